Context: an optimization exercise on an open-source flow, tuned for small area and a short achievable clock period. The choices shown serve that exercise and are no tape-out recipe. At most, simulation tests tie the RTL to the original design; equivalence was not proved. Runs are listed by start time; runs that overlapped did not see each other's results, and the first one shown may already differ from the original design. Not every run is shown, and edits may drop behaviour that the tests do not exercise. The RTL of runs 2, 3, 14 and 15 was laid out without a check of its function. Power figures rest on the tool's default switching activity, not on a simulated workload.

File: design.v
`timescale 1ns / 1ps
module TwoToOneMux(input logic [15:0] a, b,
	input logic sel_mux,
	output logic [15:0] out);
    always_comb
	    out <= sel_mux ? b : a;
endmodule
`timescale 1ns / 1ps
module alu(input logic [15:0] a, b,
	input logic [3:0] s,
	output logic [15:0] f,
	output logic ovf, take_branch);
	always_comb
	case(s)
		0: begin
			f <= a + b;
			ovf <= (~a[15] & ~b[15] & f[15]) | (a[15] & b[15] & ~f[15]);
			take_branch <= 0;
		end
		1: begin
			f <= ~b;
			ovf <= 0;
			take_branch <= 0;
		end
		2: begin
			f <= a & b;
			ovf <= 0;
			take_branch <= 0;
		end
		3: begin
			f <= a | b;
			ovf <= 0;
			take_branch <= 0;
		end
		4: begin
			f <= a >>> b;
			if (a[15]) f[15] <= 1;
			ovf <= 0;
			take_branch <= 0;
		end
		5: begin
			f <= a << b;
			ovf <= 0;
			take_branch <= 0;
		end
		6: begin
			f <= 0;
			ovf <= 0;
			if (a == 0) take_branch <= 1;
			else take_branch <= 0;
		end 
		7: begin
			f <= 0;
			ovf <= 0;
			if (a != 0) take_branch <= 1;
			else take_branch <= 0;
		end 
		8: begin
			f <= a ^ b;
			ovf <= 0;
			take_branch <= 0;
		end
		default: begin
			f <= 0;
			ovf <= 0;
			take_branch <= 0;
		end
	endcase
endmodule
`timescale 1ns / 1ps
module instruction_decoder(input logic [6:0] immediate,
    input logic [5:0] nzimm,
    input logic [8:0] offset,
    input logic [3:0] opcode,
    output logic RegWrite, RegDst, ALUSrc1, ALUSrc2, MemWrite, MemToReg, Regsrc,
    output logic [3:0] ALUOp,
    output logic [15:0] instr_i);
    always_comb
        case (opcode)
            0:  begin
                RegWrite <= 1;
                RegDst <= 1;
                instr_i <= 16'(signed'(immediate));
                ALUSrc1 <= 0;
                ALUSrc2 <= 1;
                ALUOp <= 0;
                MemWrite <= 0;
                MemToReg <= 1;
                Regsrc <= 0;
            end
            1:  begin
                RegWrite <= 0;
                RegDst <= 0;
                instr_i <= 16'(signed'(immediate));
                ALUSrc1 <= 0;
                ALUSrc2 <= 1;
                ALUOp <= 0;
                MemWrite <= 1;
                MemToReg <= 0;
                Regsrc <= 0;
            end
            2:  begin
                RegWrite <= 1;
                RegDst <= 1;
                instr_i <= 0;
                ALUSrc1 <= 0;
                ALUSrc2 <= 0;
                ALUOp <= 0;
                MemWrite <= 0;
                MemToReg <= 0;
                Regsrc <= 1;
            end
            3:  begin
                RegWrite <= 1;
                RegDst <= 1;
                instr_i <= 16'(signed'(nzimm));
                ALUSrc1 <= 0;
                ALUSrc2 <= 1;
                ALUOp <= 0;
                MemWrite <= 0;
                MemToReg <= 0;
                Regsrc <= 1;
            end
            4:  begin
                RegWrite <= 1;
                RegDst <= 1;
                instr_i <= 0;
                ALUSrc1 <= 0;
                ALUSrc2 <= 0;
                ALUOp <= 2;
                MemWrite <= 0;
                MemToReg <= 0;
                Regsrc <= 1;
            end
            5:  begin
                RegWrite <= 1;
                RegDst <= 1;
                instr_i <= 16'(signed'(immediate));
                ALUSrc1 <= 0;
                ALUSrc2 <= 1;
                ALUOp <= 2;
                MemWrite <= 0;
                MemToReg <= 0;
                Regsrc <= 1;
            end
            6:  begin
                RegWrite <= 1;
                RegDst <= 1;
                instr_i <= 0;
                ALUSrc1 <= 0;
                ALUSrc2 <= 0;
                ALUOp <= 3;
                MemWrite <= 0;
                MemToReg <= 0;
                Regsrc <= 1;
            end
            7:  begin
                RegWrite <= 1;
                RegDst <= 1;
                instr_i <= 0;
                ALUSrc1 <= 0;
                ALUSrc2 <= 0;
                ALUOp <= 8;
                MemWrite <= 0;
                MemToReg <= 0;
                Regsrc <= 1;
            end
            8:  begin
                RegWrite <= 1;
                RegDst <= 1;
                instr_i <= 16'(signed'(nzimm));
                ALUSrc1 <= 0;
                ALUSrc2 <= 1;
                ALUOp <= 4;
                MemWrite <= 0;
                MemToReg <= 0;
                Regsrc <= 1;
            end
            9:  begin
                RegWrite <= 1;
                RegDst <= 1;
                instr_i <= 16'(signed'(nzimm));
                ALUSrc1 <= 0;
                ALUSrc2 <= 1;
                ALUOp <= 5;
                MemWrite <= 0;
                MemToReg <= 0;
                Regsrc <= 1;
            end
            10:  begin
                RegWrite <= 0;
                RegDst <= 0;
                instr_i <= 16'(signed'(offset));
                ALUSrc1 <= 0;
                ALUSrc2 <= 1;
                ALUOp <= 6;
                MemWrite <= 0;
                MemToReg <= 0;
                Regsrc <= 0;
            end
            11:  begin
                RegWrite <= 0;
                RegDst <= 0;
                instr_i <= 16'(signed'(offset));
                ALUSrc1 <= 0;
                ALUSrc2 <= 1;
                ALUOp <= 7;
                MemWrite <= 0;
                MemToReg <= 0;
                Regsrc <= 0;
            end
            default: begin
                RegWrite <= 0;
                RegDst <= 0;
                instr_i <= 0;
                ALUSrc1 <= 1;
                ALUSrc2 <= 1;
                ALUOp <= 0;
                MemWrite <= 0;
                MemToReg <= 0;
                Regsrc <= 1;
            end
        endcase
endmodule
`timescale 1ns / 1ps
module mapper(input [15:0] instruction,
              output logic [2:0] rs1,rs2,rd,
              output logic [6:0] immediate,
              output logic [5:0] nzimm,
              output logic [8:0] offset,
              output logic [3:0] opcode);
  always_comb
  begin
  opcode = 4'b1111;  
  nzimm = 0;
  offset = 0;
  immediate = 0;
  rs1=0;
  rs2=0;
  rd=0;
  case(instruction[15:13])
  3'b110:begin 
         case(instruction[1:0])
            2'b00 : begin immediate = {instruction[5],instruction[12],instruction[11:10],instruction[6],2'b00};rs1=instruction[9:7];rs2=instruction[4:2];opcode=4'b0001;end  
            2'b01 : begin offset = {instruction[12],instruction[12],instruction[6:5],instruction[2],instruction[11:10],instruction[4:3]}; rs1=instruction[9:7];opcode=4'b1010; end  
         endcase
           end
  3'b010: begin immediate = {instruction[5],instruction[12],instruction[11:10],instruction[6],2'b00};rs1=instruction[9:7]; rd = instruction[4:2];opcode=4'b0000; end  
  3'b100 : begin
           case(instruction[11:10])
                2'b01 : begin
                        case(instruction[1:0])
                        2'b10: begin rd = instruction[9:7]; rs2 = instruction[4:2];opcode=4'b0010; end  
                        2'b01: begin nzimm = {instruction[12],instruction[6:5],instruction[4:2]};rd = instruction[9:7];rs1=instruction[9:7];opcode= 4'b1000; end  
                        endcase 
                        end                                    
                2'b11 : begin
                        case(instruction[6:5])
                            2'b11: begin rs1 = instruction[9:7]; rd = instruction[9:7];rs2 = instruction[4:2];opcode=4'b0100;end  
                            2'b10: begin rs1 = instruction[9:7]; rd = instruction[9:7]; rs2 = instruction[4:2];opcode=4'b0110;end  
                            2'b01 : begin rs1 = instruction[9:7]; rd = instruction[9:7]; rs2 = instruction[4:2];opcode=4'b0111; end  
                         endcase 
                        end 
                2'b10 : begin immediate = {1'b0,instruction[12],instruction[6:5],instruction[4:2]}; rs1 = instruction[9:7]; rd = instruction[9:7];opcode=4'b0101; end  
            endcase
           end
  3'b000 : begin
           case(instruction[1:0])
                2'b01: begin nzimm = {instruction[12],instruction[6:5],instruction[4:2]};rs1 = instruction[9:7]; rd = instruction[9:7];opcode=4'b0011; end  
                2'b10 : begin nzimm = {instruction[12],instruction[6:5],instruction[4:2]};rd = instruction[9:7];opcode=4'b1001; end  
           endcase 
           end
  3'b111 : begin offset = {instruction[12],instruction[12],instruction[6:5],instruction[2],instruction[11:10],instruction[4:3]}; rs1 = instruction[9:7];opcode=4'b1011; end  
  endcase
  end
endmodule
`timescale 1ns / 1ps
module program_counter(input logic clk, rst, take_branch,
    input logic [8:0] offset,
	output logic [8:0] pc);
	always_ff @(posedge clk, posedge rst)
		if (rst) pc <= 0;
		else if (take_branch) pc <= pc + offset;
		else pc <= pc + 1;
endmodule
`timescale 1ns / 1ps
module regfile(input logic rst, clk, wr_en,
	input logic [2:0] rd0_addr, rd1_addr, wr_addr,
	input logic [15:0] wr_data,
	output logic [15:0] rd0_data, rd1_data);
	reg [15:0] reg_vals [0:7];
	int i;
	always_ff @(posedge clk, posedge rst)
	begin
		if (rst)
		begin
			for (i = 0; i < 8; i = i + 1)
			reg_vals[i] <= 0;
		end
		else if (wr_en)     
			reg_vals[wr_addr] <= wr_data;
	end
	always_comb
	begin
	    rd0_data <= reg_vals[rd0_addr];
		rd1_data <= reg_vals[rd1_addr];
	end
endmodule
`timescale 1ns / 1ps
module cpu16_top(input logic clk,
        input logic reset,
        output logic [7:0] imem_addr,       
        input logic [15:0] imem_rdata,      
        output logic [9:0] dmem_addr,       
        output logic [15:0] dmem_wdata,     
        output logic dmem_we,               
        input logic [15:0] dmem_rdata,      
        output logic ovf_ctrl,
        output logic take_branch
    );
    logic [8:0] pc;
    logic [15:0] alu_input1, alu_input2,alu_input2_instr_src;
    logic [15:0] alu_output;
    logic [3:0] ALUOp;
    logic RegWrite;
    logic alu_ovf_flag, alu_take_branch;
    logic [2:0] regfile_ReadAddress1;	 
    logic [2:0] regfile_ReadAddress2;	 
    logic [2:0] regfile_WriteAddress;	 
    logic [15:0] regfile_WriteData;		 
    logic [15:0] regfile_ReadData1;		 
    logic [15:0] regfile_ReadData2;		 
    logic ALUSrc1, ALUSrc2;
    logic [15:0] DataMemOut;
    logic [15:0] zero_register;
    logic MemWrite, MemToReg;
    logic Regdst,Regsrc;
    logic [2:0] rs1,rs2,rd;
    logic [6:0] immediate;
    logic [8:0] offset;
    logic [3:0] opcode;
    logic [5:0] nzimm;
    logic [15:0] instruction;
    logic [15:0] rd_addr1_wide, wr_addr_wide;
    assign zero_register = 16'd0;
    assign ovf_ctrl = alu_ovf_flag;
    assign take_branch = alu_take_branch;
    assign imem_addr = pc[7:0];
    assign instruction = imem_rdata;
    program_counter prog_count(.clk(clk),.rst(reset),.pc(pc),.take_branch(alu_take_branch),.offset(offset));
    mapper map(.instruction(instruction), .rs1(rs1),.rs2(rs2),.rd(rd),.immediate(immediate),.nzimm(nzimm),.offset(offset),.opcode(opcode));
    instruction_decoder inst (.nzimm(nzimm),
    .opcode(opcode),.immediate(immediate),.offset(offset),.RegWrite(RegWrite),.RegDst(Regdst),
    .ALUSrc1(ALUSrc1),.ALUSrc2(ALUSrc2),.MemWrite(MemWrite),.MemToReg(MemToReg),.Regsrc(Regsrc),
    .instr_i(alu_input2_instr_src),.ALUOp(ALUOp));
    regfile reg1(.rst(reset),.clk(clk),.wr_en(RegWrite),.rd0_addr(regfile_ReadAddress1),
    .rd1_addr(regfile_ReadAddress2),.wr_addr(regfile_WriteAddress),
    .wr_data(regfile_WriteData),.rd0_data(regfile_ReadData1),.rd1_data(regfile_ReadData2)
    );
    TwoToOneMux mux1(.a(regfile_ReadData1),.b(zero_register),.sel_mux(ALUSrc1),.out(alu_input1));
    TwoToOneMux mux2(.a(regfile_ReadData2),.b(alu_input2_instr_src),.sel_mux(ALUSrc2),.out(alu_input2));
    alu sixteenbit_alu(
        .s(ALUOp),
        .a(alu_input1),
        .b(alu_input2),
        .f(alu_output),
        .ovf(alu_ovf_flag),
        .take_branch(alu_take_branch)
        );
    assign dmem_addr = alu_output[9:0];
    assign dmem_wdata = regfile_ReadData2;
    assign dmem_we = MemWrite;
    assign DataMemOut = dmem_rdata;
    TwoToOneMux mux3(.a(alu_output),.b(DataMemOut),.sel_mux(MemToReg),.out(regfile_WriteData));
    TwoToOneMux mux4(.a({13'd0, rs1}),.b({13'd0, rd}),.sel_mux(Regsrc),.out(rd_addr1_wide));
    TwoToOneMux mux5(.a({13'd0, rs2}),.b({13'd0, rd}),.sel_mux(Regdst),.out(wr_addr_wide));
    assign regfile_ReadAddress1 = rd_addr1_wide[2:0];
    assign regfile_WriteAddress = wr_addr_wide[2:0];
    assign regfile_ReadAddress2 = rs2;
endmodule
File: run.sh
#!/bin/bash
# synth_recipe.tcl (not shown) runs the flow's synth.tcl, then flattens the netlist and writes it again
# the make line also repeats each setting of config.mk as NAME=value (left out here)
make -C /OpenROAD-flow-scripts/flow DESIGN_CONFIG=/design/flow/config.mk WORK_HOME=/design/flow/orfs CLKGATE_MAP_FILE= SYNTH_SCRIPT=/design/flow/synth_recipe.tcl finish
File: config.mk
export PLATFORM = sky130hd
export DESIGN_NAME = cpu16_top
export DESIGN_NICKNAME = cpu16_top
export VERILOG_FILES = /design/flow/design.v
export SDC_FILE = /design/flow/constraint.sdc
export NUM_CORES = 4
export LEC_CHECK = 0
export CAP_MARGIN = 20
export CORE_MARGIN = 2
export CORE_UTILIZATION = 40
export SLEW_MARGIN = 20
File: constraint.sdc
create_clock -name core_clock -period 15.0 [get_ports {clk}]
set_input_delay 3.0000 -clock core_clock [delete_from_list [all_inputs] [get_ports {clk}]]
set_output_delay 3.0000 -clock core_clock [all_outputs]
set_load 0.01 [all_outputs]
==> results of run 1 <==
through the flow:
step                instances  hold slack, ns
finish                   2032          0.5189
CTS                      2032          0.5193
global route             2032          0.5458
global placement         2000          0.4904
detailed placement       2000          0.5083
floorplan                1575          0.4600
routing by layer:
| layer | part of all wire, % | global-route usage (%) |
|---|---|---|
| met1 | 41 | 49.51 |
| met2 | 45 | 59.15 |
| met3 | 8.9 | 7.943 |
| met4 | 5.8 | 20.94 |
| met5 | 0 | 0 |
sequential cells by signal, summed over array words and instances, names as in the netlist:
signal / flops
reg1.reg_vals: 128
prog_count.pc: 8
tightest hold or removal path: stages, from the launching register on:
cell and delay, ns:
dfrtp_1 0.36, nand2_1 0.06, o31ai_1 0.06
cells by family (layout without fill, tap and decap cells):
family / Yosys count / in the layout
AOI/OAI and AO/OA: 574 / 574
xor gates and xnor gates: 19 / 19
adders and majority gates: 46 / 46
buffers and inverters: 166 / 221
DFF: 136 / 136
muxes: 105 / 105
and+or+nand+nor: 529 / 529
layout make-up:
class	count	area [um^2]	area share (%)
clock buffers	18	439.2	3.022
repair buffers	116	1046	7.198
well taps	402	503.0	3.461
flip-flops and latches	136	3403	23.42
inverters	73	279.0	1.920
clock inverters	14	185.2	1.274
multi-input cells	1273	8676	59.70
Yosys cell counts, drive strengths merged, types with 7 or more instances:
cell,n,area (um^2)
ha,43,538.0
a222oi,9,90.09
o22ai,26,175.2
xor2,7,61.31
nor2b,8,50.05
nand2b,11,68.82
clkbuf,37,140.1
dfrtp,136,3403
o2bb2ai,8,70.07
a221oi,25,266.5
o211ai,22,165.2
o221ai,27,242.7
a21oi,91,481.7
nand2,210,788.3
inv,71,266.5
nor3,37,200.2
mux2i,38,400.4
o311ai,7,61.31
a31oi,23,150.1
mux2,67,769.5
buf,56,325.3
and3,14,87.58
a21o,10,82.57
o31ai,46,359.1
nor2,125,484.2
o21ai,111,563.0
o32ai,8,126.4
o2111ai,7,61.31
or3,11,73.82
a22oi,21,157.7
nand4,19,118.9
nand3,48,245.2
xnor2,12,105.1
a211oi,40,325.3
a32oi,9,86.34
and2,16,100.1
a211o,7,61.31
worst paths after layout:
kind | end | cells past startpoint
min reg2reg | reg1.reg_vals[7][14] | 2
max in group asynchronous | reg1.reg_vals[0][12] | 3
min in group asynchronous | reg1.reg_vals[1][10] | 2
max | ovf_ctrl | 23
max reg2reg | reg1.reg_vals[2][10] | 24
min | reg1.reg_vals[7][14] | 2
power breakdown:
group	internal (mW)	total [mW]	switching, mW
sequential	0.481	0.635	0.155
clock	0.270	0.454	0.184
combinational	0.412	1.12	0.710
==> impl_metrics.ini, run 1 <==
[run_status]
status = no timing/DRC/antenna violations

[final_layout]
nFillCells = 3152
antenna_cells = 0
fin_util_pct = 46.17
syn_to_final_growth_pct = 13.72
final_nets = 1696
drive_above_1_share_pct = 13.25
final_area_mm2 = 0.01453
layout_commonest_cell = nand2_1
layout_common_cells = 210 x nand2_1, 136 x dfrtp_1, 116 x nor2_1, 98 x o21ai_0, 85 x a21oi_1

[global_routing]
grt_pass1_vias = 13340
grt_pass1_wl_um = 92640
grt_overflow_total = 0
antenna_found_initial = 0
grt.total_usage_pct = 38.05
grt_start_max_net_pins = 78

[place]
hpwlAfterDp_um = 48010
place_area_mm2 = 0.01390
place_ws_ns = 1.584
numPortBuffers = 70
place_congestion = 1.035

[setup_path]
slowest_delay_ns = 1.06
crit_type = input port to primary output
worst_setup_path_start_kind = input port
reg2reg_slack_ns = 8.12
worstSetupStartpoint = imem_rdata[14]
slowest_stage = clkdlybuf4s50_1
cpMostUsedCell = o21ai_0
cp_data_required_time_ns = 12.00
cp_top_family = compound AO/OA/AOI/OAI gates
crit_chain = clkdlybuf4s50_1 > or3b_1 > nor3_1 > o21ai_0 > nand2_1 > o31ai_1 > a221oi_2 > a211oi_1 > o21ai_2 > ha_1 > a21o_1 > a21oi_1 > o21ai_0 > nand2_1 > o21ai_0 > o31ai_1 > o21ai_0 > a21o_1 > a21oi_1 > xnor2_1 > or3b_1 > a21oi_1 > clkdlybuf4s50_1
cp_num_buf_inv = 2
critPathCaptureType = primary output
critical_path_arrival_ns = 10.63
reg2reg_from = reg1.reg_vals[5][0]
path_max_fanout = 26

[yosys]
yosys.area_share.simple_pct = 19.28
synth_edf_count = 0
yosys.area_share.xor_xnor_pct = 1.302
synthMuxAreaShare_pct = 9.155
synth_fa_ha_area_share_pct = 4.602
postSynthAreaPerCell_um2 = 8.113
ys_async_sr_fraction_pct = 100.0
synth-seq-cells = 136
netlist_area_mm2 = 0.01278
syn_inst = 1575
yosysSeqAreaShare_pct = 26.63
synth_compound_area_share_pct = 33.24
ys_warn_count = 7
synth_ff_type = dfrtp_1
ys_types = 113
synth_top_family_by_area = compound AO/OA/AOI/OAI gates
synth_fp_nets = 1654

[detailed_routing]
wire_per_inst_um = 31.40
antenna_left = 0
wl_um = 63810
first_iter_violations = 1836
vias = 14200
viasPerCell = 6.987
drc = 0
first_pass_iters = 8

[clock_tree]
cts_made_buffers = 17
clk_pin_slew_ns = 0.06
hold_buffers = 0
htreeDepth = 4
cts_buffer_depth = 2
post_cts_buffers = 0
cts-root-buf = clkbuf_16
insertion_delay_ns = 0.45
cts_tree = done
ctsResizeCount = 0
cts.sinks = 136

[timing]
finalCriticalPeriod_ns = 13.63
finClkSkew_ns = 0.01149
fin_crit_sh_pct = 90.88
rsz0062_at_grt = no
setup_tns_ns = 0
fin_ws_ns = 1.368
setup_viol = 0
worstMarginPinSlew_ns = 1.165
slew_viol_final = 0
hold_viol_final = 0
fmax_mhz = 73.36
maxSlewHeadroom_pct = 22.35

[floorplanning]
die_width_um = 182.7
fp.dieH_um = 182.7
initial_core_util_pct = 40.60
fp.coreArea_mm2 = 0.03147
fp-row-count = 65
num_io_pins = 71
die_area_mm2 = 0.03339

[min_path]
worstHoldStart = reg1.reg_vals[7][14]
worstHoldPathType = flop to flop

[power_and_ir_drop]
leakagePower_nw = 5.901
ir_drop_v = 0.0001131
power_mw = 2.212
power_density_mw_per_mm2 = 152.2

[flow_run]
max-cap-violations = 0
==> run 2: changes to the inputs <==
==> design.v (replaced) <==
`timescale 1ns / 1ps
module TwoToOneMux(input logic [15:0] a, b,
	input logic sel_mux,
	output logic [15:0] out);
    always_comb
	    out <= sel_mux ? b : a;
endmodule
`timescale 1ns / 1ps
module alu(input logic [15:0] I, a, b, mem_rdata,
	input logic is_lw, is_sw, is_add, is_addi, is_and, is_or, is_xor,
	            is_andi, is_slli, is_srai,
	output logic [15:0] wd, sum,
	output logic ovf);
	logic [15:0] y, sh_in, sh_out, rev_out;
	logic [5:0] nz;
	logic [3:0] sh;
	logic sh_ok;
	assign nz = {I[12], I[6:5], I[4:2]};
	always_comb
		if (is_lw | is_sw) y = {{10{I[5]}}, I[12], I[11:10], I[6], 2'b00};
		else if (is_add) y = b;
		else y = {{10{nz[5]}}, nz};
	assign sum = a + y;
	assign ovf = (is_lw | is_sw | is_add | is_addi) &
		((~a[15] & ~y[15] & sum[15]) | (a[15] & y[15] & ~sum[15]));
	assign sh = nz[3:0];
	assign sh_ok = nz[5:4] == 2'b00;
	always_comb
		for (int i = 0; i < 16; i++)
			sh_in[i] = is_srai ? a[15 - i] : a[i];
	assign sh_out = sh_ok ? (sh_in << sh) : 16'd0;
	always_comb
		for (int i = 0; i < 16; i++)
			rev_out[i] = sh_out[15 - i];
	always_comb begin
		wd = 16'd0;
		if (is_lw) wd = mem_rdata;
		if (is_add | is_addi) wd = wd | sum;
		if (is_and) wd = wd | (a & b);
		if (is_or) wd = wd | (a | b);
		if (is_xor) wd = wd | (a ^ b);
		if (is_andi) wd = wd | (a & {10'd0, nz});
		if (is_slli) wd = wd | sh_out;
		if (is_srai) wd = wd | rev_out | {a[15], 15'd0};
	end
endmodule
`timescale 1ns / 1ps
module instruction_decoder(input logic [15:0] I,
    output logic is_lw, is_sw, is_beqz, is_bnez, is_add, is_addi, is_and,
                 is_or, is_xor, is_andi, is_slli, is_srai,
    output logic wen,
    output logic [2:0] waddr);
    logic q0, q2;
    assign q0 = I[15:13] == 3'b000;
    assign q2 = I[15:13] == 3'b100;
    assign is_lw   = I[15:13] == 3'b010;
    assign is_sw   = I[15:13] == 3'b110 && I[1:0] == 2'b00;
    assign is_beqz = I[15:13] == 3'b110 && I[1:0] == 2'b01;
    assign is_bnez = I[15:13] == 3'b111;
    assign is_add  = q2 && I[11:10] == 2'b01 && I[1:0] == 2'b10;
    assign is_srai = q2 && I[11:10] == 2'b01 && I[1:0] == 2'b01;
    assign is_and  = q2 && I[11:10] == 2'b11 && I[6:5] == 2'b11;
    assign is_or   = q2 && I[11:10] == 2'b11 && I[6:5] == 2'b10;
    assign is_xor  = q2 && I[11:10] == 2'b11 && I[6:5] == 2'b01;
    assign is_andi = q2 && I[11:10] == 2'b10;
    assign is_addi = q0 && I[1:0] == 2'b01;
    assign is_slli = q0 && I[1:0] == 2'b10;
    assign wen = is_lw | is_add | is_srai | is_and | is_or | is_xor |
                 is_andi | is_addi | is_slli;
    assign waddr = is_lw ? I[4:2] : I[9:7];
endmodule
`timescale 1ns / 1ps
module mapper(input [15:0] instruction,
              output logic [2:0] rs1,rs2,rd,
              output logic [6:0] immediate,
              output logic [5:0] nzimm,
              output logic [8:0] offset,
              output logic [3:0] opcode);
  always_comb
  begin
  opcode = 4'b1111;  
  nzimm = 0;
  offset = 0;
  immediate = 0;
  rs1=0;
  rs2=0;
  rd=0;
  case(instruction[15:13])
  3'b110:begin 
         case(instruction[1:0])
            2'b00 : begin immediate = {instruction[5],instruction[12],instruction[11:10],instruction[6],2'b00};rs1=instruction[9:7];rs2=instruction[4:2];opcode=4'b0001;end  
            2'b01 : begin offset = {instruction[12],instruction[12],instruction[6:5],instruction[2],instruction[11:10],instruction[4:3]}; rs1=instruction[9:7];opcode=4'b1010; end  
         endcase
           end
  3'b010: begin immediate = {instruction[5],instruction[12],instruction[11:10],instruction[6],2'b00};rs1=instruction[9:7]; rd = instruction[4:2];opcode=4'b0000; end  
  3'b100 : begin
           case(instruction[11:10])
                2'b01 : begin
                        case(instruction[1:0])
                        2'b10: begin rd = instruction[9:7]; rs2 = instruction[4:2];opcode=4'b0010; end  
                        2'b01: begin nzimm = {instruction[12],instruction[6:5],instruction[4:2]};rd = instruction[9:7];rs1=instruction[9:7];opcode= 4'b1000; end  
                        endcase 
                        end                                    
                2'b11 : begin
                        case(instruction[6:5])
                            2'b11: begin rs1 = instruction[9:7]; rd = instruction[9:7];rs2 = instruction[4:2];opcode=4'b0100;end  
                            2'b10: begin rs1 = instruction[9:7]; rd = instruction[9:7]; rs2 = instruction[4:2];opcode=4'b0110;end  
                            2'b01 : begin rs1 = instruction[9:7]; rd = instruction[9:7]; rs2 = instruction[4:2];opcode=4'b0111; end  
                         endcase 
                        end 
                2'b10 : begin immediate = {1'b0,instruction[12],instruction[6:5],instruction[4:2]}; rs1 = instruction[9:7]; rd = instruction[9:7];opcode=4'b0101; end  
            endcase
           end
  3'b000 : begin
           case(instruction[1:0])
                2'b01: begin nzimm = {instruction[12],instruction[6:5],instruction[4:2]};rs1 = instruction[9:7]; rd = instruction[9:7];opcode=4'b0011; end  
                2'b10 : begin nzimm = {instruction[12],instruction[6:5],instruction[4:2]};rd = instruction[9:7];opcode=4'b1001; end  
           endcase 
           end
  3'b111 : begin offset = {instruction[12],instruction[12],instruction[6:5],instruction[2],instruction[11:10],instruction[4:3]}; rs1 = instruction[9:7];opcode=4'b1011; end  
  endcase
  end
endmodule
`timescale 1ns / 1ps
module program_counter(input logic clk, rst, take_branch,
    input logic [7:0] offset,
	output logic [7:0] pc);
	always_ff @(posedge clk, posedge rst)
		if (rst) pc <= 0;
		else pc <= pc + (take_branch ? offset : 8'd1);
endmodule
`timescale 1ns / 1ps
module regfile(input logic rst, clk, wr_en,
	input logic [2:0] rd0_addr, rd1_addr, wr_addr,
	input logic [15:0] wr_data,
	output logic [15:0] rd0_data, rd1_data);
	logic [15:0] data [0:7];
	logic [7:0] valid;
	logic [7:0] we, s0, s1;
	always_comb
		for (int i = 0; i < 8; i++) begin
			we[i] = wr_en && wr_addr == i;
			s0[i] = valid[i] && rd0_addr == i;
			s1[i] = valid[i] && rd1_addr == i;
		end
	always_ff @(posedge clk, posedge rst)
		if (rst) valid <= 8'd0;
		else valid <= valid | we;
	always_ff @(posedge clk)
		for (int i = 0; i < 8; i++)
			if (we[i]) data[i] <= wr_data;
	always_comb begin
		rd0_data = 16'd0;
		rd1_data = 16'd0;
		for (int i = 0; i < 8; i++) begin
			rd0_data = rd0_data | ({16{s0[i]}} & data[i]);
			rd1_data = rd1_data | ({16{s1[i]}} & data[i]);
		end
	end
endmodule
`timescale 1ns / 1ps
module cpu16_top(input logic clk,
        input logic reset,
        output logic [7:0] imem_addr,       
        input logic [15:0] imem_rdata,      
        output logic [9:0] dmem_addr,       
        output logic [15:0] dmem_wdata,     
        output logic dmem_we,               
        input logic [15:0] dmem_rdata,      
        output logic ovf_ctrl,
        output logic take_branch
    );
    logic [15:0] I;
    logic [15:0] ra, rb, wd, sum;
    logic [2:0] waddr;
    logic wen;
    logic is_lw, is_sw, is_beqz, is_bnez, is_add, is_addi, is_and, is_or,
          is_xor, is_andi, is_slli, is_srai;
    assign I = imem_rdata;
    instruction_decoder dec(.I(I), .is_lw(is_lw), .is_sw(is_sw),
        .is_beqz(is_beqz), .is_bnez(is_bnez), .is_add(is_add),
        .is_addi(is_addi), .is_and(is_and), .is_or(is_or), .is_xor(is_xor),
        .is_andi(is_andi), .is_slli(is_slli), .is_srai(is_srai),
        .wen(wen), .waddr(waddr));
    regfile rf(.clk(clk), .rst(reset), .wr_en(wen), .wr_addr(waddr),
        .wr_data(wd), .rd0_addr(I[9:7]), .rd1_addr(I[4:2]),
        .rd0_data(ra), .rd1_data(rb));
    alu u_alu(.I(I), .a(ra), .b(rb), .mem_rdata(dmem_rdata),
        .is_lw(is_lw), .is_sw(is_sw), .is_add(is_add), .is_addi(is_addi),
        .is_and(is_and), .is_or(is_or), .is_xor(is_xor), .is_andi(is_andi),
        .is_slli(is_slli), .is_srai(is_srai),
        .wd(wd), .sum(sum), .ovf(ovf_ctrl));
    assign take_branch = (is_beqz & ~|ra) | (is_bnez & |ra);
    program_counter pcu(.clk(clk), .rst(reset), .take_branch(take_branch),
        .offset({I[12], I[6:5], I[2], I[11:10], I[4:3]}), .pc(imem_addr));
    assign dmem_addr = sum[9:0];
    assign dmem_wdata = rb;
    assign dmem_we = is_sw;
endmodule
==> impl_metrics.ini, run 2 <==
[clock_tree]
cts-root-buf = clkbuf_16
cts_tree = done
cts.sinks = 144
clk_pin_slew_ns = 0.06
ctsResizeCount = 0
cts_made_buffers = 17
cts_buffer_depth = 2
hold_buffers = 0
insertion_delay_ns = 0.43
htreeDepth = 4
post_cts_buffers = 0

[final_layout]
largest_reg_flops = 128
largest-register = rf.data
drive_above_1_share_pct = 13.38
antenna_cells = 0
regArea_mm2 = 0.004244
final_area_mm2 = 0.01116
multi_input_area_mm2 = 0.004847
fin_util_pct = 47.56
layout_common_cells = 128 x edfxtp_1, 94 x a22oi_1, 80 x nand2_1, 70 x clkdlybuf4s50_1, 56 x ha_1
layout_commonest_cell = edfxtp_1
nFillCells = 2149
syn_to_final_growth_pct = 17.06
largestRegisters = rf.data: 128 flops, pcu.pc: 8 flops, rf.valid: 8 flops
final_nets = 1028

[floorplanning]
die_width_um = 158.4
fp.dieH_um = 158.4
die_area_mm2 = 0.02509
num_io_pins = 71
fp.coreArea_mm2 = 0.02347
initial_core_util_pct = 40.63
fp-row-count = 56

[timing]
maxSlewHeadroom_pct = 25.16
slew_viol_final = 0
fmax_mhz = 85.20
worstMarginPinSlew_ns = 1.112
setup_viol = 0
rsz0062_at_grt = no
fin_crit_sh_pct = 78.25
finalCriticalPeriod_ns = 11.74
finClkSkew_ns = 0.01086
setup_tns_ns = 0
hold_viol_final = 0
timing.hold.ws_ns = 0.5022

[detailed_routing]
wire_per_inst_um = 25.45
vias = 7966
antenna_left = 0
first_iter_violations = 1058
viasPerCell = 6.282
wl_um = 32270
first_pass_iters = 7
drc = 0

[setup_path]
slowest_stage = and3_1
slowest_delay_ns = 0.82
cp_data_required_time_ns = 12.00
critPathCaptureType = primary output
cpMostUsedCell = nor2_1
critical_path_arrival_ns = 8.74
worst_setup_path_start_kind = input port
path_max_fanout = 17
cp_top_family = compound AO/OA/AOI/OAI gates
crit_type = input port to primary output
cp_num_buf_inv = 2
crit_chain = clkdlybuf4s50_1 > nor2_1 > and3_1 > a221oi_1 > and3_1 > o22ai_1 > ha_1 > a211oi_1 > o21ai_0 > a41oi_1 > a21oi_1 > a41oi_1 > mux2_2 > nor2_1 > mux2i_1 > nor2_1 > clkdlybuf4s50_1

[global_routing]
grt_pass1_wl_um = 47620
antenna_found_initial = 0
grt.total_usage_pct = 26.09
grt_pass1_vias = 7869
grt_start_max_net_pins = 27
grt_overflow_total = 0

[place]
place_area_mm2 = 0.01055
place_congestion = 0.9940
hpwlAfterDp_um = 22330
numPortBuffers = 70

[power_and_ir_drop]
power_density_mw_per_mm2 = 121.9
leakagePower_nw = 4.287
ir_drop_v = 0.00007732

[yosys]
ys_warn_count = 4
netlist_area_mm2 = 0.009537
yosys.area.top_type = edfxtp_1
ys_types = 77
ys_top_cells_by_area = edfxtp_1 40%, a22oi_1 7.4%, ha_1 7.3%
postSynthAreaPerCell_um2 = 10.92
synth_top_area_share_pct = 40.30
synth-seq-cells = 144
synth_common_cells = 128 x edfxtp_1, 94 x a22oi_1, 80 x nand2_1, 56 x ha_1, 48 x nor2_1
synth_ff_type = edfxtp_1
syn_inst = 873
synth_fp_nets = 965
synth_edf_count = 128
ys_async_sr_fraction_pct = 11.11
yosysMostFrequentCell = edfxtp_1
yosysSeqAreaShare_pct = 44.50

[run_status]
status = no timing/DRC/antenna violations

[flow_run]
max-cap-violations = 0

[min_path]
worstHoldPathType = flop to flop
## run 2: cell count changes after synthesis, sizes merged, moves of 26 or more
cell | before | now
a211oi | 40 | 7
o21ai | 111 | 25
a22oi | 21 | 96
mux2 | 67 | 7
dfrtp | 136 | 16
buf | 56 | 20
edfxtp | 0 | 128
o31ai | 46 | 3
nand3 | 48 | 5
nand2 | 210 | 81
a21oi | 91 | 42
nor2 | 125 | 57
o221ai | 27 | 1
## run 2: final timing paths
| kind | startpoint | endpoint | slack [ns] | depth (start not counted) |
|---|---|---|---|---|
| worst max-delay path | imem_rdata[4] | ovf_ctrl | 3.26 | 17 |
| worst min register to register | rf.valid[2] | rf.valid[2] | 0.50 | 1 |
| max in group asynchronous | reset | rf.valid[0] | 11.61 | 2 |
| worst max register to register | rf.valid[1] | rf.data[2][14] | 9.63 | 16 |
| min in group asynchronous | reset | rf.valid[3] | 2.96 | 2 |
| worst min-delay path | rf.valid[2] | rf.valid[2] | 0.50 | 1 |
## run 2: layer usage
| layer | up-vias | global-route usage (%) | routed length, um |
|---|---|---|---|
| met2 | 517 | 41.97 | 14730 |
| met3 | 106 | 4.818 | 3283 |
| li1 | 3543 | - | - |
| met4 | 0 | 13.77 | 1500 |
| met1 | 3800 | 33.58 | 12760 |
| met5 | - | 0 | 0 |
## run 2: cells by family after synthesis
kind of cell | after synthesis | share of synthesized area [%]
fa+ha+maj | 58 | 7.767
mux | 47 | 7.465
compound gates | 274 | 20.85
xor+xnor | 19 | 1.745
simple gates | 233 | 12.50
buf+inv | 98 | 5.169
flops | 144 | 44.50
## run 2: per-stage QoR
stage / power, mW / std cells / worst slack, ns
5_1_grt: 1.424 / 1268 / 3.024
4_1_cts: 1.361 / 1268 / 3.385
3_3_place_gp: 0.9192 / 1236 / 3.519
2_1_floorplan: 0.7524 / 873 / 5.231
6_report: 1.361 / 1268 / 3.263
3_5_place_dp: 0.9212 / 1236 / 3.426
## run 2: cell type report
class,instances,share of cell area (%)
Sequential cell,144,38.02
Clock inverter,15,1.692
Inverter,49,1.659
Timing Repair Buffer,93,7.823
Clock buffer,17,3.811
Multi-Input combinational cell,631,43.42
Tap cell,319,3.575
## run 2: worst register-to-register path, delay by kind of cell, from the launching register on
| family | cells | cell delay (ns) |
|---|---|---|
| buffers and inverters | 1 | 0.16 |
| XOR/XNOR | 1 | 0.33 |
| adder cells (fa/ha/maj) | 2 | 0.74 |
| AO/OA/AOI/OAI | 7 | 2.17 |
| flip-flops | 1 | 0.40 |
| AND/OR/NAND/NOR | 5 | 1.36 |
## run 2: power by group
group	total, mW	internal [mW]	switching [mW]
clock network	0.439	0.254	0.185
registers	0.479	0.463	0.0160
logic	0.442	0.191	0.252
==> run 3: changes to the inputs <==
--- a/config.mk
+++ b/config.mk
@@ -10,2 +10,3 @@
 export CORE_UTILIZATION = 40
+export SETUP_SLACK_MARGIN = 5
 export SLEW_MARGIN = 20
==> impl_metrics.ini, run 3 <==
[clock_tree]
clk_pin_slew_ns = 0.06
insertion_delay_ns = 0.43
cts_buffer_depth = 2
cts.sinks = 144
cts-root-buf = clkbuf_16
cts_made_buffers = 17
htreeDepth = 4
cts_tree = done
hold_buffers = 0

[yosys]
synth_top_area_share_pct = 40.30
yosysMostFrequentCell = edfxtp_1
synth_ff_type = edfxtp_1
synth_common_cells = 128 x edfxtp_1, 94 x a22oi_1, 80 x nand2_1, 56 x ha_1, 48 x nor2_1
ys_warn_count = 4
yosysSeqAreaShare_pct = 44.50
synth_edf_count = 128
ys_async_sr_fraction_pct = 11.11
ys_top_cells_by_area = edfxtp_1 40%, a22oi_1 7.4%, ha_1 7.3%
syn_inst = 873
synth-seq-cells = 144
yosys.area.top_type = edfxtp_1
netlist_area_mm2 = 0.009537
ys_types = 77
postSynthAreaPerCell_um2 = 10.92
synth_fp_nets = 965

[power_and_ir_drop]
power_density_mw_per_mm2 = 119.4
leakagePower_nw = 4.481
ir_drop_v = 0.00007718

[run_status]
status = no timing/DRC/antenna violations

[place]
hpwlAfterDp_um = 22330
placedCellCount = 1236
place_congestion = 0.9940
place_ws_ns = 3.426
numPortBuffers = 70

[timing]
hold_viol_final = 0
fin_ws_ns = 5.127
slew_viol_final = 0
maxSlewHeadroom_pct = 27.38
worstMarginPinSlew_ns = 1.079
setup_tns_ns = 0
fmax_mhz = 101.3
fin_crit_sh_pct = 65.82
finClkSkew_ns = 0.01080
rsz0062_at_grt = no
finalCriticalPeriod_ns = 9.873
setup_viol = 0

[final_layout]
largest_reg_flops = 128
largest-register = rf.data
antenna_cells = 0
largestRegisters = rf.data: 128 flops, pcu.pc: 8 flops, rf.valid: 8 flops
layout_commonest_cell = edfxtp_1
layout_common_cells = 128 x edfxtp_1, 94 x a22oi_1, 77 x nand2_1, 59 x clkdlybuf4s50_1, 53 x ha_1
drive_above_1_share_pct = 20.12
fin_cells = 1288
syn_to_final_growth_pct = 21.83
final_nets = 1048

[detailed_routing]
wire_per_inst_um = 25.46
antenna_left = 0
first_iter_violations = 1038
first_pass_iters = 6
viasPerCell = 6.331
drc = 0
wl_um = 32800
vias = 8154

[setup_path]
cp_data_required_time_ns = 12.00
critical_path_arrival_ns = 6.87
cp_top_family = buffers and inverters
critPathCaptureType = primary output
slowest_stage = ha_1
worst_setup_path_start_kind = input port
path_max_fanout = 10
crit_chain = clkdlybuf4s15_2 > buf_12 > inv_8 > nor3_2 > buf_6 > buf_4 > a22o_1 > a221oi_1 > and3_4 > a21oi_1 > ha_1 > nand2_1 > nand2_1 > a41oi_2 > a21oi_2 > a41oi_2 > mux2_2 > nor2_1 > mux2i_1 > nor2_1 > dlygate4sd2_1
crit_type = input port to primary output
slowest_delay_ns = 0.38
cp_num_buf_inv = 6

[global_routing]
grt_overflow_total = 0
antenna_found_initial = 0
grt_pass1_wl_um = 48080
grt_pass1_vias = 7982
grt_start_max_net_pins = 27
grt.total_usage_pct = 26.36

[flow_run]
max-cap-violations = 0

[floorplanning]
fp.coreArea_mm2 = 0.02347
die_area_mm2 = 0.02509
num_io_pins = 71
die_width_um = 158.4
fp-row-count = 56
initial_core_util_pct = 40.63
fp.dieH_um = 158.4

[min_path]
worstHoldPathType = flop to flop
-- run 3: cell counts after synthesis --
Identical to the previous run, type by type.
-- run 3: kinds of logic (layout without fill, tap and decap cells) --
| group | Yosys count | after routing | synth area share [%] |
|---|---|---|---|
| AO/OA/AOI/OAI | 274 | 274 | 20.85 |
| adder cells (fa/ha/maj) | 58 | 58 | 7.767 |
| buffers and inverters | 98 | 194 | 5.169 |
| AND/OR/NAND/NOR | 233 | 233 | 12.50 |
| flip-flops | 144 | 144 | 44.50 |
| multiplexers | 47 | 47 | 7.465 |
| XOR/XNOR | 19 | 19 | 1.745 |
-- run 3: path summary, 6_finish.rpt --
path | endpoint | startpoint | slack [ns] | depth (start not counted)
max | ovf_ctrl | imem_rdata[2] | 5.13 | 21
min | pcu.pc[0] | pcu.pc[0] | 0.51 | 1
max reg2reg | rf.data[2][14] | rf.valid[6] | 10.20 | 17
min reg2reg | pcu.pc[0] | pcu.pc[0] | 0.51 | 1
max in group asynchronous | rf.valid[4] | reset | 11.62 | 2
min in group asynchronous | rf.valid[3] | reset | 2.96 | 2
-- run 3: area by class of cell --
cell class,count,area [um^2]
well taps,319,399.1
repair buffers,113,1116
clock buffers,17,425.4
multi-input cells,631,5047
clock inverters,15,188.9
fillers,2118,11850
flip-flops and latches,144,4244
inverters,49,197.7
-- run 3: per-stage QoR --
step	hold WS (ns)	util, %	total power, mW	cell area (um^2)
finish	0.5133	49.50	1.387	11620
global route	0.5353	49.50	1.450	11620
CTS	0.5142	48.53	1.373	11390
detailed placement	0.4801	44.94	0.9212	10550
global placement	0.4857	44.91	0.9192	10540
floorplan	0.4457	-	0.7524	9537
-- run 3: power by group --
| group | switching [mW] | internal [mW] |
|---|---|---|
| logic | 0.260 | 0.208 |
| clock network | 0.185 | 0.254 |
| registers | 0.0169 | 0.463 |
-- run 3: metal layers --
metal,wire (um),track usage [%],up-vias
met5,0,0,-
met4,1691,13.81,0
met3,3276,5.117,117
met2,14980,43.06,544
met1,12850,33.23,3905
li1,-,-,3588
-- run 3: what timing repair did --
item                                    in CTS  in global routing
gates cloned                                 1                  0
pin swaps                                    6                 15
buffers inserted                             8                 11
resized for setup                           70                 36
endpoints found under the setup margin      11                  3
==> run 4: changes to the inputs <==
--- a/design.v
+++ b/design.v
@@ -13,15 +13,35 @@
 	output logic ovf);
-	logic [15:0] y, sh_in, sh_out, rev_out;
+	logic [15:0] y, p, g, sh_in, sh_out;
+	logic [15:0] G [0:4];
+	logic [15:0] P [0:4];
+	logic [16:0] c;
 	logic [5:0] nz;
-	logic [3:0] sh;
-	logic sh_ok;
+	logic [15:0] mimm, snz, znz;
+	logic mem_op, reg_op, sh_ok;
 	assign nz = {I[12], I[6:5], I[4:2]};
-	always_comb
-		if (is_lw | is_sw) y = {{10{I[5]}}, I[12], I[11:10], I[6], 2'b00};
-		else if (is_add) y = b;
-		else y = {{10{nz[5]}}, nz};
-	assign sum = a + y;
-	assign ovf = (is_lw | is_sw | is_add | is_addi) &
-		((~a[15] & ~y[15] & sum[15]) | (a[15] & y[15] & ~sum[15]));
-	assign sh = nz[3:0];
+	assign mimm = {{10{I[5]}}, I[12], I[11:10], I[6], 2'b00};
+	assign snz = {{10{nz[5]}}, nz};
+	assign znz = {10'd0, nz};
+	assign mem_op = is_lw | is_sw;
+	assign reg_op = is_add | is_and | is_or | is_xor;
+	assign y = ({16{mem_op}} & mimm) | ({16{reg_op}} & b) |
+	           ({16{is_addi}} & snz) | ({16{is_andi}} & znz);
+	assign p = a ^ y;
+	assign g = a & y;
+	always_comb begin
+		G[0] = g;
+		P[0] = p;
+		for (int l = 0; l < 4; l++)
+			for (int i = 0; i < 16; i++)
+				if ((i >> l) & 1) begin
+					G[l+1][i] = G[l][i] | (P[l][i] & G[l][((i >> l) << l) - 1]);
+					P[l+1][i] = P[l][i] & P[l][((i >> l) << l) - 1];
+				end else begin
+					G[l+1][i] = G[l][i];
+					P[l+1][i] = P[l][i];
+				end
+	end
+	assign c = {G[4], 1'b0};
+	assign sum = p ^ c[15:0];
+	assign ovf = (mem_op | is_add | is_addi) & ~(a[15] ^ y[15]) & (c[15] ^ a[15]);
 	assign sh_ok = nz[5:4] == 2'b00;
@@ -30,16 +50,9 @@
 			sh_in[i] = is_srai ? a[15 - i] : a[i];
-	assign sh_out = sh_ok ? (sh_in << sh) : 16'd0;
-	always_comb
+	assign sh_out = sh_in << nz[3:0];
+	always_comb begin
+		wd = ({16{is_lw}} & mem_rdata) | ({16{is_add | is_addi}} & sum) |
+		     ({16{is_and | is_andi | is_or}} & g) | ({16{is_xor | is_or}} & p) |
+		     ({16{is_slli & sh_ok}} & sh_out) | {is_srai & a[15], 15'd0};
 		for (int i = 0; i < 16; i++)
-			rev_out[i] = sh_out[15 - i];
-	always_comb begin
-		wd = 16'd0;
-		if (is_lw) wd = mem_rdata;
-		if (is_add | is_addi) wd = wd | sum;
-		if (is_and) wd = wd | (a & b);
-		if (is_or) wd = wd | (a | b);
-		if (is_xor) wd = wd | (a ^ b);
-		if (is_andi) wd = wd | (a & {10'd0, nz});
-		if (is_slli) wd = wd | sh_out;
-		if (is_srai) wd = wd | rev_out | {a[15], 15'd0};
+			wd[i] = wd[i] | (is_srai & sh_ok & sh_out[15 - i]);
 	end
@@ -127,5 +140,15 @@
 	output logic [7:0] pc);
+	logic [7:0] inc, nxt;
+	logic [8:0] c;
+	assign inc = take_branch ? offset : 8'd1;
+	always_comb begin
+		c[0] = 1'b0;
+		for (int i = 0; i < 8; i++) begin
+			nxt[i] = pc[i] ^ inc[i] ^ c[i];
+			c[i+1] = (pc[i] & inc[i]) | (pc[i] & c[i]) | (inc[i] & c[i]);
+		end
+	end
 	always_ff @(posedge clk, posedge rst)
 		if (rst) pc <= 0;
-		else pc <= pc + (take_branch ? offset : 8'd1);
+		else pc <= nxt;
 endmodule
--- a/config.mk
+++ b/config.mk
@@ -7,2 +7,3 @@
 export LEC_CHECK = 0
+export ABC_CLOCK_PERIOD_IN_PS = 4000
 export CAP_MARGIN = 20
==> impl_metrics.ini, run 4 <==
[yosys]
synth_edf_count = 128
netlist_area_mm2 = 0.008901
ys_async_sr_fraction_pct = 11.11
yosysSeqAreaShare_pct = 47.68
ys_top_cells_by_area = edfxtp_1 43%, a22oi_1 5.7%, a222oi_1 5.2%
ys_warn_count = 6
synth_common_cells = 128 x edfxtp_1, 68 x a22oi_1, 64 x nand2_1, 50 x nor2_1, 46 x a222oi_1
synth_ff_type = edfxtp_1
syn_inst = 792
synth_top_area_share_pct = 43.18
ys_types = 75
postSynthAreaPerCell_um2 = 11.24
synth_fp_nets = 853
yosysMostFrequentCell = edfxtp_1
synth-seq-cells = 144
yosys.area.top_type = edfxtp_1

[clock_tree]
cts-root-buf = clkbuf_16
insertion_delay_ns = 0.43
cts_tree = done
clk_pin_slew_ns = 0.07
cts.sinks = 144
hold_buffers = 0
cts_buffer_depth = 2
htreeDepth = 4
cts_made_buffers = 17

[setup_path]
path_max_fanout = 10
critical_path_arrival_ns = 6.92
reg2reg_slack_ns = 8.76
r2r_end = pcu.pc[7]
worst_setup_path_start_kind = input port
critPathCaptureType = primary output
reg2reg_from = rf.valid[7]
endpoint = ovf_ctrl
worstSetupStartpoint = imem_rdata[2]
cp_data_required_time_ns = 12.00
reg2regPathDepth = 20
crit_type = input port to primary output

[floorplanning]
initial_core_util_pct = 40.79
die_area_mm2 = 0.02346
fp.dieH_um = 153.2
die_width_um = 153.2
fp-row-count = 54
num_io_pins = 71
fp.coreArea_mm2 = 0.02182

[place]
hpwlAfterDp_um = 21820
numPortBuffers = 70
place_congestion = 0.9821

[final_layout]
nFillCells = 1971
antenna_cells = 0
largestRegisters = rf.data: 128 flops, pcu.pc: 8 flops, rf.valid: 8 flops
final_nets = 947
multi_input_area_mm2 = 0.004378
largest-register = rf.data
regArea_mm2 = 0.004244
syn_to_final_growth_pct = 23.78
layout_commonest_cell = edfxtp_1
drive_above_1_share_pct = 22.36
layout_common_cells = 128 x edfxtp_1, 68 x a22oi_1, 64 x nand2_1, 58 x clkdlybuf4s50_1, 56 x buf_4
largest_reg_flops = 128

[power_and_ir_drop]
power_mw = 1.257
ir_drop_v = 0.00007093
power.net_switching_mw = 0.4183
power_density_mw_per_mm2 = 114.1
combinationalPowerShare_pct = 27.9
leakagePower_nw = 4.189
sw_frac_of_total_pct = 33.29
p_clk_share_pct = 34.0
seqPwrFrac_pct = 38.1
intPower_mw = 0.8384

[timing]
finClkSkew_ns = 0.01682
hold_viol_final = 0
setup_viol = 0
setup_tns_ns = 0
fin_crit_sh_pct = 66.13
maxSlewHeadroom_pct = 25.18
slew_viol_final = 0
finalCriticalPeriod_ns = 9.919
fmax_mhz = 100.8
rsz0062_at_grt = no
worstMarginPinSlew_ns = 1.111

[detailed_routing]
antenna_left = 0
vias = 8091
first_iter_violations = 1639
wire_per_inst_um = 28.22
viasPerCell = 6.863
first_pass_iters = 14
drc = 0
wl_um = 33270

[global_routing]
grt_pass1_wl_um = 49700
grt_overflow_total = 0
grt_start_max_net_pins = 24
grt.total_usage_pct = 28.19
antenna_found_initial = 0
grt_pass1_vias = 7728

[min_path]
min_path_cells = 1
worstHoldPathType = flop to flop

[flow_run]
max-cap-violations = 0

[run_status]
status = no timing/DRC/antenna violations
-- run 4: power by group through the flow --
stage | clock, mW | combinational (mW) | sequential [mW]
6_report | 0.427 | 0.351 | 0.479
5_1_grt | 0.449 | 0.372 | 0.481
4_1_cts | 0.430 | 0.337 | 0.478
3_5_place_dp | 0 | 0.319 | 0.486
3_3_place_gp | 0 | 0.318 | 0.486
2_1_floorplan | 0 | 0.179 | 0.487
-- run 4: critical path: stages --
cell,delay [ns]
clkbuf_2,0.15
buf_12,0.18
clkinvlp_4,0.14
nor3_4,0.06
and2_4,0.15
buf_4,0.16
a222oi_1,0.40
nand3_1,0.26
a21o_1,0.24
ha_1,0.31
nor2b_2,0.17
o31a_1,0.33
o221a_4,0.26
o221ai_4,0.21
o21ai_2,0.11
a21o_1,0.20
a21oi_4,0.20
xnor2_1,0.08
nor3_1,0.13
buf_2,0.16
-- run 4: layout make-up --
cell class	count	share of cell area [%]
inverters	35	1.295
multi-input cells	553	39.73
repair buffers	135	11.71
well taps	280	3.180
clock buffers	17	3.861
clock inverters	15	1.703
flip-flops and latches	144	38.52
-- run 4: worst min path at each step --
stage,start,end,slack [ns]
after global routing,rf.valid[5],rf.valid[5],0.52
after CTS,rf.valid[5],rf.valid[5],0.50
after detailed placement,rf.valid[7],rf.valid[7],0.48
final,rf.valid[5],rf.valid[5],0.49
after global placement,rf.valid[1],rf.valid[1],0.48
after floorplan,rf.valid[1],rf.valid[1],0.45
-- run 4: cell families (layout without fill, tap and decap cells) --
logic type	Yosys count	in the layout	share of synthesized area [%]
and+or+nand+nor	235	235	13.62
buffers and inverters	95	202	5.201
DFF	144	144	47.68
muxes	27	27	4.681
xor gates and xnor gates	16	16	1.574
adders and majority gates	27	27	4.639
AOI/OAI and AO/OA	248	248	22.60
-- run 4: timing repair --
item                                    4_1_cts  5_1_grt
endpoints found under the setup margin       11        8
resized for setup                            59       21
setup buffers                                34        7
gates cloned                                  1        1
pin swaps                                    18       10
-- run 4: through the flow --
step	setup slack (ns)	std cells	instance area, um^2	hold WS [ns]	utilization [%]
global placement	2.875	1102	9807	0.4800	44.94
global route	4.979	1179	11020	0.5190	50.49
finish	5.081	1179	11020	0.4874	50.49
detailed placement	2.718	1102	9807	0.4753	44.94
floorplan	5.008	792	8902	0.4456	-
CTS	4.805	1169	10900	0.4980	49.95
-- run 4: layer usage --
metal	up-vias	global-route usage, %	wire length (um)	share of wire, %
met5	-	0	0	0
li1	3365	-	-	-
met1	3947	38.45	13260	40
met4	0	11.29	1281	3.8
met2	678	41.20	14410	43
met3	101	9.753	4321	13
==> run 5: changes to the inputs <==
--- a/config.mk
+++ b/config.mk
@@ -7,3 +7,2 @@
 export LEC_CHECK = 0
-export ABC_CLOCK_PERIOD_IN_PS = 4000
 export CAP_MARGIN = 20
==> impl_metrics.ini, run 5 <==
[run_status]
status = no timing/DRC/antenna violations

[yosys]
synth_ff_type = edfxtp_1
synth_top_area_share_pct = 43.18
yosys.area.top_type = edfxtp_1
ys_warn_count = 6
synth_edf_count = 128
ys_async_sr_fraction_pct = 11.11
synth-seq-cells = 144
ys_types = 75
syn_inst = 792
yosysSeqAreaShare_pct = 47.68
netlist_area_mm2 = 0.008901
ys_top_cells_by_area = edfxtp_1 43%, a22oi_1 5.7%, a222oi_1 5.2%
synth_fp_nets = 853
postSynthAreaPerCell_um2 = 11.24
yosysMostFrequentCell = edfxtp_1
synth_common_cells = 128 x edfxtp_1, 68 x a22oi_1, 64 x nand2_1, 50 x nor2_1, 46 x a222oi_1

[clock_tree]
insertion_delay_ns = 0.43
cts_buffer_depth = 2
cts.sinks = 144
clk_pin_slew_ns = 0.07
cts_tree = done
cts_made_buffers = 17
cts-root-buf = clkbuf_16
htreeDepth = 4

[final_layout]
antenna_cells = 0
largest-register = rf.data
layout_commonest_cell = edfxtp_1
fin_cells = 1179
largest_reg_flops = 128
drive_above_1_share_pct = 22.36
final_nets = 947
fin_util_pct = 50.49
largestRegisters = rf.data: 128 flops, pcu.pc: 8 flops, rf.valid: 8 flops
syn_to_final_growth_pct = 23.78
layout_common_cells = 128 x edfxtp_1, 68 x a22oi_1, 64 x nand2_1, 58 x clkdlybuf4s50_1, 56 x buf_4

[timing]
hold_viol_final = 0
finClkSkew_ns = 0.01682
rsz0062_at_grt = no
worstMarginPinSlew_ns = 1.111
fin_crit_sh_pct = 66.13
slew_viol_final = 0
maxSlewHeadroom_pct = 25.18
setup_viol = 0
setup_tns_ns = 0
finalCriticalPeriod_ns = 9.919
fmax_mhz = 100.8

[min_path]
worstHoldStart = rf.valid[5]
worstHoldPathType = flop to flop
min_path_cells = 1
hold_end = rf.valid[5]

[detailed_routing]
first_pass_iters = 14
drc = 0
first_iter_violations = 1639
antenna_left = 0
wl_um = 33270
wire_per_inst_um = 28.22
viasPerCell = 6.863
vias = 8091

[setup_path]
slowest_stage = a222oi_1
cpMostUsedCell = a21o_1
reg2regPathDepth = 20
cp_num_buf_inv = 5
crit_type = input port to primary output
slowest_delay_ns = 0.40
r2r_end = pcu.pc[7]
worst_setup_path_start_kind = input port
critical_path_arrival_ns = 6.92
cp_data_required_time_ns = 12.00
cp_top_family = compound AO/OA/AOI/OAI gates
reg2reg_slack_ns = 8.76
reg2reg_from = rf.valid[7]
critPathCaptureType = primary output
crit_chain = clkbuf_2 > buf_12 > clkinvlp_4 > nor3_4 > and2_4 > buf_4 > a222oi_1 > nand3_1 > a21o_1 > ha_1 > nor2b_2 > o31a_1 > o221a_4 > o221ai_4 > o21ai_2 > a21o_1 > a21oi_4 > xnor2_1 > nor3_1 > buf_2
path_max_fanout = 10

[floorplanning]
num_io_pins = 71
die_width_um = 153.2
fp-row-count = 54
fp.coreArea_mm2 = 0.02182
fp.dieH_um = 153.2
initial_core_util_pct = 40.79
die_area_mm2 = 0.02346

[global_routing]
grt_overflow_total = 0
grt.total_usage_pct = 28.19
grt_pass1_wl_um = 49700
grt_pass1_vias = 7728
antenna_found_initial = 0
grt_start_max_net_pins = 24

[place]
hpwlAfterDp_um = 21820
place_congestion = 0.9821
placedCellCount = 1102
numPortBuffers = 70

[flow_run]
max-cap-violations = 0

[power_and_ir_drop]
leakagePower_nw = 4.189
ir_drop_v = 0.00007093
power_density_mw_per_mm2 = 114.1
## run 5: cell counts in the layout (fill, tap and decap cells not counted)
No cell type changed its count.
## run 5: worst max path at each step
stage | from | endpoint | slack, ns | cells after the start
2_1_floorplan | imem_rdata[2] | ovf_ctrl | 5.01 | 21
3_3_place_gp | imem_rdata[3] | ovf_ctrl | 2.87 | 20
3_5_place_dp | imem_rdata[3] | ovf_ctrl | 2.72 | 20
4_1_cts | imem_rdata[2] | ovf_ctrl | 4.81 | 20
5_1_grt | imem_rdata[2] | ovf_ctrl | 4.98 | 20
6_report | imem_rdata[2] | ovf_ctrl | 5.08 | 20
## run 5: layout make-up
| type | count | area (um^2) |
|---|---|---|
| clock buffers | 17 | 425.4 |
| clock inverters | 15 | 187.7 |
| fillers | 1971 | 10810 |
| inverters | 35 | 142.6 |
| multi-input cells | 553 | 4378 |
| flip-flops and latches | 144 | 4244 |
| well taps | 280 | 350.3 |
| repair buffers | 135 | 1290 |
## run 5: worst register-to-register path, delay by kind of cell, from the launching register on
kind            cells  cell delay, ns
simple gates        5            1.72
fa+ha+maj           7            2.46
buf+inv             3            0.35
flops               1            0.39
compound gates      3            0.89
xor+xnor            2            0.30
## run 5: through the flow
step / setup WS [ns] / hold slack (ns) / power, mW / area (um^2)
2_1_floorplan: 5.008 / 0.4456 / 0.6664 / 8902
3_3_place_gp: 2.875 / 0.4800 / 0.8042 / 9807
3_5_place_dp: 2.718 / 0.4753 / 0.8045 / 9807
4_1_cts: 4.805 / 0.4980 / 1.245 / 10900
5_1_grt: 4.979 / 0.5190 / 1.302 / 11020
6_report: 5.081 / 0.4874 / 1.257 / 11020
## run 5: repair_timing
item	4_1_cts	5_1_grt
hold buffers	0	0
setup endpoints to repair	11	8
cloned	1	1
buffers inserted	34	7
gates resized for setup	59	21
endpoints found under the hold margin	0	0
pin swaps	18	10
## run 5: power breakdown
part | switching, mW | internal, mW | total (mW)
clock network | 0.201 | 0.227 | 0.427
registers | 0.0167 | 0.462 | 0.479
logic | 0.201 | 0.150 | 0.351
total | 0.418 | 0.838 | 1.26
## run 5: logic make-up after synthesis
| group | count (synthesis) | share of synthesized area, % |
|---|---|---|
| buf+inv | 95 | 5.201 |
| compound gates | 248 | 22.60 |
| simple gates | 235 | 13.62 |
| xor+xnor | 16 | 1.574 |
| fa+ha+maj | 27 | 4.639 |
| flops | 144 | 47.68 |
| mux | 27 | 4.681 |
## run 5: routing by layer
layer / GRT usage [%] / routed length, um / vias up
li1: - / - / 3365
met1: 38.45 / 13260 / 3947
met2: 41.20 / 14410 / 678
met3: 9.753 / 4321 / 101
met4: 11.29 / 1281 / 0
met5: 0 / 0 / -
==> run 6: changes to the inputs <==
==> flow/run.sh (new file) <==
#!/bin/bash
set -euo pipefail
cd "$(dirname "$0")/.."
export BUFFER_PORTS_ARGS="-buffer_cell sky130_fd_sc_hd__buf_1"
export SETUP_SLACK_MARGIN=7
bash standard.sh > make.log 2>&1
==> standard.sh (new file) <==
#!/bin/bash
# synth_recipe.tcl (not shown) runs the flow's synth.tcl, then flattens the netlist and writes it again
# the make line also repeats each setting of config.mk as NAME=value (left out here)
make -C /OpenROAD-flow-scripts/flow DESIGN_CONFIG=/design/flow/config.mk WORK_HOME=/design/flow/orfs CLKGATE_MAP_FILE= SYNTH_SCRIPT=/design/flow/synth_recipe.tcl "${@:-finish}"
--- a/config.mk
+++ b/config.mk
@@ -10,3 +10,2 @@
 export CORE_UTILIZATION = 40
-export SETUP_SLACK_MARGIN = 5
 export SLEW_MARGIN = 20
removed: run.sh
==> impl_metrics.ini, run 6 <==
[run_status]
status = no timing/DRC/antenna violations

[timing]
slew_viol_final = 0
finClkSkew_ns = 0.01145
hold_viol_final = 0
timing.hold.ws_ns = 0.5008
finalCriticalPeriod_ns = 9.413
fin_crit_sh_pct = 62.75
setup_tns_ns = 0
maxSlewHeadroom_pct = 23.75
fmax_mhz = 106.2
setup_viol = 0
fin_ws_ns = 5.587
worstMarginPinSlew_ns = 1.132
rsz0062_at_grt = yes

[floorplanning]
initial_core_util_pct = 40.79
fp.coreArea_mm2 = 0.02182
fp.dieH_um = 153.2
fp-row-count = 54
die_area_mm2 = 0.02346
die_width_um = 153.2
num_io_pins = 71

[final_layout]
layout_common_cells = 128 x edfxtp_1, 72 x buf_4, 64 x a22oi_1, 59 x nand2_1, 52 x buf_1
antenna_cells = 0
layout_commonest_cell = edfxtp_1
drive_above_1_share_pct = 31.91
final_nets = 982
largest-register = rf.data
largestRegisters = rf.data: 128 flops, pcu.pc: 8 flops, rf.valid: 8 flops
nFillCells = 1915
largest_reg_flops = 128
syn_to_final_growth_pct = 26.98

[detailed_routing]
first_pass_iters = 9
wire_per_inst_um = 28.92
vias = 8276
first_iter_violations = 1641
wl_um = 35110
antenna_left = 0
viasPerCell = 6.817
drc = 0

[global_routing]
grt.total_usage_pct = 29.26
antenna_found_initial = 1
grt_start_max_net_pins = 24
grt_pass1_vias = 8043
grt_overflow_total = 0
grt_pass1_wl_um = 51210

[setup_path]
critical_path_arrival_ns = 6.41
path_max_fanout = 7
worstSetupStartpoint = imem_rdata[2]
reg2reg_from = rf.valid[2]
critPathCaptureType = primary output
worst_setup_path_start_kind = input port
crit_type = input port to primary output
cp_data_required_time_ns = 12.00

[clock_tree]
htreeDepth = 4
cts_buffer_depth = 2
cts-root-buf = clkbuf_16
cts_made_buffers = 17
hold_buffers = 0
clk_pin_slew_ns = 0.06
insertion_delay_ns = 0.43
cts_tree = done
cts.sinks = 144

[yosys]
synth_compound_area_share_pct = 22.60
yosysMostFrequentCell = edfxtp_1
netlist_area_mm2 = 0.008901
syn_inst = 792
synth-seq-cells = 144
ys_top_cells_by_area = edfxtp_1 43%, a22oi_1 5.7%, a222oi_1 5.2%
ys_warn_count = 6
synth_fp_nets = 853
ys_types = 75
synth_top_area_share_pct = 43.18
yosysSeqAreaShare_pct = 47.68
synthMuxAreaShare_pct = 4.681
yosys.area.top_type = edfxtp_1
postSynthAreaPerCell_um2 = 11.24
synth_top_family_by_area = compound AO/OA/AOI/OAI gates
yosys.area_share.simple_pct = 13.62
yosys.area_share.xor_xnor_pct = 1.574
synth_fa_ha_area_share_pct = 4.639
ys_async_sr_fraction_pct = 11.11
synth_ff_type = edfxtp_1
synth_edf_count = 128
synth_common_cells = 128 x edfxtp_1, 68 x a22oi_1, 64 x nand2_1, 50 x nor2_1, 46 x a222oi_1

[min_path]
worstHoldPathType = flop to flop
worstHoldStart = rf.valid[5]

[flow_run]
max-cap-violations = 0

[place]
hpwlAfterDp_um = 22240
numPortBuffers = 70
place_congestion = 0.9763
place_ws_ns = 4.687

[power_and_ir_drop]
power_density_mw_per_mm2 = 109.8
ir_drop_v = 0.00009546
leakagePower_nw = 4.254
power_mw = 1.241
## run 6: metrics by stage
| stage | instance area, um^2 | util, % | instances |
|---|---|---|---|
| after CTS | 10980 | 50.33 | 1197 |
| final | 11300 | 51.79 | 1214 |
| after global placement | 9532 | 43.68 | 1108 |
| after global routing | 11300 | 51.79 | 1214 |
| after detailed placement | 9532 | 43.68 | 1108 |
| after floorplan | 9123 | - | 792 |
## run 6: worst paths after layout
| kind | cells after the start | to | slack [ns] |
|---|---|---|---|
| setup / recovery | 20 | ovf_ctrl | 5.59 |
| hold / removal | 1 | rf.valid[5] | 0.50 |
| setup reg to reg | 24 | pcu.pc[7] | 9.39 |
| hold reg to reg | 1 | rf.valid[5] | 0.50 |
| max in group asynchronous | 2 | pcu.pc[4] | 11.94 |
| min in group asynchronous | 2 | rf.valid[7] | 2.64 |
## run 6: logic make-up (layout without fill, tap and decap cells)
kind of cell / after synthesis / after routing
buffers and inverters: 95 / 233
DFF: 144 / 144
AOI/OAI and AO/OA: 248 / 248
muxes: 27 / 27
adders and majority gates: 27 / 27
and+or+nand+nor: 235 / 239
xor gates and xnor gates: 16 / 16
## run 6: metal layers
layer  vias up  GRT usage (%)  routed length [um]
met3       103          8.733                4656
met2       670          42.52               15280
met5         -              0                  11
li1       3437              -                   -
met4         2          10.85                1272
met1      4064          41.40               13900
## run 6: cell type report
type                    instances  area (um^2)  share of cell area [%]
flip-flops and latches        144         4244                   37.55
inverters                      35        160.2                   1.417
well taps                     280        350.3                   3.100
multi-input cells             557         4652                   41.16
clock inverters                15        125.1                   1.107
clock buffers                  17        425.4                   3.764
repair buffers                166         1345                   11.90
## run 6: what timing repair did
action / 4_1_cts / 5_1_grt
cloned: 7 / 1
endpoints found under the setup margin: 31 / 13
setup buffers: 50 / 16
gates resized for setup: 111 / 52
pin swaps: 31 / 36
## run 6: power breakdown
part / internal (mW) / total (mW) / switching (mW) / leakage, nW
Combinational: 0.143 / 0.358 / 0.215 / 2.62
Clock: 0.217 / 0.401 / 0.185 / 0.266
Sequential: 0.462 / 0.482 / 0.0192 / 1.37
Total: 0.822 / 1.24 / 0.419 / 4.25
## run 6: critical path: stages
cell and delay, ns:
buf_8 0.10, buf_12 0.14, inv_12 0.06, nor3_4 0.06, and2_4 0.18, buf_4 0.16, a222oi_1 0.39, nand3_1 0.21
a21o_1 0.22, ha_2 0.32, o21a_1 0.18, o31a_1 0.12, o221a_4 0.25, o221ai_4 0.16, o21ai_2 0.09, a21o_1 0.20
a21oi_4 0.22, xnor2_2 0.09, nor3_2 0.10, buf_2 0.15
==> run 7: changes to the inputs <==
--- a/design.v
+++ b/design.v
@@ -9,4 +9,3 @@
 module alu(input logic [15:0] I, a, b, mem_rdata,
-	input logic is_lw, is_sw, is_add, is_addi, is_and, is_or, is_xor,
-	            is_andi, is_slli, is_srai,
+	input logic add_op,
 	output logic [15:0] wd, sum,
@@ -17,13 +16,11 @@
 	logic [16:0] c;
-	logic [5:0] nz;
-	logic [15:0] mimm, snz, znz;
-	logic mem_op, reg_op, sh_ok;
+	logic [5:0] nz, lo;
+	logic use_b, hi, sh_ok;
+	logic sel_sum, sel_sll, sel_sra, sel_g, sel_p;
 	assign nz = {I[12], I[6:5], I[4:2]};
-	assign mimm = {{10{I[5]}}, I[12], I[11:10], I[6], 2'b00};
-	assign snz = {{10{nz[5]}}, nz};
-	assign znz = {10'd0, nz};
-	assign mem_op = is_lw | is_sw;
-	assign reg_op = is_add | is_and | is_or | is_xor;
-	assign y = ({16{mem_op}} & mimm) | ({16{reg_op}} & b) |
-	           ({16{is_addi}} & snz) | ({16{is_andi}} & znz);
+	assign use_b = I[15] & ~(I[11] & ~I[10]);
+	assign lo = use_b ? b[5:0] : nz;
+	assign hi = I[14] ? I[5] : ~I[15] & I[12];
+	assign y[5:0] = I[14] ? {I[12], I[11:10], I[6], 2'b00} : lo;
+	assign y[15:6] = (use_b & ~I[14]) ? b[15:6] : {10{hi}};
 	assign p = a ^ y;
@@ -45,3 +42,3 @@
 	assign sum = p ^ c[15:0];
-	assign ovf = (mem_op | is_add | is_addi) & ~(a[15] ^ y[15]) & (c[15] ^ a[15]);
+	assign ovf = add_op & ~(a[15] ^ y[15]) & (c[15] ^ a[15]);
 	assign sh_ok = nz[5:4] == 2'b00;
@@ -49,10 +46,15 @@
 		for (int i = 0; i < 16; i++)
-			sh_in[i] = is_srai ? a[15 - i] : a[i];
+			sh_in[i] = I[15] ? a[15 - i] : a[i];
 	assign sh_out = sh_in << nz[3:0];
-	always_comb begin
-		wd = ({16{is_lw}} & mem_rdata) | ({16{is_add | is_addi}} & sum) |
-		     ({16{is_and | is_andi | is_or}} & g) | ({16{is_xor | is_or}} & p) |
-		     ({16{is_slli & sh_ok}} & sh_out) | {is_srai & a[15], 15'd0};
+	assign sel_sum = ~I[14] & (I[15] ? ~I[11] & I[1] : I[0]);
+	assign sel_sll = ~I[14] & ~I[15] & ~I[0] & sh_ok;
+	assign sel_sra = ~I[14] & I[15] & ~I[11] & ~I[1];
+	assign sel_g = ~I[14] & I[15] & I[11] & (~I[10] | I[6]);
+	assign sel_p = ~I[14] & I[15] & I[11] & I[10] & (I[6] ^ I[5]);
+	always_comb begin
+		wd = ({16{I[14]}} & mem_rdata) | ({16{sel_sum}} & sum) |
+		     ({16{sel_g}} & g) | ({16{sel_p}} & p) |
+		     ({16{sel_sll}} & sh_out) | {sel_sra & a[15], 15'd0};
 		for (int i = 0; i < 16; i++)
-			wd[i] = wd[i] | (is_srai & sh_ok & sh_out[15 - i]);
+			wd[i] = wd[i] | (sel_sra & sh_ok & sh_out[15 - i]);
 	end
@@ -61,6 +63,6 @@
 module instruction_decoder(input logic [15:0] I,
-    output logic is_lw, is_sw, is_beqz, is_bnez, is_add, is_addi, is_and,
-                 is_or, is_xor, is_andi, is_slli, is_srai,
-    output logic wen,
+    output logic is_sw, is_beqz, is_bnez, add_op, wen,
     output logic [2:0] waddr);
+    logic is_lw, is_add, is_srai, is_and, is_or, is_xor, is_andi, is_addi,
+          is_slli;
     logic q0, q2;
@@ -80,5 +82,6 @@
     assign is_slli = q0 && I[1:0] == 2'b10;
+    assign add_op = is_lw | is_sw | is_add | is_addi;
     assign wen = is_lw | is_add | is_srai | is_and | is_or | is_xor |
                  is_andi | is_addi | is_slli;
-    assign waddr = is_lw ? I[4:2] : I[9:7];
+    assign waddr = I[14] ? I[4:2] : I[9:7];
 endmodule
@@ -199,10 +202,6 @@
     logic wen;
-    logic is_lw, is_sw, is_beqz, is_bnez, is_add, is_addi, is_and, is_or,
-          is_xor, is_andi, is_slli, is_srai;
+    logic is_sw, is_beqz, is_bnez, add_op;
     assign I = imem_rdata;
-    instruction_decoder dec(.I(I), .is_lw(is_lw), .is_sw(is_sw),
-        .is_beqz(is_beqz), .is_bnez(is_bnez), .is_add(is_add),
-        .is_addi(is_addi), .is_and(is_and), .is_or(is_or), .is_xor(is_xor),
-        .is_andi(is_andi), .is_slli(is_slli), .is_srai(is_srai),
-        .wen(wen), .waddr(waddr));
+    instruction_decoder dec(.I(I), .is_sw(is_sw), .is_beqz(is_beqz),
+        .is_bnez(is_bnez), .add_op(add_op), .wen(wen), .waddr(waddr));
     regfile rf(.clk(clk), .rst(reset), .wr_en(wen), .wr_addr(waddr),
@@ -210,6 +209,3 @@
         .rd0_data(ra), .rd1_data(rb));
-    alu u_alu(.I(I), .a(ra), .b(rb), .mem_rdata(dmem_rdata),
-        .is_lw(is_lw), .is_sw(is_sw), .is_add(is_add), .is_addi(is_addi),
-        .is_and(is_and), .is_or(is_or), .is_xor(is_xor), .is_andi(is_andi),
-        .is_slli(is_slli), .is_srai(is_srai),
+    alu u_alu(.I(I), .a(ra), .b(rb), .mem_rdata(dmem_rdata), .add_op(add_op),
         .wd(wd), .sum(sum), .ovf(ovf_ctrl));
==> flow/run.sh (replaced) <==
#!/bin/bash
set -euo pipefail
cd "$(dirname "$0")/.."
export BUFFER_PORTS_ARGS="-buffer_cell sky130_fd_sc_hd__buf_1"
export SETUP_SLACK_MARGIN=8
bash standard.sh > make.log 2>&1
--- a/config.mk
+++ b/config.mk
@@ -10,2 +10,3 @@
 export CORE_UTILIZATION = 40
+export CTS_BUF_LIST = sky130_fd_sc_hd__clkbuf_4 sky130_fd_sc_hd__clkbuf_8
 export SLEW_MARGIN = 20
==> impl_metrics.ini, run 7 <==
[run_status]
status = no timing/DRC/antenna violations

[detailed_routing]
first_iter_violations = 1271
m1WireLength_um = 13750
dr_wl_met3_um = 3534
antenna_left = 0
highest_layer = met4
wl_um = 35340
wire_per_inst_um = 27.70
vias = 8425
drc = 0
viasPerCell = 6.603
first_pass_iters = 7
wl_met2_um = 16470

[power_and_ir_drop]
ir_drop_v = 0.00007927
leakagePower_nw = 4.377
power_density_mw_per_mm2 = 108.3

[setup_path]
cpMostUsedCell = nor3_2
cp_num_buf_inv = 5
critical_path_arrival_ns = 6.51
cp_data_required_time_ns = 12.00
cp_top_family = simple AND/OR/NAND/NOR gates
crit_chain = buf_12 > buf_12 > buf_4 > nor2_4 > and3b_4 > a22oi_2 > nand4_1 > nor2_2 > nor3_2 > ha_2 > inv_2 > fa_2 > nor2b_4 > o31ai_4 > a211oi_2 > nor3_2 > o21bai_1 > a21o_1 > a31o_4 > xnor2_2 > nor3_2 > buf_2
slowest_stage = fa_2
reg2regPathDepth = 22
r2r_end = pcu.pc[7]
path_max_fanout = 7
crit_type = input port to primary output
reg2reg_slack_ns = 9.54
worst_setup_path_start_kind = input port
slowest_delay_ns = 0.37
reg2reg_from = rf.valid[2]
critPathCaptureType = primary output

[final_layout]
largest-register = rf.data
syn_to_final_growth_pct = 29.57
antenna_cells = 0
layout_common_cells = 128 x a22oi_1, 128 x edfxtp_1, 79 x buf_4, 60 x nand2_1, 53 x nor2_1
largest_reg_flops = 128
fin_util_pct = 52.81
final_area_mm2 = 0.01152
drive_above_1_share_pct = 32.33
final_nets = 1047
largestRegisters = rf.data: 128 flops, pcu.pc: 8 flops, rf.valid: 8 flops

[timing]
maxSlewHeadroom_pct = 20.89
fmax_mhz = 105.1
finalCriticalPeriod_ns = 9.511
finClkSkew_ns = 0.01893
rsz0062_at_grt = yes
fin_ws_ns = 5.489
worstMarginPinSlew_ns = 1.185
slew_viol_final = 0
setup_viol = 0
hold_viol_final = 0
fin_crit_sh_pct = 63.41
setup_tns_ns = 0

[yosys]
yosysMostFrequentCell = a22oi_1
ys_types = 77
syn_inst = 836
ys_top_cells_by_area = edfxtp_1 43%, a22oi_1 12%, dfrtp_1 4.5%
synth_ff_type = edfxtp_1
yosysSeqAreaShare_pct = 47.71
synth-seq-cells = 144
postSynthAreaPerCell_um2 = 10.64
yosys.area.top_type = edfxtp_1
ys_warn_count = 6
synth_common_cells = 138 x a22oi_1, 128 x edfxtp_1, 68 x nor2_1, 65 x nand2_1, 41 x clkbuf_1
synth_top_area_share_pct = 43.21
synth_edf_count = 128
netlist_area_mm2 = 0.008895
ys_async_sr_fraction_pct = 11.11
synth_fp_nets = 900

[floorplanning]
initial_core_util_pct = 40.76
die_area_mm2 = 0.02345
fp.coreArea_mm2 = 0.02182
fp.dieH_um = 153.1
die_width_um = 153.1
fp-row-count = 54
num_io_pins = 71

[place]
place_congestion = 1.002
hpwlAfterDp_um = 23060
numPortBuffers = 70
place_ws_ns = 3.263
place_area_mm2 = 0.009564

[clock_tree]
cts_buffer_depth = 2
cts_made_buffers = 17
htreeDepth = 4
clk_pin_slew_ns = 0.10
cts.sinks = 144
cts_tree = done
cts-root-buf = clkbuf_8
insertion_delay_ns = 0.47

[global_routing]
antenna_found_initial = 0
grt_start_max_net_pins = 47
grt_pass1_wl_um = 51270
grt_overflow_total = 0
grt_pass1_vias = 8113
grt.total_usage_pct = 29.17

[min_path]
worstHoldStart = rf.valid[5]
hold_end = rf.valid[5]
min_path_cells = 1
worstHoldPathType = flop to flop

[flow_run]
max-cap-violations = 0
## run 7: worst max path at each step
stage,from,endpoint,slack (ns),cells after the start
after global placement,imem_rdata[3],ovf_ctrl,3.41,19
final,imem_rdata[4],ovf_ctrl,5.49,22
after detailed placement,imem_rdata[3],ovf_ctrl,3.26,19
after floorplan,imem_rdata[2],ovf_ctrl,5.51,22
after CTS,imem_rdata[4],ovf_ctrl,5.58,23
after global routing,imem_rdata[4],ovf_ctrl,5.33,23
## run 7: final cells by class
cell class                 count  area [um^2]
tap                          280        350.3
multi-input combinational    589         4691
fill                        1895        10300
timing repair buffer         193         1704
inverter                      37        155.1
clock buffer                  17        234.0
sequential                   144         4244
clock inverter                15        141.4
timing repair inverter         1        5.005
## run 7: metrics by stage
stage / hold slack [ns] / total power, mW / instances
final: 0.5144 / 1.248 / 1276
after global routing: 0.5481 / 1.299 / 1276
after CTS: 0.5081 / 1.211 / 1255
after detailed placement: 0.4755 / 0.8514 / 1141
after global placement: 0.4758 / 0.8512 / 1140
after floorplan: 0.4462 / 0.7303 / 836
## run 7: logic make-up (layout without fill, tap and decap cells)
family | count (synthesis) | count (layout) | synth area share [%]
XOR/XNOR | 14 | 14 | 1.379
adder cells (fa/ha/maj) | 30 | 30 | 5.064
AND/OR/NAND/NOR | 254 | 254 | 14.70
flip-flops | 144 | 144 | 47.71
AO/OA/AOI/OAI | 263 | 263 | 21.76
multiplexers | 28 | 28 | 4.473
buffers and inverters | 103 | 263 | 4.909
## run 7: metal layers
layer	up-vias	track usage, %
met4	0	13.76
li1	3568	-
met3	108	4.735
met5	-	0
met1	4119	38.68
met2	630	46.90
## run 7: repair_timing
item	CTS	global route
endpoints found under the setup margin	162	32
pin swaps	57	23
hold endpoints to repair	0	0
buffers inserted	76	19
gates resized for setup	144	58
gates cloned	6	1
hold buffers	0	0
## run 7: worst register-to-register path, cell delays in order (launching register included)
cell and delay [ns]:
dfrtp_1 0.44, and4bb_2 0.31, buf_12 0.15, a22o_1 0.24, a221oi_2 0.20, and3_4 0.26, buf_6 0.10, nand4_1 0.21
or4_4 0.62, a21oi_4 0.16, buf_6 0.13, nand2_4 0.05, ha_4 0.15, fa_2 0.38, inv_2 0.06, fa_2 0.18
inv_2 0.04, fa_2 0.34, fa_2 0.37, fa_2 0.35, fa_2 0.34, xor2_1 0.16, xnor2_1 0.12
## run 7: power breakdown
part / leakage [nW] / internal [mW] / total (mW) / switching (mW)
logic: 2.84 / 0.197 / 0.464 / 0.268
registers: 1.34 / 0.472 / 0.491 / 0.0182
clock network: 0.191 / 0.123 / 0.293 / 0.171
total: 4.38 / 0.791 / 1.25 / 0.457
==> run 8: changes to the inputs <==
==> flow/run.sh (replaced) <==
#!/bin/bash
set -euo pipefail
cd "$(dirname "$0")/.."
export BUFFER_PORTS_ARGS="-buffer_cell sky130_fd_sc_hd__buf_1"
export SETUP_SLACK_MARGIN=7
bash standard.sh > make.log 2>&1
==> impl_metrics.ini, run 8 <==
[place]
numPortBuffers = 70
hpwlAfterDp_um = 22410
place_area_mm2 = 0.009544
place_congestion = 0.9686
place_ws_ns = 3.323
placedCellCount = 1144

[clock_tree]
cts.sinks = 144
hold_buffers = 0
insertion_delay_ns = 0.48
htreeDepth = 4
clk_pin_slew_ns = 0.10
cts-root-buf = clkbuf_8
cts_made_buffers = 17
cts_buffer_depth = 2
cts_tree = done

[yosys]
ys_async_sr_fraction_pct = 11.11
netlist_area_mm2 = 0.008895
synth_ff_type = edfxtp_1
yosysSeqAreaShare_pct = 47.71
syn_inst = 836
synth_fp_nets = 900
ys_types = 77
ys_top_cells_by_area = edfxtp_1 43%, a22oi_1 12%, dfrtp_1 4.5%
yosysMostFrequentCell = a22oi_1
yosys.area.top_type = edfxtp_1
synth-seq-cells = 144
postSynthAreaPerCell_um2 = 10.64
synth_edf_count = 128
ys_warn_count = 6
synth_common_cells = 138 x a22oi_1, 128 x edfxtp_1, 68 x nor2_1, 65 x nand2_1, 41 x clkbuf_1
synth_top_area_share_pct = 43.21

[global_routing]
antenna_found_initial = 0
grt_start_max_net_pins = 47
grt_pass1_vias = 7978
grt_pass1_wl_um = 50250
grt_overflow_total = 0
grt.total_usage_pct = 28.49

[timing]
slew_viol_final = 0
finalCriticalPeriod_ns = 9.571
hold_viol_final = 0
maxSlewHeadroom_pct = 28.26
fin_ws_ns = 5.429
setup_tns_ns = 0
fin_crit_sh_pct = 63.80
fmax_mhz = 104.5
setup_viol = 0
rsz0062_at_grt = yes
worstMarginPinSlew_ns = 1.072
finClkSkew_ns = 0.02302

[final_layout]
layout_commonest_cell = a22oi_1
drive_above_1_share_pct = 28.44
final_area_mm2 = 0.01110
nFillCells = 1987
syn_to_final_growth_pct = 24.81
layout_common_cells = 129 x a22oi_1, 128 x edfxtp_1, 87 x buf_4, 59 x nand2_1, 54 x nor2_1
largest-register = rf.data
largestRegisters = rf.data: 128 flops, pcu.pc: 8 flops, rf.valid: 8 flops
fin_cells = 1254
largest_reg_flops = 128
antenna_cells = 0
final_nets = 1025

[floorplanning]
fp.coreArea_mm2 = 0.02182
die_area_mm2 = 0.02345
fp.dieH_um = 153.1
num_io_pins = 71
die_width_um = 153.1
fp-row-count = 54
initial_core_util_pct = 40.76

[detailed_routing]
first_iter_violations = 1085
first_pass_iters = 6
wl_um = 33610
viasPerCell = 6.436
drc = 0
wire_per_inst_um = 26.80
antenna_left = 0
vias = 8071

[setup_path]
worst_setup_path_start_kind = input port
critical_path_arrival_ns = 6.57
crit_type = input port to primary output
cp_data_required_time_ns = 12.00
path_max_fanout = 19
critPathCaptureType = primary output

[run_status]
status = no timing/DRC/antenna violations

[power_and_ir_drop]
ir_drop_v = 0.00008283
leakagePower_nw = 4.131
power_density_mw_per_mm2 = 111.8
power_mw = 1.242

[min_path]
worstHoldPathType = flop to flop

[flow_run]
max-cap-violations = 0
## run 8: cell counts after synthesis
Identical to the previous run, type by type.
## run 8: final cells by class
class / count / area (um^2) / share of cell area (%)
timing repair buffer: 171 / 1249 / 11.25
clock buffer: 17 / 234.0 / 2.108
inverter: 37 / 157.7 / 1.420
sequential: 144 / 4244 / 38.23
tap: 280 / 350.3 / 3.156
clock inverter: 15 / 166.4 / 1.499
timing repair inverter: 1 / 5.005 / 0.04508
multi-input combinational: 589 / 4696 / 42.30
## run 8: critical path, cell delays in order
cell,delay [ns]
buf_12,0.13
clkinvlp_4,0.17
buf_6,0.16
and3_4,0.21
a22oi_1,0.20
nand4_1,0.20
buf_4,0.20
buf_4,0.12
buf_4,0.12
buf_4,0.12
buf_4,0.12
buf_4,0.12
buf_4,0.12
buf_4,0.12
buf_4,0.12
buf_4,0.12
buf_4,0.13
buf_4,0.12
buf_4,0.12
buf_4,0.12
buf_4,0.12
buf_4,0.12
buf_4,0.12
buf_4,0.12
buf_4,0.12
buf_1,0.13
## run 8: repair_timing
| action | CTS | global route |
|---|---|---|
| gates resized for setup | 103 | 49 |
| endpoints found under the setup margin | 119 | 14 |
| pin swaps | 34 | 27 |
| buffers inserted | 62 | 14 |
| cloned | 2 | 0 |
## run 8: where the power goes
part | total [mW] | internal (mW) | switching, mW
clock network | 0.314 | 0.139 | 0.175
registers | 0.489 | 0.472 | 0.0167
logic | 0.438 | 0.178 | 0.260
total | 1.24 | 0.790 | 0.452
## run 8: per-stage QoR
stage / hold slack (ns) / util (%)
2_1_floorplan: 0.4462 / -
3_3_place_gp: 0.4788 / 43.73
3_5_place_dp: 0.4678 / 43.73
4_1_cts: 0.5137 / 49.43
5_1_grt: 0.5412 / 50.87
6_report: 0.5098 / 50.87
## run 8: final timing paths
check	start	endpoint	slack, ns	cells after the start
min reg2reg	rf.valid[3]	rf.valid[3]	0.51	1
max reg2reg	rf.valid[2]	pcu.pc[7]	9.42	23
max in group asynchronous	reset	rf.valid[3]	11.99	2
max	imem_rdata[3]	dmem_wdata[2]	5.43	26
min	rf.valid[3]	rf.valid[3]	0.51	1
min in group asynchronous	reset	pcu.pc[5]	2.57	2
## run 8: kinds of logic after synthesis
kind of cell / synth area share [%]
adders and majority gates: 5.064
and+or+nand+nor: 14.70
xor gates and xnor gates: 1.379
AOI/OAI and AO/OA: 21.76
muxes: 4.473
DFF: 47.71
buffers and inverters: 4.909
## run 8: metal layers
layer / global-route usage, % / routed length (um)
met1: 37.66 / 13640
met3: 4.877 / 2796
met5: 0 / 0
met2: 47.00 / 16170
met4: 10.89 / 998
==> run 9: changes to the inputs <==
==> design.v: back to that of run 4 <==
==> run.sh (new file) <==
#!/bin/bash
# synth_recipe.tcl (not shown) runs the flow's synth.tcl, then flattens the netlist and writes it again
# the make line also repeats each setting of config.mk as NAME=value (left out here)
make -C /OpenROAD-flow-scripts/flow DESIGN_CONFIG=/design/flow/config.mk WORK_HOME=/design/flow/orfs CLKGATE_MAP_FILE= SYNTH_SCRIPT=/design/flow/synth_recipe.tcl finish
--- a/config.mk
+++ b/config.mk
@@ -11,2 +11,3 @@
 export CTS_BUF_LIST = sky130_fd_sc_hd__clkbuf_4 sky130_fd_sc_hd__clkbuf_8
+export SETUP_SLACK_MARGIN = 5
 export SLEW_MARGIN = 20
removed: flow/run.sh
removed: standard.sh
==> impl_metrics.ini, run 9 <==
[run_status]
status = no timing/DRC/antenna violations

[detailed_routing]
viasPerCell = 6.766
wl_um = 33110
wire_per_inst_um = 28.13
antenna_left = 0
first_pass_iters = 9
drc = 0
vias = 7964
first_iter_violations = 1659

[place]
place_congestion = 0.9821
hpwlAfterDp_um = 21820
numPortBuffers = 70

[clock_tree]
cts_made_buffers = 17
cts.sinks = 144
cts_tree = done
insertion_delay_ns = 0.47
htreeDepth = 4
cts-root-buf = clkbuf_8
cts_buffer_depth = 2
hold_buffers = 0
clk_pin_slew_ns = 0.09

[yosys]
yosys.area.top_type = edfxtp_1
yosysSeqAreaShare_pct = 47.68
synth_top_area_share_pct = 43.18
ys_async_sr_fraction_pct = 11.11
synth_fp_nets = 853
ys_warn_count = 6
synth_edf_count = 128
synth-seq-cells = 144
yosysMostFrequentCell = edfxtp_1
netlist_area_mm2 = 0.008901
synth_common_cells = 128 x edfxtp_1, 68 x a22oi_1, 64 x nand2_1, 50 x nor2_1, 46 x a222oi_1
postSynthAreaPerCell_um2 = 11.24
ys_top_cells_by_area = edfxtp_1 43%, a22oi_1 5.7%, a222oi_1 5.2%
ys_types = 75
synth_ff_type = edfxtp_1
syn_inst = 792

[timing]
slew_viol_final = 0
rsz0062_at_grt = no
setup_viol = 0
maxSlewHeadroom_pct = 19.30
setup_tns_ns = 0
worstMarginPinSlew_ns = 1.198
finalCriticalPeriod_ns = 9.872
fin_crit_sh_pct = 65.82
hold_viol_final = 0
fmax_mhz = 101.3
finClkSkew_ns = 0.02388

[global_routing]
grt_pass1_wl_um = 49130
grt_overflow_total = 0
grt_pass1_vias = 7697
grt_start_max_net_pins = 24
grt.total_usage_pct = 28.04
antenna_found_initial = 0

[floorplanning]
fp.coreArea_mm2 = 0.02182
die_area_mm2 = 0.02346
num_io_pins = 71
fp-row-count = 54
fp.dieH_um = 153.2
die_width_um = 153.2
initial_core_util_pct = 40.79

[setup_path]
worst_setup_path_start_kind = input port
reg2reg_slack_ns = 8.75
cp_data_required_time_ns = 12.00
crit_type = input port to primary output
critical_path_arrival_ns = 6.87
critPathCaptureType = primary output
path_max_fanout = 10

[final_layout]
nFillCells = 2003
largest-register = rf.data
largestRegisters = rf.data: 128 flops, pcu.pc: 8 flops, rf.valid: 8 flops
syn_to_final_growth_pct = 21.46
final_nets = 945
drive_above_1_share_pct = 22.19
largest_reg_flops = 128
fin_util_pct = 49.54
antenna_cells = 0
layout_commonest_cell = edfxtp_1
layout_common_cells = 128 x edfxtp_1, 68 x a22oi_1, 64 x nand2_1, 58 x clkdlybuf4s50_1, 54 x buf_4

[power_and_ir_drop]
power_density_mw_per_mm2 = 105.9
ir_drop_v = 0.00006674
leakagePower_nw = 4.092

[flow_run]
max-cap-violations = 0

[min_path]
worstHoldPathType = flop to flop
==> run 9: where the power goes <==
group / switching, mW / total, mW / internal, mW
logic: 0.201 / 0.350 / 0.149
registers: 0.0168 / 0.479 / 0.462
clock network: 0.188 / 0.316 / 0.129
==> run 9: cells by family after synthesis <==
| kind of cell | synth area share, % |
|---|---|
| mux | 4.681 |
| buf+inv | 5.201 |
| flops | 47.68 |
| compound gates | 22.60 |
| simple gates | 13.62 |
| fa+ha+maj | 4.639 |
| xor+xnor | 1.574 |
==> run 9: worst max-delay path, cell delays in order <==
cell and delay, ns:
clkbuf_2 0.15, buf_12 0.18, clkinvlp_4 0.14, nor3_4 0.06, and2_4 0.15, buf_4 0.16, a222oi_1 0.36, nand3_1 0.25
a21o_1 0.24, ha_1 0.31, nor2b_2 0.17, o31a_1 0.33, o221a_4 0.26, o221ai_4 0.21, o21ai_2 0.11, a21o_1 0.20
a21oi_4 0.20, xnor2_1 0.08, nor3_1 0.13, buf_2 0.16
==> run 9: cell type report <==
type                            instances  area (um^2)  share of cell area, %
Tap cell                              280        350.3                  3.240
Multi-Input combinational cell        553         4378                  40.49
Clock buffer                           17        234.0                  2.164
Timing Repair Buffer                  133         1275                  11.79
Sequential cell                       144         4244                  39.25
Inverter                               35        142.6                  1.319
Clock inverter                         15        187.7                  1.736
==> run 9: per-layer routing <==
metal,global-route usage [%],wire length [um]
met1,37.63,13070
met2,40.18,13930
met3,10.77,4621
met4,12.17,1488
met5,2.277,0
==> run 9: worst paths after layout <==
check | startpoint | endpoint | depth (start not counted)
setup reg to reg | rf.valid[7] | pcu.pc[7] | 20
max in group asynchronous | reset | rf.valid[4] | 2
hold / removal | rf.valid[7] | rf.valid[7] | 1
hold reg to reg | rf.valid[7] | rf.valid[7] | 1
setup / recovery | imem_rdata[2] | ovf_ctrl | 20
min in group asynchronous | reset | rf.valid[3] | 2
==> run 9: through the flow <==
stage               total power [mW]  area, um^2  setup WS [ns]  cells  hold slack (ns)
global route                   1.190       10810          4.981   1177           0.5261
floorplan                     0.6664        8902          5.008    792           0.4456
global placement              0.8042        9807          2.875   1102           0.4800
CTS                            1.134       10690          4.809   1167           0.5048
finish                         1.145       10810          5.128   1177           0.5026
detailed placement            0.8045        9807          2.718   1102           0.4753
==> run 9: timing repair <==
| item | 4_1_cts | 5_1_grt |
|---|---|---|
| cloned | 1 | 1 |
| pin swaps | 17 | 11 |
| gates resized for setup | 59 | 21 |
| buffers inserted | 32 | 7 |
| endpoints found under the setup margin | 11 | 8 |
==> run 10: changes to the inputs <==
==> design.v: back to that of run 7 <==
==> flow/run.sh (new file) <==
#!/bin/bash
set -euo pipefail
cd "$(dirname "$0")/.."
export BUFFER_PORTS_ARGS="-buffer_cell sky130_fd_sc_hd__buf_1"
export SETUP_SLACK_MARGIN=6
bash standard.sh > make.log 2>&1
==> standard.sh (new file) <==
#!/bin/bash
# synth_recipe.tcl (not shown) runs the flow's synth.tcl, then flattens the netlist and writes it again
# the make line also repeats each setting of config.mk as NAME=value (left out here)
make -C /OpenROAD-flow-scripts/flow DESIGN_CONFIG=/design/flow/config.mk WORK_HOME=/design/flow/orfs CLKGATE_MAP_FILE= SYNTH_SCRIPT=/design/flow/synth_recipe.tcl "${@:-finish}"
--- a/config.mk
+++ b/config.mk
@@ -11,3 +11,2 @@
 export CTS_BUF_LIST = sky130_fd_sc_hd__clkbuf_4 sky130_fd_sc_hd__clkbuf_8
-export SETUP_SLACK_MARGIN = 5
 export SLEW_MARGIN = 20
removed: run.sh
==> impl_metrics.ini, run 10 <==
[timing]
worstMarginPinSlew_ns = 0.8873
finalCriticalPeriod_ns = 9.421
setup_tns_ns = 0
slew_viol_final = 0
maxSlewHeadroom_pct = 40.59
finClkSkew_ns = 0.01969
rsz0062_at_grt = yes
fin_crit_sh_pct = 62.81
hold_viol_final = 0
fmax_mhz = 106.1
setup_viol = 0

[detailed_routing]
viasPerCell = 6.659
first_pass_iters = 9
wl_um = 33620
drc = 0
wire_per_inst_um = 27.27
first_iter_violations = 1362
vias = 8210
antenna_left = 0

[final_layout]
antenna_cells = 0
drive_above_1_share_pct = 24.66
fin_cells = 1233
largestRegisters = rf.data: 128 flops, pcu.pc: 8 flops, rf.valid: 8 flops
layout_common_cells = 131 x a22oi_1, 128 x edfxtp_1, 68 x buf_4, 64 x nand2_1, 57 x buf_1
layout_commonest_cell = a22oi_1
final_area_mm2 = 0.01071
largest-register = rf.data
fin_util_pct = 49.09
largest_reg_flops = 128
syn_to_final_growth_pct = 20.44
final_nets = 1006

[clock_tree]
clk_pin_slew_ns = 0.09
insertion_delay_ns = 0.47
cts_tree = done
htreeDepth = 4
cts-root-buf = clkbuf_8
cts_buffer_depth = 2
hold_buffers = 0
cts.sinks = 144
cts_made_buffers = 17

[yosys]
yosysMostFrequentCell = a22oi_1
yosysSeqAreaShare_pct = 47.71
ys_types = 77
yosys.area.top_type = edfxtp_1
netlist_area_mm2 = 0.008895
synth-seq-cells = 144
synth_edf_count = 128
ys_async_sr_fraction_pct = 11.11
synth_common_cells = 138 x a22oi_1, 128 x edfxtp_1, 68 x nor2_1, 65 x nand2_1, 41 x clkbuf_1
synth_fp_nets = 900
ys_top_cells_by_area = edfxtp_1 43%, a22oi_1 12%, dfrtp_1 4.5%
synth_top_area_share_pct = 43.21
postSynthAreaPerCell_um2 = 10.64
ys_warn_count = 6
synth_ff_type = edfxtp_1
syn_inst = 836

[setup_path]
path_max_fanout = 4
critPathCaptureType = primary output
reg2reg_slack_ns = 9.06
r2r_end = pcu.pc[7]
critical_path_arrival_ns = 6.42
reg2reg_from = rf.valid[1]
reg2regPathDepth = 20
crit_chain = buf_1 > buf_6 > clkinvlp_4 > nor2_4 > and3b_4 > buf_6 > a22oi_2 > nand4_1 > mux2i_1 > o21ai_1 > ha_1 > o21a_1 > o31ai_4 > a211oi_2 > nor3_2 > o21bai_1 > a21o_1 > a31o_4 > xnor2_2 > nor3_2 > buf_2
worst_setup_path_start_kind = input port
cp_top_family = compound AO/OA/AOI/OAI gates
cp_data_required_time_ns = 12.00
cp_num_buf_inv = 5
crit_type = input port to primary output
slowest_delay_ns = 0.32
slowest_stage = ha_1

[place]
hpwlAfterDp_um = 22110
place_congestion = 0.9700
numPortBuffers = 70
place_area_mm2 = 0.009497
placedCellCount = 1141

[min_path]
min_path_cells = 1
hold_end = rf.valid[7]
worstHoldPathType = flop to flop
worstHoldStart = rf.valid[7]

[floorplanning]
fp.dieH_um = 153.1
fp-row-count = 54
fp.coreArea_mm2 = 0.02182
die_width_um = 153.1
num_io_pins = 71
initial_core_util_pct = 40.76
die_area_mm2 = 0.02345

[power_and_ir_drop]
power_density_mw_per_mm2 = 111.6
ir_drop_v = 0.00008641
leakagePower_nw = 3.962
power_mw = 1.195

[global_routing]
grt_pass1_wl_um = 49320
grt_start_max_net_pins = 47
grt_overflow_total = 0
grt.total_usage_pct = 27.98
grt_pass1_vias = 7813
antenna_found_initial = 0

[run_status]
status = no timing/DRC/antenna violations

[flow_run]
max-cap-violations = 0
## run 10: changes by cell type in the layout (fill, tap and decap cells not counted), moves of 10 or more
| cell | previous run | this run |
|---|---|---|
| nand3_1 | 23 | 13 |
| a22oi_1 | 68 | 131 |
| nor3_1 | 16 | 6 |
| buf_4 | 54 | 68 |
| a222oi_1 | 46 | 13 |
| buf_1 | 0 | 57 |
| nand4_1 | 5 | 23 |
| buf_6 | 1 | 11 |
| clkdlybuf4s50_1 | 58 | 0 |
| a21bo_2 | 11 | 0 |
| nor2_1 | 38 | 53 |
## run 10: through the flow
| stage | setup WS [ns] | hold slack [ns] |
|---|---|---|
| CTS | 5.621 | 0.5168 |
| global route | 5.359 | 0.5201 |
| finish | 5.579 | 0.5253 |
| floorplan | 5.503 | 0.4462 |
| detailed placement | 4.055 | 0.4761 |
| global placement | 4.213 | 0.4833 |
## run 10: worst reg2reg max path: cells and delay by family (launching register included)
family                     cells  cell delay, ns
DFF                            1            0.42
AOI/OAI and AO/OA              2            0.58
xor gates and xnor gates       2            0.31
adders and majority gates      7            2.43
buffers and inverters          3            0.37
and+or+nand+nor                6            1.72
## run 10: cell families after synthesis
| family | synth area share [%] |
|---|---|
| fa+ha+maj | 5.064 |
| buf+inv | 4.909 |
| xor+xnor | 1.379 |
| flops | 47.71 |
| compound gates | 21.76 |
| mux | 4.473 |
| simple gates | 14.70 |
## run 10: what timing repair did
item                                   in CTS  in global routing
pin swaps                                  30                 16
gates cloned                                3                  0
endpoints found under the hold margin       0                  0
gates resized for setup                    78                 27
setup endpoints to repair                  11                  8
buffers inserted                           46                 13
## run 10: power breakdown
| group | switching (mW) | leakage, nW | internal, mW | total, mW |
|---|---|---|---|---|
| clock | 0.154 | 0.186 | 0.146 | 0.300 |
| sequential | 0.0170 | 1.34 | 0.473 | 0.490 |
| combinational | 0.253 | 2.43 | 0.153 | 0.406 |
## run 10: worst max-delay path by stage
stage	start	to	slack, ns	cells after the start
6_report	imem_rdata[3]	ovf_ctrl	5.58	21
3_3_place_gp	imem_rdata[3]	ovf_ctrl	4.21	19
4_1_cts	imem_rdata[3]	ovf_ctrl	5.62	21
5_1_grt	imem_rdata[3]	ovf_ctrl	5.36	23
2_1_floorplan	imem_rdata[2]	ovf_ctrl	5.50	22
3_5_place_dp	imem_rdata[3]	ovf_ctrl	4.05	20
## run 10: routing by layer
layer  wire (um)  GRT usage (%)  share of wire, %  vias to the layer above
met4        1441          12.70               4.3                        0
met5           0              0                 0                        -
li1            -              -                 -                     3488
met2       15340          43.84                46                      566
met1       13260          37.62                39                     4056
met3        3577          5.585                11                      100
## run 10: area by class of cell
class / instances / area, um^2
multi-input cells: 589 / 4556
repair inverters: 1 / 5.005
well taps: 280 / 350.3
clock buffers: 17 / 234.0
fillers: 2017 / 11110
repair buffers: 152 / 1028
flip-flops and latches: 144 / 4244
inverters: 37 / 157.7
clock inverters: 13 / 137.6
==> run 11: changes to the inputs <==
--- a/design.v
+++ b/design.v
@@ -13,5 +13,2 @@
 	logic [15:0] y, p, g, sh_in, sh_out;
-	logic [15:0] G [0:4];
-	logic [15:0] P [0:4];
-	logic [16:0] c;
 	logic [5:0] nz, lo;
@@ -25,2 +22,28 @@
 	assign y[15:6] = (use_b & ~I[14]) ? b[15:6] : {10{hi}};
+	adder16 add(.a(a), .y(y), .add_op(add_op), .p(p), .g(g), .sum(sum), .ovf(ovf));
+	assign sh_ok = nz[5:4] == 2'b00;
+	always_comb
+		for (int i = 0; i < 16; i++)
+			sh_in[i] = I[15] ? a[15 - i] : a[i];
+	assign sh_out = sh_in << nz[3:0];
+	assign sel_sum = ~I[14] & (I[15] ? ~I[11] & I[1] : I[0]);
+	assign sel_sll = ~I[14] & ~I[15] & ~I[0] & sh_ok;
+	assign sel_sra = ~I[14] & I[15] & ~I[11] & ~I[1];
+	assign sel_g = ~I[14] & I[15] & I[11] & (~I[10] | I[6]);
+	assign sel_p = ~I[14] & I[15] & I[11] & I[10] & (I[6] ^ I[5]);
+	always_comb begin
+		wd = ({16{I[14]}} & mem_rdata) | ({16{sel_sum}} & sum) |
+		     ({16{sel_g}} & g) | ({16{sel_p}} & p) |
+		     ({16{sel_sll}} & sh_out) | {sel_sra & a[15], 15'd0};
+		for (int i = 0; i < 16; i++)
+			wd[i] = wd[i] | (sel_sra & sh_ok & sh_out[15 - i]);
+	end
+endmodule
+module adder16(input logic [15:0] a, y,
+	input logic add_op,
+	output logic [15:0] p, g, sum,
+	output logic ovf);
+	logic [15:0] G [0:4];
+	logic [15:0] P [0:4];
+	logic [16:0] c;
 	assign p = a ^ y;
@@ -43,19 +66,2 @@
 	assign ovf = add_op & ~(a[15] ^ y[15]) & (c[15] ^ a[15]);
-	assign sh_ok = nz[5:4] == 2'b00;
-	always_comb
-		for (int i = 0; i < 16; i++)
-			sh_in[i] = I[15] ? a[15 - i] : a[i];
-	assign sh_out = sh_in << nz[3:0];
-	assign sel_sum = ~I[14] & (I[15] ? ~I[11] & I[1] : I[0]);
-	assign sel_sll = ~I[14] & ~I[15] & ~I[0] & sh_ok;
-	assign sel_sra = ~I[14] & I[15] & ~I[11] & ~I[1];
-	assign sel_g = ~I[14] & I[15] & I[11] & (~I[10] | I[6]);
-	assign sel_p = ~I[14] & I[15] & I[11] & I[10] & (I[6] ^ I[5]);
-	always_comb begin
-		wd = ({16{I[14]}} & mem_rdata) | ({16{sel_sum}} & sum) |
-		     ({16{sel_g}} & g) | ({16{sel_p}} & p) |
-		     ({16{sel_sll}} & sh_out) | {sel_sra & a[15], 15'd0};
-		for (int i = 0; i < 16; i++)
-			wd[i] = wd[i] | (sel_sra & sh_ok & sh_out[15 - i]);
-	end
 endmodule
--- a/config.mk
+++ b/config.mk
@@ -12 +12,3 @@
 export SLEW_MARGIN = 20
+export SYNTH_HIERARCHICAL = 1
+export SYNTH_MINIMUM_KEEP_SIZE = 0
==> impl_metrics.ini, run 11 <==
[final_layout]
layout_commonest_cell = edfxtp_1
largest_reg_flops = 128
antenna_cells = 0
syn_to_final_growth_pct = 23.65
largestRegisters = rf.data: 128 flops, pcu.pc: 8 flops, rf.valid: 8 flops
largest-register = rf.data
fin_cells = 1141
final_nets = 909
layout_common_cells = 128 x edfxtp_1, 76 x buf_4, 56 x a22oi_1, 56 x buf_1, 41 x nand2_1
drive_above_1_share_pct = 31.82
fin_util_pct = 50.13

[setup_path]
critPathCaptureType = primary output
cp_num_buf_inv = 5
cp_data_required_time_ns = 12.00
cpMostUsedCell = fa_2
critical_path_arrival_ns = 6.17
slowest_delay_ns = 0.36
cp_top_family = compound AO/OA/AOI/OAI gates
slowest_stage = fa_2
crit_chain = buf_8 > buf_12 > nor4bb_4 > buf_6 > a22o_1 > a221oi_2 > nand3_2 > mux2i_1 > nor2_1 > ha_2 > inv_2 > fa_2 > nand2b_4 > a21o_1 > a21boi_2 > o21ai_1 > nand2b_1 > fa_2 > xor2_2 > buf_2
worst_setup_path_start_kind = input port
crit_type = input port to primary output
path_max_fanout = 8

[detailed_routing]
wl_um = 31180
first_pass_iters = 6
viasPerCell = 6.589
drc = 0
wire_per_inst_um = 27.32
first_iter_violations = 856
vias = 7518
antenna_left = 0

[clock_tree]
cts_tree = done
cts.sinks = 144
cts-root-buf = clkbuf_8
insertion_delay_ns = 0.45
htreeDepth = 4
cts_buffer_depth = 2
clk_pin_slew_ns = 0.09
cts_made_buffers = 17

[yosys]
netlist_area_mm2 = 0.008793
yosysSeqAreaShare_pct = 48.26
synth_fp_nets = 775
synth_top_area_share_pct = 43.71
ys_async_sr_fraction_pct = 11.11
ys_top_cells_by_area = edfxtp_1 44%, a22oi_1 4.9%, dfrtp_1 4.6%
ys_warn_count = 13
synth_edf_count = 128
ys_types = 75
synth_ff_type = edfxtp_1
yosysMostFrequentCell = edfxtp_1
syn_inst = 714
synth-seq-cells = 144
yosys.area.top_type = edfxtp_1
synth_common_cells = 128 x edfxtp_1, 57 x a22oi_1, 42 x nand2_1, 35 x nand3_1, 33 x a22o_1
postSynthAreaPerCell_um2 = 12.32

[floorplanning]
die_area_mm2 = 0.02319
fp.coreArea_mm2 = 0.02169
num_io_pins = 71
die_width_um = 152.3
fp-row-count = 54
initial_core_util_pct = 40.54
fp.dieH_um = 152.3

[global_routing]
grt_pass1_vias = 7534
grt_pass1_wl_um = 46190
grt.total_usage_pct = 26.18
antenna_found_initial = 1
grt_start_max_net_pins = 40
grt_overflow_total = 0

[timing]
maxSlewHeadroom_pct = 32.43
rsz0062_at_grt = yes
hold_viol_final = 0
fin_ws_ns = 5.826
fmax_mhz = 109.0
timing.hold.ws_ns = 0.5066
worstMarginPinSlew_ns = 1.004
finalCriticalPeriod_ns = 9.174
setup_tns_ns = 0
finClkSkew_ns = 0.01186
fin_crit_sh_pct = 61.16
slew_viol_final = 0
setup_viol = 0

[power_and_ir_drop]
leakagePower_nw = 4.063
ir_drop_v = 0.00005871
power_density_mw_per_mm2 = 111.3

[place]
placedCellCount = 1038
numPortBuffers = 70
hpwlAfterDp_um = 20080
place_ws_ns = 4.728
place_congestion = 0.9330

[min_path]
worstHoldPathType = flop to flop

[run_status]
status = no timing/DRC/antenna violations

[flow_run]
max-cap-violations = 0
==> run 11: changes by cell type in the layout (fill, tap and decap cells not counted), moves of 13 or more <==
| cell | delta |
|---|---|
| inv_1 | -14 |
| nand2_1 | -23 |
| nand3_2 | +19 |
| a221oi_2 | +23 |
| a22o_1 | +30 |
| nor2_2 | -13 |
| o21ai_0 | -13 |
| a21oi_1 | -23 |
| a22oi_1 | -75 |
| nand4_1 | -20 |
| nor2_1 | -29 |
==> run 11: per-module statistics from Yosys, one instance, submodules excluded <==
module / times used / cells inside / area [um^2]
instruction_decoder: 1 / 21 / 153.9
adder16: 1 / 86 / 725.7
cpu16_top: 1 / 6 / 48.80
alu: 1 / 207 / 1637
regfile: 1 / 364 / 5814
program_counter: 1 / 30 / 414.1
==> run 11: power by group <==
part,switching (mW),internal (mW)
Clock,0.161,0.119
Sequential,0.0172,0.471
Combinational,0.257,0.185
==> run 11: path summary, 6_finish.rpt <==
check,start,end,slack [ns],cells past startpoint
max in group asynchronous,reset,rf.valid[2],12.27,2
worst max register to register,rf.valid[3],pcu.pc[7],9.27,19
worst max-delay path,imem_rdata[2],dmem_addr[9],5.83,20
min in group asynchronous,reset,pcu.pc[7],2.47,2
worst min register to register,rf.valid[1],rf.valid[1],0.51,1
worst min-delay path,rf.valid[1],rf.valid[1],0.51,1
==> run 11: timing repair <==
action,4_1_cts,5_1_grt
hold buffers,0,0
endpoints found under the hold margin,0,0
pin swaps,33,29
setup endpoints to repair,11,7
setup buffers,56,12
cloned,2,1
gates resized for setup,99,42
==> run 11: final cells by class <==
type / instances / area, um^2
sequential: 144 / 4244
fill: 1861 / 10820
clock buffer: 17 / 234.0
timing repair buffer: 165 / 1175
clock inverter: 15 / 123.9
tap: 280 / 350.3
multi-input combinational: 503 / 4682
inverter: 17 / 63.81
==> run 11: cell families (layout without fill, tap and decap cells) <==
| group | after synthesis | count (layout) | synth area share (%) |
|---|---|---|---|
| fa+ha+maj | 27 | 27 | 4.695 |
| compound gates | 227 | 227 | 22.41 |
| buf+inv | 67 | 214 | 3.728 |
| simple gates | 189 | 189 | 12.32 |
| xor+xnor | 14 | 14 | 1.394 |
| mux | 46 | 46 | 7.185 |
| flops | 144 | 144 | 48.26 |
==> run 11: worst register-to-register path, stage by stage, from the launching register on <==
cell	delay (ns)
dfrtp_1	0.41
and4b_1	0.20
buf_4	0.23
a222oi_1	0.40
nand3_1	0.41
nor4_1	0.40
nand4_1	0.17
mux2_1	0.37
nand2b_1	0.10
ha_1	0.22
fa_1	0.42
inv_1	0.09
fa_1	0.16
inv_1	0.05
fa_1	0.41
fa_1	0.43
fa_1	0.43
fa_1	0.41
xor2_1	0.18
xnor2_1	0.17
==> run 11: routing by layer <==
layer	GRT usage (%)	vias to the layer above	part of all wire (%)
li1	-	3212	-
met1	32.60	3700	37
met2	42.34	503	47
met3	6.428	103	10
met4	13.75	0	4.9
met5	0	-	0
==> run 11: through the flow <==
stage | total power, mW | instance area, um^2
after floorplan | 0.7214 | 8793
after global placement | 0.8331 | 9371
after detailed placement | 0.8440 | 9371
after CTS | 1.181 | 10600
after global routing | 1.258 | 10870
final | 1.210 | 10870
==> run 12: changes to the inputs <==
==> flow/run.sh (replaced) <==
#!/bin/bash
set -euo pipefail
cd "$(dirname "$0")/.."
export BUFFER_PORTS_ARGS="-buffer_cell sky130_fd_sc_hd__buf_1"
export SETUP_SLACK_MARGIN=5.5
bash standard.sh > make.log 2>&1
==> impl_metrics.ini, run 12 <==
[global_routing]
antenna_found_initial = 0
grt_pass1_wl_um = 44120
grt_overflow_total = 0
grt_start_max_net_pins = 40
grt.total_usage_pct = 25.03
grt_pass1_vias = 7244

[timing]
maxSlewHeadroom_pct = 31.00
slew_viol_final = 0
worstMarginPinSlew_ns = 1.026
setup_viol = 0
rsz0062_at_grt = yes
finClkSkew_ns = 0.01292
finalCriticalPeriod_ns = 9.409
setup_tns_ns = 0
fin_crit_sh_pct = 62.73
fmax_mhz = 106.3
hold_viol_final = 0

[setup_path]
critical_path_arrival_ns = 6.41
worst_setup_path_start_kind = input port
cp_data_required_time_ns = 12.00
crit_type = input port to primary output
reg2reg_slack_ns = 9.26
path_max_fanout = 29
critPathCaptureType = primary output

[yosys]
yosysSeqAreaShare_pct = 48.26
ys_warn_count = 13
postSynthAreaPerCell_um2 = 12.32
yosysMostFrequentCell = edfxtp_1
synth_edf_count = 128
synth_common_cells = 128 x edfxtp_1, 57 x a22oi_1, 42 x nand2_1, 35 x nand3_1, 33 x a22o_1
synth_top_area_share_pct = 43.71
ys_async_sr_fraction_pct = 11.11
yosys.area.top_type = edfxtp_1
synth_ff_type = edfxtp_1
synth-seq-cells = 144
syn_inst = 714
synth_fp_nets = 775
netlist_area_mm2 = 0.008793
ys_types = 75
ys_top_cells_by_area = edfxtp_1 44%, a22oi_1 4.9%, dfrtp_1 4.6%

[final_layout]
layout_common_cells = 128 x edfxtp_1, 63 x buf_1, 57 x a22oi_1, 42 x nand2_1, 33 x a22o_1
syn_to_final_growth_pct = 13.20
fin_util_pct = 45.90
largestRegisters = rf.data: 128 flops, pcu.pc: 8 flops, rf.valid: 8 flops
largest_reg_flops = 128
antenna_cells = 0
largest-register = rf.data
drive_above_1_share_pct = 20.10
layout_commonest_cell = edfxtp_1
fin_cells = 1081
final_nets = 849

[clock_tree]
cts.sinks = 144
cts_tree = done
cts_made_buffers = 17
hold_buffers = 0
cts-root-buf = clkbuf_8
insertion_delay_ns = 0.45
clk_pin_slew_ns = 0.09
htreeDepth = 4
cts_buffer_depth = 2

[detailed_routing]
vias = 7171
first_pass_iters = 7
antenna_left = 0
drc = 0
viasPerCell = 6.634
wl_um = 29500
wire_per_inst_um = 27.29
first_iter_violations = 884

[flow_run]
max-cap-violations = 0

[power_and_ir_drop]
leakagePower_nw = 3.592
ir_drop_v = 0.00005799
power_density_mw_per_mm2 = 114.2

[place]
hpwlAfterDp_um = 20080
numPortBuffers = 70
placedCellCount = 1038
place_congestion = 0.9330

[floorplanning]
num_io_pins = 71
initial_core_util_pct = 40.54
fp.dieH_um = 152.3
fp.coreArea_mm2 = 0.02169
fp-row-count = 54
die_area_mm2 = 0.02319
die_width_um = 152.3

[run_status]
status = no timing/DRC/antenna violations

[min_path]
worstHoldPathType = flop to flop
## run 12: changes by cell type in the layout (fill, tap and decap cells not counted), moves of 4 or more
cell      delta
ha_2         -4
a221oi_1     +5
o21ai_0      +4
nand3_1     +14
a221oi_2     -4
ha_1        +11
buf_1        +7
ha_4         -7
a21oi_1      +4
nand3_2     -14
buf_6       -13
buf_4       -47
## run 12: where the power goes
part           internal (mW)  switching (mW)  total, mW
Sequential             0.471          0.0168      0.488
Combinational          0.135           0.234      0.369
Clock                  0.119           0.161      0.280
Total                  0.725           0.411       1.14
## run 12: area by class of cell
| class | instances | area [um^2] |
|---|---|---|
| inverters | 17 | 63.81 |
| repair buffers | 105 | 579.3 |
| flip-flops and latches | 144 | 4244 |
| multi-input cells | 503 | 4359 |
| clock buffers | 17 | 234.0 |
| clock inverters | 15 | 123.9 |
| well taps | 280 | 350.3 |
| fillers | 1942 | 11730 |
## run 12: what timing repair did
action                     CTS  global route
setup buffers                3             8
pin swaps                    1             5
resized for setup           31            15
setup endpoints to repair    7             3
## run 12: critical path, cell delays in order
cell,delay [ns]
buf_1,0.10
buf_12,0.17
nor4bb_4,0.17
buf_6,0.16
a22o_1,0.25
a221oi_1,0.22
nand3_1,0.23
mux2_2,0.33
ha_1,0.36
o211ai_1,0.19
a21o_1,0.14
a21boi_1,0.07
o21ai_0,0.15
nand2b_1,0.09
fa_1,0.41
xor2_2,0.20
clkbuf_2,0.17
## run 12: worst paths after layout
| path | startpoint | cells after the start | end |
|---|---|---|---|
| setup / recovery | imem_rdata[2] | 17 | dmem_addr[9] |
| hold / removal | rf.valid[1] | 1 | rf.valid[1] |
| setup reg to reg | rf.valid[3] | 19 | pcu.pc[7] |
| hold reg to reg | rf.valid[1] | 1 | rf.valid[1] |
| max in group asynchronous | reset | 2 | rf.valid[2] |
| min in group asynchronous | reset | 2 | pcu.pc[7] |
## run 12: through the flow
stage,hold WS [ns],setup slack [ns],area [um^2],power (mW)
floorplan,0.4456,6.107,8793,0.7214
global placement,0.4726,4.801,9371,0.8331
detailed placement,0.4790,4.728,9371,0.8440
CTS,0.5027,5.505,9832,1.126
global route,0.5287,5.429,9955,1.184
finish,0.5077,5.591,9955,1.136
## run 12: cells by family after synthesis
| kind of cell | after synthesis | synth area share [%] |
|---|---|---|
| and+or+nand+nor | 189 | 12.32 |
| DFF | 144 | 48.26 |
| xor gates and xnor gates | 14 | 1.394 |
| adders and majority gates | 27 | 4.695 |
| muxes | 46 | 7.185 |
| buffers and inverters | 67 | 3.728 |
| AOI/OAI and AO/OA | 227 | 22.41 |
## run 12: layer usage
metal	wire length, um	GRT usage (%)	vias up	part of all wire [%]
li1	-	-	3088	-
met5	0	0	-	0
met1	11300	31.54	3543	38
met4	1357	13.71	0	4.6
met3	2982	6.143	87	10
met2	13860	39.77	453	47
## run 12: per-module statistics from Yosys, one instance, submodules excluded
module | flops+latches | times used | cell area, um^2 | cells
adder16 | 0 | 1 | 725.7 | 86
alu | 0 | 1 | 1637 | 207
instruction_decoder | 0 | 1 | 153.9 | 21
regfile | 136 | 1 | 5814 | 364
program_counter | 8 | 1 | 414.1 | 30
cpu16_top | 0 | 1 | 48.80 | 6
==> run 13: changes to the inputs <==
==> run.sh (new file) <==
#!/bin/bash
# synth_recipe.tcl (not shown) runs the flow's synth.tcl, then flattens the netlist and writes it again
# the make line also repeats each setting of config.mk as NAME=value (left out here)
make -C /OpenROAD-flow-scripts/flow DESIGN_CONFIG=/design/flow/config.mk WORK_HOME=/design/flow/orfs CLKGATE_MAP_FILE= SYNTH_SCRIPT=/design/flow/synth_recipe.tcl finish
--- a/config.mk
+++ b/config.mk
@@ -11,2 +11,3 @@
 export CTS_BUF_LIST = sky130_fd_sc_hd__clkbuf_4 sky130_fd_sc_hd__clkbuf_8
+export SETUP_SLACK_MARGIN = 5
 export SLEW_MARGIN = 20
removed: flow/run.sh
removed: standard.sh
==> impl_metrics.ini, run 13 <==
[detailed_routing]
first_iter_violations = 735
wl_um = 29940
wire_per_inst_um = 27.57
antenna_left = 0
vias = 7140
first_pass_iters = 5
viasPerCell = 6.575
drc = 0

[yosys]
ys_types = 75
ys_async_sr_fraction_pct = 11.11
synth_edf_count = 128
yosysSeqAreaShare_pct = 48.26
synth_common_cells = 128 x edfxtp_1, 57 x a22oi_1, 42 x nand2_1, 35 x nand3_1, 33 x a22o_1
postSynthAreaPerCell_um2 = 12.32
yosys.area_share.xor_xnor_pct = 1.394
yosysMostFrequentCell = edfxtp_1
synthMuxAreaShare_pct = 7.186
synth-seq-cells = 144
synth_fa_ha_area_share_pct = 4.696
syn_inst = 714
yosys.area.top_type = edfxtp_1
synth_top_area_share_pct = 43.71
synth_fp_nets = 775
yosys.area_share.simple_pct = 12.32
synth_compound_area_share_pct = 22.41
synth_top_family_by_area = compound AO/OA/AOI/OAI gates
ys_warn_count = 13
netlist_area_mm2 = 0.008793
ys_top_cells_by_area = edfxtp_1 44%, a22oi_1 4.9%, dfrtp_1 4.6%
synth_ff_type = edfxtp_1

[global_routing]
antenna_found_initial = 0
grt_pass1_wl_um = 44460
grt.total_usage_pct = 25.35
grt_overflow_total = 0
grt_pass1_vias = 7109
grt_start_max_net_pins = 40

[clock_tree]
cts-root-buf = clkbuf_8
htreeDepth = 4
hold_buffers = 0
cts.sinks = 144
cts_buffer_depth = 2
insertion_delay_ns = 0.46
clk_pin_slew_ns = 0.08
cts_made_buffers = 17
cts_tree = done

[setup_path]
critPathCaptureType = primary output
cp_data_required_time_ns = 12.00
worstSetupStartpoint = imem_rdata[2]
slowest_delay_ns = 0.40
crit_chain = dlygate4sd2_1 > buf_12 > nor4bb_4 > buf_2 > a22o_1 > a221oi_1 > nand3_1 > mux2_2 > ha_1 > o211ai_1 > a21o_1 > a21boi_0 > o21ai_0 > nand2b_1 > fa_1 > xor2_2 > dlygate4sd2_1
slowest_stage = fa_1
crit_type = input port to primary output
worst_setup_path_start_kind = input port
critical_path_arrival_ns = 6.78
cpMostUsedCell = dlygate4sd2_1
path_max_fanout = 15
reg2reg_from = rf.valid[5]

[floorplanning]
die_width_um = 152.3
fp.dieH_um = 152.3
die_area_mm2 = 0.02319
num_io_pins = 71
initial_core_util_pct = 40.54
fp.coreArea_mm2 = 0.02169
fp-row-count = 54

[place]
numPortBuffers = 70
hpwlAfterDp_um = 20720
place_congestion = 0.9479
place_area_mm2 = 0.009783

[final_layout]
fin_util_pct = 48.84
final_area_mm2 = 0.01059
syn_to_final_growth_pct = 20.46
largest-register = rf.data
final_nets = 854
drive_above_1_share_pct = 21.46
largest_reg_flops = 128
nFillCells = 1853
regArea_mm2 = 0.004244
antenna_cells = 0
layout_common_cells = 128 x edfxtp_1, 60 x clkdlybuf4s50_1, 57 x a22oi_1, 42 x nand2_1, 33 x a22o_1
largestRegisters = rf.data: 128 flops, pcu.pc: 8 flops, rf.valid: 8 flops
layout_commonest_cell = edfxtp_1
multi_input_area_mm2 = 0.004418

[power_and_ir_drop]
power_density_mw_per_mm2 = 116.5
ir_drop_v = 0.00005518
power_mw = 1.234
leakagePower_nw = 3.941

[timing]
hold_viol_final = 0
rsz0062_at_grt = no
fin_crit_sh_pct = 65.22
finalCriticalPeriod_ns = 9.783
setup_viol = 0
finClkSkew_ns = 0.01795
worstMarginPinSlew_ns = 1.076
slew_viol_final = 0
setup_tns_ns = 0
maxSlewHeadroom_pct = 27.64
fmax_mhz = 102.2

[min_path]
worstHoldStart = rf.valid[3]
worstHoldPathType = flop to flop

[run_status]
status = no timing/DRC/antenna violations

[flow_run]
max-cap-violations = 0
-- run 13: changes by cell type in the layout (fill, tap and decap cells not counted), sizes merged --
| cell | before | now |
|---|---|---|
| dlygate4sd2 | 0 | 4 |
| clkinvlp | 3 | 1 |
| clkinv | 4 | 6 |
| bufinv | 0 | 3 |
| buf | 101 | 39 |
| bufbuf | 0 | 2 |
| dlymetal6s2s | 0 | 4 |
| clkbuf | 21 | 18 |
| clkdlybuf4s50 | 0 | 60 |
| inv | 25 | 22 |
-- run 13: metal layers --
layer | track usage, % | vias to the layer above | wire length, um
met3 | 4.352 | 75 | 2191
met2 | 42.51 | 391 | 14450
met1 | 32.45 | 3567 | 12220
met4 | 11.04 | 0 | 1078
met5 | 0 | - | 0
li1 | - | 3107 | -
-- run 13: worst paths after layout --
kind / slack [ns] / depth (start not counted) / to
hold reg to reg: 0.52 / 1 / rf.valid[3]
setup / recovery: 5.22 / 17 / dmem_addr[9]
setup reg to reg: 9.19 / 19 / pcu.pc[7]
max in group asynchronous: 11.93 / 2 / rf.valid[3]
hold / removal: 0.52 / 1 / rf.valid[3]
min in group asynchronous: 2.80 / 2 / pcu.pc[7]
-- run 13: power breakdown --
| group | total [mW] | switching [mW] | internal (mW) | leakage (nW) |
|---|---|---|---|---|
| logic | 0.416 | 0.235 | 0.180 | 2.38 |
| registers | 0.489 | 0.0177 | 0.471 | 1.35 |
| clock network | 0.330 | 0.160 | 0.170 | 0.218 |
-- run 13: repair_timing --
item | in CTS | in global routing
endpoints found under the setup margin | 9 | 5
pin swaps | 5 | 8
resized for setup | 53 | 12
buffers inserted | 11 | 4
gates cloned | 3 | 0
-- run 13: cell type report --
| cell class | count | share of cell area, % |
|---|---|---|
| Clock buffer | 17 | 2.209 |
| Clock inverter | 15 | 1.914 |
| Inverter | 17 | 0.6024 |
| Multi-Input combinational cell | 503 | 41.71 |
| Sequential cell | 144 | 40.07 |
| Tap cell | 280 | 3.307 |
| Timing Repair Buffer | 110 | 10.19 |
-- run 13: cells by family (layout without fill, tap and decap cells) --
family | count (synthesis) | in the layout
mux | 46 | 46
fa+ha+maj | 27 | 27
compound gates | 227 | 227
simple gates | 189 | 189
buf+inv | 67 | 159
flops | 144 | 144
xor+xnor | 14 | 14
-- run 13: through the flow --
step                hold WS [ns]  setup slack [ns]  std cells
CTS                       0.5071             5.003       1082
detailed placement        0.4859             3.908       1036
finish                    0.5200             5.217       1086
global route              0.5247             5.038       1086
floorplan                 0.4456             6.107        714
global placement          0.4748             3.965       1036
-- run 13: critical path: cells and delay by family --
kind                     cells  cell delay [ns]
AO/OA/AOI/OAI                6             1.01
buffers and inverters        4             0.98
adder cells (fa/ha/maj)      2             0.76
AND/OR/NAND/NOR              3             0.49
multiplexers                 1             0.34
XOR/XNOR                     1             0.20
-- run 13: per-module statistics from Yosys (local to each module, per instance) --
module,times used,flops+latches
program_counter,1,8
alu,1,0
adder16,1,0
instruction_decoder,1,0
cpu16_top,1,0
regfile,1,136
==> run 14: changes to the inputs <==
--- a/design.v
+++ b/design.v
@@ -55,5 +55,5 @@
 			for (int i = 0; i < 16; i++)
-				if ((i >> l) & 1) begin
-					G[l+1][i] = G[l][i] | (P[l][i] & G[l][((i >> l) << l) - 1]);
-					P[l+1][i] = P[l][i] & P[l][((i >> l) << l) - 1];
+				if (i >= (1 << l)) begin
+					G[l+1][i] = G[l][i] | (P[l][i] & G[l][i - (1 << l)]);
+					P[l+1][i] = P[l][i] & P[l][i - (1 << l)];
 				end else begin
==> flow/run.sh (new file) <==
#!/bin/bash
set -euo pipefail
cd "$(dirname "$0")/.."
export BUFFER_PORTS_ARGS="-buffer_cell sky130_fd_sc_hd__buf_1"
export SETUP_SLACK_MARGIN=6
bash standard.sh > make.log 2>&1
==> standard.sh (new file) <==
#!/bin/bash
# synth_recipe.tcl (not shown) runs the flow's synth.tcl, then flattens the netlist and writes it again
# the make line also repeats each setting of config.mk as NAME=value (left out here)
make -C /OpenROAD-flow-scripts/flow DESIGN_CONFIG=/design/flow/config.mk WORK_HOME=/design/flow/orfs CLKGATE_MAP_FILE= SYNTH_SCRIPT=/design/flow/synth_recipe.tcl "${@:-finish}"
--- a/config.mk
+++ b/config.mk
@@ -11,3 +11,2 @@
 export CTS_BUF_LIST = sky130_fd_sc_hd__clkbuf_4 sky130_fd_sc_hd__clkbuf_8
-export SETUP_SLACK_MARGIN = 5
 export SLEW_MARGIN = 20
removed: run.sh
==> impl_metrics.ini, run 14 <==
[run_status]
status = no timing/DRC/antenna violations

[timing]
worstMarginPinSlew_ns = 0.9356
fin_crit_sh_pct = 59.80
finalCriticalPeriod_ns = 8.970
fmax_mhz = 111.5
rsz0062_at_grt = no
maxSlewHeadroom_pct = 37.05
setup_tns_ns = 0
finClkSkew_ns = 0.01568
hold_viol_final = 0
slew_viol_final = 0
setup_viol = 0

[yosys]
netlist_area_mm2 = 0.008952
yosys.area.top_type = edfxtp_1
synth_fp_nets = 805
postSynthAreaPerCell_um2 = 11.98
ys_async_sr_fraction_pct = 11.11
ys_top_cells_by_area = edfxtp_1 43%, a22oi_1 4.8%, dfrtp_1 4.5%
ys_warn_count = 13
synth_edf_count = 128
synth-seq-cells = 144
synth_ff_type = edfxtp_1
syn_inst = 747
ys_types = 81
synth_common_cells = 128 x edfxtp_1, 57 x a22oi_1, 44 x nand2_1, 37 x nand3_1, 33 x a22o_1
synth_top_area_share_pct = 42.94
yosysMostFrequentCell = edfxtp_1
yosysSeqAreaShare_pct = 47.41

[final_layout]
largest_reg_flops = 128
syn_to_final_growth_pct = 18.92
largestRegisters = rf.data: 128 flops, pcu.pc: 8 flops, rf.valid: 8 flops
drive_above_1_share_pct = 26.32
fin_util_pct = 48.63
nFillCells = 1966
antenna_cells = 0
final_nets = 896
largest-register = rf.data
layout_commonest_cell = edfxtp_1
layout_common_cells = 128 x edfxtp_1, 60 x buf_1, 57 x a22oi_1, 46 x buf_4, 44 x nand2_1

[place]
numPortBuffers = 70
hpwlAfterDp_um = 18970
place_congestion = 0.8993

[detailed_routing]
viasPerCell = 6.581
wl_um = 29070
first_iter_violations = 948
wire_per_inst_um = 25.70
antenna_left = 0
drc = 0
first_pass_iters = 8
vias = 7443

[clock_tree]
htreeDepth = 4
insertion_delay_ns = 0.47
cts_made_buffers = 17
cts.sinks = 144
clk_pin_slew_ns = 0.09
cts_buffer_depth = 2
cts-root-buf = clkbuf_8
cts_tree = done
hold_buffers = 0

[floorplanning]
fp.dieH_um = 153.6
fp.coreArea_mm2 = 0.02189
initial_core_util_pct = 40.90
fp-row-count = 54
die_area_mm2 = 0.02359
die_width_um = 153.6
num_io_pins = 71

[global_routing]
grt_pass1_vias = 7120
grt_pass1_wl_um = 43380
grt_start_max_net_pins = 40
grt_overflow_total = 0
antenna_found_initial = 0
grt.total_usage_pct = 24.23

[setup_path]
critical_path_arrival_ns = 5.97
reg2reg_slack_ns = 9.26
crit_type = input port to primary output
critPathCaptureType = primary output
cp_data_required_time_ns = 12.00
worst_setup_path_start_kind = input port
path_max_fanout = 16

[min_path]
worstHoldPathType = flop to flop

[power_and_ir_drop]
combinationalPowerShare_pct = 33.0
power_mw = 1.246
sw_frac_of_total_pct = 35.00
power_density_mw_per_mm2 = 117.0
p_clk_share_pct = 27.7
seqPwrFrac_pct = 39.3
ir_drop_v = 0.00004313
leakagePower_nw = 3.840
intPower_mw = 0.8099
power.net_switching_mw = 0.4361

[flow_run]
max-cap-violations = 0
run 14: cell types whose count changed after synthesis, sizes merged, moves of 3 or more:
| cell | change |
|---|---|
| o211ai | +3 |
| xnor2 | +5 |
| fa | -3 |
| xor2 | -4 |
| nand2 | +3 |
| a21oi | +9 |
| nor2 | +5 |
run 14: repair_timing:
| action | in CTS | in global routing |
|---|---|---|
| pin swaps | 11 | 25 |
| buffers inserted | 20 | 12 |
| gates cloned | 1 | 1 |
| endpoints found under the setup margin | 11 | 6 |
| gates resized for setup | 51 | 49 |
run 14: worst max-delay path: stages:
cell      delay [ns]
buf_2           0.21
and4b_1         0.22
buf_4           0.25
a222oi_1        0.36
nand3_1         0.40
ha_4            0.47
and4_4          0.26
a221o_1         0.24
mux2i_1         0.26
o311ai_2        0.13
buf_2           0.16
run 14: worst paths after layout:
| path | end | startpoint | cells after the start |
|---|---|---|---|
| setup / recovery | ovf_ctrl | imem_rdata[9] | 11 |
| hold / removal | rf.valid[6] | rf.valid[6] | 1 |
| setup reg to reg | pcu.pc[7] | rf.valid[3] | 19 |
| hold reg to reg | rf.valid[6] | rf.valid[6] | 1 |
| max in group asynchronous | rf.valid[6] | reset | 2 |
| min in group asynchronous | pcu.pc[2] | reset | 2 |
run 14: layout make-up:
| type | instances | area, um^2 | share of cell area [%] |
|---|---|---|---|
| multi-input cells | 536 | 4771 | 44.81 |
| clock inverters | 15 | 219.0 | 2.057 |
| flip-flops and latches | 144 | 4244 | 39.86 |
| well taps | 280 | 350.3 | 3.291 |
| inverters | 16 | 60.06 | 0.5641 |
| repair buffers | 123 | 768.2 | 7.216 |
| clock buffers | 17 | 234.0 | 2.198 |
run 14: cell families (layout without fill, tap and decap cells):
| kind of cell | count (synthesis) | after routing | share of synthesized area, % |
|---|---|---|---|
| simple gates | 205 | 205 | 13.05 |
| xor+xnor | 15 | 15 | 1.468 |
| mux | 47 | 47 | 7.170 |
| buf+inv | 67 | 171 | 3.676 |
| fa+ha+maj | 24 | 24 | 3.941 |
| compound gates | 245 | 245 | 23.28 |
| flops | 144 | 144 | 47.41 |
run 14: power groups by stage:
stage	Sequential [mW]	Clock [mW]	Combinational [mW]
after floorplan	0.498	0	0.239
after global placement	0.497	0	0.354
after detailed placement	0.497	0	0.359
after CTS	0.489	0.347	0.378
after global routing	0.493	0.365	0.443
final	0.489	0.345	0.412
run 14: per-layer routing:
layer  part of all wire, %  GRT usage, %  vias to the layer above
met3                   9.4         5.411                       76
met1                    41         32.25                     3674
met5                     0             0                        -
met4                   3.2         9.786                        0
li1                      -             -                     3276
met2                    47         38.54                      417
run 14: per-module statistics from Yosys, one instance, submodules excluded:
module,cell area (um^2),cells,flip-flops and latches,times used
regfile,5814,364,136,1
alu,1637,207,0,1
adder16,884.6,119,0,1
program_counter,414.1,30,8,1
instruction_decoder,153.9,21,0,1
cpu16_top,48.80,6,0,1
run 14: stage by stage:
stage / hold WS (ns) / cell area [um^2] / instances / setup WS [ns]
global route: 0.5217 / 10650 / 1131 / 5.976
CTS: 0.5201 / 10300 / 1118 / 5.989
global placement: 0.4895 / 9512 / 1065 / 4.948
detailed placement: 0.4863 / 9512 / 1065 / 4.891
floorplan: 0.4456 / 8952 / 747 / 6.340
finish: 0.5127 / 10650 / 1131 / 6.030
==> run 15: changes to the inputs <==
==> flow/run.sh (replaced) <==
#!/bin/bash
set -euo pipefail
cd "$(dirname "$0")/.."
export BUFFER_PORTS_ARGS="-buffer_cell sky130_fd_sc_hd__buf_1"
export SETUP_SLACK_MARGIN=5.5
bash standard.sh > make.log 2>&1
==> impl_metrics.ini, run 15 <==
[run_status]
status = no timing/DRC/antenna violations

[setup_path]
crit_chain = buf_4 > nand2_1 > nor3_2 > buf_4 > a22oi_1 > nand3_1 > mux2i_1 > o21ai_0 > ha_1 > and2_4 > a221oi_2 > a211o_2 > nand2_2 > o311ai_1 > buf_1
slowest_delay_ns = 0.37
slowest_stage = buf_4
critPathCaptureType = primary output
reg2reg_slack_ns = 9.27
crit_type = input port to primary output
cpMostUsedCell = buf_4
critical_path_arrival_ns = 6.29
worst_setup_path_start_kind = input port
path_max_fanout = 35
cp_data_required_time_ns = 12.00

[floorplanning]
die_width_um = 153.6
fp.dieH_um = 153.6
initial_core_util_pct = 40.90
fp-row-count = 54
num_io_pins = 71
fp.coreArea_mm2 = 0.02189
die_area_mm2 = 0.02359

[timing]
rsz0062_at_grt = no
fin_crit_sh_pct = 61.95
finalCriticalPeriod_ns = 9.293
setup_tns_ns = 0
timing.hold.ws_ns = 0.5123
finClkSkew_ns = 0.01260
setup_viol = 0
maxSlewHeadroom_pct = 39.95
worstMarginPinSlew_ns = 0.8925
slew_viol_final = 0
fmax_mhz = 107.6
hold_viol_final = 0

[yosys]
ys_top_cells_by_area = edfxtp_1 43%, a22oi_1 4.8%, dfrtp_1 4.5%
netlist_area_mm2 = 0.008952
ys_warn_count = 13
synth_fp_nets = 805
ys_types = 81
yosysSeqAreaShare_pct = 47.41
yosysMostFrequentCell = edfxtp_1
synth-seq-cells = 144
syn_inst = 747
synth_common_cells = 128 x edfxtp_1, 57 x a22oi_1, 44 x nand2_1, 37 x nand3_1, 33 x a22o_1
ys_async_sr_fraction_pct = 11.11
synth_top_area_share_pct = 42.94
synth_ff_type = edfxtp_1
yosys.area.top_type = edfxtp_1
postSynthAreaPerCell_um2 = 11.98
synth_edf_count = 128

[global_routing]
grt.total_usage_pct = 23.73
grt_overflow_total = 0
antenna_found_initial = 0
grt_pass1_wl_um = 42520
grt_start_max_net_pins = 40
grt_pass1_vias = 7031

[power_and_ir_drop]
p_clk_share_pct = 28.5
sw_frac_of_total_pct = 34.92
intPower_mw = 0.7827
ir_drop_v = 0.00004289
power_density_mw_per_mm2 = 118.9
combinationalPowerShare_pct = 30.9
leakagePower_nw = 3.577
power.net_switching_mw = 0.4200
seqPwrFrac_pct = 40.7

[place]
hpwlAfterDp_um = 18970
numPortBuffers = 70
place_congestion = 0.8993

[clock_tree]
cts-root-buf = clkbuf_8
htreeDepth = 4
cts_made_buffers = 17
hold_buffers = 0
cts_tree = done
cts.sinks = 144
insertion_delay_ns = 0.46
clk_pin_slew_ns = 0.08
cts_buffer_depth = 2

[detailed_routing]
first_pass_iters = 8
first_iter_violations = 999
antenna_left = 0
wl_um = 28390
wire_per_inst_um = 25.62
viasPerCell = 6.626
drc = 0
vias = 7342

[final_layout]
nFillCells = 2024
layout_commonest_cell = edfxtp_1
layout_common_cells = 128 x edfxtp_1, 64 x buf_1, 57 x a22oi_1, 44 x nand2_1, 36 x nand3_1
drive_above_1_share_pct = 19.08
final_nets = 873
syn_to_final_growth_pct = 12.96
largest_reg_flops = 128
largestRegisters = rf.data: 128 flops, pcu.pc: 8 flops, rf.valid: 8 flops
largest-register = rf.data
antenna_cells = 0

[flow_run]
max-cap-violations = 0

[min_path]
worstHoldPathType = flop to flop
==> run 15: per-module statistics from Yosys, one instance, submodules excluded <==
module	cells	copies in the design
adder16	119	1
alu	207	1
regfile	364	1
program_counter	30	1
cpu16_top	6	1
instruction_decoder	21	1
==> run 15: power by group through the flow <==
stage | clock network [mW] | registers, mW | logic [mW]
floorplan | 0 | 0.498 | 0.239
detailed placement | 0 | 0.497 | 0.359
CTS | 0.347 | 0.489 | 0.363
finish | 0.343 | 0.489 | 0.371
global route | 0.365 | 0.492 | 0.402
global placement | 0 | 0.497 | 0.354
==> run 15: stage by stage <==
stage | cell area (um^2) | setup WS [ns] | power [mW] | utilization [%] | instances
3_5_place_dp | 9512 | 4.891 | 0.8561 | 43.45 | 1065
4_1_cts | 10030 | 5.524 | 1.199 | 45.83 | 1103
2_1_floorplan | 8952 | 6.340 | 0.7365 | - | 747
3_3_place_gp | 9512 | 4.948 | 0.8515 | 43.45 | 1065
5_1_grt | 10110 | 5.455 | 1.259 | 46.19 | 1108
6_report | 10110 | 5.707 | 1.203 | 46.19 | 1108
==> run 15: timing repair <==
action	4_1_cts	5_1_grt
setup buffers	6	5
endpoints found under the setup margin	7	6
pin swaps	2	3
gates resized for setup	11	20
==> run 15: path summary, 6_finish.rpt <==
path / end / cells past startpoint / startpoint
max: ovf_ctrl / 15 / imem_rdata[4]
min: rf.valid[6] / 1 / rf.valid[6]
max reg2reg: pcu.pc[7] / 20 / rf.valid[4]
min reg2reg: rf.valid[6] / 1 / rf.valid[6]
max in group asynchronous: rf.valid[6] / 2 / reset
min in group asynchronous: pcu.pc[2] / 2 / reset
==> run 15: kinds of logic (layout without fill, tap and decap cells) <==
group	Yosys count	in the layout	synth area share (%)
DFF	144	144	47.41
adders and majority gates	24	24	3.941
muxes	47	47	7.170
and+or+nand+nor	205	205	13.05
buffers and inverters	67	148	3.676
AOI/OAI and AO/OA	245	245	23.28
xor gates and xnor gates	15	15	1.468
==> run 15: cell type report <==
cell class | instances | area [um^2] | area share [%]
Tap cell | 280 | 350.3 | 3.464
Multi-Input combinational cell | 536 | 4494 | 44.44
Clock buffer | 17 | 234.0 | 2.314
Inverter | 16 | 60.06 | 0.5939
Sequential cell | 144 | 4244 | 41.97
Timing Repair Buffer | 100 | 510.5 | 5.048
Clock inverter | 15 | 219.0 | 2.165
==> run 15: critical path: cells and delay by family <==
family / cells / cell delay [ns]
simple gates: 5 / 0.71
mux: 1 / 0.08
fa+ha+maj: 1 / 0.36
buf+inv: 3 / 0.86
compound gates: 5 / 1.27
==> run 15: routing by layer <==
metal | up-vias | global-route usage [%] | routed length [um]
li1 | 3230 | - | -
met1 | 3630 | 32.01 | 11840
met2 | 410 | 37.19 | 13140
met3 | 72 | 5.130 | 2558
met4 | 0 | 9.961 | 843
met5 | - | 0 | 0

## static timing again, ports no longer ideal
No port has a modelled driver above. Below, the same layouts with a new extraction and two added sets of constraints.
Step 1 assumes that a clkbuf_16 drives the clock port and a buf_2 every other input.
Step 2 adds t to the input delays and takes it off the output delays; t is the mean of the earliest and latest rising clock arrival at the registers after step 1. Input paths then give back, and output paths get back, about the clock's delay inside the block.
a / b / c = ideal ports / drivers / drivers and shift; a / b = the first two.
run | shift t [ns] | slack for setup (ns) | worst slew at a driven data input, ns
run 1 | 0.495 | 1.368 / 1.339 / 1.339 | 0.04
run 2 | 0.473 | 3.263 / 3.239 / 3.239 | 0.06
run 3 | 0.474 | 5.127 / 5.106 / 5.106 | 0.06
run 4 | 0.469 | 5.081 / 5.052 / 5.052 | 0.06
run 5 | 0.469 | 5.081 / 5.052 / 5.052 | 0.06
run 6 | 0.472 | 5.587 / 5.548 / 5.548 | 0.07
run 7 | 0.506 | 5.489 / 5.441 / 5.441 | 0.12
run 8 | 0.510 | 5.429 / 5.350 / 5.350 | 0.08
run 9 | 0.508 | 5.128 / 5.099 / 5.099 | 0.05
run 10 | 0.497 | 5.579 / 5.542 / 5.542 | 0.04
run 11 | 0.482 | 5.826 / 5.786 / 5.786 | 0.05
run 12 | 0.487 | 5.591 / 5.567 / 5.567 | 0.04
run 13 | 0.490 | 5.217 / 5.197 / 5.197 | 0.04
run 14 | 0.504 | 6.030 / 6.010 / 6.010 | 0.05
run 15 | 0.492 | 5.707 / 5.682 / 5.682 | 0.04
After both steps setup and hold are still met in every run listed. The setup slack of run 8, which loses most, moves by -0.079 ns with the drivers and by -0.079 ns with both steps.
